From an optimization exercise on the open Yosys and OpenROAD flow, aimed at small area and a short achievable clock period; shortcuts taken in it are not production practice.
In this exercise RTL edits were held to simulation tests only and were not proved equivalent to the original.
The runs stand in the order in which they began. Some may have run side by side, so a run need not build on the results above it, and the first need not be the original design.
The series may have gaps, and a smaller design here may also do less where the tests do not look.

--- flow/config.mk ---
export PLATFORM = sky130hd
export DESIGN_NAME = systolic_array
export DESIGN_NICKNAME = systolic_array
export VERILOG_FILES = /design/flow/design.v
export SDC_FILE = /design/flow/constraint.sdc
export NUM_CORES = 4
export LEC_CHECK = 0
export CAP_MARGIN = 20
export CORE_MARGIN = 2
export CORE_UTILIZATION = 40
export SLEW_MARGIN = 20
--- flow/constraint.sdc ---
create_clock -name core_clock -period 9.0 [get_ports {clk}]
set_input_delay 1.8000 -clock core_clock [delete_from_list [all_inputs] [get_ports {clk}]]
set_output_delay 1.8000 -clock core_clock [all_outputs]
set_load 0.01 [all_outputs]
--- flow/design.v ---
module pe #(
    parameter DATA_W = 16
) (
    input  logic clk,
    input  logic rst_n,
    input  logic signed [DATA_W-1:0] a_in,
    input  logic signed [DATA_W-1:0] b_in,
    input  logic signed [2*DATA_W-1:0] acc_in,
    input  logic valid_in,             
    output logic ready_out,            
    output logic signed [DATA_W-1:0] a_out,
    output logic signed [DATA_W-1:0] b_out,
    output logic signed [2*DATA_W-1:0] acc_out,
    output logic valid_out,            
    input  logic ready_in              
);
    logic reg_valid0, reg_valid1;
    logic signed [DATA_W-1:0] a0, b0, a1, b1;
    logic signed [2*DATA_W-1:0] acc0, acc1;
    assign ready_out = !(reg_valid0 && reg_valid1);
    assign valid_out = reg_valid1;
    assign a_out = a1;
    assign b_out = b1;
    assign acc_out = acc1;
    always_ff @(posedge clk or negedge rst_n) begin
        if (!rst_n) begin
            reg_valid0 <= 0;
            reg_valid1 <= 0;
            a0 <= '0; b0 <= '0; acc0 <= '0;
            a1 <= '0; b1 <= '0; acc1 <= '0;
        end else begin
            if (reg_valid1 && ready_in) begin
                reg_valid1 <= 0;
            end
            if (reg_valid0 && !reg_valid1) begin
                reg_valid1 <= 1;
                a1 <= a0;
                b1 <= b0;
                acc1 <= acc0 + $signed(a0) * $signed(b0);
                reg_valid0 <= 0;
            end
            if (valid_in && ready_out) begin
                reg_valid0 <= 1;
                a0 <= a_in;
                b0 <= b_in;
                acc0 <= acc_in;
            end
        end
    end
endmodule
module systolic_array #(
    parameter DATA_W = 16,
    parameter DIM = 4
) (
    input  logic clk,
    input  logic rst_n,
    input  logic [DIM*DATA_W-1:0] a_in,  
    input  logic [DIM*DATA_W-1:0] b_in,  
    input  logic valid_in,
    output logic [DIM*2*DATA_W-1:0] c_out,
    output logic valid_out
);
    logic [DIM*DIM*DATA_W-1:0] a_out_sig;
    logic [DIM*DIM*DATA_W-1:0] b_out_sig;
    logic [DIM*DIM*2*DATA_W-1:0] acc_out_sig;
    logic [DIM*DIM-1:0] valid_out_sig;
    logic [DIM*DIM-1:0] ready_out_sig;
    genvar i, j;
    generate
        for (i = 0; i < DIM; i++) begin : row
            for (j = 0; j < DIM; j++) begin : col
                logic signed [DATA_W-1:0] local_a_in;
                logic signed [DATA_W-1:0] local_b_in;
                logic signed [2*DATA_W-1:0] local_acc_in;
                logic local_valid_in;
                logic local_ready_in;
                if (j == 0) begin
                    assign local_a_in = a_in[i*DATA_W +: DATA_W];
                end else begin
                    assign local_a_in = a_out_sig[(i*DIM+j-1)*DATA_W +: DATA_W];
                end
                if (i == 0) begin
                    assign local_b_in = b_in[j*DATA_W +: DATA_W];
                end else begin
                    assign local_b_in = b_out_sig[((i-1)*DIM+j)*DATA_W +: DATA_W];
                end
                if (j == 0) begin
                    assign local_acc_in = '0;
                end else begin
                    assign local_acc_in = acc_out_sig[(i*DIM+j-1)*2*DATA_W +: 2*DATA_W];
                end
                if (j == 0) begin
                    assign local_valid_in = valid_in;
                end else begin
                    assign local_valid_in = valid_out_sig[i*DIM+j-1];
                end
                if (j == DIM-1) begin
                    assign local_ready_in = 1'b1;  
                end else begin
                    assign local_ready_in = ready_out_sig[i*DIM+j+1];
                end
                pe #(.DATA_W(DATA_W)) pe_inst (
                    .clk(clk),
                    .rst_n(rst_n),
                    .a_in(local_a_in),
                    .b_in(local_b_in),
                    .acc_in(local_acc_in),
                    .valid_in(local_valid_in),
                    .ready_out(ready_out_sig[i*DIM+j]),
                    .a_out(a_out_sig[(i*DIM+j)*DATA_W +: DATA_W]),
                    .b_out(b_out_sig[(i*DIM+j)*DATA_W +: DATA_W]),
                    .acc_out(acc_out_sig[(i*DIM+j)*2*DATA_W +: 2*DATA_W]),
                    .valid_out(valid_out_sig[i*DIM+j]),
                    .ready_in(local_ready_in)
                );
                if (j == DIM-1) begin
                    assign c_out[i*2*DATA_W +: 2*DATA_W] = acc_out_sig[(i*DIM+j)*2*DATA_W +: 2*DATA_W];
                end
            end
        end
    endgenerate
    assign valid_out = valid_out_sig[DIM*DIM-1];
endmodule
--- flow/run.sh ---
#!/bin/bash
# synth_recipe.tcl (not shown) runs the flow's synth.tcl, then flattens the netlist and writes it again
# the make line also repeats each setting of config.mk as NAME=value (left out here)
make -C /OpenROAD-flow-scripts/flow DESIGN_CONFIG=/design/flow/config.mk WORK_HOME=/design/flow/orfs CLKGATE_MAP_FILE= SYNTH_SCRIPT=/design/flow/synth_recipe.tcl finish
==> flow_summary.ini, run 1 <==
[run_status]
outcome = timing/DRC/antenna clean

[cts]
cts_tree = yes
numCtsBuffers = 223
cts_hold_buf = 0
post-cts-setup-buffer-count = 0
clk_pin_slew_ns = 0.06
cts-root-buf = clkbuf_16
cts_resized = 0
clock_latency_ns = 0.98
htree_levels = 4
cts_sinks = 1824
cts.path.max_buffers = 4

[logic_synthesis]
synth_edf_count = 0
yosysTopAreaCellShare = 0.3887
yosys_warnings = 1
ys_seq_area_frac = 0.1947
yosys.cell_types.count = 91
yosys.area.top_type = fa_1
yosys-top-cells-area = fa_1, dfrtp_1, inv_1
synth_top_cells_by_count = inv_1, fa_1, nand2_1
synth_area_um2 = 234500
synth_flop_cell = dfrtp_1
synthArstFlopShare = 1.000
syn_area_per_cell_um2 = 10.19
yosysMostFrequentCell = inv_1
synth-seq-cells = 1824
synth_nets = 29210
synth_cells = 23020

[global_route]
grt_overflow_total = 0
grt_pass1_wl_um = 955000
grt_usage = 0.2051
grt-busiest-layer = met2
first_global_vias = 165600
grt_use_met2 = 0.3484
grt_use_met1 = 0.2720
antenna_found_initial = 24
use_met3 = 0.02006
grt_max_degree = 131

[critical_path]
critPathBufInv = 3
cp_common_cell = fa_1
cpLargestDelayFamily = adder cells
worstSetupPathType = reg2reg
cp_slowest_stage_delay_ns = 0.93
required_ns = 9.87
crit_chain = nand2_1 -> fa_1 -> fa_1 -> fa_1 -> inv_1 -> fa_1 -> fa_1 -> inv_1 -> fa_1 -> inv_1 -> ha_1 -> and4_1 -> nand4_1 -> a2111oi_0 -> nor3b_1 -> o31ai_1 -> a21oi_1 -> or4b_1 -> nand3_1
cp_max_fo = 18
worst_path_max_delay_cell = a2111oi_0
worstSetupStartpointType = flop
arrival_ns = 8.29
end_kind = flop

[drt]
drcViolationCount = 0
drtIter0Drc = 8020
vias = 151800
routedWlPerCell_um = 19.28
drt-total-wl_um = 593700
drtPass1Iterations = 6
ant_nets = 0
via_per_inst = 4.932

[die]
dieArea_um2 = 592300
die_x_um = 769.6
start_util = 0.4010
chipHeight_um = 769.6
ios = 260
core_um2 = 584700
rows = 281

[timing]
slew_headroom = 0.2688
clock_skew_ns = 0.07477
setup_violations = 0
finalHoldViolCount = 0
tns_ns = 0
post-route-min-period_ns = 7.420
fmax_mhz = 134.8
finalCritPeriodShare = 0.8244
drv_slew = 0
rsz0062_at_grt = false
tightest_slew_ns = 1.097
hold_slack_ns = 0.4711

[place]
dp_hpwl_um = 475500
port_buffers = 259
gp_congestion = 0.8853

[final_layout]
final_util = 0.4326
fin_nets = 28990
syn2layout_area_growth_pct = 7.873
final_layout_size_suffix_gt1_frac = 0.07832

[hold_path]
worstHoldPathType = reg2reg

[job]
drv_cap = 0
## metal layers
layer | share of wire | vias to the layer above
met5 | 0.000034 | -
li1 | - | 68500
met3 | 0.039 | 796
met1 | 0.43 | 79470
met2 | 0.49 | 3068
met4 | 0.045 | 2
## kinds of logic (layout without fill, tap and decap cells)
family	Yosys count	after routing	share of synthesized area
other cells	0	10	0
buf+inv	6045	6020	0.09681
mux	1201	1201	0.05767
compound gates	1595	1595	0.04243
fa+ha+maj	6056	6056	0.4689
xor+xnor	592	592	0.02212
flops	1824	1824	0.1947
simple gates	5706	5706	0.1174
## state kept, by name, indices dropped and copies added (netlist names)
signal                      count
row.col.pe_inst.a0            256
row.col.pe_inst.reg_valid0     16
row.col.pe_inst.b1            192
row.col.pe_inst.a1            192
row.col.pe_inst.acc1          512
row.col.pe_inst.b0            256
row.col.pe_inst.acc0          384
row.col.pe_inst.reg_valid1     16
## tightest hold or removal path: stages, from the launching register on
cell,delay (ns)
dfrtp_1,0.34
nand2_1,0.05
nand2_1,0.05
## layout by cell type (no fill, tap or decap), types with 30 or more instances in the layout
cell type and instances:
o21a_1 67, buf_4 135, o21ai_0 533, nand2_1 2843
a21oi_1 314, clkbuf_16 223, a211oi_1 60, a21o_1 195
o31ai_1 59, xnor2_1 385, mux2_2 1198, nor2b_1 36
clkinv_2 39, clkbuf_1 30, inv_1 5195, o21ai_1 69
nor3_1 75, and3_1 40, nand2b_1 118, nor2_1 398
a31oi_1 42, clkbuf_8 45, fa_1 4552, xor2_1 207
ha_1 1504, o21bai_1 51, and2_1 1992, clkdlybuf4s50_1 258
dfrtp_1 1824, nand3_1 65
## per-stage QoR
step | area [um2] | setup WS, ns | std cells
after CTS | 252800 | 1.654 | 30770
final | 252900 | 1.580 | 30790
after detailed placement | 245100 | 1.665 | 30360
after global routing | 252900 | 1.274 | 30780
after global placement | 245100 | 1.763 | 30360
after floorplan | 234500 | 2.493 | 23020
## final cells by class
class | instances | area, um2
tap | 7782 | 9737
timing repair buffer | 409 | 3939
multi-input combinational | 15150 | 166400
fill | 56170 | 331800
sequential | 1824 | 45640
clock buffer | 298 | 6312
antenna | 10 | 25.02
clock inverter | 114 | 1355
inverter | 5199 | 19520
## final timing paths
path / depth (start not counted) / end / from / slack [ns]
max in group asynchronous: 3 / row[0].col[3].pe_inst.acc1[23] / rst_n / 6.04
max: 19 / row[1].col[0].pe_inst.acc1[28] / row[1].col[0].pe_inst.b0[1] / 1.58
min in group asynchronous: 1 / row[3].col[3].pe_inst.reg_valid0 / rst_n / 0.71
min: 2 / row[0].col[2].pe_inst.a1[15] / row[0].col[2].pe_inst.a1[15] / 0.47
min reg2reg: 2 / row[0].col[2].pe_inst.a1[15] / row[0].col[2].pe_inst.a1[15] / 0.47
max reg2reg: 19 / row[1].col[0].pe_inst.acc1[28] / row[1].col[0].pe_inst.b0[1] / 1.58
Power of run 1 is left out: the tool's default activity adds up to more than one toggle a clock period on the data nets, which glitch-free logic cannot reach.
--- run 2: outline of the changes from run 1 ---
flow/design.v: 123 -> 2903 lines; modules unchanged: 0
  mul0: new, 410 lines, not shown
  mac1_r0: new, 517 lines, not shown
  fin1_r0: new, 72 lines
  mac2_r0: new, 458 lines, not shown
  fin2_r0: new, 80 lines
  mac1_rn: new, 530 lines, shown in part
  fin1_rn: new, 64 lines
  mac2_rn: new, 475 lines, not shown
  fin2_rn: new, 66 lines
  systolic_array: edited, 73 -> 231 lines
  removed: pe
==> module fin1_r0 as of run 2 <==
module fin1_r0 (
    input  wire [78:0] i,
    output wire [31:0] o
);
    wire u0 = i[18] ^ i[19] ^ i[20];
    wire u1 = (i[18] & i[19]) | (i[18] & i[20]) | (i[19] & i[20]);
    wire u2 = i[21] ^ i[22];
    wire u3 = i[21] & i[22];
    wire u4 = i[23] ^ i[24] ^ i[25];
    wire u5 = (i[23] & i[24]) | (i[23] & i[25]) | (i[24] & i[25]);
    wire u6 = i[26] ^ u3;
    wire u7 = i[26] & u3;
    wire u8 = i[27] ^ i[28] ^ i[29];
    wire u9 = (i[27] & i[28]) | (i[27] & i[29]) | (i[28] & i[29]);
    wire u10 = u5 ^ u7 ^ u8;
    wire u11 = (u5 & u7) | (u5 & u8) | (u7 & u8);
    wire u12 = i[30] ^ i[31] ^ i[32];
    wire u13 = (i[30] & i[31]) | (i[30] & i[32]) | (i[31] & i[32]);
    wire u14 = u9 ^ u12;
    wire u15 = u9 & u12;
    wire u16 = i[33] ^ i[34] ^ i[35];
    wire u17 = (i[33] & i[34]) | (i[33] & i[35]) | (i[34] & i[35]);
    wire u18 = u13 ^ u16;
    wire u19 = u13 & u16;
    wire u20 = i[36] ^ i[37] ^ i[38];
    wire u21 = (i[36] & i[37]) | (i[36] & i[38]) | (i[37] & i[38]);
    wire u22 = u17 ^ u20;
    wire u23 = u17 & u20;
    wire u24 = i[39] ^ i[40] ^ i[41];
    wire u25 = (i[39] & i[40]) | (i[39] & i[41]) | (i[40] & i[41]);
    wire u26 = i[42] ^ u21 ^ u24;
    wire u27 = (i[42] & u21) | (i[42] & u24) | (u21 & u24);
    wire u28 = i[43] ^ i[44] ^ i[45];
    wire u29 = (i[43] & i[44]) | (i[43] & i[45]) | (i[44] & i[45]);
    wire u30 = u25 ^ u28;
    wire u31 = u25 & u28;
    wire u32 = i[46] ^ i[47] ^ i[48];
    wire u33 = (i[46] & i[47]) | (i[46] & i[48]) | (i[47] & i[48]);
    wire u34 = i[49] ^ u29 ^ u32;
    wire u35 = (i[49] & u29) | (i[49] & u32) | (u29 & u32);
    wire u36 = i[50] ^ i[51] ^ i[52];
    wire u37 = (i[50] & i[51]) | (i[50] & i[52]) | (i[51] & i[52]);
    wire u38 = i[53] ^ u33 ^ u36;
    wire u39 = (i[53] & u33) | (i[53] & u36) | (u33 & u36);
    wire u40 = i[54] ^ i[55] ^ i[56];
    wire u41 = (i[54] & i[55]) | (i[54] & i[56]) | (i[55] & i[56]);
    wire u42 = u37 ^ u40;
    wire u43 = u37 & u40;
    wire u44 = i[57] ^ i[58] ^ u41;
    wire u45 = (i[57] & i[58]) | (i[57] & u41) | (i[58] & u41);
    wire u46 = i[59] ^ i[60] ^ i[61];
    wire u47 = (i[59] & i[60]) | (i[59] & i[61]) | (i[60] & i[61]);
    wire u48 = i[62] ^ i[63] ^ i[64];
    wire u49 = (i[62] & i[63]) | (i[62] & i[64]) | (i[63] & i[64]);
    wire u50 = i[65] ^ i[66];
    wire u51 = i[65] & i[66];
    wire u52 = i[67] ^ i[68];
    wire u53 = i[67] & i[68];
    wire u54 = i[69] ^ i[70];
    wire u55 = i[69] & i[70];
    wire u56 = i[71] ^ i[72];
    wire u57 = i[71] & i[72];
    wire u58 = i[73] ^ i[74];
    wire u59 = i[73] & i[74];
    wire u60 = i[75] ^ i[76];
    wire u61 = i[75] & i[76];
    wire u62 = 1'b1 ^ i[77] ^ i[78];
    wire u63 = (1'b1 & i[77]) | (1'b1 & i[78]) | (i[77] & i[78]);
    wire [31:0] s = {u61, u59, u57, u55, u53, u51, u50, u47, u46, u43, u42, u35, u31, u30, u23, u19, u15, u14, u10, u4, u2, u0, i[16], i[14], i[12], i[10], i[9], i[7], i[5], i[4], i[2], i[0]};
    wire [31:0] c = {u62, u60, u58, u56, u54, u52, u49, u48, u45, u44, u39, u38, u34, u27, u26, u22, u18, u11, 1'b0, u6, u1, 1'b0, i[17], i[15], i[13], i[11], 1'b0, i[8], i[6], 1'b0, i[3], i[1]};
    assign o = s + c;
endmodule
==> module fin2_r0 as of run 2 <==
module fin2_r0 (
    input  wire [79:0] i,
    output wire [31:0] o
);
    wire u0 = i[13] ^ i[14] ^ i[15];
    wire u1 = (i[13] & i[14]) | (i[13] & i[15]) | (i[14] & i[15]);
    wire u2 = i[16] ^ i[17];
    wire u3 = i[16] & i[17];
    wire u4 = i[18] ^ i[19];
    wire u5 = i[18] & i[19];
    wire u6 = i[20] ^ i[21];
    wire u7 = i[20] & i[21];
    wire u8 = i[22] ^ i[23] ^ i[24];
    wire u9 = (i[22] & i[23]) | (i[22] & i[24]) | (i[23] & i[24]);
    wire u10 = i[25] ^ u7;
    wire u11 = i[25] & u7;
    wire u12 = i[26] ^ i[27] ^ i[28];
    wire u13 = (i[26] & i[27]) | (i[26] & i[28]) | (i[27] & i[28]);
    wire u14 = u9 ^ u11 ^ u12;
    wire u15 = (u9 & u11) | (u9 & u12) | (u11 & u12);
    wire u16 = i[29] ^ i[30] ^ i[31];
    wire u17 = (i[29] & i[30]) | (i[29] & i[31]) | (i[30] & i[31]);
    wire u18 = u13 ^ u16;
    wire u19 = u13 & u16;
    wire u20 = i[32] ^ i[33] ^ i[34];
    wire u21 = (i[32] & i[33]) | (i[32] & i[34]) | (i[33] & i[34]);
    wire u22 = u17 ^ u20;
    wire u23 = u17 & u20;
    wire u24 = i[35] ^ i[36] ^ i[37];
    wire u25 = (i[35] & i[36]) | (i[35] & i[37]) | (i[36] & i[37]);
    wire u26 = u21 ^ u24;
    wire u27 = u21 & u24;
    wire u28 = i[38] ^ i[39] ^ i[40];
    wire u29 = (i[38] & i[39]) | (i[38] & i[40]) | (i[39] & i[40]);
    wire u30 = i[41] ^ u25 ^ u28;
    wire u31 = (i[41] & u25) | (i[41] & u28) | (u25 & u28);
    wire u32 = i[42] ^ i[43] ^ i[44];
    wire u33 = (i[42] & i[43]) | (i[42] & i[44]) | (i[43] & i[44]);
    wire u34 = u29 ^ u32;
    wire u35 = u29 & u32;
    wire u36 = i[45] ^ i[46] ^ i[47];
    wire u37 = (i[45] & i[46]) | (i[45] & i[47]) | (i[46] & i[47]);
    wire u38 = i[48] ^ u33 ^ u36;
    wire u39 = (i[48] & u33) | (i[48] & u36) | (u33 & u36);
    wire u40 = i[49] ^ i[50] ^ i[51];
    wire u41 = (i[49] & i[50]) | (i[49] & i[51]) | (i[50] & i[51]);
    wire u42 = u37 ^ u40;
    wire u43 = u37 & u40;
    wire u44 = i[52] ^ i[53] ^ i[54];
    wire u45 = (i[52] & i[53]) | (i[52] & i[54]) | (i[53] & i[54]);
    wire u46 = i[55] ^ u41 ^ u44;
    wire u47 = (i[55] & u41) | (i[55] & u44) | (u41 & u44);
    wire u48 = i[56] ^ i[57] ^ i[58];
    wire u49 = (i[56] & i[57]) | (i[56] & i[58]) | (i[57] & i[58]);
    wire u50 = u45 ^ u48;
    wire u51 = u45 & u48;
    wire u52 = i[59] ^ i[60] ^ u49;
    wire u53 = (i[59] & i[60]) | (i[59] & u49) | (i[60] & u49);
    wire u54 = i[61] ^ i[62];
    wire u55 = i[61] & i[62];
    wire u56 = i[63] ^ i[64] ^ i[65];
    wire u57 = (i[63] & i[64]) | (i[63] & i[65]) | (i[64] & i[65]);
    wire u58 = i[66] ^ i[67];
    wire u59 = i[66] & i[67];
    wire u60 = i[68] ^ i[69];
    wire u61 = i[68] & i[69];
    wire u62 = i[70] ^ i[71];
    wire u63 = i[70] & i[71];
    wire u64 = i[72] ^ i[73];
    wire u65 = i[72] & i[73];
    wire u66 = i[74] ^ i[75];
    wire u67 = i[74] & i[75];
    wire u68 = i[76] ^ i[77];
    wire u69 = i[76] & i[77];
    wire u70 = i[78] ^ i[79];
    wire u71 = i[78] & i[79];
    wire [31:0] s = {u69, u67, u65, u63, u61, u59, u58, u55, u54, u51, u50, u43, u42, u35, u34, u27, u23, u19, u18, u14, u8, u5, u3, u2, u0, i[11], i[10], i[7], i[5], i[4], i[2], i[0]};
    wire [31:0] c = {u70, u68, u66, u64, u62, u60, u57, u56, u53, u52, u47, u46, u39, u38, u31, u30, u26, u22, u15, 1'b0, u10, u6, u4, u1, 1'b0, i[12], i[9], i[8], i[6], 1'b0, i[3], i[1]};
    assign o = s + c;
endmodule
==> module mac1_rn as of run 2, first 35 of 530 lines <==
module mac1_rn (
    input  wire [15:0] x,
    input  wire [15:0] y,
    input  wire [64:0] acc0,
    output wire [77:0] o
);
    wire two0 = ~x[0] & (x[1] ^ 1'b0);
    wire pp0_0 = ((x[0] & y[0]) | (two0 & 1'b0)) ^ x[1];
    wire pp0_1 = ((x[0] & y[1]) | (two0 & y[0])) ^ x[1];
    wire pp0_2 = ((x[0] & y[2]) | (two0 & y[1])) ^ x[1];
    wire pp0_3 = ((x[0] & y[3]) | (two0 & y[2])) ^ x[1];
    wire pp0_4 = ((x[0] & y[4]) | (two0 & y[3])) ^ x[1];
    wire pp0_5 = ((x[0] & y[5]) | (two0 & y[4])) ^ x[1];
    wire pp0_6 = ((x[0] & y[6]) | (two0 & y[5])) ^ x[1];
    wire pp0_7 = ((x[0] & y[7]) | (two0 & y[6])) ^ x[1];
    wire pp0_8 = ((x[0] & y[8]) | (two0 & y[7])) ^ x[1];
    wire pp0_9 = ((x[0] & y[9]) | (two0 & y[8])) ^ x[1];
    wire pp0_10 = ((x[0] & y[10]) | (two0 & y[9])) ^ x[1];
    wire pp0_11 = ((x[0] & y[11]) | (two0 & y[10])) ^ x[1];
    wire pp0_12 = ((x[0] & y[12]) | (two0 & y[11])) ^ x[1];
    wire pp0_13 = ((x[0] & y[13]) | (two0 & y[12])) ^ x[1];
    wire pp0_14 = ((x[0] & y[14]) | (two0 & y[13])) ^ x[1];
    wire pp0_15 = ((x[0] & y[15]) | (two0 & y[14])) ^ x[1];
    wire pp0_16 = ((x[0] & y[15]) | (two0 & y[15])) ^ x[1];
    wire two1 = ~x[2] & (x[3] ^ x[1]);
    wire pp1_0 = ((x[2] & y[0]) | (two1 & 1'b0)) ^ x[3];
    wire pp1_1 = ((x[2] & y[1]) | (two1 & y[0])) ^ x[3];
    wire pp1_2 = ((x[2] & y[2]) | (two1 & y[1])) ^ x[3];
    wire pp1_3 = ((x[2] & y[3]) | (two1 & y[2])) ^ x[3];
    wire pp1_4 = ((x[2] & y[4]) | (two1 & y[3])) ^ x[3];
    wire pp1_5 = ((x[2] & y[5]) | (two1 & y[4])) ^ x[3];
    wire pp1_6 = ((x[2] & y[6]) | (two1 & y[5])) ^ x[3];
    wire pp1_7 = ((x[2] & y[7]) | (two1 & y[6])) ^ x[3];
    wire pp1_8 = ((x[2] & y[8]) | (two1 & y[7])) ^ x[3];
    wire pp1_9 = ((x[2] & y[9]) | (two1 & y[8])) ^ x[3];
==> module fin1_rn as of run 2 <==
module fin1_rn (
    input  wire [77:0] i,
    output wire [31:0] o
);
    wire u0 = i[19] ^ i[20] ^ i[21];
    wire u1 = (i[19] & i[20]) | (i[19] & i[21]) | (i[20] & i[21]);
    wire u2 = i[22] ^ i[23];
    wire u3 = i[22] & i[23];
    wire u4 = i[24] ^ i[25];
    wire u5 = i[24] & i[25];
    wire u6 = i[26] ^ i[27] ^ i[28];
    wire u7 = (i[26] & i[27]) | (i[26] & i[28]) | (i[27] & i[28]);
    wire u8 = i[29] ^ u5;
    wire u9 = i[29] & u5;
    wire u10 = i[30] ^ i[31] ^ u7;
    wire u11 = (i[30] & i[31]) | (i[30] & u7) | (i[31] & u7);
    wire u12 = i[32] ^ i[33] ^ i[34];
    wire u13 = (i[32] & i[33]) | (i[32] & i[34]) | (i[33] & i[34]);
    wire u14 = i[35] ^ u12;
    wire u15 = i[35] & u12;
    wire u16 = i[36] ^ i[37] ^ u13;
    wire u17 = (i[36] & i[37]) | (i[36] & u13) | (i[37] & u13);
    wire u18 = i[38] ^ i[39] ^ i[40];
    wire u19 = (i[38] & i[39]) | (i[38] & i[40]) | (i[39] & i[40]);
    wire u20 = i[41] ^ i[42] ^ u18;
    wire u21 = (i[41] & i[42]) | (i[41] & u18) | (i[42] & u18);
    wire u22 = i[43] ^ i[44] ^ u19;
    wire u23 = (i[43] & i[44]) | (i[43] & u19) | (i[44] & u19);
    wire u24 = i[45] ^ i[46] ^ i[47];
    wire u25 = (i[45] & i[46]) | (i[45] & i[47]) | (i[46] & i[47]);
    wire u26 = i[48] ^ i[49] ^ u24;
    wire u27 = (i[48] & i[49]) | (i[48] & u24) | (i[49] & u24);
    wire u28 = i[50] ^ i[51] ^ u25;
    wire u29 = (i[50] & i[51]) | (i[50] & u25) | (i[51] & u25);
    wire u30 = i[52] ^ i[53];
    wire u31 = i[52] & i[53];
    wire u32 = i[54] ^ i[55];
    wire u33 = i[54] & i[55];
    wire u34 = i[56] ^ i[57] ^ i[58];
    wire u35 = (i[56] & i[57]) | (i[56] & i[58]) | (i[57] & i[58]);
    wire u36 = i[59] ^ u33;
    wire u37 = i[59] & u33;
    wire u38 = i[60] ^ i[61] ^ u35;
    wire u39 = (i[60] & i[61]) | (i[60] & u35) | (i[61] & u35);
    wire u40 = i[62] ^ i[63];
    wire u41 = i[62] & i[63];
    wire u42 = i[64] ^ i[65] ^ i[66];
    wire u43 = (i[64] & i[65]) | (i[64] & i[66]) | (i[65] & i[66]);
    wire u44 = i[67] ^ u41;
    wire u45 = i[67] & u41;
    wire u46 = i[68] ^ i[69] ^ u43;
    wire u47 = (i[68] & i[69]) | (i[68] & u43) | (i[69] & u43);
    wire u48 = i[70] ^ i[71];
    wire u49 = i[70] & i[71];
    wire u50 = i[72] ^ i[73];
    wire u51 = i[72] & i[73];
    wire u52 = i[74] ^ i[75];
    wire u53 = i[74] & i[75];
    wire u54 = 1'b1 ^ i[76] ^ i[77];
    wire u55 = (1'b1 & i[76]) | (1'b1 & i[77]) | (i[76] & i[77]);
    wire [31:0] s = {u53, u51, u49, u48, u45, u42, u40, u37, u34, u31, u30, u27, u23, u21, u17, u15, u14, u9, u6, u3, u2, u0, i[17], i[15], i[13], i[11], i[10], i[8], i[6], i[4], i[2], i[0]};
    wire [31:0] c = {u54, u52, u50, u47, u46, u44, u39, u38, u36, u32, u29, u28, u26, u22, u20, u16, u11, u10, u8, u4, u1, 1'b0, i[18], i[16], i[14], i[12], 1'b0, i[9], i[7], i[5], i[3], i[1]};
    assign o = s + c;
endmodule
==> module fin2_rn as of run 2 <==
module fin2_rn (
    input  wire [76:0] i,
    output wire [31:0] o
);
    wire u0 = i[16] ^ i[17] ^ i[18];
    wire u1 = (i[16] & i[17]) | (i[16] & i[18]) | (i[17] & i[18]);
    wire u2 = i[19] ^ i[20];
    wire u3 = i[19] & i[20];
    wire u4 = i[21] ^ i[22];
    wire u5 = i[21] & i[22];
    wire u6 = i[23] ^ i[24];
    wire u7 = i[23] & i[24];
    wire u8 = i[25] ^ i[26];
    wire u9 = i[25] & i[26];
    wire u10 = i[27] ^ i[28] ^ i[29];
    wire u11 = (i[27] & i[28]) | (i[27] & i[29]) | (i[28] & i[29]);
    wire u12 = i[30] ^ u9;
    wire u13 = i[30] & u9;
    wire u14 = i[31] ^ i[32] ^ u11;
    wire u15 = (i[31] & i[32]) | (i[31] & u11) | (i[32] & u11);
    wire u16 = i[33] ^ i[34] ^ i[35];
    wire u17 = (i[33] & i[34]) | (i[33] & i[35]) | (i[34] & i[35]);
    wire u18 = i[36] ^ u16;
    wire u19 = i[36] & u16;
    wire u20 = i[37] ^ i[38] ^ i[39];
    wire u21 = (i[37] & i[38]) | (i[37] & i[39]) | (i[38] & i[39]);
    wire u22 = i[40] ^ u17 ^ u20;
    wire u23 = (i[40] & u17) | (i[40] & u20) | (u17 & u20);
    wire u24 = i[41] ^ i[42] ^ u21;
    wire u25 = (i[41] & i[42]) | (i[41] & u21) | (i[42] & u21);
    wire u26 = i[43] ^ i[44] ^ i[45];
    wire u27 = (i[43] & i[44]) | (i[43] & i[45]) | (i[44] & i[45]);
    wire u28 = i[46] ^ i[47] ^ u26;
    wire u29 = (i[46] & i[47]) | (i[46] & u26) | (i[47] & u26);
    wire u30 = i[48] ^ i[49] ^ u27;
    wire u31 = (i[48] & i[49]) | (i[48] & u27) | (i[49] & u27);
    wire u32 = i[50] ^ i[51] ^ i[52];
    wire u33 = (i[50] & i[51]) | (i[50] & i[52]) | (i[51] & i[52]);
    wire u34 = i[53] ^ i[54];
    wire u35 = i[53] & i[54];
    wire u36 = i[55] ^ i[56];
    wire u37 = i[55] & i[56];
    wire u38 = i[57] ^ i[58];
    wire u39 = i[57] & i[58];
    wire u40 = i[59] ^ i[60] ^ i[61];
    wire u41 = (i[59] & i[60]) | (i[59] & i[61]) | (i[60] & i[61]);
    wire u42 = i[62] ^ u39;
    wire u43 = i[62] & u39;
    wire u44 = i[63] ^ i[64] ^ u41;
    wire u45 = (i[63] & i[64]) | (i[63] & u41) | (i[64] & u41);
    wire u46 = i[65] ^ i[66];
    wire u47 = i[65] & i[66];
    wire u48 = i[67] ^ i[68];
    wire u49 = i[67] & i[68];
    wire u50 = i[69] ^ i[70];
    wire u51 = i[69] & i[70];
    wire u52 = i[71] ^ i[72];
    wire u53 = i[71] & i[72];
    wire u54 = i[73] ^ i[74];
    wire u55 = i[73] & i[74];
    wire u56 = i[75] ^ i[76];
    wire u57 = i[75] & i[76];
    wire [31:0] s = {u55, u53, u51, u49, u47, u46, u43, u40, u37, u35, u34, u32, u29, u25, u23, u19, u18, u13, u10, u7, u5, u3, u2, u0, i[14], i[12], i[10], i[8], i[6], i[4], i[2], i[0]};
    wire [31:0] c = {u56, u54, u52, u50, u48, u45, u44, u42, u38, u36, u33, u31, u30, u28, u24, u22, u15, u14, u12, u8, u6, u4, u1, 1'b0, i[15], i[13], i[11], i[9], i[7], i[5], i[3], i[1]};
    assign o = s + c;
endmodule
==> module systolic_array as of run 2 <==
module systolic_array #(
    parameter DATA_W = 16,
    parameter DIM = 4
) (
    input  logic clk,
    input  logic rst_n,
    input  logic [DIM*DATA_W-1:0] a_in,
    input  logic [DIM*DATA_W-1:0] b_in,
    input  logic valid_in,
    output logic [DIM*2*DATA_W-1:0] c_out,
    output logic valid_out
);
    logic [3:0] v0, v1;
    logic [3:0] vin, rdy, rin, cap, mv;
    assign vin = {v1[2:0], valid_in};
    assign rdy = ~(v0 & v1);
    assign rin = {1'b1, rdy[3:1]};
    assign cap = vin & rdy;           
    assign mv  = v0 & ~v1;            
    always_ff @(posedge clk or negedge rst_n) begin
        if (!rst_n) begin
            v0 <= '0;
            v1 <= '0;
        end else begin
            v0 <= vin | (v0 & v1);
            v1 <= mv | (v1 & ~rin);
        end
    end
    assign valid_out = v1[3];
    logic [15:0] a_rec0;
    assign a_rec0 = a_in[15:0] ^ ({a_in[14:0], 1'b0} & 16'h5555);
    logic [15:0] a0_0_0, a1_0_0, b0_0_0;
    logic [64:0] p_0, pn_0;
    mul0 u_mul_0 (.x(a0_0_0), .y(b0_0_0), .o(pn_0));
    always_ff @(posedge clk) begin
        if (cap[0]) begin a0_0_0 <= a_rec0; b0_0_0 <= b_in[15:0]; end
        if (mv[0]) begin a1_0_0 <= a0_0_0; p_0 <= pn_0; end
    end
    logic [15:0] b1_0_0;
    always_ff @(posedge clk or negedge rst_n)
        if (!rst_n) b1_0_0 <= '0; else if (mv[0]) b1_0_0 <= b0_0_0;
    logic [78:0] x0_0_1, xn_0_1;
    logic [31:0] acc1_0_1, sum_0_1;
    mac1_r0 u_mac_0_1 (.x(a1_0_0), .y(b_in[31:16]), .acc0(p_0), .o(xn_0_1));
    fin1_r0 u_fin_0_1 (.i(x0_0_1), .o(sum_0_1));
    always_ff @(posedge clk) if (cap[1]) x0_0_1 <= xn_0_1;
    always_ff @(posedge clk) if (mv[1]) acc1_0_1 <= sum_0_1;
    logic [15:0] a0_0_1, a1_0_1;
    always_ff @(posedge clk) begin
        if (cap[1]) a0_0_1 <= a1_0_0;
        if (mv[1]) a1_0_1 <= a0_0_1;
    end
    logic [15:0] b0_0_1, b1_0_1;
    always_ff @(posedge clk) if (cap[1]) b0_0_1 <= b_in[31:16];
    always_ff @(posedge clk or negedge rst_n)
        if (!rst_n) b1_0_1 <= '0; else if (mv[1]) b1_0_1 <= b0_0_1;
    logic [79:0] x0_0_2, xn_0_2;
    logic [31:0] acc1_0_2, sum_0_2;
    mac2_r0 u_mac_0_2 (.x(a1_0_1), .y(b_in[47:32]), .acc0(acc1_0_1), .o(xn_0_2));
    fin2_r0 u_fin_0_2 (.i(x0_0_2), .o(sum_0_2));
    always_ff @(posedge clk) if (cap[2]) x0_0_2 <= xn_0_2;
    always_ff @(posedge clk) if (mv[2]) acc1_0_2 <= sum_0_2;
    logic [15:0] a0_0_2, a1_0_2;
    always_ff @(posedge clk) begin
        if (cap[2]) a0_0_2 <= a1_0_1;
        if (mv[2]) a1_0_2 <= a0_0_2;
    end
    logic [15:0] b0_0_2, b1_0_2;
    always_ff @(posedge clk) if (cap[2]) b0_0_2 <= b_in[47:32];
    always_ff @(posedge clk or negedge rst_n)
        if (!rst_n) b1_0_2 <= '0; else if (mv[2]) b1_0_2 <= b0_0_2;
    logic [79:0] x0_0_3, xn_0_3;
    logic [31:0] acc1_0_3, sum_0_3;
    mac2_r0 u_mac_0_3 (.x(a1_0_2), .y(b_in[63:48]), .acc0(acc1_0_2), .o(xn_0_3));
    fin2_r0 u_fin_0_3 (.i(x0_0_3), .o(sum_0_3));
    always_ff @(posedge clk) if (cap[3]) x0_0_3 <= xn_0_3;
    always_ff @(posedge clk or negedge rst_n)
        if (!rst_n) acc1_0_3 <= '0; else if (mv[3]) acc1_0_3 <= sum_0_3;
    assign c_out[31:0] = acc1_0_3;
    logic [15:0] b0_0_3, b1_0_3;
    always_ff @(posedge clk) if (cap[3]) b0_0_3 <= b_in[63:48];
    always_ff @(posedge clk or negedge rst_n)
        if (!rst_n) b1_0_3 <= '0; else if (mv[3]) b1_0_3 <= b0_0_3;
    logic [15:0] a_rec1;
    assign a_rec1 = a_in[31:16] ^ ({a_in[30:16], 1'b0} & 16'h5555);
    logic [15:0] a0_1_0, a1_1_0, b0_1_0;
    logic [64:0] p_1, pn_1;
    mul0 u_mul_1 (.x(a0_1_0), .y(b0_1_0), .o(pn_1));
    always_ff @(posedge clk) begin
        if (cap[0]) begin a0_1_0 <= a_rec1; b0_1_0 <= b1_0_0; end
        if (mv[0]) begin a1_1_0 <= a0_1_0; p_1 <= pn_1; end
    end
    logic [15:0] b1_1_0;
    always_ff @(posedge clk or negedge rst_n)
        if (!rst_n) b1_1_0 <= '0; else if (mv[0]) b1_1_0 <= b0_1_0;
    logic [77:0] x0_1_1, xn_1_1;
    logic [31:0] acc1_1_1, sum_1_1;
    mac1_rn u_mac_1_1 (.x(a1_1_0), .y(b1_0_1), .acc0(p_1), .o(xn_1_1));
    fin1_rn u_fin_1_1 (.i(x0_1_1), .o(sum_1_1));
    always_ff @(posedge clk) if (cap[1]) x0_1_1 <= xn_1_1;
    always_ff @(posedge clk) if (mv[1]) acc1_1_1 <= sum_1_1;
    logic [15:0] a0_1_1, a1_1_1;
    always_ff @(posedge clk) begin
        if (cap[1]) a0_1_1 <= a1_1_0;
        if (mv[1]) a1_1_1 <= a0_1_1;
    end
    logic [15:0] b0_1_1, b1_1_1;
    always_ff @(posedge clk) if (cap[1]) b0_1_1 <= b1_0_1;
    always_ff @(posedge clk or negedge rst_n)
        if (!rst_n) b1_1_1 <= '0; else if (mv[1]) b1_1_1 <= b0_1_1;
    logic [76:0] x0_1_2, xn_1_2;
    logic [31:0] acc1_1_2, sum_1_2;
    mac2_rn u_mac_1_2 (.x(a1_1_1), .y(b1_0_2), .acc0(acc1_1_1), .o(xn_1_2));
    fin2_rn u_fin_1_2 (.i(x0_1_2), .o(sum_1_2));
    always_ff @(posedge clk) if (cap[2]) x0_1_2 <= xn_1_2;
    always_ff @(posedge clk) if (mv[2]) acc1_1_2 <= sum_1_2;
    logic [15:0] a0_1_2, a1_1_2;
    always_ff @(posedge clk) begin
        if (cap[2]) a0_1_2 <= a1_1_1;
        if (mv[2]) a1_1_2 <= a0_1_2;
    end
    logic [15:0] b0_1_2, b1_1_2;
    always_ff @(posedge clk) if (cap[2]) b0_1_2 <= b1_0_2;
    always_ff @(posedge clk or negedge rst_n)
        if (!rst_n) b1_1_2 <= '0; else if (mv[2]) b1_1_2 <= b0_1_2;
    logic [76:0] x0_1_3, xn_1_3;
    logic [31:0] acc1_1_3, sum_1_3;
    mac2_rn u_mac_1_3 (.x(a1_1_2), .y(b1_0_3), .acc0(acc1_1_2), .o(xn_1_3));
    fin2_rn u_fin_1_3 (.i(x0_1_3), .o(sum_1_3));
    always_ff @(posedge clk) if (cap[3]) x0_1_3 <= xn_1_3;
    always_ff @(posedge clk or negedge rst_n)
        if (!rst_n) acc1_1_3 <= '0; else if (mv[3]) acc1_1_3 <= sum_1_3;
    assign c_out[63:32] = acc1_1_3;
    logic [15:0] b0_1_3, b1_1_3;
    always_ff @(posedge clk) if (cap[3]) b0_1_3 <= b1_0_3;
    always_ff @(posedge clk or negedge rst_n)
        if (!rst_n) b1_1_3 <= '0; else if (mv[3]) b1_1_3 <= b0_1_3;
    logic [15:0] a_rec2;
    assign a_rec2 = a_in[47:32] ^ ({a_in[46:32], 1'b0} & 16'h5555);
    logic [15:0] a0_2_0, a1_2_0, b0_2_0;
    logic [64:0] p_2, pn_2;
    mul0 u_mul_2 (.x(a0_2_0), .y(b0_2_0), .o(pn_2));
    always_ff @(posedge clk) begin
        if (cap[0]) begin a0_2_0 <= a_rec2; b0_2_0 <= b1_1_0; end
        if (mv[0]) begin a1_2_0 <= a0_2_0; p_2 <= pn_2; end
    end
    logic [15:0] b1_2_0;
    always_ff @(posedge clk or negedge rst_n)
        if (!rst_n) b1_2_0 <= '0; else if (mv[0]) b1_2_0 <= b0_2_0;
    logic [77:0] x0_2_1, xn_2_1;
    logic [31:0] acc1_2_1, sum_2_1;
    mac1_rn u_mac_2_1 (.x(a1_2_0), .y(b1_1_1), .acc0(p_2), .o(xn_2_1));
    fin1_rn u_fin_2_1 (.i(x0_2_1), .o(sum_2_1));
    always_ff @(posedge clk) if (cap[1]) x0_2_1 <= xn_2_1;
    always_ff @(posedge clk) if (mv[1]) acc1_2_1 <= sum_2_1;
    logic [15:0] a0_2_1, a1_2_1;
    always_ff @(posedge clk) begin
        if (cap[1]) a0_2_1 <= a1_2_0;
        if (mv[1]) a1_2_1 <= a0_2_1;
    end
    logic [15:0] b0_2_1, b1_2_1;
    always_ff @(posedge clk) if (cap[1]) b0_2_1 <= b1_1_1;
    always_ff @(posedge clk or negedge rst_n)
        if (!rst_n) b1_2_1 <= '0; else if (mv[1]) b1_2_1 <= b0_2_1;
    logic [76:0] x0_2_2, xn_2_2;
    logic [31:0] acc1_2_2, sum_2_2;
    mac2_rn u_mac_2_2 (.x(a1_2_1), .y(b1_1_2), .acc0(acc1_2_1), .o(xn_2_2));
    fin2_rn u_fin_2_2 (.i(x0_2_2), .o(sum_2_2));
    always_ff @(posedge clk) if (cap[2]) x0_2_2 <= xn_2_2;
    always_ff @(posedge clk) if (mv[2]) acc1_2_2 <= sum_2_2;
    logic [15:0] a0_2_2, a1_2_2;
    always_ff @(posedge clk) begin
        if (cap[2]) a0_2_2 <= a1_2_1;
        if (mv[2]) a1_2_2 <= a0_2_2;
    end
    logic [15:0] b0_2_2, b1_2_2;
    always_ff @(posedge clk) if (cap[2]) b0_2_2 <= b1_1_2;
    always_ff @(posedge clk or negedge rst_n)
        if (!rst_n) b1_2_2 <= '0; else if (mv[2]) b1_2_2 <= b0_2_2;
    logic [76:0] x0_2_3, xn_2_3;
    logic [31:0] acc1_2_3, sum_2_3;
    mac2_rn u_mac_2_3 (.x(a1_2_2), .y(b1_1_3), .acc0(acc1_2_2), .o(xn_2_3));
    fin2_rn u_fin_2_3 (.i(x0_2_3), .o(sum_2_3));
    always_ff @(posedge clk) if (cap[3]) x0_2_3 <= xn_2_3;
    always_ff @(posedge clk or negedge rst_n)
        if (!rst_n) acc1_2_3 <= '0; else if (mv[3]) acc1_2_3 <= sum_2_3;
    assign c_out[95:64] = acc1_2_3;
    logic [15:0] b0_2_3, b1_2_3;
    always_ff @(posedge clk) if (cap[3]) b0_2_3 <= b1_1_3;
    always_ff @(posedge clk or negedge rst_n)
        if (!rst_n) b1_2_3 <= '0; else if (mv[3]) b1_2_3 <= b0_2_3;
    logic [15:0] a_rec3;
    assign a_rec3 = a_in[63:48] ^ ({a_in[62:48], 1'b0} & 16'h5555);
    logic [15:0] a0_3_0, a1_3_0, b0_3_0;
    logic [64:0] p_3, pn_3;
    mul0 u_mul_3 (.x(a0_3_0), .y(b0_3_0), .o(pn_3));
    always_ff @(posedge clk) begin
        if (cap[0]) begin a0_3_0 <= a_rec3; b0_3_0 <= b1_2_0; end
        if (mv[0]) begin a1_3_0 <= a0_3_0; p_3 <= pn_3; end
    end
    logic [77:0] x0_3_1, xn_3_1;
    logic [31:0] acc1_3_1, sum_3_1;
    mac1_rn u_mac_3_1 (.x(a1_3_0), .y(b1_2_1), .acc0(p_3), .o(xn_3_1));
    fin1_rn u_fin_3_1 (.i(x0_3_1), .o(sum_3_1));
    always_ff @(posedge clk) if (cap[1]) x0_3_1 <= xn_3_1;
    always_ff @(posedge clk) if (mv[1]) acc1_3_1 <= sum_3_1;
    logic [15:0] a0_3_1, a1_3_1;
    always_ff @(posedge clk) begin
        if (cap[1]) a0_3_1 <= a1_3_0;
        if (mv[1]) a1_3_1 <= a0_3_1;
    end
    logic [76:0] x0_3_2, xn_3_2;
    logic [31:0] acc1_3_2, sum_3_2;
    mac2_rn u_mac_3_2 (.x(a1_3_1), .y(b1_2_2), .acc0(acc1_3_1), .o(xn_3_2));
    fin2_rn u_fin_3_2 (.i(x0_3_2), .o(sum_3_2));
    always_ff @(posedge clk) if (cap[2]) x0_3_2 <= xn_3_2;
    always_ff @(posedge clk) if (mv[2]) acc1_3_2 <= sum_3_2;
    logic [15:0] a0_3_2, a1_3_2;
    always_ff @(posedge clk) begin
        if (cap[2]) a0_3_2 <= a1_3_1;
        if (mv[2]) a1_3_2 <= a0_3_2;
    end
    logic [76:0] x0_3_3, xn_3_3;
    logic [31:0] acc1_3_3, sum_3_3;
    mac2_rn u_mac_3_3 (.x(a1_3_2), .y(b1_2_3), .acc0(acc1_3_2), .o(xn_3_3));
    fin2_rn u_fin_3_3 (.i(x0_3_3), .o(sum_3_3));
    always_ff @(posedge clk) if (cap[3]) x0_3_3 <= xn_3_3;
    always_ff @(posedge clk or negedge rst_n)
        if (!rst_n) acc1_3_3 <= '0; else if (mv[3]) acc1_3_3 <= sum_3_3;
    assign c_out[127:96] = acc1_3_3;
endmodule
--- a/flow/config.mk
+++ b/flow/config.mk
@@ -10,2 +10,3 @@
 export CORE_UTILIZATION = 40
+export SETUP_SLACK_MARGIN = 5
 export SLEW_MARGIN = 20
==> flow_summary.ini, run 2 <==
[logic_synthesis]
synth_area_um2 = 199600
ys_seq_area_frac = 0.3478
yosysTopAreaCellShare = 0.3067
yosys.area.top_type = edfxtp_1
yosysMostFrequentCell = inv_1
synth_cells = 19650
synth_flop_cell = edfxtp_1
synth_edf_count = 2039
synth-seq-cells = 2367
yosys_warnings = 1
synthArstFlopShare = 0.1386
syn_area_per_cell_um2 = 10.16
synth_nets = 22440
yosys-top-cells-area = edfxtp_1, fa_1, xor2_1
yosys.cell_types.count = 76
synth_top_cells_by_count = inv_1, edfxtp_1, fa_1

[timing]
fmax_mhz = 253.4
setup_violations = 0
post-route-min-period_ns = 3.946
finalHoldViolCount = 0
rsz0062_at_grt = true
clock_skew_ns = 0.09099
drv_slew = 0
finalCritPeriodShare = 0.4385
slew_headroom = 0.2173
tightest_slew_ns = 1.174
tns_ns = 0
hold_slack_ns = 0.3923

[drt]
ant_nets = 0
drcViolationCount = 0
drtIter0Drc = 11730
vias = 136200
drtPass1Iterations = 6
drt-total-wl_um = 524000
via_per_inst = 5.249
routedWlPerCell_um = 20.19

[global_route]
grt_usage = 0.2044
grt_pass1_wl_um = 816900
grt_max_degree = 160
grt_overflow_total = 0
first_global_vias = 132900
antenna_found_initial = 17

[critical_path]
end_kind = flop
r2r_end = acc1_1_1[25]
critPathBufInv = 3
r2r_start = x0_1_1[26]
cp_slowest_stage_delay_ns = 0.56
reg2reg_slack_ns = 5.08
cp_max_fo = 21
worstSetupPathType = in2reg
crit_chain = clkdlybuf4s50_1 -> buf_4 -> mux2_2 -> o21ai_0 -> fa_1 -> fa_1 -> inv_1 -> fa_1
required_ns = 9.69
r2r_cells = 14
cpLargestDelayFamily = adder cells
cp_common_cell = fa_1
worst_path_max_delay_cell = fa_1
arrival_ns = 4.63
worstSetupStartpointType = input port

[cts]
cts-root-buf = clkbuf_16
htree_levels = 5
clock_latency_ns = 0.96
cts_sinks = 2367
cts.path.max_buffers = 4
cts_tree = yes
numCtsBuffers = 291
clk_pin_slew_ns = 0.06

[die]
rows = 259
start_util = 0.4014
chipHeight_um = 710.5
ios = 260
dieArea_um2 = 504800
core_um2 = 497400
die_x_um = 710.5

[final_layout]
syn2layout_area_growth_pct = 9.695
final_common_cell = inv_1
most-common-layout-cells = inv_1, edfxtp_1, fa_1, xor2_1, nand2_1
final_cell_count_no_fill = 25950
multi_input_comb_area_um2 = 114800
fin_nets = 21830
seqCellArea_um2 = 69450
final_layout_size_suffix_gt1_frac = 0.07191
top_regs = x0_0_2: 80 flops, x0_0_3: 80 flops, x0_0_1: 79 flops
fillers = 46710

[place]
dp_hpwl_um = 362700
dp.cells = 25350
gp_congestion = 0.8574
port_buffers = 259

[hold_path]
whs_path_depth = 0
hold_end = b0_1_0[12]
min_from = b1_0_0[12]
worstHoldPathType = reg2reg

[run_status]
outcome = timing/DRC/antenna clean

[job]
drv_cap = 0
-- run 2: changes by cell type in the layout (fill, tap and decap cells not counted), moves of 1250 or more --
cell	previous run	this run
fa_1	4552	1809
inv_1	5195	2490
edfxtp_1	0	2039
and2_1	1992	41
dfrtp_1	1824	316
nand2_1	2843	1374
xor2_1	207	1457
-- run 2: worst register-to-register path, cell delays in order (launching register included) --
cell,delay [ns]
edfxtp_1,0.40
fa_1,0.42
inv_1,0.12
fa_1,0.43
inv_1,0.07
ha_1,0.28
a21o_1,0.18
a21oi_1,0.25
nor2_1,0.09
a31oi_1,0.17
o21ai_0,0.21
or3_1,0.45
and3_1,0.24
a31oi_1,0.20
xnor2_1,0.09
-- run 2: per-stage QoR --
step,worst slack (ns),util,cell area (um2)
5_1_grt,4.906,0.4402,219000
4_1_cts,4.760,0.4382,218000
6_report,5.054,0.4403,219000
3_5_place_dp,3.659,0.4184,208100
2_1_floorplan,0.8118,-,199700
3_3_place_gp,3.626,0.4183,208100
-- run 2: worst max path at each step --
stage / from / end / slack (ns) / cells after the start
after floorplan: v0[1] / a0_0_1[0] / 0.81 / 1
after global placement: b_in[19] / x0_0_1[38] / 3.63 / 7
after detailed placement: b_in[19] / x0_0_1[42] / 3.66 / 7
after CTS: x0_1_3[27] / acc1_1_3[31] / 4.76 / 14
after global routing: x0_1_3[27] / acc1_1_3[31] / 4.91 / 14
final: b_in[23] / x0_0_1[22] / 5.05 / 8
-- run 2: layout make-up --
| cell class | count | area share |
|---|---|---|
| Antenna cell | 10 | 0.0001143 |
| Multi-Input combinational cell | 13050 | 0.5242 |
| Clock inverter | 160 | 0.008187 |
| Clock buffer | 375 | 0.03602 |
| Inverter | 2525 | 0.04365 |
| Timing Repair Buffer | 812 | 0.03264 |
| Tap cell | 6655 | 0.03802 |
| Sequential cell | 2367 | 0.3171 |
-- run 2: kinds of logic after synthesis --
family | synth area share
compound gates | 0.1273
xor+xnor | 0.08576
fa+ha+maj | 0.2343
buf+inv | 0.07966
flops | 0.3478
mux | 0.05611
simple gates | 0.06906
-- run 2: per-layer routing --
| layer | vias up | track usage | share of wire |
|---|---|---|---|
| li1 | 64470 | - | - |
| met1 | 66960 | 0.3049 | 0.47 |
| met2 | 4179 | 0.3146 | 0.44 |
| met3 | 625 | 0.02733 | 0.063 |
| met4 | 10 | 0.04867 | 0.023 |
| met5 | - | 0 | 0.00013 |
-- run 2: what timing repair did --
action	CTS	global route
pin swaps	2	18
gates resized for setup	52	120
hold buffers	0	0
endpoints found under the setup margin	75	123
cloned	0	1
buffers inserted	7	37
Power of run 2 is left out for the same reason.
==> run 3: too many edits to list; what changed since run 2 <==
flow/design.v: 2903 -> 1840 lines; modules unchanged: 0
  mul2: new, 460 lines, not shown
  mac3_r0: new, 510 lines, not shown
  fin3_r0: new, 70 lines
  mac3_rn: new, 529 lines, shown in part
  fin3_rn: new, 46 lines
  systolic_array: edited, 231 -> 225 lines
  removed: mul0, mac1_r0, fin1_r0, mac2_r0, fin2_r0, mac1_rn, fin1_rn, mac2_rn, fin2_rn
==> module fin3_r0 as of run 3 <==
module fin3_r0 (
    input  wire [78:0] i,
    output wire [31:0] o
);
    wire u0 = i[18] ^ i[19] ^ i[20];
    wire u1 = (i[18] & i[19]) | (i[18] & i[20]) | (i[19] & i[20]);
    wire u2 = i[21] ^ i[22] ^ i[23];
    wire u3 = (i[21] & i[22]) | (i[21] & i[23]) | (i[22] & i[23]);
    wire u4 = i[24] ^ i[25] ^ i[26];
    wire u5 = (i[24] & i[25]) | (i[24] & i[26]) | (i[25] & i[26]);
    wire u6 = i[27] ^ i[28] ^ i[29];
    wire u7 = (i[27] & i[28]) | (i[27] & i[29]) | (i[28] & i[29]);
    wire u8 = i[30] ^ u5;
    wire u9 = i[30] & u5;
    wire u10 = i[31] ^ i[32] ^ i[33];
    wire u11 = (i[31] & i[32]) | (i[31] & i[33]) | (i[32] & i[33]);
    wire u12 = u7 ^ u10;
    wire u13 = u7 & u10;
    wire u14 = i[34] ^ i[35] ^ i[36];
    wire u15 = (i[34] & i[35]) | (i[34] & i[36]) | (i[35] & i[36]);
    wire u16 = u11 ^ u14;
    wire u17 = u11 & u14;
    wire u18 = i[37] ^ i[38] ^ i[39];
    wire u19 = (i[37] & i[38]) | (i[37] & i[39]) | (i[38] & i[39]);
    wire u20 = i[40] ^ u15 ^ u18;
    wire u21 = (i[40] & u15) | (i[40] & u18) | (u15 & u18);
    wire u22 = i[41] ^ i[42] ^ i[43];
    wire u23 = (i[41] & i[42]) | (i[41] & i[43]) | (i[42] & i[43]);
    wire u24 = u19 ^ u22;
    wire u25 = u19 & u22;
    wire u26 = i[44] ^ i[45] ^ i[46];
    wire u27 = (i[44] & i[45]) | (i[44] & i[46]) | (i[45] & i[46]);
    wire u28 = u23 ^ u26;
    wire u29 = u23 & u26;
    wire u30 = i[47] ^ i[48] ^ i[49];
    wire u31 = (i[47] & i[48]) | (i[47] & i[49]) | (i[48] & i[49]);
    wire u32 = i[50] ^ u27 ^ u30;
    wire u33 = (i[50] & u27) | (i[50] & u30) | (u27 & u30);
    wire u34 = i[51] ^ i[52] ^ i[53];
    wire u35 = (i[51] & i[52]) | (i[51] & i[53]) | (i[52] & i[53]);
    wire u36 = u31 ^ u34;
    wire u37 = u31 & u34;
    wire u38 = i[54] ^ i[55] ^ i[56];
    wire u39 = (i[54] & i[55]) | (i[54] & i[56]) | (i[55] & i[56]);
    wire u40 = i[57] ^ u35 ^ u38;
    wire u41 = (i[57] & u35) | (i[57] & u38) | (u35 & u38);
    wire u42 = i[58] ^ i[59] ^ u39;
    wire u43 = (i[58] & i[59]) | (i[58] & u39) | (i[59] & u39);
    wire u44 = i[60] ^ i[61];
    wire u45 = i[60] & i[61];
    wire u46 = i[62] ^ i[63] ^ i[64];
    wire u47 = (i[62] & i[63]) | (i[62] & i[64]) | (i[63] & i[64]);
    wire u48 = i[65] ^ i[66];
    wire u49 = i[65] & i[66];
    wire u50 = i[67] ^ i[68];
    wire u51 = i[67] & i[68];
    wire u52 = i[69] ^ i[70];
    wire u53 = i[69] & i[70];
    wire u54 = i[71] ^ i[72];
    wire u55 = i[71] & i[72];
    wire u56 = i[73] ^ i[74];
    wire u57 = i[73] & i[74];
    wire u58 = i[75] ^ i[76];
    wire u59 = i[75] & i[76];
    wire u60 = i[77] ^ i[78];
    wire u61 = i[77] & i[78];
    wire [31:0] s = {u59, u57, u55, u53, u51, u49, u48, u45, u44, u41, u37, u36, u29, u25, u24, u17, u13, u9, u6, u3, u1, u0, i[16], i[14], i[12], i[10], i[9], i[7], i[5], i[4], i[2], i[0]};
    wire [31:0] c = {u60, u58, u56, u54, u52, u50, u47, u46, u43, u42, u40, u33, u32, u28, u21, u20, u16, u12, u8, u4, u2, 1'b0, i[17], i[15], i[13], i[11], 1'b0, i[8], i[6], 1'b0, i[3], i[1]};
    assign o = s + c;
endmodule
==> module mac3_rn as of run 3, first 35 of 529 lines <==
module mac3_rn (
    input  wire [15:0] x,
    input  wire [15:0] y,
    input  wire [61:0] acc0,
    output wire [65:0] o
);
    wire two0 = ~x[0] & (x[1] ^ 1'b0);
    wire pp0_0 = ((x[0] & y[0]) | (two0 & 1'b0)) ^ x[1];
    wire pp0_1 = ((x[0] & y[1]) | (two0 & y[0])) ^ x[1];
    wire pp0_2 = ((x[0] & y[2]) | (two0 & y[1])) ^ x[1];
    wire pp0_3 = ((x[0] & y[3]) | (two0 & y[2])) ^ x[1];
    wire pp0_4 = ((x[0] & y[4]) | (two0 & y[3])) ^ x[1];
    wire pp0_5 = ((x[0] & y[5]) | (two0 & y[4])) ^ x[1];
    wire pp0_6 = ((x[0] & y[6]) | (two0 & y[5])) ^ x[1];
    wire pp0_7 = ((x[0] & y[7]) | (two0 & y[6])) ^ x[1];
    wire pp0_8 = ((x[0] & y[8]) | (two0 & y[7])) ^ x[1];
    wire pp0_9 = ((x[0] & y[9]) | (two0 & y[8])) ^ x[1];
    wire pp0_10 = ((x[0] & y[10]) | (two0 & y[9])) ^ x[1];
    wire pp0_11 = ((x[0] & y[11]) | (two0 & y[10])) ^ x[1];
    wire pp0_12 = ((x[0] & y[12]) | (two0 & y[11])) ^ x[1];
    wire pp0_13 = ((x[0] & y[13]) | (two0 & y[12])) ^ x[1];
    wire pp0_14 = ((x[0] & y[14]) | (two0 & y[13])) ^ x[1];
    wire pp0_15 = ((x[0] & y[15]) | (two0 & y[14])) ^ x[1];
    wire pp0_16 = ((x[0] & y[15]) | (two0 & y[15])) ^ x[1];
    wire two1 = ~x[2] & (x[3] ^ x[1]);
    wire pp1_0 = ((x[2] & y[0]) | (two1 & 1'b0)) ^ x[3];
    wire pp1_1 = ((x[2] & y[1]) | (two1 & y[0])) ^ x[3];
    wire pp1_2 = ((x[2] & y[2]) | (two1 & y[1])) ^ x[3];
    wire pp1_3 = ((x[2] & y[3]) | (two1 & y[2])) ^ x[3];
    wire pp1_4 = ((x[2] & y[4]) | (two1 & y[3])) ^ x[3];
    wire pp1_5 = ((x[2] & y[5]) | (two1 & y[4])) ^ x[3];
    wire pp1_6 = ((x[2] & y[6]) | (two1 & y[5])) ^ x[3];
    wire pp1_7 = ((x[2] & y[7]) | (two1 & y[6])) ^ x[3];
    wire pp1_8 = ((x[2] & y[8]) | (two1 & y[7])) ^ x[3];
    wire pp1_9 = ((x[2] & y[9]) | (two1 & y[8])) ^ x[3];
==> module fin3_rn as of run 3 <==
module fin3_rn (
    input  wire [65:0] i,
    output wire [31:0] o
);
    wire u0 = i[24] ^ i[25] ^ i[26];
    wire u1 = (i[24] & i[25]) | (i[24] & i[26]) | (i[25] & i[26]);
    wire u2 = i[27] ^ i[28];
    wire u3 = i[27] & i[28];
    wire u4 = i[29] ^ i[30];
    wire u5 = i[29] & i[30];
    wire u6 = i[31] ^ i[32] ^ i[33];
    wire u7 = (i[31] & i[32]) | (i[31] & i[33]) | (i[32] & i[33]);
    wire u8 = i[34] ^ i[35];
    wire u9 = i[34] & i[35];
    wire u10 = i[36] ^ i[37];
    wire u11 = i[36] & i[37];
    wire u12 = i[38] ^ i[39] ^ i[40];
    wire u13 = (i[38] & i[39]) | (i[38] & i[40]) | (i[39] & i[40]);
    wire u14 = i[41] ^ i[42];
    wire u15 = i[41] & i[42];
    wire u16 = i[43] ^ i[44] ^ i[45];
    wire u17 = (i[43] & i[44]) | (i[43] & i[45]) | (i[44] & i[45]);
    wire u18 = i[46] ^ i[47];
    wire u19 = i[46] & i[47];
    wire u20 = i[48] ^ i[49];
    wire u21 = i[48] & i[49];
    wire u22 = i[50] ^ i[51];
    wire u23 = i[50] & i[51];
    wire u24 = i[52] ^ i[53];
    wire u25 = i[52] & i[53];
    wire u26 = i[54] ^ i[55];
    wire u27 = i[54] & i[55];
    wire u28 = i[56] ^ i[57];
    wire u29 = i[56] & i[57];
    wire u30 = i[58] ^ i[59];
    wire u31 = i[58] & i[59];
    wire u32 = i[60] ^ i[61];
    wire u33 = i[60] & i[61];
    wire u34 = i[62] ^ i[63];
    wire u35 = i[62] & i[63];
    wire u36 = i[64] ^ i[65];
    wire u37 = i[64] & i[65];
    wire [31:0] s = {u35, u33, u31, u29, u27, u25, u23, u21, u19, u18, u15, u14, u11, u9, u8, u5, u3, u2, u0, i[22], i[20], i[19], i[17], i[15], i[13], i[11], i[10], i[8], i[6], i[4], i[2], i[0]};
    wire [31:0] c = {u36, u34, u32, u30, u28, u26, u24, u22, u20, u17, u16, u13, u12, u10, u7, u6, u4, u1, 1'b0, i[23], i[21], 1'b0, i[18], i[16], i[14], i[12], 1'b0, i[9], i[7], i[5], i[3], i[1]};
    assign o = s + c;
endmodule
==> module systolic_array as of run 3 <==
module systolic_array #(
    parameter DATA_W = 16,
    parameter DIM = 4
) (
    input  logic clk,
    input  logic rst_n,
    input  logic [DIM*DATA_W-1:0] a_in,
    input  logic [DIM*DATA_W-1:0] b_in,
    input  logic valid_in,
    output logic [DIM*2*DATA_W-1:0] c_out,
    output logic valid_out
);
    logic [3:0] v0, v1;
    logic [3:0] vin, rdy, rin, cap, mv;
    assign vin = {v1[2:0], valid_in};
    assign rdy = ~(v0 & v1);
    assign rin = {1'b1, rdy[3:1]};
    assign cap = vin & rdy;           
    assign mv  = v0 & ~v1;            
    always_ff @(posedge clk or negedge rst_n) begin
        if (!rst_n) begin
            v0 <= '0;
            v1 <= '0;
        end else begin
            v0 <= vin | (v0 & v1);
            v1 <= mv | (v1 & ~rin);
        end
    end
    assign valid_out = v1[3];
    logic [15:0] b0_0_0, b1_0_0;
    always_ff @(posedge clk) if (cap[0]) b0_0_0 <= b_in[15:0];
    always_ff @(posedge clk or negedge rst_n)
        if (!rst_n) b1_0_0 <= '0; else if (mv[0]) b1_0_0 <= b0_0_0;
    logic [15:0] b0_0_1, b1_0_1;
    always_ff @(posedge clk) if (cap[1]) b0_0_1 <= b_in[31:16];
    always_ff @(posedge clk or negedge rst_n)
        if (!rst_n) b1_0_1 <= '0; else if (mv[1]) b1_0_1 <= b0_0_1;
    logic [15:0] b0_0_2, b1_0_2;
    always_ff @(posedge clk) if (cap[2]) b0_0_2 <= b_in[47:32];
    always_ff @(posedge clk or negedge rst_n)
        if (!rst_n) b1_0_2 <= '0; else if (mv[2]) b1_0_2 <= b0_0_2;
    logic [15:0] b0_0_3, b1_0_3;
    always_ff @(posedge clk) if (cap[3]) b0_0_3 <= b_in[63:48];
    always_ff @(posedge clk or negedge rst_n)
        if (!rst_n) b1_0_3 <= '0; else if (mv[3]) b1_0_3 <= b0_0_3;
    logic [15:0] a_rec0;
    assign a_rec0 = a_in[15:0] ^ ({a_in[14:0], 1'b0} & 16'h5555);
    logic [15:0] a0_0_0, a1_0_0;
    always_ff @(posedge clk) begin
        if (cap[0]) a0_0_0 <= a_rec0;
        if (mv[0]) a1_0_0 <= a0_0_0;
    end
    logic [15:0] a0_0_1, a1_0_1;
    always_ff @(posedge clk) begin
        if (cap[1]) a0_0_1 <= a1_0_0;
        if (mv[1]) a1_0_1 <= a0_0_1;
    end
    logic [15:0] a0_0_2, a1_0_2;
    always_ff @(posedge clk) begin
        if (cap[2]) a0_0_2 <= a1_0_1;
        if (mv[2]) a1_0_2 <= a0_0_2;
    end
    logic [16:0] bs0_0_1, bs1_0_1;
    always_ff @(posedge clk) begin
        if (cap[1]) bs0_0_1 <= {b1_0_0[15], b1_0_0} + {b_in[31], b_in[31:16]};
        if (mv[1]) bs1_0_1 <= bs0_0_1;
    end
    logic [17:0] bs0_0_2;
    always_ff @(posedge clk)
        if (cap[2]) bs0_0_2 <= {bs1_0_1[16], bs1_0_1} + {{2{b_in[47]}}, b_in[47:32]};
    logic [61:0] p2_0, p2n_0;
    mul2 u_mul2_0 (.x(a0_0_2), .y(bs0_0_2), .o(p2n_0));
    always_ff @(posedge clk) if (mv[2]) p2_0 <= p2n_0;
    logic [78:0] x0_0_3, xn_0_3;
    logic [31:0] acc1_0_3, sum_0_3;
    mac3_r0 u_mac3_0 (.x(a1_0_2), .y(b_in[63:48]), .acc0(p2_0), .o(xn_0_3));
    fin3_r0 u_fin3_0 (.i(x0_0_3), .o(sum_0_3));
    always_ff @(posedge clk) if (cap[3]) x0_0_3 <= xn_0_3;
    always_ff @(posedge clk or negedge rst_n)
        if (!rst_n) acc1_0_3 <= '0; else if (mv[3]) acc1_0_3 <= sum_0_3;
    assign c_out[31:0] = acc1_0_3;
    logic [15:0] b0_1_0, b1_1_0;
    always_ff @(posedge clk) if (cap[0]) b0_1_0 <= b1_0_0;
    always_ff @(posedge clk or negedge rst_n)
        if (!rst_n) b1_1_0 <= '0; else if (mv[0]) b1_1_0 <= b0_1_0;
    logic [15:0] b0_1_1, b1_1_1;
    always_ff @(posedge clk) if (cap[1]) b0_1_1 <= b1_0_1;
    always_ff @(posedge clk or negedge rst_n)
        if (!rst_n) b1_1_1 <= '0; else if (mv[1]) b1_1_1 <= b0_1_1;
    logic [15:0] b0_1_2, b1_1_2;
    always_ff @(posedge clk) if (cap[2]) b0_1_2 <= b1_0_2;
    always_ff @(posedge clk or negedge rst_n)
        if (!rst_n) b1_1_2 <= '0; else if (mv[2]) b1_1_2 <= b0_1_2;
    logic [15:0] b0_1_3, b1_1_3;
    always_ff @(posedge clk) if (cap[3]) b0_1_3 <= b1_0_3;
    always_ff @(posedge clk or negedge rst_n)
        if (!rst_n) b1_1_3 <= '0; else if (mv[3]) b1_1_3 <= b0_1_3;
    logic [15:0] a_rec1;
    assign a_rec1 = a_in[31:16] ^ ({a_in[30:16], 1'b0} & 16'h5555);
    logic [15:0] a0_1_0, a1_1_0;
    always_ff @(posedge clk) begin
        if (cap[0]) a0_1_0 <= a_rec1;
        if (mv[0]) a1_1_0 <= a0_1_0;
    end
    logic [15:0] a0_1_1, a1_1_1;
    always_ff @(posedge clk) begin
        if (cap[1]) a0_1_1 <= a1_1_0;
        if (mv[1]) a1_1_1 <= a0_1_1;
    end
    logic [15:0] a0_1_2, a1_1_2;
    always_ff @(posedge clk) begin
        if (cap[2]) a0_1_2 <= a1_1_1;
        if (mv[2]) a1_1_2 <= a0_1_2;
    end
    logic [16:0] bs0_1_1, bs1_1_1;
    always_ff @(posedge clk) begin
        if (cap[1]) bs0_1_1 <= {b1_1_0[15], b1_1_0} + {b1_0_1[15], b1_0_1};
        if (mv[1]) bs1_1_1 <= bs0_1_1;
    end
    logic [17:0] bs0_1_2;
    always_ff @(posedge clk)
        if (cap[2]) bs0_1_2 <= {bs1_1_1[16], bs1_1_1} + {{2{b1_0_2[15]}}, b1_0_2};
    logic [61:0] p2_1, p2n_1;
    mul2 u_mul2_1 (.x(a0_1_2), .y(bs0_1_2), .o(p2n_1));
    always_ff @(posedge clk) if (mv[2]) p2_1 <= p2n_1;
    logic [65:0] x0_1_3, xn_1_3;
    logic [31:0] acc1_1_3, sum_1_3;
    mac3_rn u_mac3_1 (.x(a1_1_2), .y(b1_0_3), .acc0(p2_1), .o(xn_1_3));
    fin3_rn u_fin3_1 (.i(x0_1_3), .o(sum_1_3));
    always_ff @(posedge clk) if (cap[3]) x0_1_3 <= xn_1_3;
    always_ff @(posedge clk or negedge rst_n)
        if (!rst_n) acc1_1_3 <= '0; else if (mv[3]) acc1_1_3 <= sum_1_3;
    assign c_out[63:32] = acc1_1_3;
    logic [15:0] b0_2_0, b1_2_0;
    always_ff @(posedge clk) if (cap[0]) b0_2_0 <= b1_1_0;
    always_ff @(posedge clk or negedge rst_n)
        if (!rst_n) b1_2_0 <= '0; else if (mv[0]) b1_2_0 <= b0_2_0;
    logic [15:0] b0_2_1, b1_2_1;
    always_ff @(posedge clk) if (cap[1]) b0_2_1 <= b1_1_1;
    always_ff @(posedge clk or negedge rst_n)
        if (!rst_n) b1_2_1 <= '0; else if (mv[1]) b1_2_1 <= b0_2_1;
    logic [15:0] b0_2_2, b1_2_2;
    always_ff @(posedge clk) if (cap[2]) b0_2_2 <= b1_1_2;
    always_ff @(posedge clk or negedge rst_n)
        if (!rst_n) b1_2_2 <= '0; else if (mv[2]) b1_2_2 <= b0_2_2;
    logic [15:0] b0_2_3, b1_2_3;
    always_ff @(posedge clk) if (cap[3]) b0_2_3 <= b1_1_3;
    always_ff @(posedge clk or negedge rst_n)
        if (!rst_n) b1_2_3 <= '0; else if (mv[3]) b1_2_3 <= b0_2_3;
    logic [15:0] a_rec2;
    assign a_rec2 = a_in[47:32] ^ ({a_in[46:32], 1'b0} & 16'h5555);
    logic [15:0] a0_2_0, a1_2_0;
    always_ff @(posedge clk) begin
        if (cap[0]) a0_2_0 <= a_rec2;
        if (mv[0]) a1_2_0 <= a0_2_0;
    end
    logic [15:0] a0_2_1, a1_2_1;
    always_ff @(posedge clk) begin
        if (cap[1]) a0_2_1 <= a1_2_0;
        if (mv[1]) a1_2_1 <= a0_2_1;
    end
    logic [15:0] a0_2_2, a1_2_2;
    always_ff @(posedge clk) begin
        if (cap[2]) a0_2_2 <= a1_2_1;
        if (mv[2]) a1_2_2 <= a0_2_2;
    end
    logic [16:0] bs0_2_1, bs1_2_1;
    always_ff @(posedge clk) begin
        if (cap[1]) bs0_2_1 <= {b1_2_0[15], b1_2_0} + {b1_1_1[15], b1_1_1};
        if (mv[1]) bs1_2_1 <= bs0_2_1;
    end
    logic [17:0] bs0_2_2;
    always_ff @(posedge clk)
        if (cap[2]) bs0_2_2 <= {bs1_2_1[16], bs1_2_1} + {{2{b1_1_2[15]}}, b1_1_2};
    logic [61:0] p2_2, p2n_2;
    mul2 u_mul2_2 (.x(a0_2_2), .y(bs0_2_2), .o(p2n_2));
    always_ff @(posedge clk) if (mv[2]) p2_2 <= p2n_2;
    logic [65:0] x0_2_3, xn_2_3;
    logic [31:0] acc1_2_3, sum_2_3;
    mac3_rn u_mac3_2 (.x(a1_2_2), .y(b1_1_3), .acc0(p2_2), .o(xn_2_3));
    fin3_rn u_fin3_2 (.i(x0_2_3), .o(sum_2_3));
    always_ff @(posedge clk) if (cap[3]) x0_2_3 <= xn_2_3;
    always_ff @(posedge clk or negedge rst_n)
        if (!rst_n) acc1_2_3 <= '0; else if (mv[3]) acc1_2_3 <= sum_2_3;
    assign c_out[95:64] = acc1_2_3;
    logic [15:0] b0_3_0, b1_3_0;
    always_ff @(posedge clk) if (cap[0]) b0_3_0 <= b1_2_0;
    always_ff @(posedge clk) if (mv[0]) b1_3_0 <= b0_3_0;
    logic [15:0] a_rec3;
    assign a_rec3 = a_in[63:48] ^ ({a_in[62:48], 1'b0} & 16'h5555);
    logic [15:0] a0_3_0, a1_3_0;
    always_ff @(posedge clk) begin
        if (cap[0]) a0_3_0 <= a_rec3;
        if (mv[0]) a1_3_0 <= a0_3_0;
    end
    logic [15:0] a0_3_1, a1_3_1;
    always_ff @(posedge clk) begin
        if (cap[1]) a0_3_1 <= a1_3_0;
        if (mv[1]) a1_3_1 <= a0_3_1;
    end
    logic [15:0] a0_3_2, a1_3_2;
    always_ff @(posedge clk) begin
        if (cap[2]) a0_3_2 <= a1_3_1;
        if (mv[2]) a1_3_2 <= a0_3_2;
    end
    logic [16:0] bs0_3_1, bs1_3_1;
    always_ff @(posedge clk) begin
        if (cap[1]) bs0_3_1 <= {b1_3_0[15], b1_3_0} + {b1_2_1[15], b1_2_1};
        if (mv[1]) bs1_3_1 <= bs0_3_1;
    end
    logic [17:0] bs0_3_2;
    always_ff @(posedge clk)
        if (cap[2]) bs0_3_2 <= {bs1_3_1[16], bs1_3_1} + {{2{b1_2_2[15]}}, b1_2_2};
    logic [61:0] p2_3, p2n_3;
    mul2 u_mul2_3 (.x(a0_3_2), .y(bs0_3_2), .o(p2n_3));
    always_ff @(posedge clk) if (mv[2]) p2_3 <= p2n_3;
    logic [65:0] x0_3_3, xn_3_3;
    logic [31:0] acc1_3_3, sum_3_3;
    mac3_rn u_mac3_3 (.x(a1_3_2), .y(b1_2_3), .acc0(p2_3), .o(xn_3_3));
    fin3_rn u_fin3_3 (.i(x0_3_3), .o(sum_3_3));
    always_ff @(posedge clk) if (cap[3]) x0_3_3 <= xn_3_3;
    always_ff @(posedge clk or negedge rst_n)
        if (!rst_n) acc1_3_3 <= '0; else if (mv[3]) acc1_3_3 <= sum_3_3;
    assign c_out[127:96] = acc1_3_3;
endmodule
==> flow_summary.ini, run 3 <==
[final_layout]
largest_register = x0_0_3
most-common-layout-cells = edfxtp_1, inv_1, fa_1, nand2_1, xor2_1
largest_reg_flops = 79
final_layout_size_suffix_gt1_frac = 0.09120
fillers = 27570
final_common_cell = edfxtp_1
final_cell_count_no_fill = 15180
syn2layout_area_growth_pct = 11.22
seqCellArea_um2 = 48370
multi_input_comb_area_um2 = 63880
final_util = 0.4468
fin_nets = 12590

[critical_path]
worstSetupStartpointType = input port
crit_chain = clkdlybuf4s50_1 -> inv_1 -> fa_2 -> nor2b_1 -> o21ai_2 -> a21oi_2 -> o21ai_2 -> a211o_1 -> a21bo_2 -> a2111oi_4 -> o21ai_2 -> a31o_2
r2r_cells = 8
end_kind = flop
arrival_ns = 4.57
cp_slowest_stage_delay_ns = 0.51
r2r_end = p2_1[29]
cp_max_fo = 3
cp_common_cell = o21ai_2
required_ns = 9.58
worstSetupPathType = in2reg
reg2reg_slack_ns = 5.07
worst_path_max_delay_cell = clkdlybuf4s50_1
r2r_start = bs0_1_2[3]

[cts]
clock_latency_ns = 0.90
cts.path.max_buffers = 4
htree_levels = 4
numCtsBuffers = 191
cts_tree = yes
cts_hold_buf = 0
cts-root-buf = clkbuf_16
cts_sinks = 1665
clk_pin_slew_ns = 0.06

[logic_synthesis]
yosys-top-cells-area = edfxtp_1, fa_1, dfrtp_1
synth_area_um2 = 120300
synth_flop_cell = edfxtp_1
yosysTopAreaCellShare = 0.3337
yosys.area.top_type = edfxtp_1
synth_nets = 12750
synth_cells = 11220
synth-seq-cells = 1665
yosys_warnings = 1
yosysMostFrequentCell = edfxtp_1
syn_area_per_cell_um2 = 10.73
synthArstFlopShare = 0.1970
ys_seq_area_frac = 0.4019
synth_top_cells_by_count = edfxtp_1, inv_1, fa_1
yosys.cell_types.count = 92
synth_edf_count = 1337

[global_route]
first_global_vias = 82320
grt_max_degree = 211
grt_overflow_total = 0
antenna_found_initial = 24
grt_usage = 0.2023
grt_pass1_wl_um = 492000

[timing]
finalCritPeriodShare = 0.4435
rsz0062_at_grt = true
setup_violations = 0
tns_ns = 0
finalHoldViolCount = 0
tightest_slew_ns = 1.188
clock_skew_ns = 0.09297
slew_headroom = 0.2079
post-route-min-period_ns = 3.992
fmax_mhz = 250.5
drv_slew = 0

[place]
dp.cells = 14740
gp_congestion = 0.8783
port_buffers = 259
dp_hpwl_um = 214100

[drt]
drtIter0Drc = 6929
drt-total-wl_um = 312600
routedWlPerCell_um = 20.59
ant_nets = 0
drtPass1Iterations = 6
vias = 81050
via_per_inst = 5.339
drcViolationCount = 0

[hold_path]
whs_path_depth = 0
worstHoldPathType = reg2reg
hold_end = a0_2_2[1]
min_from = a1_2_1[1]

[die]
start_util = 0.4017
core_um2 = 299500
chipHeight_um = 552.5
rows = 201
dieArea_um2 = 305200
ios = 260
die_x_um = 552.5

[job]
drv_cap = 0

[run_status]
outcome = timing/DRC/antenna clean
==> run 3: how the worst max path moves through the flow <==
| stage | end | cells after the start | startpoint | slack (ns) |
|---|---|---|---|---|
| final | bs0_0_1[16] | 12 | b_in[17] | 5.01 |
| after global routing | bs0_0_1[16] | 12 | b_in[17] | 4.94 |
| after CTS | x0_1_3[37] | 8 | a1_1_2[8] | 5.00 |
| after detailed placement | bs0_0_1[16] | 13 | b_in[16] | 3.96 |
| after global placement | x0_0_3[46] | 10 | b_in[50] | 3.99 |
| after floorplan | b0_0_3[0] | 1 | v0[3] | 2.53 |
==> run 3: logic make-up after synthesis <==
logic type / after synthesis / synth area share
AOI/OAI and AO/OA: 2328 / 0.1195
xor gates and xnor gates: 1032 / 0.07512
adders and majority gates: 1400 / 0.2055
buffers and inverters: 2200 / 0.06873
DFF: 1665 / 0.4019
muxes: 721 / 0.06297
and+or+nand+nor: 1872 / 0.06626
==> run 3: timing repair <==
action / in CTS / in global routing
pin swaps: 4 / 3
buffers inserted: 55 / 15
endpoints found under the setup margin: 90 / 103
hold endpoints to repair: 0 / 0
cloned: 0 / 1
gates resized for setup: 35 / 65
==> run 3: final cells by class <==
cell class                      instances  share of cell area
Antenna cell                            6           0.0001122
Inverter                             1264             0.03590
Clock inverter                        114            0.008733
Timing Repair Buffer                  584             0.04105
Clock buffer                          237             0.03837
Multi-Input combinational cell       7353              0.4773
Tap cell                             3958             0.03701
Sequential cell                      1665              0.3615
==> run 3: critical path: cells and delay by family <==
| kind | cells | cell delay, ns |
|---|---|---|
| simple gates | 1 | 0.14 |
| fa+ha+maj | 1 | 0.39 |
| buf+inv | 2 | 0.59 |
| compound gates | 8 | 1.63 |
==> run 3: metrics by stage <==
step | worst slack (ns) | hold slack, ns | area [um2]
floorplan | 2.530 | 0.4003 | 120400
global placement | 3.985 | 0.4007 | 126300
detailed placement | 3.960 | 0.4045 | 126300
CTS | 5.002 | 0.3322 | 133200
global route | 4.936 | 0.3316 | 133800
finish | 5.008 | 0.3252 | 133800
==> run 3: per-layer routing <==
layer,vias to the layer above,global-route usage,wire length (um)
li1,37660,-,-
met5,-,0,46
met1,40250,0.2937,144200
met4,8,0.06030,8671
met2,2626,0.3139,140200
met3,504,0.02747,19400
Power of run 3 is left out for the same reason.
==> run 4, diff against run 3 <==
==> flow/flow/run.sh (new file) <==
#!/bin/bash
set -euo pipefail
bash standard.sh SETUP_SLACK_MARGIN=5.5 finish > standard.log 2>&1
==> flow/standard.sh (new file) <==
#!/bin/bash
# synth_recipe.tcl (not shown) runs the flow's synth.tcl, then flattens the netlist and writes it again
# the make line also repeats each setting of config.mk as NAME=value (left out here)
make -C /OpenROAD-flow-scripts/flow DESIGN_CONFIG=/design/flow/config.mk WORK_HOME=/design/flow/orfs CLKGATE_MAP_FILE= SYNTH_SCRIPT=/design/flow/synth_recipe.tcl "${@:-finish}"
--- a/flow/config.mk
+++ b/flow/config.mk
@@ -10,3 +10,2 @@
 export CORE_UTILIZATION = 40
-export SETUP_SLACK_MARGIN = 5
 export SLEW_MARGIN = 20
removed: flow/run.sh
==> flow_summary.ini, run 4 <==
[global_route]
grt_usage = 0.2152
first_global_vias = 84290
grt_pass1_wl_um = 517200
grt_max_degree = 218
grt_overflow_total = 0
antenna_found_initial = 19

[die]
ios = 260
rows = 201
core_um2 = 299500
chipHeight_um = 552.5
start_util = 0.4017
die_x_um = 552.5
dieArea_um2 = 305200

[logic_synthesis]
synth_area_um2 = 120300
synth_edf_count = 1337
yosysTopAreaCellShare = 0.3337
synthArstFlopShare = 0.1970
syn_area_per_cell_um2 = 10.73
ys_seq_area_frac = 0.4019
yosys_warnings = 1
synth_cells = 11220
synth-seq-cells = 1665
synth_nets = 12750
synth_flop_cell = edfxtp_1
yosys.cell_types.count = 92
yosysMostFrequentCell = edfxtp_1
yosys-top-cells-area = edfxtp_1, fa_1, dfrtp_1
synth_top_cells_by_count = edfxtp_1, inv_1, fa_1
yosys.area.top_type = edfxtp_1

[critical_path]
cp_max_fo = 4
end_kind = flop
worst_path_max_delay_cell = fa_2
worstSetupStartpointType = flop
crit_chain = fa_1 -> inv_2 -> fa_2 -> inv_2 -> ha_4 -> a21o_1 -> a21o_1 -> a21oi_4 -> o2111ai_4 -> a211o_1 -> nand3_4 -> o21bai_4 -> xnor2_2 -> o21ai_1
r2r_end = acc1_0_3[29]
r2r_start = x0_0_3[38]
required_ns = 9.72
reg2reg_slack_ns = 5.41
r2r_cells = 14
cp_slowest_stage_delay_ns = 0.57
worstSetupPathType = reg2reg
arrival_ns = 4.31

[timing]
tns_ns = 0
tightest_slew_ns = 1.148
finalHoldViolCount = 0
fmax_mhz = 278.8
clock_skew_ns = 0.06894
setup_violations = 0
drv_slew = 0
slew_headroom = 0.2348
rsz0062_at_grt = true
post-route-min-period_ns = 3.586
finalCritPeriodShare = 0.3985

[final_layout]
final_layout_size_suffix_gt1_frac = 0.1585
most-common-layout-cells = edfxtp_1, inv_1, fa_1, nand2_1, xor2_1
syn2layout_area_growth_pct = 18.20
final_common_cell = edfxtp_1
fin_nets = 13090
fillers = 26760
largest_register = x0_0_3
largest_reg_flops = 79

[place]
dp_hpwl_um = 213600
gp_congestion = 0.8797
port_buffers = 259

[drt]
via_per_inst = 5.464
vias = 85680
drtPass1Iterations = 9
routedWlPerCell_um = 21.98
drt-total-wl_um = 344600
ant_nets = 0
drtIter0Drc = 8597
drcViolationCount = 0

[cts]
htree_levels = 4
numCtsBuffers = 188
cts.path.max_buffers = 4
cts_sinks = 1665
cts-root-buf = clkbuf_16
cts_tree = yes
clk_pin_slew_ns = 0.06
clock_latency_ns = 0.89

[hold_path]
whs_path_depth = 0
min_from = bs0_2_1[5]
hold_end = bs1_2_1[5]
worstHoldPathType = reg2reg

[job]
drv_cap = 0

[run_status]
outcome = timing/DRC/antenna clean
-- run 4: cell counts after synthesis --
Identical to the previous run, type by type.
-- run 4: through the flow --
step / hold WS, ns / cells / setup WS (ns) / cell area, um2 / util
final: 0.3663 / 15680 / 5.414 / 142200 / 0.4748
after global routing: 0.3979 / 15680 / 5.315 / 142200 / 0.4748
after floorplan: 0.4003 / 11220 / 2.530 / 120400 / -
after global placement: 0.4009 / 14760 / 4.001 / 126400 / 0.4221
after CTS: 0.3716 / 15440 / 5.378 / 138400 / 0.4620
after detailed placement: 0.4045 / 14760 / 3.980 / 126500 / 0.4222
-- run 4: logic make-up after synthesis --
group / count (synthesis) / synth area share
buffers and inverters: 2200 / 0.06873
multiplexers: 721 / 0.06297
XOR/XNOR: 1032 / 0.07512
AO/OA/AOI/OAI: 2328 / 0.1195
flip-flops: 1665 / 0.4019
adder cells (fa/ha/maj): 1400 / 0.2055
AND/OR/NAND/NOR: 1872 / 0.06626
-- run 4: worst max-delay path by stage --
stage	from	endpoint	slack (ns)	depth (start not counted)
2_1_floorplan	v0[3]	b0_0_3[0]	2.53	1
3_3_place_gp	b_in[50]	x0_0_3[46]	4.00	10
3_5_place_dp	b_in[16]	bs0_0_1[16]	3.98	13
4_1_cts	x0_0_3[39]	acc1_0_3[29]	5.38	14
5_1_grt	x0_0_3[39]	acc1_0_3[29]	5.31	14
6_report	x0_0_3[38]	acc1_0_3[29]	5.41	14
-- run 4: worst max-delay path, delay by kind of cell, from the launching register on --
family          cells  cell delay, ns
buf+inv             2            0.10
xor+xnor            1            0.21
fa+ha+maj           3            1.34
compound gates      7            1.21
simple gates        1            0.14
flops               1            0.43
-- run 4: layer usage --
metal | track usage | wire length (um)
met1 | 0.3085 | 150300
met2 | 0.3344 | 153500
met3 | 0.03468 | 28730
met4 | 0.06406 | 11980
met5 | 0 | 74
-- run 4: timing repair --
item,in CTS,in global routing
setup buffers,268,198
setup endpoints to repair,453,212
gates cloned,64,39
hold buffers,0,0
gates resized for setup,616,452
pin swaps,62,143
-- run 4: layout make-up --
type / count / area (um2) / area share
Sequential cell: 1665 / 48430 / 0.3405
Timing Repair Buffer: 1082 / 12510 / 0.08795
Inverter: 1264 / 4870 / 0.03424
Antenna cell: 8 / 20.02 / 0.0001408
Clock inverter: 113 / 1260 / 0.008859
Multi-Input combinational cell: 7357 / 65120 / 0.4579
Clock buffer: 233 / 5060 / 0.03558
Tap cell: 3958 / 4952 / 0.03482
Power of run 4 is left out for the same reason.
==> run 5, diff against run 4 <==
==> flow/flow/run.sh (replaced) <==
#!/bin/bash
set -euo pipefail
bash standard.sh SETUP_SLACK_MARGIN=5.5 "BUFFER_PORTS_ARGS=-buffer_cell sky130_fd_sc_hd__buf_2" finish > standard.log 2>&1
--- a/flow/config.mk
+++ b/flow/config.mk
@@ -10,2 +10,4 @@
 export CORE_UTILIZATION = 40
+export CTS_BUF_LIST = sky130_fd_sc_hd__clkbuf_8
+export PLACE_DENSITY = 0.7
 export SLEW_MARGIN = 20
==> flow_summary.ini, run 5 <==
[drt]
via_per_inst = 5.350
vias = 83970
drt-total-wl_um = 318700
drtPass1Iterations = 7
drtIter0Drc = 9256
routedWlPerCell_um = 20.31
drcViolationCount = 0
ant_nets = 0

[global_route]
first_global_vias = 80010
grt_pass1_wl_um = 474600
grt_overflow_total = 0
grt_usage = 0.1955
grt_max_degree = 170
antenna_found_initial = 25

[cts]
clk_pin_slew_ns = 0.06
cts.path.max_buffers = 4
clock_latency_ns = 1.02
cts_sinks = 1665
cts_hold_buf = 0
cts-root-buf = clkbuf_8
numCtsBuffers = 286
cts_tree = yes
htree_levels = 5

[logic_synthesis]
yosysMostFrequentCell = edfxtp_1
synth_flop_cell = edfxtp_1
yosys_warnings = 1
synth-seq-cells = 1665
synth_top_cells_by_count = edfxtp_1, inv_1, fa_1
synth_area_um2 = 120300
yosysTopAreaCellShare = 0.3337
yosys.area.top_type = edfxtp_1
ys_seq_area_frac = 0.4019
synth_edf_count = 1337
synth_nets = 12750
syn_area_per_cell_um2 = 10.73
synthArstFlopShare = 0.1970
yosys.cell_types.count = 92
synth_cells = 11220
yosys-top-cells-area = edfxtp_1, fa_1, dfrtp_1

[final_layout]
final_common_cell = edfxtp_1
largest_register = x0_0_3
syn2layout_area_growth_pct = 14.16
final_cell_area_um2 = 137400
fin_nets = 13040
fillers = 27010
most-common-layout-cells = edfxtp_1, inv_1, fa_1, nand2_1, xor2_1
largest_reg_flops = 79
final_layout_size_suffix_gt1_frac = 0.1616

[critical_path]
r2r_cells = 10
end_kind = flop
required_ns = 9.67
crit_cells = 10
worstSetupPathType = reg2reg
cp_slowest_stage_delay_ns = 0.54
cp_common_cell = fa_1
arrival_ns = 4.17
crit_chain = buf_4 -> clkbuf_16 -> nor2_1 -> a211oi_1 -> a21oi_1 -> fa_2 -> fa_1 -> fa_1 -> inv_1 -> fa_1
critPathBufInv = 3
worst_path_max_delay_cell = fa_1
worstSetupStartpointType = flop
cpLargestDelayFamily = adder cells
cp_max_fo = 24

[timing]
finalCritPeriodShare = 0.3892
tns_ns = 0
rsz0062_at_grt = true
slew_headroom = 0.2492
post-route-min-period_ns = 3.503
tightest_slew_ns = 1.126
fmax_mhz = 285.5
drv_slew = 0
clock_skew_ns = 0.1033
setup_violations = 0
finalHoldViolCount = 0

[hold_path]
whs_path_depth = 0
worstHoldPathType = reg2reg

[die]
start_util = 0.4017
core_um2 = 299500
dieArea_um2 = 305200
rows = 201
die_x_um = 552.5
chipHeight_um = 552.5
ios = 260

[place]
port_buffers = 259
dp_hpwl_um = 199200
placed_cell_area_um2 = 125000
gp_congestion = 0.8724

[run_status]
outcome = timing/DRC/antenna clean

[job]
drv_cap = 0
==> run 5: cell counts after synthesis <==
No cell type changed its count.
==> run 5: area by class of cell <==
class / count / area [um2] / share of cell area
sequential: 1665 / 48430 / 0.3526
clock inverter: 199 / 1333 / 0.009701
tap: 3958 / 4952 / 0.03605
antenna: 8 / 20.02 / 0.0001457
clock buffer: 311 / 4280 / 0.03116
inverter: 1264 / 4853 / 0.03533
multi-input combinational: 7354 / 64420 / 0.4690
timing repair buffer: 936 / 9065 / 0.06599
==> run 5: stage by stage <==
stage	setup slack, ns	hold WS (ns)	utilization	instances
2_1_floorplan	2.530	0.4003	-	11220
3_3_place_gp	4.300	0.4016	0.4172	14730
3_5_place_dp	4.279	0.4045	0.4172	14730
4_1_cts	5.408	0.3818	0.4458	15440
5_1_grt	5.385	0.3788	0.4586	15690
6_report	5.497	0.3850	0.4586	15700
==> run 5: metal layers <==
| layer | vias to the layer above | GRT usage | share of wire |
|---|---|---|---|
| li1 | 38620 | - | - |
| met1 | 40550 | 0.2887 | 0.44 |
| met2 | 4051 | 0.2927 | 0.44 |
| met3 | 714 | 0.03683 | 0.099 |
| met4 | 36 | 0.05250 | 0.028 |
| met5 | - | 0 | 0.00068 |
==> run 5: path summary, 6_finish.rpt <==
check | startpoint | to | slack (ns)
worst max register to register | a1_2_2[5] | x0_2_3[28] | 5.50
max in group asynchronous | rst_n | b1_0_2[3] | 6.61
min in group asynchronous | rst_n | acc1_2_3[30] | 0.68
worst min-delay path | bs0_1_1[6] | bs1_1_1[6] | 0.39
worst max-delay path | a1_2_2[5] | x0_2_3[28] | 5.50
worst min register to register | bs0_1_1[6] | bs1_1_1[6] | 0.39
==> run 5: timing repair <==
item | in CTS | in global routing
pin swaps | 11 | 63
setup buffers | 174 | 200
endpoints found under the setup margin | 274 | 253
resized for setup | 249 | 330
cloned | 19 | 50
==> run 5: kinds of logic after synthesis <==
family / after synthesis / synth area share
AOI/OAI and AO/OA: 2328 / 0.1195
muxes: 721 / 0.06297
adders and majority gates: 1400 / 0.2055
DFF: 1665 / 0.4019
buffers and inverters: 2200 / 0.06873
and+or+nand+nor: 1872 / 0.06626
xor gates and xnor gates: 1032 / 0.07512
Power of run 5 is left out for the same reason.
==> run 6, diff against run 5 <==
--- a/flow/config.mk
+++ b/flow/config.mk
@@ -11,3 +11,2 @@
 export CTS_BUF_LIST = sky130_fd_sc_hd__clkbuf_8
-export PLACE_DENSITY = 0.7
 export SLEW_MARGIN = 20
==> flow_summary.ini, run 6 <==
[die]
dieArea_um2 = 305200
ios = 260
start_util = 0.4017
rows = 201
die_x_um = 552.5
core_um2 = 299500
chipHeight_um = 552.5

[critical_path]
worstSetupStartpointType = flop
required_ns = 9.85
cp_max_fo = 3
arrival_ns = 4.42
worstSetupPathType = reg2reg
end_kind = flop

[logic_synthesis]
synthArstFlopShare = 0.1970
synth_area_um2 = 120300
yosysTopAreaCellShare = 0.3337
synth_edf_count = 1337
ys_seq_area_frac = 0.4019
syn_area_per_cell_um2 = 10.73
synth-seq-cells = 1665
synth_top_cells_by_count = edfxtp_1, inv_1, fa_1
yosys.area.top_type = edfxtp_1
synth_flop_cell = edfxtp_1
synth_nets = 12750
yosys-top-cells-area = edfxtp_1, fa_1, dfrtp_1
yosys.cell_types.count = 92
synth_cells = 11220
yosysMostFrequentCell = edfxtp_1
yosys_warnings = 1

[final_layout]
multi_input_comb_area_um2 = 64650
fillers = 27240
syn2layout_area_growth_pct = 15.65
final_layout_size_suffix_gt1_frac = 0.1708
most-common-layout-cells = edfxtp_1, inv_1, fa_1, nand2_1, xor2_1
largest_register = x0_0_3
seqCellArea_um2 = 48440
final_common_cell = edfxtp_1
largest_reg_flops = 79
fin_nets = 13110

[cts]
numCtsBuffers = 303
htree_levels = 5
cts-root-buf = clkbuf_8
cts.path.max_buffers = 4
cts_sinks = 1665
clk_pin_slew_ns = 0.06
cts_hold_buf = 0
cts_tree = yes
clock_latency_ns = 1.04

[global_route]
antenna_found_initial = 27
grt_max_degree = 206
grt_pass1_wl_um = 509500
grt_usage = 0.2110
grt_overflow_total = 0
first_global_vias = 84140

[timing]
worst_slack_ns = 5.430
finalHoldViolCount = 0
hold_slack_ns = 0.3801
rsz0062_at_grt = true
post-route-min-period_ns = 3.570
fmax_mhz = 280.1
finalCritPeriodShare = 0.3967
setup_violations = 0
tightest_slew_ns = 1.133
clock_skew_ns = 0.09155
slew_headroom = 0.2448
tns_ns = 0
drv_slew = 0

[drt]
ant_nets = 0
via_per_inst = 5.402
drt-total-wl_um = 342700
routedWlPerCell_um = 21.69
drtPass1Iterations = 6
drtIter0Drc = 8311
vias = 85340
drcViolationCount = 0

[run_status]
outcome = timing/DRC/antenna clean

[place]
gp_congestion = 0.8802
port_buffers = 259
dp_hpwl_um = 213600
dp_worst_setup_slack_ns = 4.270

[hold_path]
worstHoldPathType = reg2reg

[job]
drv_cap = 0
## run 6: cell counts after synthesis
No cell type changed its count.
## run 6: worst paths after layout
kind	startpoint	to	slack [ns]	cells past startpoint
max	x0_0_3[39]	acc1_0_3[29]	5.43	14
min	a1_1_1[12]	a0_1_2[12]	0.38	0
max reg2reg	x0_0_3[39]	acc1_0_3[29]	5.43	14
min reg2reg	a1_1_1[12]	a0_1_2[12]	0.38	0
max in group asynchronous	rst_n	b1_2_0[15]	6.73	2
min in group asynchronous	rst_n	acc1_3_3[28]	0.80	1
## run 6: cells by family (layout without fill, tap and decap cells)
kind of cell,Yosys count,after routing,share of synthesized area
simple gates,1872,1875,0.06626
other cells,0,11,0
buf+inv,2200,2809,0.06873
fa+ha+maj,1400,1400,0.2055
mux,721,721,0.06297
compound gates,2328,2328,0.1195
xor+xnor,1032,1032,0.07512
flops,1665,1665,0.4019
## run 6: per-stage QoR
| stage | util | cells | area (um2) |
|---|---|---|---|
| after floorplan | - | 11220 | 120400 |
| after global placement | 0.4170 | 14720 | 124900 |
| after detailed placement | 0.4170 | 14720 | 124900 |
| after CTS | 0.4499 | 15520 | 134800 |
| after global routing | 0.4645 | 15790 | 139100 |
| final | 0.4646 | 15800 | 139100 |
## run 6: per-layer routing
layer | track usage | part of all wire
met3 | 0.03533 | 0.082
met4 | 0.06150 | 0.030
met1 | 0.3023 | 0.44
met2 | 0.3278 | 0.45
met5 | 0 | 0.00026
## run 6: what timing repair did
| action | in CTS | in global routing |
|---|---|---|
| pin swaps | 26 | 79 |
| gates resized for setup | 310 | 355 |
| buffers inserted | 214 | 210 |
| endpoints found under the setup margin | 316 | 195 |
| cloned | 27 | 58 |
## run 6: layout make-up
type,instances,area share
diodes,11,0.0001978
clock inverters,230,0.01091
multi-input cells,7356,0.4646
clock buffers,324,0.03205
well taps,3958,0.03559
repair buffers,991,0.07354
flip-flops and latches,1665,0.3481
inverters,1264,0.03501
## run 6: critical path, cell delays in order (launching register included)
cell and delay (ns):
edfxtp_1 0.41, fa_1 0.54, inv_1 0.05, fa_1 0.49, inv_2 0.05, ha_4 0.22
a21o_1 0.16, a21o_1 0.18, a21oi_4 0.19, o2111ai_4 0.19, a211o_1 0.36, nand3_4 0.12
o21bai_4 0.09, xnor2_4 0.27, o21ai_2 0.08
Power of run 6 is left out for the same reason.
==> run 7, diff against run 6 <==
--- a/flow/design.v
+++ b/flow/design.v
@@ -464,3 +464,3 @@
     input  wire [61:0] acc0,
-    output wire [78:0] o
+    output wire [64:0] o
 );
@@ -680,212 +680,244 @@
     wire t69 = (t62 & t64) | (t62 & t57) | (t64 & t57);
-    wire t70 = acc0[17] ^ acc0[18] ^ pp0_11;
-    wire t71 = (acc0[17] & acc0[18]) | (acc0[17] & pp0_11) | (acc0[18] & pp0_11);
-    wire t72 = pp1_9 ^ pp2_7 ^ pp3_5;
-    wire t73 = (pp1_9 & pp2_7) | (pp1_9 & pp3_5) | (pp2_7 & pp3_5);
-    wire t74 = pp4_3 ^ pp5_1 ^ t61;
-    wire t75 = (pp4_3 & pp5_1) | (pp4_3 & t61) | (pp5_1 & t61);
-    wire t76 = t63 ^ t65 ^ t70;
-    wire t77 = (t63 & t65) | (t63 & t70) | (t65 & t70);
-    wire t78 = t72 ^ t74 ^ t67;
-    wire t79 = (t72 & t74) | (t72 & t67) | (t74 & t67);
-    wire t80 = acc0[19] ^ acc0[20] ^ x[13];
-    wire t81 = (acc0[19] & acc0[20]) | (acc0[19] & x[13]) | (acc0[20] & x[13]);
-    wire t82 = t80 ^ pp0_12 ^ pp1_10;
-    wire t83 = (t80 & pp0_12) | (t80 & pp1_10) | (pp0_12 & pp1_10);
-    wire t84 = pp2_8 ^ pp3_6 ^ pp4_4;
-    wire t85 = (pp2_8 & pp3_6) | (pp2_8 & pp4_4) | (pp3_6 & pp4_4);
-    wire t86 = pp5_2 ^ pp6_0 ^ t71;
-    wire t87 = (pp5_2 & pp6_0) | (pp5_2 & t71) | (pp6_0 & t71);
-    wire t88 = t73 ^ t82 ^ t84;
-    wire t89 = (t73 & t82) | (t73 & t84) | (t82 & t84);
-    wire t90 = t75 ^ t77 ^ t86;
-    wire t91 = (t75 & t77) | (t75 & t86) | (t77 & t86);
-    wire t92 = acc0[21] ^ acc0[22] ^ acc0[23];
-    wire t93 = (acc0[21] & acc0[22]) | (acc0[21] & acc0[23]) | (acc0[22] & acc0[23]);
-    wire t94 = t81 ^ t92 ^ pp0_13;
-    wire t95 = (t81 & t92) | (t81 & pp0_13) | (t92 & pp0_13);
-    wire t96 = pp1_11 ^ pp2_9 ^ pp3_7;
-    wire t97 = (pp1_11 & pp2_9) | (pp1_11 & pp3_7) | (pp2_9 & pp3_7);
-    wire t98 = pp4_5 ^ pp5_3 ^ pp6_1;
-    wire t99 = (pp4_5 & pp5_3) | (pp4_5 & pp6_1) | (pp5_3 & pp6_1);
-    wire t100 = t83 ^ t85 ^ t94;
-    wire t101 = (t83 & t85) | (t83 & t94) | (t85 & t94);
-    wire t102 = t96 ^ t98 ^ t87;
-    wire t103 = (t96 & t98) | (t96 & t87) | (t98 & t87);
-    wire t104 = acc0[24] ^ acc0[25] ^ x[15];
-    wire t105 = (acc0[24] & acc0[25]) | (acc0[24] & x[15]) | (acc0[25] & x[15]);
-    wire t106 = t93 ^ t104 ^ pp0_14;
-    wire t107 = (t93 & t104) | (t93 & pp0_14) | (t104 & pp0_14);
-    wire t108 = pp1_12 ^ pp2_10 ^ pp3_8;
-    wire t109 = (pp1_12 & pp2_10) | (pp1_12 & pp3_8) | (pp2_10 & pp3_8);
-    wire t110 = pp4_6 ^ pp5_4 ^ pp6_2;
-    wire t111 = (pp4_6 & pp5_4) | (pp4_6 & pp6_2) | (pp5_4 & pp6_2);
-    wire t112 = pp7_0 ^ t95 ^ t97;
-    wire t113 = (pp7_0 & t95) | (pp7_0 & t97) | (t95 & t97);
-    wire t114 = t99 ^ t106 ^ t108;
-    wire t115 = (t99 & t106) | (t99 & t108) | (t106 & t108);
-    wire t116 = t110 ^ t101 ^ t112;
-    wire t117 = (t110 & t101) | (t110 & t112) | (t101 & t112);
-    wire t118 = acc0[26] ^ acc0[27] ^ t105;
-    wire t119 = (acc0[26] & acc0[27]) | (acc0[26] & t105) | (acc0[27] & t105);
-    wire t120 = t118 ^ pp0_15 ^ pp1_13;
-    wire t121 = (t118 & pp0_15) | (t118 & pp1_13) | (pp0_15 & pp1_13);
-    wire t122 = pp2_11 ^ pp3_9 ^ pp4_7;
-    wire t123 = (pp2_11 & pp3_9) | (pp2_11 & pp4_7) | (pp3_9 & pp4_7);
-    wire t124 = pp5_5 ^ pp6_3 ^ pp7_1;
-    wire t125 = (pp5_5 & pp6_3) | (pp5_5 & pp7_1) | (pp6_3 & pp7_1);
-    wire t126 = t107 ^ t109 ^ t111;
-    wire t127 = (t107 & t109) | (t107 & t111) | (t109 & t111);
-    wire t128 = t120 ^ t122 ^ t124;
-    wire t129 = (t120 & t122) | (t120 & t124) | (t122 & t124);
-    wire t130 = t113 ^ t115 ^ t126;
-    wire t131 = (t113 & t115) | (t113 & t126) | (t115 & t126);
-    wire t132 = 1'b1 ^ acc0[28] ^ acc0[29];
-    wire t133 = (1'b1 & acc0[28]) | (1'b1 & acc0[29]) | (acc0[28] & acc0[29]);
-    wire t134 = t132 ^ t119 ^ pp1_14;
-    wire t135 = (t132 & t119) | (t132 & pp1_14) | (t119 & pp1_14);
-    wire t136 = pp2_12 ^ pp3_10 ^ pp4_8;
-    wire t137 = (pp2_12 & pp3_10) | (pp2_12 & pp4_8) | (pp3_10 & pp4_8);
-    wire t138 = pp5_6 ^ pp6_4 ^ pp7_2;
-    wire t139 = (pp5_6 & pp6_4) | (pp5_6 & pp7_2) | (pp6_4 & pp7_2);
-    wire t140 = ~pp0_16 ^ t121 ^ t123;
-    wire t141 = (~pp0_16 & t121) | (~pp0_16 & t123) | (t121 & t123);
-    wire t142 = t125 ^ t134 ^ t136;
-    wire t143 = (t125 & t134) | (t125 & t136) | (t134 & t136);
-    wire t144 = t138 ^ t127 ^ t129;
-    wire t145 = (t138 & t127) | (t138 & t129) | (t127 & t129);
-    wire t146 = 1'b1 ^ acc0[30] ^ acc0[31];
-    wire t147 = (1'b1 & acc0[30]) | (1'b1 & acc0[31]) | (acc0[30] & acc0[31]);
-    wire t148 = t133 ^ t146 ^ pp1_15;
-    wire t149 = (t133 & t146) | (t133 & pp1_15) | (t146 & pp1_15);
-    wire t150 = pp2_13 ^ pp3_11 ^ pp4_9;
-    wire t151 = (pp2_13 & pp3_11) | (pp2_13 & pp4_9) | (pp3_11 & pp4_9);
-    wire t152 = pp5_7 ^ pp6_5 ^ pp7_3;
-    wire t153 = (pp5_7 & pp6_5) | (pp5_7 & pp7_3) | (pp6_5 & pp7_3);
-    wire t154 = t135 ^ t137 ^ t139;
-    wire t155 = (t135 & t137) | (t135 & t139) | (t137 & t139);
-    wire t156 = t148 ^ t150 ^ t152;
-    wire t157 = (t148 & t150) | (t148 & t152) | (t150 & t152);
-    wire t158 = t141 ^ t143 ^ t154;
-    wire t159 = (t141 & t143) | (t141 & t154) | (t143 & t154);
-    wire t160 = acc0[32] ^ acc0[33] ^ acc0[34];
-    wire t161 = (acc0[32] & acc0[33]) | (acc0[32] & acc0[34]) | (acc0[33] & acc0[34]);
-    wire t162 = t147 ^ t160 ^ pp2_14;
-    wire t163 = (t147 & t160) | (t147 & pp2_14) | (t160 & pp2_14);
-    wire t164 = pp3_12 ^ pp4_10 ^ pp5_8;
-    wire t165 = (pp3_12 & pp4_10) | (pp3_12 & pp5_8) | (pp4_10 & pp5_8);
-    wire t166 = pp6_6 ^ pp7_4 ^ ~pp1_16;
-    wire t167 = (pp6_6 & pp7_4) | (pp6_6 & ~pp1_16) | (pp7_4 & ~pp1_16);
-    wire t168 = t149 ^ t151 ^ t153;
-    wire t169 = (t149 & t151) | (t149 & t153) | (t151 & t153);
+    wire t70 = t66 ^ t59 ^ t68;
+    wire t71 = (t66 & t59) | (t66 & t68) | (t59 & t68);
+    wire t72 = acc0[17] ^ acc0[18] ^ pp0_11;
+    wire t73 = (acc0[17] & acc0[18]) | (acc0[17] & pp0_11) | (acc0[18] & pp0_11);
+    wire t74 = pp1_9 ^ pp2_7 ^ pp3_5;
+    wire t75 = (pp1_9 & pp2_7) | (pp1_9 & pp3_5) | (pp2_7 & pp3_5);
+    wire t76 = pp4_3 ^ pp5_1 ^ t61;
+    wire t77 = (pp4_3 & pp5_1) | (pp4_3 & t61) | (pp5_1 & t61);
+    wire t78 = t63 ^ t65 ^ t72;
+    wire t79 = (t63 & t65) | (t63 & t72) | (t65 & t72);
+    wire t80 = t74 ^ t76 ^ t67;
+    wire t81 = (t74 & t76) | (t74 & t67) | (t76 & t67);
+    wire t82 = t78 ^ t69 ^ t80;
+    wire t83 = (t78 & t69) | (t78 & t80) | (t69 & t80);
+    wire t84 = acc0[19] ^ acc0[20] ^ x[13];
+    wire t85 = (acc0[19] & acc0[20]) | (acc0[19] & x[13]) | (acc0[20] & x[13]);
+    wire t86 = t84 ^ pp0_12 ^ pp1_10;
+    wire t87 = (t84 & pp0_12) | (t84 & pp1_10) | (pp0_12 & pp1_10);
+    wire t88 = pp2_8 ^ pp3_6 ^ pp4_4;
+    wire t89 = (pp2_8 & pp3_6) | (pp2_8 & pp4_4) | (pp3_6 & pp4_4);
+    wire t90 = pp5_2 ^ pp6_0 ^ t73;
+    wire t91 = (pp5_2 & pp6_0) | (pp5_2 & t73) | (pp6_0 & t73);
+    wire t92 = t75 ^ t86 ^ t88;
+    wire t93 = (t75 & t86) | (t75 & t88) | (t86 & t88);
+    wire t94 = t77 ^ t79 ^ t90;
+    wire t95 = (t77 & t79) | (t77 & t90) | (t79 & t90);
+    wire t96 = t92 ^ t81 ^ t94;
+    wire t97 = (t92 & t81) | (t92 & t94) | (t81 & t94);
+    wire t98 = acc0[21] ^ acc0[22] ^ acc0[23];
+    wire t99 = (acc0[21] & acc0[22]) | (acc0[21] & acc0[23]) | (acc0[22] & acc0[23]);
+    wire t100 = t85 ^ t98 ^ pp0_13;
+    wire t101 = (t85 & t98) | (t85 & pp0_13) | (t98 & pp0_13);
+    wire t102 = pp1_11 ^ pp2_9 ^ pp3_7;
+    wire t103 = (pp1_11 & pp2_9) | (pp1_11 & pp3_7) | (pp2_9 & pp3_7);
+    wire t104 = pp4_5 ^ pp5_3 ^ pp6_1;
+    wire t105 = (pp4_5 & pp5_3) | (pp4_5 & pp6_1) | (pp5_3 & pp6_1);
+    wire t106 = t87 ^ t89 ^ t100;
+    wire t107 = (t87 & t89) | (t87 & t100) | (t89 & t100);
+    wire t108 = t102 ^ t104 ^ t91;
+    wire t109 = (t102 & t104) | (t102 & t91) | (t104 & t91);
+    wire t110 = t93 ^ t106 ^ t108;
+    wire t111 = (t93 & t106) | (t93 & t108) | (t106 & t108);
+    wire t112 = acc0[24] ^ acc0[25] ^ x[15];
+    wire t113 = (acc0[24] & acc0[25]) | (acc0[24] & x[15]) | (acc0[25] & x[15]);
+    wire t114 = t99 ^ t112 ^ pp0_14;
+    wire t115 = (t99 & t112) | (t99 & pp0_14) | (t112 & pp0_14);
+    wire t116 = pp1_12 ^ pp2_10 ^ pp3_8;
+    wire t117 = (pp1_12 & pp2_10) | (pp1_12 & pp3_8) | (pp2_10 & pp3_8);
+    wire t118 = pp4_6 ^ pp5_4 ^ pp6_2;
+    wire t119 = (pp4_6 & pp5_4) | (pp4_6 & pp6_2) | (pp5_4 & pp6_2);
+    wire t120 = pp7_0 ^ t101 ^ t103;
+    wire t121 = (pp7_0 & t101) | (pp7_0 & t103) | (t101 & t103);
+    wire t122 = t105 ^ t114 ^ t116;
+    wire t123 = (t105 & t114) | (t105 & t116) | (t114 & t116);
+    wire t124 = t118 ^ t107 ^ t120;
+    wire t125 = (t118 & t107) | (t118 & t120) | (t107 & t120);
+    wire t126 = t122 ^ t109 ^ t124;
+    wire t127 = (t122 & t109) | (t122 & t124) | (t109 & t124);
+    wire t128 = acc0[26] ^ acc0[27] ^ t113;
+    wire t129 = (acc0[26] & acc0[27]) | (acc0[26] & t113) | (acc0[27] & t113);
+    wire t130 = t128 ^ pp0_15 ^ pp1_13;
+    wire t131 = (t128 & pp0_15) | (t128 & pp1_13) | (pp0_15 & pp1_13);
+    wire t132 = pp2_11 ^ pp3_9 ^ pp4_7;
+    wire t133 = (pp2_11 & pp3_9) | (pp2_11 & pp4_7) | (pp3_9 & pp4_7);
+    wire t134 = pp5_5 ^ pp6_3 ^ pp7_1;
+    wire t135 = (pp5_5 & pp6_3) | (pp5_5 & pp7_1) | (pp6_3 & pp7_1);
+    wire t136 = t115 ^ t117 ^ t119;
+    wire t137 = (t115 & t117) | (t115 & t119) | (t117 & t119);
+    wire t138 = t130 ^ t132 ^ t134;
+    wire t139 = (t130 & t132) | (t130 & t134) | (t132 & t134);
+    wire t140 = t121 ^ t123 ^ t136;
+    wire t141 = (t121 & t123) | (t121 & t136) | (t123 & t136);
+    wire t142 = t138 ^ t125 ^ t140;
+    wire t143 = (t138 & t125) | (t138 & t140) | (t125 & t140);
+    wire t144 = 1'b1 ^ acc0[28] ^ acc0[29];
+    wire t145 = (1'b1 & acc0[28]) | (1'b1 & acc0[29]) | (acc0[28] & acc0[29]);
+    wire t146 = t144 ^ t129 ^ pp1_14;
+    wire t147 = (t144 & t129) | (t144 & pp1_14) | (t129 & pp1_14);
+    wire t148 = pp2_12 ^ pp3_10 ^ pp4_8;
+    wire t149 = (pp2_12 & pp3_10) | (pp2_12 & pp4_8) | (pp3_10 & pp4_8);
+    wire t150 = pp5_6 ^ pp6_4 ^ pp7_2;
+    wire t151 = (pp5_6 & pp6_4) | (pp5_6 & pp7_2) | (pp6_4 & pp7_2);
+    wire t152 = ~pp0_16 ^ t131 ^ t133;
+    wire t153 = (~pp0_16 & t131) | (~pp0_16 & t133) | (t131 & t133);
+    wire t154 = t135 ^ t146 ^ t148;
+    wire t155 = (t135 & t146) | (t135 & t148) | (t146 & t148);
+    wire t156 = t150 ^ t137 ^ t139;
+    wire t157 = (t150 & t137) | (t150 & t139) | (t137 & t139);
+    wire t158 = t152 ^ t154 ^ t141;
+    wire t159 = (t152 & t154) | (t152 & t141) | (t154 & t141);
+    wire t160 = 1'b1 ^ acc0[30] ^ acc0[31];
+    wire t161 = (1'b1 & acc0[30]) | (1'b1 & acc0[31]) | (acc0[30] & acc0[31]);
+    wire t162 = t145 ^ t160 ^ pp1_15;
+    wire t163 = (t145 & t160) | (t145 & pp1_15) | (t160 & pp1_15);
+    wire t164 = pp2_13 ^ pp3_11 ^ pp4_9;
+    wire t165 = (pp2_13 & pp3_11) | (pp2_13 & pp4_9) | (pp3_11 & pp4_9);
+    wire t166 = pp5_7 ^ pp6_5 ^ pp7_3;
+    wire t167 = (pp5_7 & pp6_5) | (pp5_7 & pp7_3) | (pp6_5 & pp7_3);
+    wire t168 = t147 ^ t149 ^ t151;
+    wire t169 = (t147 & t149) | (t147 & t151) | (t149 & t151);
     wire t170 = t162 ^ t164 ^ t166;
     wire t171 = (t162 & t164) | (t162 & t166) | (t164 & t166);
-    wire t172 = t155 ^ t157 ^ t168;
-    wire t173 = (t155 & t157) | (t155 & t168) | (t157 & t168);
-    wire t174 = 1'b1 ^ acc0[35] ^ acc0[36];
-    wire t175 = (1'b1 & acc0[35]) | (1'b1 & acc0[36]) | (acc0[35] & acc0[36]);
-    wire t176 = t161 ^ t174 ^ pp2_15;
-    wire t177 = (t161 & t174) | (t161 & pp2_15) | (t174 & pp2_15);
-    wire t178 = pp3_13 ^ pp4_11 ^ pp5_9;
-    wire t179 = (pp3_13 & pp4_11) | (pp3_13 & pp5_9) | (pp4_11 & pp5_9);
-    wire t180 = pp6_7 ^ pp7_5 ^ t163;
-    wire t181 = (pp6_7 & pp7_5) | (pp6_7 & t163) | (pp7_5 & t163);
-    wire t182 = t165 ^ t167 ^ t176;
-    wire t183 = (t165 & t167) | (t165 & t176) | (t167 & t176);
-    wire t184 = t178 ^ t169 ^ t171;
-    wire t185 = (t178 & t169) | (t178 & t171) | (t169 & t171);
-    wire t186 = acc0[37] ^ acc0[38] ^ acc0[39];
-    wire t187 = (acc0[37] & acc0[38]) | (acc0[37] & acc0[39]) | (acc0[38] & acc0[39]);
-    wire t188 = t175 ^ t186 ^ pp3_14;
-    wire t189 = (t175 & t186) | (t175 & pp3_14) | (t186 & pp3_14);
-    wire t190 = pp4_12 ^ pp5_10 ^ pp6_8;
-    wire t191 = (pp4_12 & pp5_10) | (pp4_12 & pp6_8) | (pp5_10 & pp6_8);
-    wire t192 = pp7_6 ^ ~pp2_16 ^ t177;
-    wire t193 = (pp7_6 & ~pp2_16) | (pp7_6 & t177) | (~pp2_16 & t177);
-    wire t194 = t179 ^ t188 ^ t190;
-    wire t195 = (t179 & t188) | (t179 & t190) | (t188 & t190);
-    wire t196 = t181 ^ t183 ^ t192;
-    wire t197 = (t181 & t183) | (t181 & t192) | (t183 & t192);
-    wire t198 = 1'b1 ^ acc0[40] ^ acc0[41];
-    wire t199 = (1'b1 & acc0[40]) | (1'b1 & acc0[41]) | (acc0[40] & acc0[41]);
-    wire t200 = t187 ^ t198 ^ pp3_15;
-    wire t201 = (t187 & t198) | (t187 & pp3_15) | (t198 & pp3_15);
-    wire t202 = pp4_13 ^ pp5_11 ^ pp6_9;
-    wire t203 = (pp4_13 & pp5_11) | (pp4_13 & pp6_9) | (pp5_11 & pp6_9);
-    wire t204 = pp7_7 ^ t189 ^ t191;
-    wire t205 = (pp7_7 & t189) | (pp7_7 & t191) | (t189 & t191);
-    wire t206 = t200 ^ t202 ^ t193;
-    wire t207 = (t200 & t202) | (t200 & t193) | (t202 & t193);
-    wire t208 = acc0[42] ^ acc0[43] ^ t199;
-    wire t209 = (acc0[42] & acc0[43]) | (acc0[42] & t199) | (acc0[43] & t199);
-    wire t210 = t208 ^ pp4_14 ^ pp5_12;
-    wire t211 = (t208 & pp4_14) | (t208 & pp5_12) | (pp4_14 & pp5_12);
-    wire t212 = pp6_10 ^ pp7_8 ^ ~pp3_16;
-    wire t213 = (pp6_10 & pp7_8) | (pp6_10 & ~pp3_16) | (pp7_8 & ~pp3_16);
-    wire t214 = t201 ^ t203 ^ t210;
-    wire t215 = (t201 & t203) | (t201 & t210) | (t203 & t210);
-    wire t216 = t212 ^ t205 ^ t214;
-    wire t217 = (t212 & t205) | (t212 & t214) | (t205 & t214);
-    wire t218 = 1'b1 ^ acc0[44] ^ acc0[45];
-    wire t219 = (1'b1 & acc0[44]) | (1'b1 & acc0[45]) | (acc0[44] & acc0[45]);
-    wire t220 = t218 ^ t209 ^ pp4_15;
-    wire t221 = (t218 & t209) | (t218 & pp4_15) | (t209 & pp4_15);
-    wire t222 = pp5_13 ^ pp6_11 ^ pp7_9;
-    wire t223 = (pp5_13 & pp6_11) | (pp5_13 & pp7_9) | (pp6_11 & pp7_9);
-    wire t224 = t211 ^ t213 ^ t220;
-    wire t225 = (t211 & t213) | (t211 & t220) | (t213 & t220);
-    wire t226 = t222 ^ t215 ^ t224;
-    wire t227 = (t222 & t215) | (t222 & t224) | (t215 & t224);
-    wire t228 = acc0[46] ^ acc0[47] ^ t219;
-    wire t229 = (acc0[46] & acc0[47]) | (acc0[46] & t219) | (acc0[47] & t219);
-    wire t230 = t228 ^ pp5_14 ^ pp6_12;
-    wire t231 = (t228 & pp5_14) | (t228 & pp6_12) | (pp5_14 & pp6_12);
-    wire t232 = pp7_10 ^ ~pp4_16 ^ t221;
-    wire t233 = (pp7_10 & ~pp4_16) | (pp7_10 & t221) | (~pp4_16 & t221);
-    wire t234 = t223 ^ t230 ^ t225;
-    wire t235 = (t223 & t230) | (t223 & t225) | (t230 & t225);
-    wire t236 = 1'b1 ^ acc0[48] ^ acc0[49];
-    wire t237 = (1'b1 & acc0[48]) | (1'b1 & acc0[49]) | (acc0[48] & acc0[49]);
-    wire t238 = t236 ^ t229 ^ pp5_15;
-    wire t239 = (t236 & t229) | (t236 & pp5_15) | (t229 & pp5_15);
-    wire t240 = pp6_13 ^ pp7_11 ^ t231;
-    wire t241 = (pp6_13 & pp7_11) | (pp6_13 & t231) | (pp7_11 & t231);
-    wire t242 = t238 ^ t233 ^ t240;
-    wire t243 = (t238 & t233) | (t238 & t240) | (t233 & t240);
-    wire t244 = acc0[50] ^ acc0[51] ^ t237;
-    wire t245 = (acc0[50] & acc0[51]) | (acc0[50] & t237) | (acc0[51] & t237);
-    wire t246 = t244 ^ pp6_14 ^ pp7_12;
-    wire t247 = (t244 & pp6_14) | (t244 & pp7_12) | (pp6_14 & pp7_12);
-    wire t248 = ~pp5_16 ^ t239 ^ t246;
-    wire t249 = (~pp5_16 & t239) | (~pp5_16 & t246) | (t239 & t246);
-    wire t250 = t241 ^ t248;
-    wire t251 = t241 & t248;
-    wire t252 = 1'b1 ^ acc0[52] ^ acc0[53];
-    wire t253 = (1'b1 & acc0[52]) | (1'b1 & acc0[53]) | (acc0[52] & acc0[53]);
-    wire t254 = t252 ^ t245 ^ pp6_15;
-    wire t255 = (t252 & t245) | (t252 & pp6_15) | (t245 & pp6_15);
-    wire t256 = pp7_13 ^ t247 ^ t254;
-    wire t257 = (pp7_13 & t247) | (pp7_13 & t254) | (t247 & t254);
-    wire t258 = t249 ^ t256;
-    wire t259 = t249 & t256;
-    wire t260 = acc0[54] ^ acc0[55] ^ t253;
-    wire t261 = (acc0[54] & acc0[55]) | (acc0[54] & t253) | (acc0[55] & t253);
-    wire t262 = t260 ^ pp7_14 ^ ~pp6_16;
-    wire t263 = (t260 & pp7_14) | (t260 & ~pp6_16) | (pp7_14 & ~pp6_16);
-    wire t264 = t255 ^ t262 ^ t257;
-    wire t265 = (t255 & t262) | (t255 & t257) | (t262 & t257);
-    wire t266 = 1'b1 ^ acc0[56] ^ acc0[57];
-    wire t267 = (1'b1 & acc0[56]) | (1'b1 & acc0[57]) | (acc0[56] & acc0[57]);
-    wire t268 = t266 ^ t261 ^ pp7_15;
-    wire t269 = (t266 & t261) | (t266 & pp7_15) | (t261 & pp7_15);
-    wire t270 = t263 ^ t268;
-    wire t271 = t263 & t268;
-    wire t272 = acc0[58] ^ acc0[59] ^ t267;
-    wire t273 = (acc0[58] & acc0[59]) | (acc0[58] & t267) | (acc0[59] & t267);
-    wire t274 = t272 ^ ~pp7_16 ^ t269;
-    wire t275 = (t272 & ~pp7_16) | (t272 & t269) | (~pp7_16 & t269);
-    wire t276 = 1'b1 ^ acc0[60] ^ acc0[61];
-    wire t277 = (1'b1 & acc0[60]) | (1'b1 & acc0[61]) | (acc0[60] & acc0[61]);
-    wire t278 = t276 ^ t273;
-    wire t279 = t276 & t273;
+    wire t172 = t153 ^ t155 ^ t168;
+    wire t173 = (t153 & t155) | (t153 & t168) | (t155 & t168);
+    wire t174 = t170 ^ t157 ^ t172;
+    wire t175 = (t170 & t157) | (t170 & t172) | (t157 & t172);
+    wire t176 = acc0[32] ^ acc0[33] ^ acc0[34];
+    wire t177 = (acc0[32] & acc0[33]) | (acc0[32] & acc0[34]) | (acc0[33] & acc0[34]);
+    wire t178 = t161 ^ t176 ^ pp2_14;
+    wire t179 = (t161 & t176) | (t161 & pp2_14) | (t176 & pp2_14);
+    wire t180 = pp3_12 ^ pp4_10 ^ pp5_8;
+    wire t181 = (pp3_12 & pp4_10) | (pp3_12 & pp5_8) | (pp4_10 & pp5_8);
+    wire t182 = pp6_6 ^ pp7_4 ^ ~pp1_16;
+    wire t183 = (pp6_6 & pp7_4) | (pp6_6 & ~pp1_16) | (pp7_4 & ~pp1_16);
+    wire t184 = t163 ^ t165 ^ t167;
+    wire t185 = (t163 & t165) | (t163 & t167) | (t165 & t167);
+    wire t186 = t178 ^ t180 ^ t182;
+    wire t187 = (t178 & t180) | (t178 & t182) | (t180 & t182);
+    wire t188 = t169 ^ t171 ^ t184;
+    wire t189 = (t169 & t171) | (t169 & t184) | (t171 & t184);
+    wire t190 = t186 ^ t173 ^ t188;
+    wire t191 = (t186 & t173) | (t186 & t188) | (t173 & t188);
+    wire t192 = 1'b1 ^ acc0[35] ^ acc0[36];
+    wire t193 = (1'b1 & acc0[35]) | (1'b1 & acc0[36]) | (acc0[35] & acc0[36]);
+    wire t194 = t177 ^ t192 ^ pp2_15;
+    wire t195 = (t177 & t192) | (t177 & pp2_15) | (t192 & pp2_15);
+    wire t196 = pp3_13 ^ pp4_11 ^ pp5_9;
+    wire t197 = (pp3_13 & pp4_11) | (pp3_13 & pp5_9) | (pp4_11 & pp5_9);
+    wire t198 = pp6_7 ^ pp7_5 ^ t179;
+    wire t199 = (pp6_7 & pp7_5) | (pp6_7 & t179) | (pp7_5 & t179);
+    wire t200 = t181 ^ t183 ^ t194;
+    wire t201 = (t181 & t183) | (t181 & t194) | (t183 & t194);
+    wire t202 = t196 ^ t185 ^ t187;
+    wire t203 = (t196 & t185) | (t196 & t187) | (t185 & t187);
+    wire t204 = t198 ^ t200 ^ t189;
+    wire t205 = (t198 & t200) | (t198 & t189) | (t200 & t189);
+    wire t206 = acc0[37] ^ acc0[38] ^ acc0[39];
+    wire t207 = (acc0[37] & acc0[38]) | (acc0[37] & acc0[39]) | (acc0[38] & acc0[39]);
+    wire t208 = t193 ^ t206 ^ pp3_14;
+    wire t209 = (t193 & t206) | (t193 & pp3_14) | (t206 & pp3_14);
+    wire t210 = pp4_12 ^ pp5_10 ^ pp6_8;
+    wire t211 = (pp4_12 & pp5_10) | (pp4_12 & pp6_8) | (pp5_10 & pp6_8);
+    wire t212 = pp7_6 ^ ~pp2_16 ^ t195;
+    wire t213 = (pp7_6 & ~pp2_16) | (pp7_6 & t195) | (~pp2_16 & t195);
+    wire t214 = t197 ^ t208 ^ t210;
+    wire t215 = (t197 & t208) | (t197 & t210) | (t208 & t210);
+    wire t216 = t199 ^ t201 ^ t212;
+    wire t217 = (t199 & t201) | (t199 & t212) | (t201 & t212);
+    wire t218 = t214 ^ t203 ^ t216;
+    wire t219 = (t214 & t203) | (t214 & t216) | (t203 & t216);
+    wire t220 = 1'b1 ^ acc0[40] ^ acc0[41];
+    wire t221 = (1'b1 & acc0[40]) | (1'b1 & acc0[41]) | (acc0[40] & acc0[41]);
+    wire t222 = t207 ^ t220 ^ pp3_15;
+    wire t223 = (t207 & t220) | (t207 & pp3_15) | (t220 & pp3_15);
+    wire t224 = pp4_13 ^ pp5_11 ^ pp6_9;
+    wire t225 = (pp4_13 & pp5_11) | (pp4_13 & pp6_9) | (pp5_11 & pp6_9);
+    wire t226 = pp7_7 ^ t209 ^ t211;
+    wire t227 = (pp7_7 & t209) | (pp7_7 & t211) | (t209 & t211);
+    wire t228 = t222 ^ t224 ^ t213;
+    wire t229 = (t222 & t224) | (t222 & t213) | (t224 & t213);
+    wire t230 = t215 ^ t226 ^ t217;
+    wire t231 = (t215 & t226) | (t215 & t217) | (t226 & t217);
+    wire t232 = acc0[42] ^ acc0[43] ^ t221;
+    wire t233 = (acc0[42] & acc0[43]) | (acc0[42] & t221) | (acc0[43] & t221);
+    wire t234 = t232 ^ pp4_14 ^ pp5_12;
+    wire t235 = (t232 & pp4_14) | (t232 & pp5_12) | (pp4_14 & pp5_12);
+    wire t236 = pp6_10 ^ pp7_8 ^ ~pp3_16;
+    wire t237 = (pp6_10 & pp7_8) | (pp6_10 & ~pp3_16) | (pp7_8 & ~pp3_16);
+    wire t238 = t223 ^ t225 ^ t234;
+    wire t239 = (t223 & t225) | (t223 & t234) | (t225 & t234);
+    wire t240 = t236 ^ t227 ^ t238;
+    wire t241 = (t236 & t227) | (t236 & t238) | (t227 & t238);
+    wire t242 = t229 ^ t240;
+    wire t243 = t229 & t240;
+    wire t244 = 1'b1 ^ acc0[44] ^ acc0[45];
+    wire t245 = (1'b1 & acc0[44]) | (1'b1 & acc0[45]) | (acc0[44] & acc0[45]);
+    wire t246 = t244 ^ t233 ^ pp4_15;
+    wire t247 = (t244 & t233) | (t244 & pp4_15) | (t233 & pp4_15);
+    wire t248 = pp5_13 ^ pp6_11 ^ pp7_9;
+    wire t249 = (pp5_13 & pp6_11) | (pp5_13 & pp7_9) | (pp6_11 & pp7_9);
+    wire t250 = t235 ^ t237 ^ t246;
+    wire t251 = (t235 & t237) | (t235 & t246) | (t237 & t246);
+    wire t252 = t248 ^ t239 ^ t250;
+    wire t253 = (t248 & t239) | (t248 & t250) | (t239 & t250);
+    wire t254 = t241 ^ t252;
+    wire t255 = t241 & t252;
+    wire t256 = acc0[46] ^ acc0[47] ^ t245;
+    wire t257 = (acc0[46] & acc0[47]) | (acc0[46] & t245) | (acc0[47] & t245);
+    wire t258 = t256 ^ pp5_14 ^ pp6_12;
+    wire t259 = (t256 & pp5_14) | (t256 & pp6_12) | (pp5_14 & pp6_12);
+    wire t260 = pp7_10 ^ ~pp4_16 ^ t247;
+    wire t261 = (pp7_10 & ~pp4_16) | (pp7_10 & t247) | (~pp4_16 & t247);
+    wire t262 = t249 ^ t258 ^ t251;
+    wire t263 = (t249 & t258) | (t249 & t251) | (t258 & t251);
+    wire t264 = t260 ^ t253 ^ t262;
+    wire t265 = (t260 & t253) | (t260 & t262) | (t253 & t262);
+    wire t266 = 1'b1 ^ acc0[48] ^ acc0[49];
+    wire t267 = (1'b1 & acc0[48]) | (1'b1 & acc0[49]) | (acc0[48] & acc0[49]);
+    wire t268 = t266 ^ t257 ^ pp5_15;
+    wire t269 = (t266 & t257) | (t266 & pp5_15) | (t257 & pp5_15);
+    wire t270 = pp6_13 ^ pp7_11 ^ t259;
+    wire t271 = (pp6_13 & pp7_11) | (pp6_13 & t259) | (pp7_11 & t259);
+    wire t272 = t268 ^ t261 ^ t270;
+    wire t273 = (t268 & t261) | (t268 & t270) | (t261 & t270);
+    wire t274 = t263 ^ t272;
+    wire t275 = t263 & t272;
+    wire t276 = acc0[50] ^ acc0[51] ^ t267;
+    wire t277 = (acc0[50] & acc0[51]) | (acc0[50] & t267) | (acc0[51] & t267);
+    wire t278 = t276 ^ pp6_14 ^ pp7_12;
+    wire t279 = (t276 & pp6_14) | (t276 & pp7_12) | (pp6_14 & pp7_12);
+    wire t280 = ~pp5_16 ^ t269 ^ t278;
+    wire t281 = (~pp5_16 & t269) | (~pp5_16 & t278) | (t269 & t278);
+    wire t282 = t271 ^ t280 ^ t273;
+    wire t283 = (t271 & t280) | (t271 & t273) | (t280 & t273);
+    wire t284 = 1'b1 ^ acc0[52] ^ acc0[53];
+    wire t285 = (1'b1 & acc0[52]) | (1'b1 & acc0[53]) | (acc0[52] & acc0[53]);
+    wire t286 = t284 ^ t277 ^ pp6_15;
+    wire t287 = (t284 & t277) | (t284 & pp6_15) | (t277 & pp6_15);
+    wire t288 = pp7_13 ^ t279 ^ t286;
+    wire t289 = (pp7_13 & t279) | (pp7_13 & t286) | (t279 & t286);
+    wire t290 = t281 ^ t288;
+    wire t291 = t281 & t288;
+    wire t292 = acc0[54] ^ acc0[55] ^ t285;
+    wire t293 = (acc0[54] & acc0[55]) | (acc0[54] & t285) | (acc0[55] & t285);
+    wire t294 = t292 ^ pp7_14 ^ ~pp6_16;
+    wire t295 = (t292 & pp7_14) | (t292 & ~pp6_16) | (pp7_14 & ~pp6_16);
+    wire t296 = t287 ^ t294 ^ t289;
+    wire t297 = (t287 & t294) | (t287 & t289) | (t294 & t289);
+    wire t298 = 1'b1 ^ acc0[56] ^ acc0[57];
+    wire t299 = (1'b1 & acc0[56]) | (1'b1 & acc0[57]) | (acc0[56] & acc0[57]);
+    wire t300 = t298 ^ t293 ^ pp7_15;
+    wire t301 = (t298 & t293) | (t298 & pp7_15) | (t293 & pp7_15);
+    wire t302 = t295 ^ t300;
+    wire t303 = t295 & t300;
+    wire t304 = acc0[58] ^ acc0[59] ^ t299;
+    wire t305 = (acc0[58] & acc0[59]) | (acc0[58] & t299) | (acc0[59] & t299);
+    wire t306 = t304 ^ ~pp7_16 ^ t301;
+    wire t307 = (t304 & ~pp7_16) | (t304 & t301) | (~pp7_16 & t301);
+    wire t308 = 1'b1 ^ acc0[60] ^ acc0[61];
+    wire t309 = (1'b1 & acc0[60]) | (1'b1 & acc0[61]) | (acc0[60] & acc0[61]);
+    wire t310 = t308 ^ t305;
+    wire t311 = t308 & t305;
     assign o[0] = t0;
@@ -908,132 +940,94 @@
     assign o[17] = t58;
-    assign o[18] = t66;
-    assign o[19] = t59;
-    assign o[20] = t68;
-    assign o[21] = t76;
-    assign o[22] = t69;
-    assign o[23] = t78;
-    assign o[24] = t88;
-    assign o[25] = t79;
-    assign o[26] = t90;
-    assign o[27] = t89;
-    assign o[28] = t100;
-    assign o[29] = t102;
-    assign o[30] = t91;
-    assign o[31] = t114;
-    assign o[32] = t103;
-    assign o[33] = t116;
-    assign o[34] = t128;
-    assign o[35] = t117;
-    assign o[36] = t130;
-    assign o[37] = t140;
-    assign o[38] = t142;
-    assign o[39] = t131;
-    assign o[40] = t144;
-    assign o[41] = t156;
-    assign o[42] = t145;
-    assign o[43] = t158;
-    assign o[44] = t170;
-    assign o[45] = t159;
-    assign o[46] = t172;
-    assign o[47] = t180;
-    assign o[48] = t182;
-    assign o[49] = t173;
-    assign o[50] = t184;
-    assign o[51] = t194;
-    assign o[52] = t185;
-    assign o[53] = t196;
-    assign o[54] = t195;
-    assign o[55] = t204;
-    assign o[56] = t197;
-    assign o[57] = t206;
-    assign o[58] = t207;
-    assign o[59] = t216;
-    assign o[60] = t217;
-    assign o[61] = t226;
-    assign o[62] = t232;
-    assign o[63] = t227;
-    assign o[64] = t234;
-    assign o[65] = t235;
-    assign o[66] = t242;
-    assign o[67] = t250;
-    assign o[68] = t243;
-    assign o[69] = t251;
-    assign o[70] = t258;
-    assign o[71] = t259;
-    assign o[72] = t264;
-    assign o[73] = t270;
-    assign o[74] = t265;
-    assign o[75] = t271;
-    assign o[76] = t274;
-    assign o[77] = t278;
-    assign o[78] = t275;
+    assign o[18] = t70;
+    assign o[19] = t71;
+    assign o[20] = t82;
+    assign o[21] = t83;
+    assign o[22] = t96;
+    assign o[23] = t95;
+    assign o[24] = t110;
+    assign o[25] = t97;
+    assign o[26] = t111;
+    assign o[27] = t126;
+    assign o[28] = t127;
+    assign o[29] = t142;
+    assign o[30] = t156;
+    assign o[31] = t143;
+    assign o[32] = t158;
+    assign o[33] = t159;
+    assign o[34] = t174;
+    assign o[35] = t175;
+    assign o[36] = t190;
+    assign o[37] = t202;
+    assign o[38] = t191;
+    assign o[39] = t204;
+    assign o[40] = t205;
+    assign o[41] = t218;
+    assign o[42] = t228;
+    assign o[43] = t219;
+    assign o[44] = t230;
+    assign o[45] = t242;
+    assign o[46] = t231;
+    assign o[47] = t243;
+    assign o[48] = t254;
+    assign o[49] = t255;
+    assign o[50] = t264;
+    assign o[51] = t274;
+    assign o[52] = t265;
+    assign o[53] = t275;
+    assign o[54] = t282;
+    assign o[55] = t290;
+    assign o[56] = t283;
+    assign o[57] = t291;
+    assign o[58] = t296;
+    assign o[59] = t302;
+    assign o[60] = t297;
+    assign o[61] = t303;
+    assign o[62] = t306;
+    assign o[63] = t310;
+    assign o[64] = t307;
 endmodule
 module fin3_r0 (
-    input  wire [78:0] i,
+    input  wire [64:0] i,
     output wire [31:0] o
 );
-    wire u0 = i[18] ^ i[19] ^ i[20];
-    wire u1 = (i[18] & i[19]) | (i[18] & i[20]) | (i[19] & i[20]);
-    wire u2 = i[21] ^ i[22] ^ i[23];
-    wire u3 = (i[21] & i[22]) | (i[21] & i[23]) | (i[22] & i[23]);
-    wire u4 = i[24] ^ i[25] ^ i[26];
-    wire u5 = (i[24] & i[25]) | (i[24] & i[26]) | (i[25] & i[26]);
-    wire u6 = i[27] ^ i[28] ^ i[29];
-    wire u7 = (i[27] & i[28]) | (i[27] & i[29]) | (i[28] & i[29]);
-    wire u8 = i[30] ^ u5;
-    wire u9 = i[30] & u5;
-    wire u10 = i[31] ^ i[32] ^ i[33];
-    wire u11 = (i[31] & i[32]) | (i[31] & i[33]) | (i[32] & i[33]);
-    wire u12 = u7 ^ u10;
-    wire u13 = u7 & u10;
-    wire u14 = i[34] ^ i[35] ^ i[36];
-    wire u15 = (i[34] & i[35]) | (i[34] & i[36]) | (i[35] & i[36]);
-    wire u16 = u11 ^ u14;
-    wire u17 = u11 & u14;
-    wire u18 = i[37] ^ i[38] ^ i[39];
-    wire u19 = (i[37] & i[38]) | (i[37] & i[39]) | (i[38] & i[39]);
-    wire u20 = i[40] ^ u15 ^ u18;
-    wire u21 = (i[40] & u15) | (i[40] & u18) | (u15 & u18);
-    wire u22 = i[41] ^ i[42] ^ i[43];
-    wire u23 = (i[41] & i[42]) | (i[41] & i[43]) | (i[42] & i[43]);
-    wire u24 = u19 ^ u22;
-    wire u25 = u19 & u22;
-    wire u26 = i[44] ^ i[45] ^ i[46];
-    wire u27 = (i[44] & i[45]) | (i[44] & i[46]) | (i[45] & i[46]);
-    wire u28 = u23 ^ u26;
-    wire u29 = u23 & u26;
-    wire u30 = i[47] ^ i[48] ^ i[49];
-    wire u31 = (i[47] & i[48]) | (i[47] & i[49]) | (i[48] & i[49]);
-    wire u32 = i[50] ^ u27 ^ u30;
-    wire u33 = (i[50] & u27) | (i[50] & u30) | (u27 & u30);
-    wire u34 = i[51] ^ i[52] ^ i[53];
-    wire u35 = (i[51] & i[52]) | (i[51] & i[53]) | (i[52] & i[53]);
-    wire u36 = u31 ^ u34;
-    wire u37 = u31 & u34;
-    wire u38 = i[54] ^ i[55] ^ i[56];
-    wire u39 = (i[54] & i[55]) | (i[54] & i[56]) | (i[55] & i[56]);
-    wire u40 = i[57] ^ u35 ^ u38;
-    wire u41 = (i[57] & u35) | (i[57] & u38) | (u35 & u38);
-    wire u42 = i[58] ^ i[59] ^ u39;
-    wire u43 = (i[58] & i[59]) | (i[58] & u39) | (i[59] & u39);
-    wire u44 = i[60] ^ i[61];
-    wire u45 = i[60] & i[61];
-    wire u46 = i[62] ^ i[63] ^ i[64];
-    wire u47 = (i[62] & i[63]) | (i[62] & i[64]) | (i[63] & i[64]);
-    wire u48 = i[65] ^ i[66];
-    wire u49 = i[65] & i[66];
-    wire u50 = i[67] ^ i[68];
-    wire u51 = i[67] & i[68];
-    wire u52 = i[69] ^ i[70];
-    wire u53 = i[69] & i[70];
-    wire u54 = i[71] ^ i[72];
-    wire u55 = i[71] & i[72];
-    wire u56 = i[73] ^ i[74];
-    wire u57 = i[73] & i[74];
-    wire u58 = i[75] ^ i[76];
-    wire u59 = i[75] & i[76];
-    wire u60 = i[77] ^ i[78];
-    wire u61 = i[77] & i[78];
-    wire [31:0] s = {u59, u57, u55, u53, u51, u49, u48, u45, u44, u41, u37, u36, u29, u25, u24, u17, u13, u9, u6, u3, u1, u0, i[16], i[14], i[12], i[10], i[9], i[7], i[5], i[4], i[2], i[0]};
-    wire [31:0] c = {u60, u58, u56, u54, u52, u50, u47, u46, u43, u42, u40, u33, u32, u28, u21, u20, u16, u12, u8, u4, u2, 1'b0, i[17], i[15], i[13], i[11], 1'b0, i[8], i[6], 1'b0, i[3], i[1]};
+    wire u0 = i[23] ^ i[24] ^ i[25];
+    wire u1 = (i[23] & i[24]) | (i[23] & i[25]) | (i[24] & i[25]);
+    wire u2 = i[26] ^ i[27];
+    wire u3 = i[26] & i[27];
+    wire u4 = i[28] ^ i[29];
+    wire u5 = i[28] & i[29];
+    wire u6 = i[30] ^ i[31] ^ i[32];
+    wire u7 = (i[30] & i[31]) | (i[30] & i[32]) | (i[31] & i[32]);
+    wire u8 = i[33] ^ i[34];
+    wire u9 = i[33] & i[34];
+    wire u10 = i[35] ^ i[36];
+    wire u11 = i[35] & i[36];
+    wire u12 = i[37] ^ i[38] ^ i[39];
+    wire u13 = (i[37] & i[38]) | (i[37] & i[39]) | (i[38] & i[39]);
+    wire u14 = i[40] ^ i[41];
+    wire u15 = i[40] & i[41];
+    wire u16 = i[42] ^ i[43] ^ i[44];
+    wire u17 = (i[42] & i[43]) | (i[42] & i[44]) | (i[43] & i[44]);
+    wire u18 = i[45] ^ i[46];
+    wire u19 = i[45] & i[46];
+    wire u20 = i[47] ^ i[48];
+    wire u21 = i[47] & i[48];
+    wire u22 = i[49] ^ i[50];
+    wire u23 = i[49] & i[50];
+    wire u24 = i[51] ^ i[52];
+    wire u25 = i[51] & i[52];
+    wire u26 = i[53] ^ i[54];
+    wire u27 = i[53] & i[54];
+    wire u28 = i[55] ^ i[56];
+    wire u29 = i[55] & i[56];
+    wire u30 = i[57] ^ i[58];
+    wire u31 = i[57] & i[58];
+    wire u32 = i[59] ^ i[60];
+    wire u33 = i[59] & i[60];
+    wire u34 = i[61] ^ i[62];
+    wire u35 = i[61] & i[62];
+    wire u36 = i[63] ^ i[64];
+    wire u37 = i[63] & i[64];
+    wire [31:0] s = {u35, u33, u31, u29, u27, u25, u23, u21, u19, u18, u15, u14, u11, u9, u8, u5, u3, u2, u0, i[21], i[19], i[18], i[16], i[14], i[12], i[10], i[9], i[7], i[5], i[4], i[2], i[0]};
+    wire [31:0] c = {u36, u34, u32, u30, u28, u26, u24, u22, u20, u17, u16, u13, u12, u10, u7, u6, u4, u1, 1'b0, i[22], i[20], 1'b0, i[17], i[15], i[13], i[11], 1'b0, i[8], i[6], 1'b0, i[3], i[1]};
     assign o = s + c;
@@ -1688,3 +1682,3 @@
     always_ff @(posedge clk) if (mv[2]) p2_0 <= p2n_0;
-    logic [78:0] x0_0_3, xn_0_3;
+    logic [64:0] x0_0_3, xn_0_3;
     logic [31:0] acc1_0_3, sum_0_3;
==> flow_summary.ini, run 7 <==
[critical_path]
crit_chain = fa_1 -> ha_4 -> a21o_1 -> a2111o_1 -> a221oi_4 -> o221ai_2 -> a21o_1 -> and3_4 -> a221oi_4 -> xnor2_4 -> o21ai_1
cp_max_fo = 4
cpLargestDelayFamily = compound AO/OA/AOI/OAI gates
end_kind = flop
arrival_ns = 4.58
crit_start = x0_0_3[30]
worstSetupPathType = reg2reg
critPathBufInv = 0
crit_cells = 11
r2r_end = acc1_0_3[31]
required_ns = 9.86
cp_slowest_stage_delay_ns = 0.57
worstSetupStartpointType = flop
crit_end = acc1_0_3[31]
r2r_start = x0_0_3[30]
r2r_cells = 11
reg2reg_slack_ns = 5.28
worst_path_max_delay_cell = fa_1

[timing]
tightest_slew_ns = 1.268
rsz0062_at_grt = true
finalCritPeriodShare = 0.4137
slew_headroom = 0.1486
clock_skew_ns = 0.07403
finalHoldViolCount = 0
drv_slew = 0
tns_ns = 0
fmax_mhz = 268.6
setup_violations = 0
post-route-min-period_ns = 3.724

[final_layout]
final_layout_size_suffix_gt1_frac = 0.1801
most-common-layout-cells = edfxtp_1, inv_1, xor2_1, fa_1, nand2_1
fillers = 26770
fin_nets = 13120
multi_input_comb_area_um2 = 64800
final_cell_count_no_fill = 15800
seqCellArea_um2 = 48030
syn2layout_area_growth_pct = 17.25
top_regs = x0_1_3: 66 flops, x0_2_3: 66 flops, x0_3_3: 66 flops
final_common_cell = edfxtp_1

[place]
port_buffers = 259
dp_hpwl_um = 215900
gp_congestion = 0.8797
dp.cells = 14680

[die]
dieArea_um2 = 302900
chipHeight_um = 550.3
core_um2 = 297000
die_x_um = 550.3
start_util = 0.4019
ios = 260
rows = 200

[global_route]
first_global_vias = 84750
grt_overflow_total = 0
grt_max_degree = 155
antenna_found_initial = 24
grt_pass1_wl_um = 516400
grt_usage = 0.2193

[logic_synthesis]
synth_cells = 11170
synth_area_um2 = 119400
yosys.area.top_type = edfxtp_1
synth_nets = 12710
synth_flop_cell = edfxtp_1
yosys.cell_types.count = 72
synth_edf_count = 1323
synth-seq-cells = 1651
yosysTopAreaCellShare = 0.3328
ys_seq_area_frac = 0.4015
synthArstFlopShare = 0.1987
syn_area_per_cell_um2 = 10.69
synth_top_cells_by_count = edfxtp_1, inv_1, fa_1
yosys_warnings = 1
yosysMostFrequentCell = edfxtp_1
yosys-top-cells-area = edfxtp_1, fa_1, dfrtp_1

[hold_path]
worstHoldPathType = reg2reg

[cts]
clk_pin_slew_ns = 0.07
clock_latency_ns = 1.07
cts-root-buf = clkbuf_8
cts.path.max_buffers = 4
cts_sinks = 1651
numCtsBuffers = 301
cts_tree = yes
htree_levels = 5

[drt]
ant_nets = 0
drcViolationCount = 0
drt-total-wl_um = 348500
drtIter0Drc = 7771
wl_met3_um = 26830
maxUsedRoutingLayer = met5
met1Wirelength_um = 147300
routed-wl-met2_um = 159700
via_per_inst = 5.393
drtPass1Iterations = 6
vias = 85190
routedWlPerCell_um = 22.06

[run_status]
outcome = timing/DRC/antenna clean

[job]
drv_cap = 0
[run 7: cell types whose count changed in the layout (fill, tap and decap cells not counted), sizes merged, moves of 29 or more]
| cell | change |
|---|---|
| buf | +36 |
| a21oi | +84 |
| a211oi | +43 |
| a22oi | -42 |
| nand2 | -30 |
| o21ai | -29 |
| nor2 | +59 |
| xor2 | +98 |
| mux2 | -34 |
[run 7: layer usage]
layer	vias to the layer above	track usage
li1	38610	-
met1	42060	0.3000
met2	3633	0.3503
met3	848	0.03702
met4	28	0.07913
met5	-	0
[run 7: layout make-up]
type                       count  area share
antenna                       17   0.0003039
clock buffer                 327     0.03215
clock inverter               230     0.01390
inverter                    1262     0.03523
multi-input combinational   7356      0.4629
sequential                  1651      0.3431
tap                         3939     0.03521
timing repair buffer        1013     0.07722
[run 7: worst min path at each step]
| stage | from | endpoint | slack (ns) | depth (start not counted) |
|---|---|---|---|---|
| after floorplan | a1_0_0[0] | a0_0_1[0] | 0.40 | 0 |
| after global placement | a1_3_1[9] | a0_3_2[9] | 0.40 | 0 |
| after detailed placement | a1_2_0[15] | a0_2_1[15] | 0.40 | 0 |
| after CTS | bs0_3_1[15] | bs1_3_1[15] | 0.37 | 0 |
| after global routing | bs0_3_1[15] | bs1_3_1[15] | 0.37 | 0 |
| final | a0_1_0[15] | a1_1_0[15] | 0.38 | 0 |
[run 7: logic make-up after synthesis]
| group | count (synthesis) | synth area share |
|---|---|---|
| buf+inv | 2171 | 0.06825 |
| flops | 1651 | 0.4015 |
| simple gates | 1845 | 0.06489 |
| mux | 692 | 0.06067 |
| fa+ha+maj | 1403 | 0.2075 |
| xor+xnor | 1108 | 0.08128 |
| compound gates | 2303 | 0.1159 |
[run 7: what timing repair did]
action / in CTS / in global routing
setup endpoints to repair: 356 / 186
buffers inserted: 269 / 183
hold buffers: 0 / 0
gates resized for setup: 453 / 473
cloned: 48 / 43
pin swaps: 46 / 161
[run 7: stage by stage]
step / util / setup slack [ns] / area [um2] / hold slack (ns)
after floorplan: - / 2.771 / 119600 / 0.4003
final: 0.4713 / 5.276 / 140000 / 0.3777
after detailed placement: 0.4176 / 3.852 / 124000 / 0.4045
after CTS: 0.4579 / 5.314 / 136000 / 0.3663
after global routing: 0.4713 / 5.190 / 140000 / 0.3683
after global placement: 0.4175 / 3.823 / 124000 / 0.4005
Power of run 7 is left out for the same reason.
==> run 8, diff against run 7 <==
--- a/flow/config.mk
+++ b/flow/config.mk
@@ -11,2 +11,3 @@
 export CTS_BUF_LIST = sky130_fd_sc_hd__clkbuf_8
+export PLACE_DENSITY = 0.7
 export SLEW_MARGIN = 20
==> flow_summary.ini, run 8 <==
[critical_path]
worstSetupPathType = in2reg
end_kind = flop
cp_max_fo = 20
required_ns = 9.75
worstSetupStartpointType = input port
crit_start = b_in[60]
arrival_ns = 4.33
r2r_start = a1_0_2[9]

[place]
gp_congestion = 0.8669
dp.cells = 14690
port_buffers = 259
dp_hpwl_um = 201400

[global_route]
grt-busiest-layer = met2
use_met3 = 0.03485
grt_overflow_total = 0
first_global_vias = 80500
grt_usage = 0.2016
antenna_found_initial = 20
grt_max_degree = 152
grt_use_met1 = 0.2791
grt_use_met2 = 0.3181
grt_pass1_wl_um = 479800

[job]
drv_cap = 0

[die]
core_um2 = 297000
start_util = 0.4019
rows = 200
die_x_um = 550.3
chipHeight_um = 550.3
dieArea_um2 = 302900
ios = 260

[drt]
drt-total-wl_um = 323500
drcViolationCount = 0
ant_nets = 0
drtIter0Drc = 8232
vias = 84030
drtPass1Iterations = 8
via_per_inst = 5.356
routedWlPerCell_um = 20.62

[cts]
numCtsBuffers = 295
cts_hold_buf = 0
cts_tree = yes
cts-root-buf = clkbuf_8
htree_levels = 5
cts.path.max_buffers = 4
cts_sinks = 1651
clock_latency_ns = 1.04
clk_pin_slew_ns = 0.06

[logic_synthesis]
yosys.area.top_type = edfxtp_1
ys_seq_area_frac = 0.4015
synth_area_um2 = 119400
synth_cells = 11170
yosys.cell_types.count = 72
synth_edf_count = 1323
yosys-top-cells-area = edfxtp_1, fa_1, dfrtp_1
synthArstFlopShare = 0.1987
synth-seq-cells = 1651
synth_nets = 12710
yosysMostFrequentCell = edfxtp_1
syn_area_per_cell_um2 = 10.69
synth_flop_cell = edfxtp_1
yosys_warnings = 1
synth_top_cells_by_count = edfxtp_1, inv_1, fa_1
yosysTopAreaCellShare = 0.3328

[timing]
post-route-min-period_ns = 3.577
fmax_mhz = 279.5
finalCritPeriodShare = 0.3975
finalHoldViolCount = 0
rsz0062_at_grt = true
clock_skew_ns = 0.07714
drv_slew = 0
tightest_slew_ns = 1.020
tns_ns = 0
setup_violations = 0
slew_headroom = 0.3200

[final_layout]
fin_nets = 13040
syn2layout_area_growth_pct = 15.59
top_regs = x0_1_3: 66 flops, x0_2_3: 66 flops, x0_3_3: 66 flops
final_cell_count_no_fill = 15690
final_layout_size_suffix_gt1_frac = 0.1630
final_common_cell = edfxtp_1
most-common-layout-cells = edfxtp_1, inv_1, fa_1, xor2_1, nand2_1

[hold_path]
worstHoldPathType = reg2reg
min_from = a0_3_0[9]

[run_status]
outcome = timing/DRC/antenna clean
-- run 8: cell counts after synthesis --
No cell type changed its count.
-- run 8: logic make-up (layout without fill, tap and decap cells) --
kind of cell,count (synthesis),in the layout,synth area share
compound gates,2303,2303,0.1159
mux,692,692,0.06067
buf+inv,2171,2737,0.06825
simple gates,1845,1851,0.06489
other cells,0,6,0
fa+ha+maj,1403,1403,0.2075
flops,1651,1651,0.4015
xor+xnor,1108,1108,0.08128
-- run 8: metrics by stage --
step | area (um2) | utilization | setup slack [ns] | hold WS (ns)
after floorplan | 119600 | - | 2.771 | 0.4003
after global placement | 124100 | 0.4178 | 3.868 | 0.4005
after detailed placement | 124100 | 0.4178 | 3.850 | 0.4045
after CTS | 134000 | 0.4512 | 5.378 | 0.3934
after global routing | 138000 | 0.4646 | 5.363 | 0.3915
final | 138000 | 0.4646 | 5.423 | 0.3827
-- run 8: timing repair --
action | in CTS | in global routing
pin swaps | 29 | 104
setup endpoints to repair | 342 | 176
resized for setup | 373 | 364
cloned | 31 | 58
hold endpoints to repair | 0 | 0
setup buffers | 193 | 172
-- run 8: cell type report --
type	instances	area (um2)
inverters	1262	4916
repair buffers	939	9907
multi-input cells	7357	64350
diodes	6	15.01
clock buffers	318	4377
clock inverters	218	1516
well taps	3939	4928
flip-flops and latches	1651	47990
fillers	26530	159000
-- run 8: final timing paths --
check | endpoint | slack, ns | cells after the start
max reg2reg | x0_0_3[18] | 5.48 | 9
max in group asynchronous | b1_0_1[6] | 6.78 | 2
min reg2reg | a1_3_0[9] | 0.38 | 0
min in group asynchronous | acc1_3_3[26] | 0.76 | 1
max | x0_0_3[41] | 5.42 | 10
min | a1_3_0[9] | 0.38 | 0
-- run 8: layer usage --
layer,up-vias,share of wire
li1,38410,-
met1,40740,0.41
met2,3983,0.45
met3,865,0.089
met4,24,0.042
met5,-,0.00050
-- run 8: critical path, stage by stage --
cell     delay, ns
buf_12        0.14
xor2_1        0.17
nand2_1       0.08
o21ai_0       0.13
fa_1          0.53
inv_1         0.07
fa_1          0.44
fa_1          0.43
inv_1         0.09
fa_1          0.42
Power of run 8 is left out for the same reason.
==> run 9, diff against run 8 <==
==> flow/design.v: back to that of run 3 <==
--- a/flow/config.mk
+++ b/flow/config.mk
@@ -11,3 +11,3 @@
 export CTS_BUF_LIST = sky130_fd_sc_hd__clkbuf_8
-export PLACE_DENSITY = 0.7
+export PLACE_DENSITY = 0.8
 export SLEW_MARGIN = 20
==> flow_summary.ini, run 9 <==
[run_status]
outcome = timing/DRC/antenna clean

[place]
dp_worst_setup_slack_ns = 4.312
dp.cells = 14710
port_buffers = 259
dp_hpwl_um = 198400
gp_congestion = 0.9095

[logic_synthesis]
synth_edf_count = 1337
synth-seq-cells = 1665
yosysMostFrequentCell = edfxtp_1
ys_seq_area_frac = 0.4019
synth_nets = 12750
yosys.area.top_type = edfxtp_1
synth_top_cells_by_count = edfxtp_1, inv_1, fa_1
yosys-top-cells-area = edfxtp_1, fa_1, dfrtp_1
synth_flop_cell = edfxtp_1
synth_area_um2 = 120300
yosysTopAreaCellShare = 0.3337
yosys.cell_types.count = 92
synth_cells = 11220
synthArstFlopShare = 0.1970
syn_area_per_cell_um2 = 10.73
yosys_warnings = 1

[final_layout]
largest_reg_flops = 79
final_cell_count_no_fill = 15720
fillers = 25730
fin_nets = 13050
final_layout_size_suffix_gt1_frac = 0.1635
syn2layout_area_growth_pct = 14.64
most-common-layout-cells = edfxtp_1, inv_1, fa_1, nand2_1, xor2_1
final_common_cell = edfxtp_1
largest_register = x0_0_3

[timing]
rsz0062_at_grt = true
worst_slack_ns = 5.446
finalCritPeriodShare = 0.3949
tns_ns = 0
clock_skew_ns = 0.1191
slew_headroom = 0.2159
drv_slew = 0
finalHoldViolCount = 0
setup_violations = 0
fmax_mhz = 281.4
tightest_slew_ns = 1.176
post-route-min-period_ns = 3.554

[cts]
numCtsBuffers = 285
cts.path.max_buffers = 4
cts_sinks = 1665
clock_latency_ns = 1.00
clk_pin_slew_ns = 0.07
cts-root-buf = clkbuf_8
htree_levels = 5
cts_tree = yes

[drt]
drtPass1Iterations = 8
drcViolationCount = 0
drt-total-wl_um = 325700
vias = 86780
maxUsedRoutingLayer = met5
wl_met3_um = 36560
ant_nets = 0
routed-wl-met2_um = 142900
drtIter0Drc = 10740
via_per_inst = 5.522
routedWlPerCell_um = 20.73
met1Wirelength_um = 130900

[die]
core_um2 = 299500
start_util = 0.4017
rows = 201
chipHeight_um = 552.5
dieArea_um2 = 305200
die_x_um = 552.5
ios = 260

[critical_path]
end_kind = primary output
cp_max_fo = 2
arrival_ns = 1.75
worstSetupStartpointType = flop
worst_path_max_delay_cell = dfrtp_4
critPathBufInv = 1
worstSetupPathType = reg2out
crit_chain = buf_6
cpLargestDelayFamily = flip-flops
required_ns = 7.20
cp_slowest_stage_delay_ns = 0.58

[global_route]
grt_usage = 0.1964
grt_max_degree = 177
grt_overflow_total = 0
first_global_vias = 82350
grt_pass1_wl_um = 479200
antenna_found_initial = 35

[hold_path]
worstHoldPathType = reg2reg

[job]
drv_cap = 0
## run 9: final cells by class
type	count	area [um2]	area share
diodes	17	42.54	0.0003084
repair buffers	943	9399	0.06814
multi-input cells	7355	64450	0.4672
inverters	1264	4855	0.03519
well taps	3958	4952	0.03590
flip-flops and latches	1665	48450	0.3513
repair inverters	1	7.507	0.00005442
clock inverters	199	1461	0.01059
clock buffers	314	4322	0.03133
## run 9: cell families after synthesis
kind of cell / Yosys count / share of synthesized area
multiplexers: 721 / 0.06297
flip-flops: 1665 / 0.4019
adder cells (fa/ha/maj): 1400 / 0.2055
buffers and inverters: 2200 / 0.06873
AND/OR/NAND/NOR: 1872 / 0.06626
XOR/XNOR: 1032 / 0.07512
AO/OA/AOI/OAI: 2328 / 0.1195
## run 9: what timing repair did
item | 4_1_cts | 5_1_grt
hold buffers | 0 | 0
resized for setup | 249 | 348
endpoints found under the setup margin | 362 | 352
pin swaps | 10 | 71
gates cloned | 22 | 53
buffers inserted | 180 | 222
## run 9: routing by layer
metal,track usage,up-vias
met1,0.2767,41700
met3,0.04124,1171
met4,0.06726,58
met2,0.2995,5214
met5,0,-
li1,-,38630
## run 9: worst paths after layout
path                         startpoint      endpoint  slack [ns]  cells after the start
max in group asynchronous         rst_n    b1_0_0[13]        6.66                      2
min in group asynchronous         rst_n  acc1_3_3[15]        0.82                      1
max reg2reg                  a1_2_2[11]    x0_2_3[35]        5.46                     12
max                        acc1_0_3[31]     c_out[31]        5.45                      1
min reg2reg                 bs0_2_1[14]   bs1_2_1[14]        0.33                      0
min                         bs0_2_1[14]   bs1_2_1[14]        0.33                      0
## run 9: per-stage QoR
step | util | cell area, um2 | hold slack, ns
floorplan | - | 120400 | 0.4003
global placement | 0.4166 | 124800 | 0.4010
detailed placement | 0.4166 | 124800 | 0.4045
CTS | 0.4459 | 133600 | 0.3489
global route | 0.4605 | 137900 | 0.3658
finish | 0.4605 | 137900 | 0.3315
Power of run 9 is left out for the same reason.
==> run 10, diff against run 9 <==
--- a/flow/config.mk
+++ b/flow/config.mk
@@ -9,5 +9,5 @@
 export CORE_MARGIN = 2
-export CORE_UTILIZATION = 40
+export CORE_UTILIZATION = 50
 export CTS_BUF_LIST = sky130_fd_sc_hd__clkbuf_8
-export PLACE_DENSITY = 0.8
+export PLACE_DENSITY = 0.7
 export SLEW_MARGIN = 20
==> flow_summary.ini, run 10 <==
[critical_path]
end_kind = flop
r2r_start = x0_0_3[39]
arrival_ns = 4.48
crit_chain = fa_1 -> inv_1 -> fa_1 -> inv_2 -> ha_4 -> a21o_1 -> a21o_1 -> a21oi_4 -> o2111ai_4 -> a211o_1 -> nand3_4 -> buf_6 -> xor2_4 -> o21ai_1
crit_start = x0_0_3[39]
worstSetupStartpointType = flop
cp_max_fo = 3
required_ns = 9.88
cp_slowest_stage_delay_ns = 0.52
worst_path_max_delay_cell = fa_1
reg2reg_slack_ns = 5.40
cpLargestDelayFamily = adder cells
worstSetupPathType = reg2reg
critPathBufInv = 3

[logic_synthesis]
yosys.cell_types.count = 92
ys_seq_area_frac = 0.4019
yosys.area.top_type = edfxtp_1
synth_cells = 11220
synthArstFlopShare = 0.1970
yosys-top-cells-area = edfxtp_1, fa_1, dfrtp_1
synth_edf_count = 1337
yosys_warnings = 1
synth-seq-cells = 1665
syn_area_per_cell_um2 = 10.73
synth_top_cells_by_count = edfxtp_1, inv_1, fa_1
synth_area_um2 = 120300
yosysMostFrequentCell = edfxtp_1
synth_nets = 12750
synth_flop_cell = edfxtp_1
yosysTopAreaCellShare = 0.3337

[global_route]
grt_usage = 0.2563
antenna_found_initial = 13
grt_pass1_wl_um = 492400
first_global_vias = 84660
grt_max_degree = 167
grt_overflow_total = 0

[drt]
ant_nets = 0
drtPass1Iterations = 8
routedWlPerCell_um = 22.30
vias = 86880
drtIter0Drc = 9094
via_per_inst = 5.794
drt-total-wl_um = 334400
drcViolationCount = 0

[final_layout]
final_cell_count_no_fill = 15000
final_layout_size_suffix_gt1_frac = 0.1724
syn2layout_area_growth_pct = 14.84
largest_register = x0_0_3
fin_nets = 13120
fillers = 19440
largest_reg_flops = 79
final_common_cell = edfxtp_1
multi_input_comb_area_um2 = 64790
most-common-layout-cells = edfxtp_1, inv_1, fa_1, nand2_1, xor2_1
seqCellArea_um2 = 48460

[timing]
tns_ns = 0
setup_violations = 0
clock_skew_ns = 0.08093
post-route-min-period_ns = 3.597
finalHoldViolCount = 0
tightest_slew_ns = 1.049
slew_headroom = 0.3006
rsz0062_at_grt = true
drv_slew = 0
hold_slack_ns = 0.3645
fmax_mhz = 278.0
finalCritPeriodShare = 0.3997

[place]
dp_hpwl_um = 206000
port_buffers = 259
dp.cells = 13950
gp_congestion = 0.9078

[cts]
cts_tree = yes
htree_levels = 5
cts_sinks = 1665
clk_pin_slew_ns = 0.07
cts-root-buf = clkbuf_8
cts.path.max_buffers = 4
numCtsBuffers = 304
clock_latency_ns = 1.09

[die]
core_um2 = 239900
chipHeight_um = 494.6
start_util = 0.5016
rows = 180
die_x_um = 494.6
dieArea_um2 = 244600
ios = 260

[run_status]
outcome = timing/DRC/antenna clean

[hold_path]
min_from = a1_3_0[1]
worstHoldPathType = reg2reg

[job]
drv_cap = 0
-- run 10: final cells by class --
| cell class | instances | share of cell area |
|---|---|---|
| tap | 3185 | 0.02884 |
| antenna | 3 | 0.00005433 |
| sequential | 1665 | 0.3507 |
| clock buffer | 327 | 0.03257 |
| inverter | 1264 | 0.03521 |
| multi-input combinational | 7356 | 0.4689 |
| clock inverter | 199 | 0.01047 |
| timing repair buffer | 997 | 0.07329 |
-- run 10: worst paths after layout --
kind                                      to  cells past startpoint
min in group asynchronous       acc1_3_3[17]                      1
max in group asynchronous          b1_0_1[0]                      2
worst min-delay path               a0_3_1[1]                      0
worst max-delay path            acc1_0_3[27]                     14
worst min register to register     a0_3_1[1]                      0
worst max register to register  acc1_0_3[27]                     14
-- run 10: layer usage --
layer | up-vias | GRT usage | part of all wire
met5 | - | 0 | 0.00022
met4 | 10 | 0.08558 | 0.038
met3 | 1009 | 0.05043 | 0.10
met2 | 4652 | 0.3973 | 0.45
met1 | 42440 | 0.3615 | 0.41
li1 | 38770 | - | -
-- run 10: what timing repair did --
item	in CTS	in global routing
cloned	26	61
endpoints found under the setup margin	324	201
pin swaps	17	96
hold buffers	0	0
gates resized for setup	311	384
buffers inserted	234	200
-- run 10: kinds of logic (layout without fill, tap and decap cells) --
group	after synthesis	after routing	synth area share
XOR/XNOR	1032	1032	0.07512
AND/OR/NAND/NOR	1872	1875	0.06626
other	0	3	0
buffers and inverters	2200	2787	0.06873
adder cells (fa/ha/maj)	1400	1400	0.2055
AO/OA/AOI/OAI	2328	2328	0.1195
multiplexers	721	721	0.06297
flip-flops	1665	1665	0.4019
-- run 10: through the flow --
step | area [um2] | setup slack (ns) | utilization
finish | 138200 | 5.403 | 0.5761
global route | 138200 | 5.315 | 0.5761
floorplan | 120400 | 2.530 | -
CTS | 133800 | 5.383 | 0.5580
global placement | 123900 | 4.258 | 0.5165
detailed placement | 123900 | 4.298 | 0.5167
Power of run 10 is left out for the same reason.

what the ideal ports hide:
Ports are ideal in the flow. The routed layouts listed here were re-timed in OpenROAD. Step 1 sets driving cells, clkbuf_16 on the clock port and buf_2 on the other inputs (assumed; they add their load-dependent delay and slew). Step 2 adds t to the input delays and takes it off the output delays; t is the mean of the earliest and latest rising clock arrival at the registers after step 1. Input paths then give back, and output paths get back, about the clock's delay inside the block. a / b / c = no drivers / after step 1 / after step 2; a / b = the first two.
run | t, ns | setup slack, ns | worst hold slack (ns) | worst setup path after step 2 | cell pins on the clock port's net
run 1 | 1.070 | 1.580 / 1.580 / 1.580 | 0.471 / 0.471 / 0.471 | register to register | 1
run 2 | 1.030 | 5.054 / 5.021 / 4.069 | 0.392 / 0.392 / 0.392 | input to register | 1
run 3 | 0.963 | 5.008 / 5.036 / 4.130 | 0.325 / 0.325 / 0.325 | input to register | 1
run 4 | 0.968 | 5.414 / 5.414 / 4.576 | 0.366 / 0.366 / 0.366 | input to register | 1
run 5 | 1.056 | 5.497 / 5.405 / 4.515 | 0.385 / 0.385 / 0.385 | input to register | 1
run 6 | 1.088 | 5.430 / 5.392 / 4.508 | 0.380 / 0.380 / 0.380 | input to register | 1
run 7 | 1.114 | 5.276 / 5.276 / 4.256 | 0.378 / 0.378 / 0.378 | input to register | 1
run 8 | 1.091 | 5.423 / 5.319 / 4.227 | 0.383 / 0.383 / 0.383 | input to register | 1
run 9 | 1.033 | 5.446 / 5.354 / 4.466 | 0.332 / 0.332 / 0.332 | input to register | 1
run 10 | 1.120 | 5.403 / 5.403 / 4.421 | 0.365 / 0.365 / 0.365 | input to register | 1
After both steps setup and hold are still met in every run listed. The setup slack of run 8, which loses most, moves by -0.104 ns with the drivers and by -1.196 ns with both steps.
